Source: an optimization exercise on an open RTL-to-GDS flow (aim: small area, a short achievable clock period and few clock cycles). Production flows keep margins and buffers that such runs may drop. RTL that was checked went through simulation tests only; none was proved equivalent to the original. The runs stand in the order in which they began. Some may have run side by side, so a run need not build on the results above it, and the first need not be the original design. Not every run is shown, and edits may drop behaviour that the tests do not exercise. Only the layout flow was run in runs 3, 4, 7 and 8; the RTL was not checked for function there. No activity file was given, so power comes from the tool's default toggle rates.

$ cat design.v
`timescale 1ns/1ns
module risc_v(clk, rst, imem_addr, imem_rdata, dmem_addr, dmem_wdata, dmem_we, dmem_rdata);
    input clk, rst;
    output [31:0] imem_addr;
    input  [31:0] imem_rdata;
    output [31:0] dmem_addr;
    output [31:0] dmem_wdata;
    output dmem_we;
    input  [31:0] dmem_rdata;
    wire RegWriteD, MemWriteD, ALUSrc2D, branchD,luiD;
    wire [1:0] ResultSrcD, PCSrcD, branch_selD;
    wire [2:0] ALUControlD, ImmSrcD;
    wire [6:0] opcode;
    wire[2:0] func3;
    wire[6:0] func7;
    datapath dp(clk, rst, RegWriteD, MemWriteD, ResultSrcD, PCSrcD,
                ALUSrc2D, ALUControlD, ImmSrcD, branchD,luiD,branch_selD, 
                opcode, func3, func7,
                imem_addr, imem_rdata, dmem_addr, dmem_wdata, dmem_we, dmem_rdata);
    controller cntr(opcode, func3, func7, 
                    PCSrcD, ResultSrcD, MemWriteD, ALUControlD, ALUSrc2D, ImmSrcD, RegWriteD, branchD, luiD, branch_selD);
endmodule
`timescale 1ns/1ns
module datapath(clk, rst, RegWriteD, MemWriteD, ResultSrcD, PCSrcD,
                ALUSrc2D, ALUControlD, ImmSrcD, branchD,luiD,branch_selD, 
                opcode, func3, func7,
                imem_addr, imem_rdata, dmem_addr, dmem_wdata, dmem_we, dmem_rdata);
    input clk, rst, RegWriteD, MemWriteD, ALUSrc2D, branchD,luiD;
    input[1:0] ResultSrcD, PCSrcD, branch_selD;
    input[2:0] ALUControlD, ImmSrcD;
    output [6:0] opcode;
    output[2:0] func3;
    output[6:0] func7;
    output [31:0] imem_addr;
    input  [31:0] imem_rdata;
    output [31:0] dmem_addr;
    output [31:0] dmem_wdata;
    output dmem_we;
    input  [31:0] dmem_rdata;
    wire [4:0] A1, A2, A3, Rs1D, Rs2D, RdD, Rs1E, Rs2E, RdE, RdM, RdW;
    wire stallF,stallD,flushD;
    wire[1:0] PCSrcE,PCSrc_undone;
    wire[31:0] PCPlus4F,PCTargetE,ALUResultE,PCF,PC_outF,instrF;
    wire[31:0] PCPlus4D,instrD, PCD, ImmExtD;
    wire [31:0] ResultW, WD, RD1, RD2;
    wire flushE;
    wire RegWriteE, MemWriteE, ALUSrc2E, branchE,luiE,out;
    wire[1:0] ResultSrcE,branch_selE;
    wire[2:0] ALUControlE;
    wire [31:0]PCPlus4E, RD1E, RD2E, PCE, SrcAE, SrcBE,writeDataE,ImmExtE;
    wire[1:0] ForwardAE,ForwardBE;
    wire lt, bge, zero;
    wire [31:0] mux_outM, writeDataM, ALUResultM, PCPlus4M, ReadDataM;
    wire RegWriteM, MemWriteM,luiM;
    wire[1:0] ResultSrcM;
    wire[31:0] ImmExtM;   
    wire [31:0] ALUResultW, PCPlus4W, ReadDataW;
    wire RegWriteW;
    wire[1:0] ResultSrcW;
    wire[31:0] ImmExtW;    
    mux3 pc_selector(PCSrcE, PCPlus4F, PCTargetE, ALUResultE, PCF);
    Register PC_reg(PCF, ~stallF, rst, clk, PC_outF);
    assign imem_addr = PC_outF;
    assign instrF = imem_rdata;
    adder_4 pc_updator(PC_outF, PCPlus4F);
    RegIF_ID F_to_D(clk, rst, ~stallD, flushD, instrF, PC_outF, PCPlus4F, PCPlus4D,instrD, PCD);
    assign A1 = instrD[19:15];
    assign A2 = instrD[24:20];
    assign A3 = instrD[11:7];
    assign WD = ResultW;
    assign opcode = instrD[6:0];
    assign func3 = instrD[14:12];
    assign func7 = instrD[31:25];
    assign Rs1D=A1;
    assign Rs2D=A2;
    assign RdD=A3;
    regfile register_file(clk,rst, RegWriteW, A1, A2, RdW, WD, RD1, RD2); 
    extension_unit extnd(instrD, ImmSrcD, ImmExtD);
    RegID_EX D_to_E(clk, rst, flushE, RegWriteD, ResultSrcD, MemWriteD, branchD, ALUControlD, ALUSrc2D, 
                RD1, RD2, PCD, Rs1D, Rs2D, RdD, ImmExtD, PCPlus4D, luiD,
                RegWriteE, ALUSrc2E, MemWriteE, luiE,
                branchE, ALUControlE, ResultSrcE, RD1E, RD2E, PCE,Rs1E,
                Rs2E,RdE, ImmExtE,PCPlus4E,PCSrcD , PCSrc_undone,branch_selD,branch_selE);
    ALU alu_comp(SrcAE, SrcBE, ALUControlE, ALUResultE, zero, bge, lt);
    mux3 A_input(ForwardAE, RD1E, ResultW, mux_outM, SrcAE);
    mux3 B_input(ForwardBE, RD2E, ResultW, mux_outM, writeDataE);
    mux2 src1_alu_selector(ALUSrc2E, writeDataE ,ImmExtE, SrcBE);
    adder_imm pc_target_counter(PCE, ImmExtE, PCTargetE);
    pc_select pc_en(branch_selE, zero, zero, lt, bge, PCSrc_undone,branchE, PCSrcE);
    RegEX_MEM E_to_M(clk, rst, RegWriteE, ResultSrcE, MemWriteE,
                 ALUResultE, writeDataE, RdE, PCPlus4E, luiE, ImmExtE,
                 RegWriteM, ResultSrcM, MemWriteM, ALUResultM,
                 writeDataM, RdM, PCPlus4M, luiM, ImmExtM);
    assign dmem_addr = ALUResultM;
    assign dmem_wdata = writeDataM;
    assign dmem_we = MemWriteM;
    assign ReadDataM = dmem_rdata;
    mux2 lui_select(luiM,ALUResultM,ImmExtM, mux_outM);
    RegMEM_WB M_to_W(clk, rst, RegWriteM, ResultSrcM, ALUResultM, ReadDataM, RdM, PCPlus4M,ImmExtM, 
                ImmExtW, RegWriteW, ResultSrcW, ALUResultW, ReadDataW, RdW, PCPlus4W);
    mux4 result_selector(ResultSrcW, ALUResultW, ReadDataW, PCPlus4W, ImmExtW, ResultW);
    HazardUnit hazard(
        .Rs1D(Rs1D), .Rs2D(Rs2D), .RdE(RdE), .RdM(RdM), 
        .RdW(RdW), .Rs2E(Rs2E), .Rs1E(Rs1E), .stallF(stallF),
        .PCSrcE(PCSrcE), .resultSrc0(ResultSrcE[0]), 
        .regWriteW(RegWriteW),.regWriteM(RegWriteM), 
        .stallD(stallD), .flushD(flushD), .flushE(flushE), 
        .forwardAE(ForwardAE), .forwardBE(ForwardBE)
    );
endmodule
`timescale 1ns/1ns
module controller (opcode, func3, func7, 
                    PCSrc, ResultSrc, MemWrite, ALUControl, ALUSrc2, ImmSrc, RegWrite, branch, lui, branch_sel);
    input [6:0] opcode;
    input [2:0] func3;
    input [6:0] func7;
    output  MemWrite, RegWrite, branch,ALUSrc2,lui;
    output [1:0] PCSrc, ResultSrc,branch_sel;
    output [2:0] ALUControl, ImmSrc;
    reg MemWrite, branch, ALUSrc2,lui,RegWrite;
    reg [1:0] PCSrc, ResultSrc,branch_sel;
    reg [2:0] ALUControl, ImmSrc;
    wire [9:0] function_choose={func7,func3};
    always @(*) begin
        {MemWrite, RegWrite} =2'd0;
        {PCSrc, ResultSrc, ALUSrc2} =5'd0;
        {ALUControl, ImmSrc} =6'd0;
        {branch,lui}=2'b00;
        branch_sel=2'b00;
        case (opcode)
            7'd51: case (function_choose)
                10'd0: {RegWrite}=2'b1;               
                10'd256:begin
                    RegWrite=1'b1;
                    ALUControl=3'b001;
                end            
                10'd6:begin
                    RegWrite=1'b1;
                    ALUControl=3'b011;
                end               
                10'd7:begin
                    ALUControl=3'b010;
                    RegWrite=1'b1;
                end               
                10'd2:begin
                    RegWrite=1'b1;
                    ALUControl=3'b101;
                end               
                10'd3:begin
                    ALUControl=3'b110;
                    RegWrite=1'b1;
                end                
            endcase 
            7'd19:case (func3)
                3'b000:begin
                    RegWrite=1'b1;
                    ALUSrc2=1'b1;
                end      
                3'b100:begin
                    ALUControl=3'b100;
                    RegWrite=1'b1;
                    ALUSrc2=1'b1;
                end      
                3'b110:begin
                    ALUControl=3'b011;
                    RegWrite=1'b1;
                    ALUSrc2=1'b1;
                end      
                3'b010:begin
                    ALUControl=3'b101;
                    RegWrite=1'b1;
                    ALUSrc2=1'b1;
                end      
                3'b011:begin
                    ALUControl=3'b110;
                    ALUSrc2=1'b1;
                    RegWrite=1'b1;
                end      
            endcase
            7'd3:begin
                ResultSrc=2'b01;
                ALUSrc2=1'b1;
                RegWrite=1'b1;
            end            
            7'd35:begin
                MemWrite=1'b1;
                ImmSrc=3'b001;
                ALUSrc2=1'b1;
            end           
            7'd99:case (func3)
                3'b000:begin
                    branch=1'b1;
                    ImmSrc=3'd2;
                    branch_sel=2'b00;
                end              
                3'b001:begin
                    branch=1'b1;
                    ImmSrc=3'd2;
                    branch_sel=2'b01;
                end              
                3'b100:begin
                    branch=1'b1;
                    ImmSrc=3'd2;
                    branch_sel=2'b10;
                end              
                3'b101:begin
                    branch=1'b1;
                    branch_sel=2'b11;
                    ImmSrc=3'd2;
                end    
            endcase
            7'd55:begin
                ImmSrc= 3'b011;
                RegWrite= 1'b1;
                ResultSrc=2'b11;
                lui=1'b1;
            end            
            7'd111:begin
                PCSrc=2'b01;
                ResultSrc=2'b10;
                ImmSrc=3'b100;
                RegWrite=1'b1;
            end             
            7'd103:begin
                PCSrc=2'b10;
                ResultSrc=2'b10;
                RegWrite=1'b1;
                ALUSrc2=1'b1;
            end  
        endcase
    end
endmodule
module HazardUnit(Rs1D, Rs2D, RdE, RdM, RdW, Rs2E, Rs1E,
                 PCSrcE, resultSrc0, regWriteW,
                 regWriteM, stallF, stallD, flushD,
                 flushE, forwardAE, forwardBE);
    input [4:0] Rs1D, Rs2D, RdE, RdM, RdW, Rs1E, Rs2E;
    input [1:0] PCSrcE;
    input regWriteM, regWriteW, resultSrc0;
    output reg [1:0] forwardAE, forwardBE;
    output stallF, stallD, flushD, flushE;
    always @(Rs1E or RdM or RdW or regWriteM or regWriteW) begin
        if(Rs1E == 5'b0)
            forwardAE <= 2'b00;
        else if((Rs1E == RdM) && regWriteM)
            forwardAE <= 2'b10;
        else if((Rs1E == RdW) && regWriteW)
            forwardAE <= 2'b01;
        else 
            forwardAE <= 2'b00;
    end    
    always @(Rs2E or RdM or RdW or regWriteM or regWriteW) begin
        if(Rs2E == 5'b0)
            forwardBE <= 2'b00;
        else if((Rs2E == RdM) && regWriteM)
            forwardBE <= 2'b10;
        else if((Rs2E == RdW) && regWriteW)
            forwardBE <= 2'b01;
        else 
            forwardBE <= 2'b00;
    end 
    wire lwStall;
    assign lwStall = ((((Rs1D == RdE) || (Rs2D == RdE)) && resultSrc0)) ? 1'b1 : 1'b0;
    assign stallF = lwStall;
    assign stallD = lwStall;
    assign flushD = (PCSrcE != 2'b00) ? 1'b1 : 1'b0 ;
    assign flushE = lwStall || (PCSrcE != 2'b00);
endmodule
`timescale 1ns/1ns
module ALU (SrcA, SrcB, ALUControl, ALUResult, zero, bge, lt);
    input [31:0] SrcA, SrcB;
    input [2:0] ALUControl;
    output [31:0] ALUResult;
    output  zero, bge, lt;
    reg [31:0] ALUResult;
    wire [1:0] mode_choose;
    assign mode_choose={SrcA[31],SrcB[31]};
    always @(*) begin
        case (ALUControl)
            3'd0: ALUResult=SrcA+SrcB;
            3'd1: ALUResult=SrcA-SrcB;
            3'd2: ALUResult=SrcA & SrcB;
            3'd3: ALUResult=SrcA | SrcB;
            3'd4: ALUResult= SrcA ^ SrcB;
            3'd5:case (mode_choose)
                2'b00: ALUResult = (SrcA < SrcB) ? 32'd1 : 32'd0;
                2'b01: ALUResult = 32'd0;
                2'b10: ALUResult = 32'd1;
                2'b11: ALUResult= (SrcA < SrcB) ? 32'd1 : 32'd0;  
            endcase  
            3'd6: ALUResult= (SrcA < SrcB) ? 32'd1 : 32'd0;  
            default: ALUResult=32'd0;
        endcase
    end
    assign zero = (SrcA == SrcB)? 1'b1 :1'b0;
    assign bge =($signed(SrcA) >= $signed(SrcB))? 1'b1 :1'b0;
    assign lt =($signed(SrcA) < $signed(SrcB))? 1'b1 :1'b0;
endmodule
module RegEX_MEM(clk, rst, regWriteE, resultSrcE, memWriteE,
                 ALUResultE, writeDataE, RdE, PCPlus4E, luiE, extImmE,
                 regWriteM, resultSrcM, memWriteM, ALUResultM,
                 writeDataM, RdM, PCPlus4M, luiM,extImmM);
    input clk, rst, memWriteE, regWriteE, luiE;
    input [1:0] resultSrcE;
    input [4:0] RdE;
    input [31:0] ALUResultE, writeDataE, PCPlus4E, extImmE;
    output reg  memWriteM, regWriteM , luiM;
    output reg [1:0] resultSrcM;
    output reg [4:0] RdM;
    output reg [31:0] ALUResultM, writeDataM, PCPlus4M, extImmM;
    always @(posedge clk or posedge rst) begin
        if (rst) begin
            ALUResultM <= 32'b0;
            writeDataM <= 32'b0;
            PCPlus4M   <= 32'b0;
            extImmM    <= 32'b0;
            RdM        <= 5'b0;
            memWriteM  <= 1'b0;
            regWriteM  <= 1'b0;
            resultSrcM <= 2'b0;
            luiM       <= 1'b0;
        end 
        else begin
            ALUResultM <= ALUResultE;
            writeDataM <= writeDataE;
            PCPlus4M   <= PCPlus4E;
            RdM        <= RdE;
            memWriteM  <= memWriteE;
            regWriteM  <= regWriteE;
            resultSrcM <= resultSrcE;
            luiM       <= luiE;
            extImmM    <= extImmE;
        end
    end
endmodule
module RegID_EX(clk, rst, clr, regWriteD, resultSrcD, memWriteD,
                branchD, ALUControlD, ALUSrcD, RD1D, RD2D, PCD,Rs1D,
                Rs2D,RdD, extImmD,PCPlus4D, luiD,
                regWriteE, ALUSrcE, memWriteE, luiE,
                branchE, ALUControlE, resultSrcE, RD1E, RD2E, PCE,Rs1E,
                Rs2E,RdE, extImmE,PCPlus4E,PCSrcD, PCSrc_undone,branch_selD,branch_selE);
    input clk, rst, clr, ALUSrcD, luiD, regWriteD, memWriteD;
    input [31:0] RD1D, RD2D, PCD;
    input [31:0] PCPlus4D, extImmD;
    input [4:0] Rs1D, Rs2D,RdD;
    input [2:0] branchD, ALUControlD;
    input [1:0] resultSrcD,PCSrcD,branch_selD;
    output reg ALUSrcE ,luiE, regWriteE, memWriteE;
    output reg [31:0] RD1E, RD2E, PCE;
    output reg [31:0] PCPlus4E, extImmE;
    output reg [4:0] Rs1E, Rs2E,RdE;
    output reg [2:0] branchE, ALUControlE;
    output reg [1:0] resultSrcE, PCSrc_undone,branch_selE;
    always @(posedge clk or posedge rst) begin
        if (rst) begin
            regWriteE <= 1'b0;
            memWriteE <= 1'b0;
            ALUControlE <= 3'b000;
            RD1E <= 32'b0;
            RD2E <= 32'b0;
            PCE <= 32'b0;
            PCPlus4E <= 32'b0;
            extImmE <= 32'b0;
            Rs1E <= 5'b0;
            Rs2E <= 5'b0;
            RdE <= 5'b0;
            branchE <= 3'b0;
            ALUSrcE <= 1'b0;
            resultSrcE <= 2'b00;
            luiE <= 1'b0;
            PCSrc_undone <= 2'b00;
            branch_selE <=2'b00;
        end
        else if (clr) begin
            regWriteE <= 1'b0;
            memWriteE <= 1'b0;
            ALUControlE <= 3'b000;
            RD1E <= 32'b0;
            RD2E <= 32'b0;
            PCE <= 32'b0;
            PCPlus4E <= 32'b0;
            extImmE <= 32'b0;
            Rs1E <= 5'b0;
            Rs2E <= 5'b0;
            RdE <= 5'b0;
            branchE <= 3'b0;
            ALUSrcE <= 1'b0;
            resultSrcE <= 2'b00;
            luiE <= 1'b0;
            PCSrc_undone <= 2'b00;
            branch_selE <=2'b00;
        end
        else begin
            regWriteE <= regWriteD;
            memWriteE <= memWriteD;
            ALUControlE <= ALUControlD;
            RD1E <= RD1D;
            RD2E <= RD2D;
            PCE <= PCD;
            PCPlus4E <= PCPlus4D;
            extImmE <= extImmD;
            Rs1E <= Rs1D;
            Rs2E <= Rs2D;
            RdE <= RdD;
            branchE <= branchD;
            ALUSrcE <= ALUSrcD;
            resultSrcE <= resultSrcD;
            luiE <= luiD;
            PCSrc_undone <= PCSrcD;
            branch_selE <= branch_selD;
        end
    end
endmodule
module RegIF_ID(clk, rst, en, clr, instrF, PCF, PCPlus4F, 
                PCPlus4D,instrD, PCD);
    input clk, rst, clr, en;
    input [31:0] instrF, PCF, PCPlus4F;
    output reg [31:0] instrD, PCD, PCPlus4D;
    always @(posedge clk or posedge rst) begin 
        if(rst) begin
            instrD   <= 32'b0;
            PCD      <= 32'b0;
            PCPlus4D <= 3'b0;
        end 
        else if(clr) begin
            instrD   <= 32'b0;
            PCD      <= 32'b0;
            PCPlus4D <= 3'b0;
        end 
        else if(en) begin
            instrD   <= instrF;
            PCD      <= PCF;
            PCPlus4D <= PCPlus4F;
        end
    end
endmodule
module RegMEM_WB(clk, rst, regWriteM, resultSrcM,
                 ALUResultM, ReadDataM, RdM, PCPlus4M,
                extImmM, extImmW, regWriteW, resultSrcW,
                ALUResultW, ReadDataW, RdW, PCPlus4W);
    input clk, rst, regWriteM;
    input [1:0] resultSrcM;
    input [4:0] RdM;
    input [31:0] ALUResultM, ReadDataM, PCPlus4M, extImmM;
    output reg regWriteW;
    output reg [1:0] resultSrcW;
    output reg [4:0] RdW;
    output reg [31:0] ALUResultW, ReadDataW, PCPlus4W, extImmW;
    always @(posedge clk or posedge rst) begin
        if (rst) begin
            regWriteW  <= 32'b0;
            ALUResultW <= 32'b0;
            PCPlus4W   <= 32'b0;
            ReadDataW  <= 32'b0;
            RdW        <= 5'b0;
            resultSrcW <= 2'b0;
            extImmW    <= 32'b0;
        end 
        else begin
            regWriteW  <= regWriteM; 
            ALUResultW <= ALUResultM;
            PCPlus4W   <= PCPlus4M;
            ReadDataW        <= ReadDataM;
            RdW        <= RdM;
            resultSrcW <= resultSrcM;
            extImmW    <= extImmM;
        end
    end
endmodule
module Register(in, en, rst, clk, out);
    input [31:0] in;
    input en, clk, rst;
    output reg [31:0] out;
    always @(posedge clk or posedge rst) begin
        if(rst)
            out <= {32{1'b0}};
        else if(en)
            out <= in;
    end
endmodule
`timescale 1ns/1ns
module adder_4(PC, PCPlus4);
    input [31:0] PC;
    output [31:0] PCPlus4;
    wire co;
    assign {co,PCPlus4} = PC + 32'd4;
endmodule
`timescale 1ns/1ns
module adder_imm(PC, immediate_data, PCTarget);
    input [31:0] PC;
    input [31:0] immediate_data;
    output [31:0] PCTarget;
    wire co;
    assign {co,PCTarget} = PC+immediate_data;
endmodule
`timescale 1ns/1ns
module extension_unit (instruction, ImmSrc, ImmExt);
    input [31:0] instruction;
    input [2:0] ImmSrc;
    output [31:0] ImmExt;
    reg [31:0] ImmExt;
    always @(*) begin
        case (ImmSrc)
            3'd0: ImmExt={{20{instruction[31]}},instruction[31:20]};  
            3'd1: ImmExt={{20{instruction[31]}},instruction[31:25],instruction[11:7]};  
            3'd2: ImmExt={{20{instruction[31]}},instruction[7],instruction[30:25],instruction[11:8],1'b0};  
            3'd3: ImmExt={instruction[31:12],12'd0};  
            3'd4: ImmExt={{12{instruction[31]}},instruction[19:12],instruction[20],instruction[30:21],1'b0};  
            3'd5:  ImmExt =32'd0;
            default: ImmExt =32'd0; 
        endcase
    end
endmodule
`timescale 1ns/1ns
module mux2(select, Src1, Src2, out);
    input select;
    input [31:0] Src1, Src2;
    output [31:0] out;
    reg [31:0] out;
    always @(*) begin
        case (select)
            1'd0: out= Src1;
            1'd1: out= Src2;
            default: out=32'd0;
        endcase
    end
endmodule
`timescale 1ns/1ns
module mux3(select, Src1, Src2, Src3, out);
    input [1:0]select;
    input [31:0] Src1, Src2, Src3;
    output [31:0] out;
    reg [31:0] out;
    always @(*) begin
        case (select)
            2'd0: out= Src1;
            2'd1: out= Src2;
            2'd2: out= Src3;
            default: out=32'd0;
        endcase
    end
endmodule
`timescale 1ns/1ns
module mux4 (select, Src1, Src2, Src3, Src4, out);
    input [1:0]select;
    input [31:0] Src1, Src2, Src3, Src4;
    output [31:0] out;
    reg [31:0] out;
    always @(*) begin
        case (select)
            2'd0: out= Src1;
            2'd1: out= Src2;
            2'd2: out= Src3;
            2'd3: out= Src4;
            default: out=32'd0;
        endcase
    end
endmodule
`timescale 1ns/1ns
module pc_select (select, Src1, Src2, Src3, Src4, PCSrc_undone,branch, out);
    input [1:0]select,PCSrc_undone;
    input  Src1, Src2, Src3, Src4,branch;
    output[1:0] out;
    reg[1:0] out;
    always @(*) begin
        case (select)
            2'd0: out= (Src1 & branch)?2'b01:PCSrc_undone;
            2'd1: out= (~Src2  &branch )?2'b01:PCSrc_undone;
            2'd2: out= (Src3 & branch)?2'b01:PCSrc_undone;
            2'd3: out= (Src4 & branch)?2'b01:PCSrc_undone;
            default: out=1'd0;
        endcase
    end
endmodule
`timescale 1ns/1ns
module regfile(clk,rst, RegWrite, A1, A2, A3, WD3, RD1, RD2);
    input clk, rst;
    input RegWrite;
    input [4:0] A1;
    input [4:0] A2;
    input [4:0] A3;
    input [31:0] WD3;
    output [31:0] RD1;
    output [31:0] RD2;
    reg [31:0] registers [31:0];
    assign RD1 = (A1 == 5'd0) ? 32'd0 : registers[A1];
    assign RD2 = (A2 == 5'd0) ? 32'd0 : registers[A2];
    always @(negedge clk) begin
      if (RegWrite & A3 !=5'd0)
	    begin
	        registers[A3] <= WD3;
      end
    end
endmodule
$ cat run.sh
#!/bin/bash
# synth_recipe.tcl (not shown) runs the flow's synth.tcl, then flattens the netlist and writes it again
# the make line also repeats each setting of config.mk as NAME=value (left out here)
make -C /OpenROAD-flow-scripts/flow DESIGN_CONFIG=/design/flow/config.mk WORK_HOME=/design/flow/orfs CLKGATE_MAP_FILE= SYNTH_SCRIPT=/design/flow/synth_recipe.tcl finish
$ cat config.mk
export PLATFORM = sky130hd
export DESIGN_NAME = risc_v
export DESIGN_NICKNAME = risc_v
export VERILOG_FILES = /design/flow/design.v
export SDC_FILE = /design/flow/constraint.sdc
export NUM_CORES = 4
export LEC_CHECK = 0
export CAP_MARGIN = 20
export CORE_MARGIN = 2
export CORE_UTILIZATION = 40
export SLEW_MARGIN = 20
$ cat constraint.sdc
create_clock -name core_clock -period 10.0 [get_ports {clk}]
set_input_delay 2.0000 -clock core_clock [delete_from_list [all_inputs] [get_ports {clk}]]
set_output_delay 2.0000 -clock core_clock [all_outputs]
set_load 0.01 [all_outputs]
==> results_dict.tcl, run 1 <==
set metrics [dict create \
    insertion_delay_ns 0.85 \
    status "no timing/DRC/antenna violations" \
    dr_total_vias 50200 \
    whs_path_depth 0 \
    setup_viol 0 \
    ys_warn_count 16 \
    synth_top_family_by_area "multiplexers" \
    finClkSkew_ns 0.0620 \
    fin_area_um2 90100 \
    final_core_util_pct 48.1 \
    cts.hold.buffers_added 0 \
    synth-edff-count 1024 \
    placed_cells 7206 \
    critPathLaunchType "flop" \
    reg2regPathDepth 27 \
    grt_first_pass_wirelength_um 356000 \
    ant_nets 0 \
    cp-end-kind "flop" \
    yosysSeqAreaShare_pct 60.3 \
    io_buffer_count 162 \
    finalNonFillerCells 8559 \
    cts_tree "yes" \
    syn_avg_cell_area_um2 15.9 \
    slowest_stage "nor2b_4" \
    synth-main-ff-cell "edfxtp_1" \
    cp-startpoint "dp.D_to_E.Rs2E[1]$_DFF_PP0_" \
    place_area_um2 80200 \
    nets 6108 \
    drt_iter0_drc 5045 \
    fp.dieH_um 438 \
    synth_fa_ha_area_share_pct 2.23 \
    antenna_found_initial 12 \
    htree_levels 4 \
    crit_family "simple AND/OR/NAND/NOR gates" \
    ir_worst_vdd_v 0.000192 \
    synth_cell_types 95 \
    cp.required_ns 10.74 \
    crit_type "reg2reg" \
    clock_path_buffers 3 \
    layout-drive-gt1-share_pct 19.2 \
    min_period_over_period_pct 89.0 \
    max_freq_ghz 0.112 \
    rsz0062_at_grt "false" \
    layout_commonest_cell "inv_1" \
    root_buffer "clkbuf_16" \
    post_cts_buffers 0 \
    viasPerCell 5.87 \
    cp_max_fo 33 \
    wirelength_um 248000 \
    grt_max_degree 160 \
    synth_compound_area_share_pct 6.15 \
    met2_wirelength_um 120000 \
    cellPowerDensity_nw_per_um2 241 \
    critical_path_depth 27 \
    synth-xor-area-share_pct 1.13 \
    pin_count 163 \
    grt_overflow 0 \
    coreArea_um2 187000 \
    layout_common_cells "inv_1 (1152), edfxtp_1 (1024), mux4_2 (673)" \
    syn_inst 4747 \
    dieArea_um2 192000 \
    die_w_um 438 \
    start_util_pct 40.2 \
    maxSlewHeadroom_pct 25.1 \
    p_leak_uw 0.0361 \
    max-cap-violations 0 \
    path_buf_inv 2 \
    finalSetupTns_ns 0 \
    finalWeightedCongestion 0.962 \
    top_layer "met5" \
    cts.clk_slew.worst_paths_ns 0.06 \
    finalHoldViolCount 0 \
    dpl.hpwl_um 156000 \
    cp.arrival_ns 9.64 \
    r2r-start "dp.D_to_E.Rs2E[1]$_DFF_PP0_" \
    synth_mux_area_share_pct 21.9 \
    worst_hold_slack_ns 0.332 \
    synth.ff_latch_count 1611 \
    gr-usage-all-layers_pct 25.8 \
    synthArstFlopShare_pct 36.4 \
    routedWlPerCell_um 29.0 \
    min-delay-start "dp.E_to_M.PCPlus4M[13]$_DFF_PP0_" \
    synth_simple_gate_area_share_pct 5.92 \
    max_stage_delay_ns 0.75 \
    clock_sinks 1611 \
    postCtsResizedCells 0 \
    ff2ff_setup_slack_ns 1.10 \
    wl_met1_um 96400 \
    tightest_slew_ns 1.12 \
    finalCriticalPeriod_ns 8.90 \
    area_growth_pct 19.7 \
    drtPass1Iterations 6 \
    row_count 159 \
    hold_class "reg2reg" \
    dr_wl_met3_um 19800 \
    grt_pass1_vias 52600 \
    drc_errors 0 \
    slew_violations 0 \
    numCtsBuffers 174 \
    syn_area_um2 75300 \
]
-- worst reg2reg max path: stages, from the launching register on --
cell      delay (ns)
dfrtp_1         0.41
or4_1           0.61
o21ai_4         0.15
buf_4           0.41
nor2b_4         0.79
a221o_1         0.31
mux2_2          0.19
ha_1            0.16
inv_1           0.06
fa_1            0.47
a21o_1          0.21
a221oi_2        0.50
nor4_1          0.11
a31oi_1         0.29
a21oi_1         0.25
a31oi_2         0.36
o21bai_1        0.12
a21oi_1         0.21
fa_1            0.44
nor2b_1         0.17
xnor2_1         0.13
nand2_1         0.07
mux2_4          0.30
nand2_2         0.41
nand2_4         0.25
nor2_4          0.68
o21ai_4         0.48
nor2_1          0.28
-- cell type report --
type | instances | area (um2)
diodes | 8 | 20.0
clock buffers | 207 | 4650
clock inverters | 1139 | 5280
fillers | 16200 | 97300
inverters | 109 | 413
multi-input cells | 2725 | 28600
flip-flops and latches | 1611 | 45500
well taps | 2495 | 3120
repair buffers | 265 | 2590
-- per-stage QoR --
| step | setup WS [ns] | power [uW] |
|---|---|---|
| 2_1_floorplan | -0.00139 | 12000 |
| 3_3_place_gp | 1.28 | 13900 |
| 3_5_place_dp | 1.16 | 13900 |
| 4_1_cts | 1.13 | 21800 |
| 5_1_grt | 0.645 | 22800 |
| 6_report | 1.10 | 21700 |
-- per-layer routing --
layer  vias up  GRT usage [%]
li1      21000              -
met1     26200           32.5
met2      2486           40.7
met3       531           6.66
met4        12           14.1
met5         -              0
-- Yosys cell counts, drive strengths merged, types with 20 or more instances --
cell type / n / area share [%]
nand2: 272 / 1.4
xnor2: 54 / 0.63
edfxtp: 1024 / 41
and2: 86 / 0.72
buf: 90 / 0.53
nor2b: 25 / 0.21
a221o: 76 / 1.0
inv: 109 / 0.54
dfrtp: 587 / 20
clkbuf: 242 / 1.2
mux4: 673 / 20
o21ai: 107 / 0.71
nand2b: 20 / 0.17
a21o: 32 / 0.32
nand3: 48 / 0.32
and3: 21 / 0.17
nor2: 374 / 1.9
o211ai: 27 / 0.27
mux2i: 114 / 1.5
a211oi: 50 / 0.51
a21oi: 224 / 1.5
xor2: 43 / 0.50
nor3: 55 / 0.38
ha: 128 / 2.1
-- flip-flops by register name, indices dropped and copies added, names as in the netlist, 3 cells and up --
name                        count
dp.register_file.registers   1024
dp.D_to_E.PCE                  32
dp.D_to_E.RD1E                 32
dp.D_to_E.RD2E                 32
dp.D_to_E.extImmE              32
dp.E_to_M.ALUResultM           32
dp.E_to_M.PCPlus4M             32
dp.E_to_M.extImmM              32
dp.E_to_M.writeDataM           32
dp.F_to_D.PCPlus4D             32
dp.F_to_D.instrD               32
dp.M_to_W.ALUResultW           32
dp.M_to_W.PCPlus4W             32
dp.M_to_W.ReadDataW            32
dp.M_to_W.extImmW              32
dp.PC_reg.out                  32
dp.D_to_E.PCPlus4E             30
dp.F_to_D.PCD                  30
dp.D_to_E.RdE                   5
dp.D_to_E.Rs1E                  5
dp.D_to_E.Rs2E                  5
dp.E_to_M.RdM                   5
dp.M_to_W.RdW                   5
dp.D_to_E.ALUControlE           3
-- power breakdown --
| part | total (uW) | switching (uW) | internal (uW) |
|---|---|---|---|
| clock | 8420 | 3920 | 4500 |
| sequential | 9090 | 664 | 8420 |
| combinational | 4180 | 2620 | 1560 |
-- kinds of logic (layout without fill, tap and decap cells) --
logic type | Yosys count | in the layout
muxes | 805 | 805
buffers and inverters | 442 | 1720
AOI/OAI and AO/OA | 683 | 683
adders and majority gates | 132 | 132
DFF | 1611 | 1611
other | 1 | 40
and+or+nand+nor | 976 | 976
xor gates and xnor gates | 97 | 97
-- path summary, 6_finish.rpt --
kind / endpoint
max: dp.D_to_E.RD1E[15]$_DFF_PP0_
min: dp.M_to_W.PCPlus4W[13]$_DFF_PP0_
min in group asynchronous: dp.M_to_W.ReadDataW[16]$_DFF_PP0_
max in group asynchronous: dp.F_to_D.instrD[16]$_DFFE_PP0P_
max reg2reg: dp.D_to_E.RD1E[15]$_DFF_PP0_
min reg2reg: dp.M_to_W.PCPlus4W[13]$_DFF_PP0_
Testbench counts, summed over its fixed seeds: cycles 37,703.
==> inputs of run 2 (changes only) <==
==> design.v (replaced) <==
`timescale 1ns/1ns
module risc_v(clk, rst, imem_addr, imem_rdata, dmem_addr, dmem_wdata, dmem_we, dmem_rdata);
    input clk, rst;
    output [31:0] imem_addr;
    input  [31:0] imem_rdata;
    output [31:0] dmem_addr;
    output [31:0] dmem_wdata;
    output dmem_we;
    input  [31:0] dmem_rdata;
    reg  [31:0] pc_f;
    reg  [31:0] ir;       
    reg  [31:0] pc_x;     
    reg         v_x;      
    wire [31:0] fi = imem_rdata;
    wire f_jal  = (fi[6:2] == 5'b11011);
    wire f_bbak = (fi[6:2] == 5'b11000) & fi[31];
    wire [31:0] f_imm = f_jal ? {{12{fi[31]}}, fi[19:12], fi[20], fi[30:21], 1'b0}
                              : {{20{fi[31]}}, fi[7], fi[30:25], fi[11:8], 1'b0};
    wire [31:0] f_target = pc_f + f_imm;
    wire [31:0] f_seq    = pc_f + 32'd4;
    wire [31:0] f_next   = (f_jal | f_bbak) ? f_target : f_seq;
    assign imem_addr = pc_f;
    wire [4:0] rs1 = ir[19:15];
    wire [4:0] rs2 = ir[24:20];
    wire [4:0] rd  = ir[11:7];
    wire [2:0] f3  = ir[14:12];
    wire is_r    = (ir[6:2] == 5'b01100);
    wire is_i    = (ir[6:2] == 5'b00100);
    wire is_ld   = (ir[6:2] == 5'b00000);
    wire is_st   = (ir[6:2] == 5'b01000);
    wire is_br   = (ir[6:2] == 5'b11000);
    wire is_lui  = (ir[6:2] == 5'b01101);
    wire is_jal  = (ir[6:2] == 5'b11011);
    wire is_jalr = (ir[6:2] == 5'b11001);
    wire [31:0] imm_i = {{20{ir[31]}}, ir[31:20]};
    wire [31:0] imm_s = {{20{ir[31]}}, ir[31:25], ir[11:7]};
    wire [31:0] imm_b = {{20{ir[31]}}, ir[7], ir[30:25], ir[11:8], 1'b0};
    wire [31:0] imm_u = {ir[31:12], 12'd0};
    reg  [31:0] rf [1:31];
    wire [31:0] a = (rs1 == 5'd0) ? 32'd0 : rf[rs1];
    wire [31:0] b = (rs2 == 5'd0) ? 32'd0 : rf[rs2];
    wire [31:0] opb = is_r ? b : (is_st ? imm_s : imm_i);
    wire        sub = is_r & ir[30];
    wire [31:0] sum = sub ? (a - opb) : (a + opb);
    wire        lt  = $signed(a) < $signed(opb);
    wire        ltu = a < opb;
    reg [31:0] alu;
    always @(*) begin
        case (f3)
            3'b010:  alu = {31'd0, lt};
            3'b011:  alu = {31'd0, ltu};
            3'b100:  alu = a ^ opb;
            3'b110:  alu = a | opb;
            3'b111:  alu = a & opb;
            default: alu = sum;
        endcase
    end
    wire [31:0] link = pc_x + 32'd4;
    wire [31:0] wd = is_ld ? dmem_rdata :
                     is_lui ? imm_u :
                     (is_jal | is_jalr) ? link : alu;
    wire rf_we = v_x & (is_r | is_i | is_ld | is_lui | is_jal | is_jalr) & (rd != 5'd0);
    always @(posedge clk) begin
        if (rf_we) rf[rd] <= wd;
    end
    wire b_eq = (a == b);
    wire b_lt = $signed(a) < $signed(b);
    reg  cond;
    always @(*) begin
        case ({f3[2], f3[0]})
            2'b00: cond = b_eq;
            2'b01: cond = ~b_eq;
            2'b10: cond = b_lt;
            default: cond = ~b_lt;
        endcase
    end
    wire redirect = v_x & (is_jalr | (is_br & (cond != ir[31])));
    wire [31:0] x_target = is_jalr ? sum : (ir[31] ? link : (pc_x + imm_b));
    assign dmem_addr  = sum;
    assign dmem_wdata = b;
    assign dmem_we    = v_x & is_st;
    always @(posedge clk or posedge rst) begin
        if (rst) begin
            pc_f <= 32'd0;
            v_x  <= 1'b0;
        end else begin
            pc_f <= redirect ? x_target : f_next;
            v_x  <= ~redirect;
        end
    end
    always @(posedge clk) begin
        ir   <= fi;
        pc_x <= pc_f;
    end
endmodule
==> run 2 against run 1 <==
Against the previous run:
- non-clock buffer count increased by 63
- cell count fell by 21%
- total power shrank 38%
- critical path depth decreased by 8
- largest cell class unchanged
- count of clock-buffer cells in the layout down 69
- still clean on timing, DRC and antenna
- final area decreased by 23%
==> results_dict.tcl, run 2 <==
set metrics [dict create \
    status "no timing/DRC/antenna violations" \
    synth_most_common_cell "edfxtp_1" \
    layout-drive-gt1-share_pct 18.0 \
    slowest_stage "dfxtp_4" \
    dieArea_um2 154000 \
    pin_count 163 \
    synth_top_area_cell "edfxtp_1" \
    wirelength_um 206000 \
    finalWeightedCongestion 0.966 \
    synthArstFlopShare_pct 3.04 \
    syn_inst 4512 \
    ys_warn_count 1 \
    grt_first_pass_wirelength_um 293000 \
    grt_pass1_vias 41200 \
    max_stage_delay_ns 0.70 \
    max-cap-violations 0 \
    drtPass1Iterations 8 \
    numCtsBuffers 112 \
    top_regs "rf: 992 flops, pc_f: 32 flops, pc_x: 32 flops" \
    yosysSeqAreaShare_pct 52.7 \
    layout_common_cells "edfxtp_1 (992), mux4_2 (402), a21oi_1 (308)" \
    cp_max_fo 86 \
    antenna_found_initial 4 \
    synth_area_leaders "edfxtp_1 (49%), mux4_2 (15%), mux2i_1 (4.7%)" \
    layout_commonest_cell "edfxtp_1" \
    finClkSkew_ns 0.0718 \
    cp.arrival_ns 7.61 \
    place_ws_ns 1.09 \
    htree_levels 3 \
    rsz0062_at_grt "false" \
    coreArea_um2 150000 \
    largest_reg_flops 992 \
    nets 4904 \
    cts_tree "yes" \
    cp_cell_sequence "buf_12 > buf_12 > mux4_2 > o22ai_1 > a211oi_1 > o21ai_0 > o21a_1 > ha_1 > nand3b_1 > or3_1 > nor2_1 > a41oi_1 > nand4b_1 > nand3_1 > a221oi_1 > nor4bb_1 > a21oi_1 > xor2_1 > clkdlybuf4s50_1" \
    insertion_delay_ns 0.78 \
    root_buffer "clkbuf_16" \
    final_core_util_pct 46.1 \
    top_register "rf" \
    crit_top_cell "buf_12" \
    fp.dieH_um 393 \
    synth.ff_latch_count 1087 \
    finalCriticalPeriod_ns 9.61 \
    tightest_slew_ns 1.13 \
    fin_area_um2 69100 \
    grt_max_degree 112 \
    critPathLaunchType "flop" \
    drt_iter0_drc 5378 \
    max_freq_ghz 0.104 \
    clock_path_buffers 3 \
    synth_cell_types 89 \
    syn_area_um2 60400 \
    area_growth_pct 14.4 \
    min_period_over_period_pct 96.1 \
    cp.required_ns 8.00 \
    io_buffer_count 160 \
    dr_total_vias 42700 \
    place_area_um2 65300 \
    synth-edff-count 992 \
    cp-end-kind "primary output" \
    worst_hold_slack_ns 0.410 \
    ant_nets 0 \
    clock_sinks 1087 \
    p_leak_uw 0.0240 \
    dpl.hpwl_um 128000 \
    cts.clk_slew.worst_paths_ns 0.06 \
    row_count 142 \
    ir_worst_vdd_v 0.000168 \
    viasPerCell 6.32 \
    fillCellCount 13300 \
    maxSlewHeadroom_pct 23.6 \
    cellPowerDensity_nw_per_um2 195 \
    finalHoldViolCount 0 \
    crit_type "reg2out" \
    slew_violations 0 \
    start_util_pct 40.3 \
    die_w_um 393 \
    drc_errors 0 \
    synth-main-ff-cell "edfxtp_1" \
    setup_viol 0 \
    synth_common_cells "edfxtp_1 (992), mux4_2 (402), a21oi_1 (317)" \
    routedWlPerCell_um 30.5 \
    synth_top_area_share_pct 49.3 \
    finalSetupTns_ns 0 \
    grt_overflow 0 \
    finalWorstSetupSlack_ns 0.393 \
    gr-usage-all-layers_pct 26.4 \
    syn_avg_cell_area_um2 13.4 \
    hold_class "reg2reg" \
]
[run 2: cell types whose count changed in the layout (fill, tap and decap cells not counted), sizes merged, moves of 103 or more]
cell / before / now
o221ai: 4 / 107
mux2i: 114 / 283
dfrtp: 587 / 33
o21ai: 107 / 244
inv: 1164 / 160
mux4: 673 / 403
nor2: 374 / 253
[run 2: area by class of cell]
cell class	count	area [um2]	share of cell area (%)
antenna	2	5.00	0.00724
clock buffer	138	2960	4.29
clock inverter	73	847	1.23
inverter	156	586	0.847
multi-input combinational	2961	27200	39.3
sequential	1087	31900	46.1
tap	2016	2520	3.65
timing repair buffer	328	3150	4.56
[run 2: where the power goes]
part / internal [uW] / total [uW] / switching, uW
Sequential: 5330 / 5600 / 267
Clock: 2480 / 4340 / 1860
Combinational: 1470 / 3570 / 2100
[run 2: path summary, 6_finish.rpt]
kind                                       endpoint  slack (ns)  cells after the start                 from
min in group asynchronous         pc_f[3]$_DFF_PP0_        1.66                      3                  rst
max in group asynchronous        pc_f[30]$_DFF_PP0_        7.97                      3                  rst
worst min-delay path                pc_x[0]$_DFF_P_        0.41                      0  pc_f[0]$_DFFE_PP0P_
worst min register to register      pc_x[0]$_DFF_P_        0.41                      0  pc_f[0]$_DFFE_PP0P_
worst max-delay path                  dmem_addr[31]        0.39                     19       ir[21]$_DFF_P_
worst max register to register  rf[6][25]$_DFFE_PP_        2.51                     22       ir[20]$_DFF_P_
[run 2: stage by stage]
step           power, uW  cells
2_1_floorplan       7890   4512
3_3_place_gp        9160   6547
3_5_place_dp        9180   6547
4_1_cts            13500   6758
5_1_grt            14100   6759
6_report           13500   6761
[run 2: kinds of logic (layout without fill, tap and decap cells)]
group,Yosys count,count (layout),synth area share (%)
adders and majority gates,194,194,4.05
DFF,1087,1087,52.7
xor gates and xnor gates,149,149,2.17
buffers and inverters,464,695,2.97
other,0,2,0
AOI/OAI and AO/OA,1117,1117,11.9
and+or+nand+nor,801,801,6.19
muxes,700,700,20.0
[run 2: repair_timing]
item | CTS | global route
setup endpoints to repair | 0 | 3
hold endpoints to repair | 0 | 0
hold buffers | 0 | 0
setup buffers | 0 | 1
resized for setup | 0 | 0
[run 2: metal layers]
layer / track usage [%] / wire (um)
met5: 0 / 8
met4: 11.3 / 9780
met3: 5.16 / 20800
met2: 40.5 / 92500
met1: 36.5 / 83300
[run 2: worst max-delay path, delay by kind of cell, from the launching register on]
| family | cells | cell delay [ns] |
|---|---|---|
| AOI/OAI and AO/OA | 7 | 2.05 |
| and+or+nand+nor | 6 | 1.48 |
| buffers and inverters | 3 | 1.32 |
| DFF | 1 | 0.70 |
| muxes | 1 | 0.40 |
| xor gates and xnor gates | 1 | 0.39 |
| adders and majority gates | 1 | 0.31 |
Testbench counts for the RTL of run 2, summed over its fixed seeds: cycles 30,804.
==> inputs of run 3 (changes only) <==
==> design.v (replaced) <==
`timescale 1ns/1ns
module risc_v(clk, rst, imem_addr, imem_rdata, dmem_addr, dmem_wdata, dmem_we, dmem_rdata);
    input clk, rst;
    output [31:0] imem_addr;
    input  [31:0] imem_rdata;
    output [31:0] dmem_addr;
    output [31:0] dmem_wdata;
    output dmem_we;
    input  [31:0] dmem_rdata;
    reg  [31:0] pc_f;
    wire [31:0] fi = imem_rdata;
    wire f_jal  = (fi[6:2] == 5'b11011);
    wire f_br   = (fi[6:2] == 5'b11000);
    wire f_pred = f_jal | (f_br & fi[31]);
    wire [11:0] f_off = f_jal ? {fi[20], fi[30:21], 1'b0} : {fi[7], fi[30:25], fi[11:8], 1'b0};
    wire [12:0] f_lo  = {1'b0, pc_f[11:0]} + {1'b0, f_off};
    wire f_ok = f_jal ? (f_lo[12] ? ({fi[31], fi[19:12]} == 9'h1ff) : ({fi[31], fi[19:12]} == 9'h000))
                      : (f_lo[12] == fi[31]);
    wire [31:0] f_seq  = pc_f + 32'd4;
    wire [31:0] f_next = f_pred ? {pc_f[31:12], f_lo[11:0]} : f_seq;
    assign imem_addr = pc_f;
    reg  [31:0] ir;
    reg  [31:0] pc_x;
    reg         v_x;
    reg         bad_x;    
    wire [4:0] rs1 = ir[19:15];
    wire [4:0] rs2 = ir[24:20];
    wire [4:0] rd  = ir[11:7];
    wire [2:0] f3  = ir[14:12];
    wire is_r    = (ir[6:2] == 5'b01100);
    wire is_i    = (ir[6:2] == 5'b00100);
    wire is_ld   = (ir[6:2] == 5'b00000);
    wire is_st   = (ir[6:2] == 5'b01000);
    wire is_br   = (ir[6:2] == 5'b11000);
    wire is_lui  = (ir[6:2] == 5'b01101);
    wire is_jal  = (ir[6:2] == 5'b11011);
    wire is_jalr = (ir[6:2] == 5'b11001);
    wire [31:0] imm_i = {{20{ir[31]}}, ir[31:20]};
    wire [31:0] imm_s = {{20{ir[31]}}, ir[31:25], ir[11:7]};
    wire [31:0] imm_b = {{20{ir[31]}}, ir[7], ir[30:25], ir[11:8], 1'b0};
    wire [31:0] imm_j = {{12{ir[31]}}, ir[19:12], ir[20], ir[30:21], 1'b0};
    wire [31:0] imm_u = {ir[31:12], 12'd0};
    reg  [31:0] res_m, wdata_m;
    reg  [4:0]  rd_m;
    reg         we_m, ld_m, st_m;
    wire [31:0] wd_m = ld_m ? dmem_rdata : res_m;
    reg  [31:0] rf [1:31];
    reg  [31:0] a, b;
    wire fwd_a = we_m & (rd_m == rs1);
    wire fwd_b = we_m & (rd_m == rs2);
    integer k;
    always @(*) begin
        a = {32{fwd_a}} & wd_m;
        b = {32{fwd_b}} & wd_m;
        for (k = 1; k < 32; k = k + 1) begin
            a = a | ({32{(rs1 == k) & ~fwd_a}} & rf[k]);
            b = b | ({32{(rs2 == k) & ~fwd_b}} & rf[k]);
        end
    end
    wire        addsub = is_ld | is_st | is_jalr | (f3 == 3'b000);
    wire [31:0] opb = (is_r | is_br) ? b : (is_st ? imm_s : imm_i);
    wire        neg = is_br | (~addsub & f3[1]) | (is_r & ir[30] & (f3 == 3'b000));
    wire [32:0] d   = {1'b0, a} + {1'b0, opb ^ {32{neg}}} + {32'd0, neg};
    wire [31:0] x   = a ^ opb;
    wire        ltu = ~d[32];
    wire        lt  = (a[31] ^ opb[31]) ? a[31] : d[31];
    wire        eq  = (x == 32'd0);
    reg [31:0] alu;
    always @(*) begin
        if (addsub) alu = d[31:0];
        else case (f3)
            3'b010:  alu = {31'd0, lt};
            3'b011:  alu = {31'd0, ltu};
            3'b100:  alu = x;
            3'b110:  alu = a | opb;
            3'b111:  alu = a & opb;
            default: alu = d[31:0];
        endcase
    end
    wire [31:0] pc4 = pc_x + 32'd4;
    wire [31:0] tgt = pc_x + (is_jal ? imm_j : imm_b);
    wire [31:0] res = (is_jal | is_jalr) ? pc4 : (is_lui ? imm_u : alu);
    wire        x_we = v_x & (is_r | is_i | is_ld | is_lui | is_jal | is_jalr) & (rd != 5'd0);
    reg  cond;
    always @(*) begin
        case ({f3[2], f3[0]})
            2'b00: cond = eq;
            2'b01: cond = ~eq;
            2'b10: cond = lt;
            default: cond = ~lt;
        endcase
    end
    wire redirect = v_x & (is_jalr | (is_jal & bad_x) |
                           (is_br & (ir[31] ? (~cond | bad_x) : cond)));
    wire [31:0] x_target = is_jalr ? d[31:0] : ((is_br & ~cond) ? pc4 : tgt);
    assign dmem_addr  = res_m;
    assign dmem_wdata = wdata_m;
    assign dmem_we    = st_m;
    always @(posedge clk) begin
        if (we_m) rf[rd_m] <= wd_m;
    end
    always @(posedge clk or posedge rst) begin
        if (rst) begin
            pc_f <= 32'd0;
            v_x  <= 1'b0;
            we_m <= 1'b0;
            ld_m <= 1'b0;
            st_m <= 1'b0;
        end else begin
            pc_f <= redirect ? x_target : f_next;
            v_x  <= ~redirect;
            we_m <= x_we;
            ld_m <= v_x & is_ld;
            st_m <= v_x & is_st;
        end
    end
    always @(posedge clk) begin
        ir      <= fi;
        pc_x    <= pc_f;
        bad_x   <= f_pred & ~f_ok;
        res_m   <= res;
        wdata_m <= b;
        rd_m    <= rd;
    end
endmodule
--- a/config.mk
+++ b/config.mk
@@ -10,2 +10,3 @@
 export CORE_UTILIZATION = 40
+export SETUP_SLACK_MARGIN = 4
 export SLEW_MARGIN = 20
==> run 3 against run 2 <==
Against the previous run:
- still clean on timing, DRC and antenna
- die area is 8.8% lower
- flip-flop and latch count rose by 73
- non-clock buffer count increased by 401
- first-iteration DRC count grew 120%
- via count increased by 19%
- hold slack better by 0.00090 ns
- area after synthesis fell by 8.9%
==> results_dict.tcl, run 3 <==
set metrics [dict create \
    finalSetupTns_ns 0 \
    dr_total_vias 50900 \
    hold_class "reg2reg" \
    antenna_found_initial 27 \
    grt_pass1_vias 46500 \
    max_freq_ghz 0.146 \
    rsz0062_at_grt "true" \
    place_area_um2 60000 \
    critPathLaunchType "flop" \
    dpl.hpwl_um 161000 \
    row_count 136 \
    cts.hold.buffers_added 0 \
    syn_inst 4376 \
    cp.required_ns 10.65 \
    htree_levels 3 \
    setup_viol 0 \
    fin_area_um2 70200 \
    start_util_pct 40.2 \
    path_buf_inv 7 \
    area_growth_pct 27.6 \
    syn_avg_cell_area_um2 12.6 \
    nets 5145 \
    crit_top_cell "buf_4" \
    slew_violations 0 \
    wirelength_um 293000 \
    viasPerCell 7.41 \
    final_core_util_pct 51.3 \
    drt_iter0_drc 11800 \
    grt_first_pass_wirelength_um 385000 \
    cts.clk_slew.worst_paths_ns 0.07 \
    ant_nets 0 \
    numCtsBuffers 116 \
    regArea_um2 33400 \
    ir_worst_vdd_v 0.000156 \
    clock_sinks 1160 \
    coreArea_um2 137000 \
    synth_most_common_cell "edfxtp_1" \
    pin_count 163 \
    grt_max_degree 42 \
    ys_warn_count 1 \
    drc_errors 0 \
    multi_input_area_um2 22700 \
    syn_area_um2 55000 \
    cts_tree "yes" \
    synth-main-ff-cell "edfxtp_1" \
    fp.dieH_um 375 \
    finalWorstSetupSlack_ns 3.13 \
    synth_area_leaders "edfxtp_1 (54%), a22oi_1 (7.9%), dfxtp_1 (4.8%)" \
    layout-drive-gt1-share_pct 24.4 \
    status "no timing/DRC/antenna violations" \
    synth-edff-count 992 \
    insertion_delay_ns 0.80 \
    cellPowerDensity_nw_per_um2 214 \
    grt_overflow 0 \
    io_buffer_count 160 \
    layout_common_cells "edfxtp_1 (992), a22oi_1 (575), buf_4 (379)" \
    synth_top_area_share_pct 54.1 \
    finalWeightedCongestion 0.972 \
    crit_family "simple AND/OR/NAND/NOR gates" \
    max_stage_delay_ns 0.88 \
    gr-usage-all-layers_pct 39.9 \
    drtPass1Iterations 12 \
    layout_commonest_cell "edfxtp_1" \
    fillCellCount 11600 \
    synthArstFlopShare_pct 3.10 \
    cp.arrival_ns 7.52 \
    die_w_um 375 \
    root_buffer "clkbuf_16" \
    crit_type "reg2reg" \
    largest_reg_flops 992 \
    clock_path_buffers 3 \
    cp-end-kind "flop" \
    synth_cell_types 83 \
    synth_common_cells "edfxtp_1 (992), a22oi_1 (582), clkbuf_1 (244)" \
    top_register "rf" \
    p_leak_uw 0.0248 \
    finalHoldViolCount 0 \
    routedWlPerCell_um 42.6 \
    max-cap-violations 0 \
    min_period_over_period_pct 68.7 \
    placed_cells 6206 \
    synth.ff_latch_count 1160 \
    tightest_slew_ns 1.19 \
    maxSlewHeadroom_pct 20.4 \
    finClkSkew_ns 0.0596 \
    cp_max_fo 16 \
    finalCriticalPeriod_ns 6.87 \
    finalNonFillerCells 6868 \
    yosysSeqAreaShare_pct 60.6 \
    dieArea_um2 141000 \
    slowest_stage "nor2_4" \
    place_ws_ns 1.48 \
    synth_top_area_cell "edfxtp_1" \
]
## run 3: cell count changes after synthesis, sizes merged, moves of 70 or more
cell and delta:
dfxtp +70, a22oi +570, a21oi -208, mux2i -165, a221oi +159, a22o +146
o21ai -125, nand3 +134, mux4 -401, nand4 +96, o221ai -103
## run 3: worst reg2reg max path, cell delays in order, from the launching register on
cell      delay (ns)
dfxtp_1         0.32
buf_6           0.22
xnor2_2         0.13
and4_4          0.24
nand2_1         0.07
buf_4           0.36
nand3_4         0.24
buf_4           0.21
nor2_4          0.88
buf_4           0.46
a22oi_1         0.15
nand3_1         0.15
or4_1           0.34
inv_1           0.09
ha_1            0.30
nor4_1          0.41
nand4_1         0.21
nor3_2          0.24
a21oi_1         0.09
xnor2_1         0.20
nor4b_4         0.25
buf_4           0.17
and3b_4         0.26
buf_12          0.17
nor3_1          0.23
a211oi_1        0.10
mux2_2          0.28
## run 3: repair_timing
item | in CTS | in global routing
hold endpoints to repair | 0 | 0
cloned | 24 | 7
setup endpoints to repair | 64 | 91
pin swaps | 120 | 102
resized for setup | 380 | 260
setup buffers | 277 | 100
## run 3: cell type report
class / instances / area share, %
inverters: 146 / 0.830
diodes: 32 / 0.114
well taps: 1794 / 3.20
flip-flops and latches: 1160 / 47.5
clock inverters: 86 / 1.20
clock buffers: 136 / 4.41
repair buffers: 729 / 10.4
repair inverters: 5 / 0.0356
multi-input cells: 2780 / 32.3
## run 3: cell families after synthesis
family	count (synthesis)	share of synthesized area, %
adder cells (fa/ha/maj)	141	3.25
flip-flops	1160	60.6
AND/OR/NAND/NOR	921	8.42
buffers and inverters	446	3.16
XOR/XNOR	163	2.59
multiplexers	155	2.94
AO/OA/AOI/OAI	1390	19.1
## run 3: power by group
group,switching [uW],internal [uW],leakage (uW)
registers,345,5850,0.0106
logic,2510,1780,0.0123
clock network,2020,2560,0.00193
total,4870,10200,0.0248
## run 3: path summary, 6_finish.rpt
path	cells past startpoint	to	startpoint	slack (ns)
max	26	pc_f[14]$_DFFE_PP0P_	ir[16]$_DFF_P_	3.13
min	0	rd_m[0]$_DFF_P_	ir[7]$_DFF_P_	0.41
max reg2reg	26	pc_f[14]$_DFFE_PP0P_	ir[16]$_DFF_P_	3.13
min reg2reg	0	rd_m[0]$_DFF_P_	ir[7]$_DFF_P_	0.41
max in group asynchronous	3	ld_m$_DFF_PP0_	rst	7.89
min in group asynchronous	3	pc_f[27]$_DFFE_PP0P_	rst	1.68
## run 3: layer usage
metal	global-route usage [%]	routed length, um	vias up
met5	1.13	528	-
met4	29.3	29900	26
met3	20.1	52600	1866
met2	55.7	115000	5857
met1	46.9	94500	24300
li1	-	-	18900
## run 3: through the flow
| stage | total power (uW) | hold WS (ns) |
|---|---|---|
| floorplan | 8000 | 0.358 |
| finish | 15100 | 0.411 |
| detailed placement | 9440 | 0.403 |
| global placement | 9420 | 0.413 |
| global route | 15400 | 0.416 |
| CTS | 14500 | 0.407 |
==> inputs of run 4 (changes only) <==
--- a/config.mk
+++ b/config.mk
@@ -10,3 +10,2 @@
 export CORE_UTILIZATION = 40
-export SETUP_SLACK_MARGIN = 4
 export SLEW_MARGIN = 20
==> run 4 against run 3 <==
Against the previous run:
- register-to-register slack lost 2.0 ns
- flip-flop and latch count unchanged
- area after synthesis unchanged
- synthesized cell count did not move
- still clean
- utilization down 4.6 points
- hold slack gained 0.016 ns
- sequential share of layout area increased by 4.6 points
==> results_dict.tcl, run 4 <==
set metrics [dict create \
    synth-main-ff-cell "edfxtp_1" \
    top_register "rf" \
    syn_avg_cell_area_um2 12.6 \
    cp_max_fo 17 \
    cp-end-kind "flop" \
    cts.hold.buffers_added 0 \
    pin_count 163 \
    worst_hold_slack_ns 0.427 \
    multi_input_area_um2 20700 \
    cp.required_ns 10.66 \
    area_growth_pct 16.2 \
    htree_levels 3 \
    layout_common_cells "edfxtp_1 (992), a22oi_1 (582), nand2_1 (196)" \
    synth_common_cells "edfxtp_1 (992), a22oi_1 (582), clkbuf_1 (244)" \
    ant_nets 0 \
    grt_first_pass_wirelength_um 362000 \
    slowest_stage "nor2_4" \
    viasPerCell 7.35 \
    p_leak_uw 0.0220 \
    status "no timing/DRC/antenna violations" \
    cts.clk_slew.worst_paths_ns 0.06 \
    wirelength_um 269000 \
    finalWorstSetupSlack_ns 1.18 \
    yosysSeqAreaShare_pct 60.6 \
    max-cap-violations 0 \
    ir_worst_vdd_v 0.000154 \
    synth_top_area_cell "edfxtp_1" \
    antenna_found_initial 12 \
    crit_top_cell "buf_4" \
    synthArstFlopShare_pct 3.10 \
    synth_top_area_share_pct 54.1 \
    syn_area_um2 55000 \
    post_cts_buffers 0 \
    grt_pass1_vias 44200 \
    fin_area_um2 64000 \
    drtPass1Iterations 14 \
    die_w_um 375 \
    grt_max_degree 37 \
    synth_most_common_cell "edfxtp_1" \
    row_count 136 \
    io_buffer_count 160 \
    placed_cells 6219 \
    grt_overflow 0 \
    drc_errors 0 \
    dpl.hpwl_um 160000 \
    min_period_over_period_pct 88.2 \
    slew_violations 0 \
    numCtsBuffers 117 \
    dieArea_um2 141000 \
    place_area_um2 59900 \
    synth-edff-count 992 \
    ys_warn_count 1 \
    root_buffer "clkbuf_16" \
    hold_class "reg2reg" \
    gr-usage-all-layers_pct 37.1 \
    routedWlPerCell_um 41.5 \
    place_ws_ns 1.27 \
    insertion_delay_ns 0.79 \
    syn_inst 4376 \
    max_stage_delay_ns 0.90 \
    nets 4752 \
    maxSlewHeadroom_pct 18.3 \
    max_freq_ghz 0.113 \
    start_util_pct 40.2 \
    largest_reg_flops 992 \
    fp.dieH_um 375 \
    setup_viol 0 \
    postCtsResizedCells 0 \
    finalHoldViolCount 0 \
    drt_iter0_drc 11600 \
    tightest_slew_ns 1.23 \
    dr_total_vias 47500 \
    cp.arrival_ns 9.48 \
    clock_path_buffers 3 \
    synth_area_leaders "edfxtp_1 (54%), a22oi_1 (7.9%), dfxtp_1 (4.8%)" \
    finalWeightedCongestion 1.03 \
    layout-drive-gt1-share_pct 11.3 \
    regArea_um2 33300 \
    finClkSkew_ns 0.0689 \
    layout_commonest_cell "edfxtp_1" \
    clock_sinks 1160 \
    synth_cell_types 83 \
    finalCriticalPeriod_ns 8.82 \
    synth.ff_latch_count 1160 \
    cellPowerDensity_nw_per_um2 220 \
    finalSetupTns_ns 0 \
    critPathLaunchType "flop" \
    coreArea_um2 137000 \
    fillCellCount 12100 \
    rsz0062_at_grt "false" \
    finalNonFillerCells 6466 \
    crit_type "reg2reg" \
    cts_tree "yes" \
]
==> run 4: layer usage <==
| layer | up-vias | track usage [%] | part of all wire [%] |
|---|---|---|---|
| li1 | 18000 | - | - |
| met1 | 22800 | 45.7 | 34 |
| met2 | 5207 | 52.4 | 40 |
| met3 | 1448 | 15.6 | 17 |
| met4 | 12 | 25.8 | 9.0 |
| met5 | - | 0.515 | 0.054 |
==> run 4: final timing paths <==
| kind | cells after the start | to | start | slack [ns] |
|---|---|---|---|---|
| setup / recovery | 25 | pc_f[30]$_DFFE_PP0P_ | ir[15]$_DFF_P_ | 1.18 |
| hold / removal | 0 | pc_x[31]$_DFF_P_ | pc_f[31]$_DFFE_PP0P_ | 0.43 |
| setup reg to reg | 25 | pc_f[30]$_DFFE_PP0P_ | ir[15]$_DFF_P_ | 1.18 |
| hold reg to reg | 0 | pc_x[31]$_DFF_P_ | pc_f[31]$_DFFE_PP0P_ | 0.43 |
| max in group asynchronous | 3 | ld_m$_DFF_PP0_ | rst | 7.89 |
| min in group asynchronous | 3 | pc_f[27]$_DFFE_PP0P_ | rst | 1.69 |
==> run 4: cell type report <==
class,instances,area share [%]
Sequential cell,1160,52.1
Multi-Input combinational cell,2770,32.4
Clock buffer,140,4.83
Timing Repair Buffer,350,4.76
Tap cell,1794,3.51
Clock inverter,76,1.43
Inverter,146,0.857
Antenna cell,30,0.117
==> run 4: kinds of logic after synthesis <==
family | count (synthesis) | synth area share [%]
AOI/OAI and AO/OA | 1390 | 19.1
xor gates and xnor gates | 163 | 2.59
adders and majority gates | 141 | 3.25
buffers and inverters | 446 | 3.16
DFF | 1160 | 60.6
muxes | 155 | 2.94
and+or+nand+nor | 921 | 8.42
==> run 4: stage by stage <==
| step | total power [uW] | util, % |
|---|---|---|
| floorplan | 7950 | - |
| global placement | 9340 | 43.7 |
| finish | 14100 | 46.7 |
| CTS | 13900 | 46.6 |
| detailed placement | 9370 | 43.7 |
| global route | 14400 | 46.7 |
==> run 4: critical path: cells and delay by family, from the launching register on <==
family / cells / cell delay [ns]
compound gates: 11 / 2.98
simple gates: 7 / 2.56
buf+inv: 3 / 1.11
flops: 1 / 0.78
xor+xnor: 2 / 0.48
fa+ha+maj: 1 / 0.43
mux: 1 / 0.29
==> run 4: power by group <==
group          internal (uW)  total [uW]  leakage [uW]  switching, uW
logic                   1140        3250       0.00945           2110
clock network           2650        4650       0.00195           2010
registers               5860        6140        0.0106            287
==> inputs of run 5 (changes only) <==
==> design.v (replaced) <==
`timescale 1ns/1ns
module risc_v(clk, rst, imem_addr, imem_rdata, dmem_addr, dmem_wdata, dmem_we, dmem_rdata);
    input clk, rst;
    output [31:0] imem_addr;
    input  [31:0] imem_rdata;
    output [31:0] dmem_addr;
    output [31:0] dmem_wdata;
    output dmem_we;
    input  [31:0] dmem_rdata;
    reg  [31:0] pc_f;
    wire [31:0] fi = imem_rdata;
    wire [2:0]  ff3 = fi[14:12];
    wire f_r    = (fi[6:2] == 5'b01100);
    wire f_i    = (fi[6:2] == 5'b00100);
    wire f_ld   = (fi[6:2] == 5'b00000);
    wire f_st   = (fi[6:2] == 5'b01000);
    wire f_br   = (fi[6:2] == 5'b11000);
    wire f_lui  = (fi[6:2] == 5'b01101);
    wire f_jal  = (fi[6:2] == 5'b11011);
    wire f_jalr = (fi[6:2] == 5'b11001);
    wire f_pred = f_jal | (f_br & fi[31]);
    wire [11:0] f_off = f_jal ? {fi[20], fi[30:21], 1'b0} : {fi[7], fi[30:25], fi[11:8], 1'b0};
    wire [11:0] f_lo  = pc_f[11:0] + f_off;
    wire [31:0] f_seq  = pc_f + 32'd4;
    wire [31:0] f_next = f_pred ? {pc_f[31:12], f_lo} : f_seq;
    assign imem_addr = pc_f;
    wire x_we, x_ld;
    wire [4:0] rd;
    wire f_use1 = ~(f_lui | f_jal);
    wire f_use2 = f_r | f_st | f_br;
    wire f_hit_a = x_we & (rd == fi[19:15]);
    wire f_hit_b = x_we & (rd == fi[24:20]);
    wire f_hold  = x_ld & ((f_hit_a & f_use1) | (f_hit_b & f_use2));
    wire f_fwd_a = f_hit_a & ~x_ld;
    wire f_fwd_b = f_hit_b & ~x_ld;
    reg  [31:1] f_sel_a, f_sel_b;
    integer n;
    always @(*) begin
        for (n = 1; n < 32; n = n + 1) begin
            f_sel_a[n] = (fi[19:15] == n) & ~f_fwd_a;
            f_sel_b[n] = (fi[24:20] == n) & ~f_fwd_b;
        end
    end
    wire f_add  = f_ld | f_st | ((f_r | f_i) & (ff3 == 3'b000));
    wire f_slt  = (f_r | f_i) & (ff3[2:1] == 2'b01);
    wire f_xor  = (f_r | f_i) & (ff3 == 3'b100);
    wire f_or   = (f_r | f_i) & (ff3 == 3'b110);
    wire f_and  = (f_r | f_i) & (ff3 == 3'b111);
    wire f_sub  = f_r & fi[30] & (ff3 == 3'b000);
    wire f_sgn  = ~(~f_br & (ff3 == 3'b011));
    wire f_immb = ~(f_r | f_br);
    wire [11:0] f_imm12 = f_st ? {fi[31:25], fi[11:7]} : fi[31:20];
    wire f_we   = (f_r | f_i | f_ld | f_lui | f_jal | f_jalr) & (fi[11:7] != 5'd0);
    reg  [31:0] ir;
    reg  [31:0] pc_x;
    reg         v_x;
    reg  [31:1] sel_a, sel_b;
    reg         fwd_a, fwd_b;
    reg  [11:0] imm12;
    reg         k_add, k_slt, k_xor, k_or, k_and, k_sub, k_sgn, k_immb;
    reg         k_we, k_ld, k_st, k_br, k_jal, k_jalr, k_lui;
    assign rd = ir[11:7];
    wire [2:0]  f3 = ir[14:12];
    wire [31:0] imm_b = {{20{ir[31]}}, ir[7], ir[30:25], ir[11:8], 1'b0};
    wire [31:0] imm_j = {{12{ir[31]}}, ir[19:12], ir[20], ir[30:21], 1'b0};
    wire [31:0] imm_u = {ir[31:12], 12'd0};
    reg  [31:0] res_m, wdata_m;
    reg  [4:0]  rd_m;
    reg         we_m, ld_m, st_m;
    reg  [31:0] rf [1:31];
    reg  [31:0] a, b;
    integer k;
    always @(*) begin
        a = {32{fwd_a}} & res_m;
        b = {32{fwd_b}} & res_m;
        for (k = 1; k < 32; k = k + 1) begin
            a = a | ({32{sel_a[k]}} & rf[k]);
            b = b | ({32{sel_b[k]}} & rf[k]);
        end
    end
    wire [31:0] opb = k_immb ? {{20{imm12[11]}}, imm12} : b;
    wire [31:0] d   = k_sub ? (a - opb) : (a + opb);
    wire [31:0] x   = a ^ opb;
    wire [31:0] ca = {a[31] ^ k_sgn, a[30:0]};
    wire [31:0] cb = {opb[31] ^ k_sgn, opb[30:0]};
    wire [31:0] l0 = ~ca & cb;
    wire [31:0] e0 = ~(ca ^ cb);
    wire [15:0] l1, e1;
    wire [7:0]  l2, e2;
    wire [3:0]  l3, e3;
    wire [1:0]  l4, e4;
    genvar gi;
    generate
        for (gi = 0; gi < 16; gi = gi + 1) begin : c1
            assign l1[gi] = l0[2*gi+1] | (e0[2*gi+1] & l0[2*gi]);
            assign e1[gi] = e0[2*gi+1] & e0[2*gi];
        end
        for (gi = 0; gi < 8; gi = gi + 1) begin : c2
            assign l2[gi] = l1[2*gi+1] | (e1[2*gi+1] & l1[2*gi]);
            assign e2[gi] = e1[2*gi+1] & e1[2*gi];
        end
        for (gi = 0; gi < 4; gi = gi + 1) begin : c3
            assign l3[gi] = l2[2*gi+1] | (e2[2*gi+1] & l2[2*gi]);
            assign e3[gi] = e2[2*gi+1] & e2[2*gi];
        end
        for (gi = 0; gi < 2; gi = gi + 1) begin : c4
            assign l4[gi] = l3[2*gi+1] | (e3[2*gi+1] & l3[2*gi]);
            assign e4[gi] = e3[2*gi+1] & e3[2*gi];
        end
    endgenerate
    wire lt = l4[1] | (e4[1] & l4[0]);
    wire eq = e4[1] & e4[0];
    wire [31:0] pc4 = pc_x + 32'd4;
    wire [31:0] tgt = pc_x + (k_jal ? imm_j : imm_b);
    wire [31:0] res = ({32{k_add}} & d) |
                      {31'd0, k_slt & lt} |
                      ({32{k_xor}} & x) |
                      ({32{k_or}} & (a | opb)) |
                      ({32{k_and}} & (a & opb)) |
                      ({32{k_jal | k_jalr}} & pc4) |
                      ({32{k_lui}} & imm_u);
    assign x_we = v_x & k_we;
    assign x_ld = k_ld;
    reg  cond;
    always @(*) begin
        case ({f3[2], f3[0]})
            2'b00: cond = eq;
            2'b01: cond = ~eq;
            2'b10: cond = lt;
            default: cond = ~lt;
        endcase
    end
    wire bad = (tgt[31:12] != pc_x[31:12]);
    wire redirect = v_x & (k_jalr | (k_jal & bad) |
                           (k_br & (ir[31] ? (~cond | bad) : cond)));
    wire [31:0] x_target = k_jalr ? d : ((k_br & ~cond) ? pc4 : tgt);
    assign dmem_addr  = res_m;
    assign dmem_wdata = wdata_m;
    assign dmem_we    = st_m;
    wire [31:0] wd_m = ld_m ? dmem_rdata : res_m;
    always @(posedge clk) begin
        if (we_m) rf[rd_m] <= wd_m;
    end
    always @(posedge clk or posedge rst) begin
        if (rst) begin
            pc_f <= 32'd0;
            v_x  <= 1'b0;
            we_m <= 1'b0;
            ld_m <= 1'b0;
            st_m <= 1'b0;
        end else begin
            pc_f <= redirect ? x_target : (f_hold ? pc_f : f_next);
            v_x  <= ~redirect & ~f_hold;
            we_m <= x_we;
            ld_m <= v_x & k_ld;
            st_m <= v_x & k_st;
        end
    end
    always @(posedge clk) begin
        ir      <= fi;
        pc_x    <= pc_f;
        sel_a   <= f_sel_a;
        sel_b   <= f_sel_b;
        fwd_a   <= f_fwd_a;
        fwd_b   <= f_fwd_b;
        imm12   <= f_imm12;
        k_add   <= f_add;
        k_slt   <= f_slt;
        k_xor   <= f_xor;
        k_or    <= f_or;
        k_and   <= f_and;
        k_sub   <= f_sub;
        k_sgn   <= f_sgn;
        k_immb  <= f_immb;
        k_we    <= f_we;
        k_ld    <= f_ld;
        k_st    <= f_st;
        k_br    <= f_br;
        k_jal   <= f_jal;
        k_jalr  <= f_jalr;
        k_lui   <= f_lui;
        res_m   <= res;
        wdata_m <= b;
        rd_m    <= rd;
    end
endmodule
--- a/config.mk
+++ b/config.mk
@@ -10,2 +10,3 @@
 export CORE_UTILIZATION = 40
+export PLACE_DENSITY = 0.5
 export SLEW_MARGIN = 20
==> run 5 against run 4 <==
Against the previous run:
- critical endpoint is now pc_f[31]$_DFFE_PP0P_
- sequential power increased by 2%
- fmax increased by 8.4%
- utilization decreased by 0.13 points
- hold slack improved by 0.0055 ns
- final area increased by 4.1%
- combinational power decreased by 6%
- area after synthesis increased by 4.3%
- clock power increased by 12%
- largest power group unchanged
- non-clock buffer count decreased by 26
- still clean on timing, DRC and antenna
==> results_dict.tcl, run 5 <==
set metrics [dict create \
    synth_cell_types 85 \
    cellPowerDensity_nw_per_um2 218 \
    reg2regPathDepth 22 \
    max_freq_ghz 0.123 \
    fp.dieH_um 383 \
    synth_top_area_share_pct 51.9 \
    htree_levels 4 \
    r2r-start "sel_b[11]$_DFF_P_" \
    r2r-end "pc_f[31]$_DFFE_PP0P_" \
    cp_max_fo 23 \
    hold_class "reg2reg" \
    drc_errors 0 \
    layout-drive-gt1-share_pct 11.2 \
    syn_inst 4661 \
    finalSetupTns_ns 0 \
    insertion_delay_ns 0.80 \
    finClkSkew_ns 0.0348 \
    grt_overflow 0 \
    rsz0062_at_grt "false" \
    crit_type "reg2reg" \
    layout_common_cells "a22oi_1 (1001), edfxtp_1 (992), nand2_1 (273)" \
    nets 5082 \
    dieArea_um2 147000 \
    min-delay-start "pc_f[31]$_DFFE_PP0P_" \
    cts.hold.buffers_added 0 \
    yosysSeqAreaShare_pct 60.8 \
    cts_tree "yes" \
    finalWorstSetupSlack_ns 1.86 \
    layout_commonest_cell "a22oi_1" \
    io_buffer_count 160 \
    grt_max_degree 51 \
    finalHoldViolCount 0 \
    placed_cells 6603 \
    whs_path_depth 0 \
    start_util_pct 40.2 \
    finalNonFillerCells 6863 \
    synth_area_leaders "edfxtp_1 (52%), a22oi_1 (13%), dfxtp_1 (7.3%)" \
    dr_total_vias 49300 \
    p_leak_uw 0.0227 \
    grt_first_pass_wirelength_um 396000 \
    dpl.hpwl_um 180000 \
    drt_iter0_drc 9649 \
    grt_pass1_vias 45800 \
    die_w_um 383 \
    root_buffer "clkbuf_16" \
    synth-main-ff-cell "edfxtp_1" \
    antenna_found_initial 19 \
    syn_avg_cell_area_um2 12.3 \
    max-cap-violations 0 \
    ff2ff_setup_slack_ns 1.86 \
    top_register "rf" \
    synthArstFlopShare_pct 2.91 \
    cts.clk_slew.worst_paths_ns 0.06 \
    coreArea_um2 143000 \
    finalWeightedCongestion 0.943 \
    tightest_slew_ns 1.21 \
    setup_viol 0 \
    multi_input_area_um2 21200 \
    ir_worst_vdd_v 0.000172 \
    cp-end-kind "flop" \
    slew_violations 0 \
    numCtsBuffers 137 \
    fillCellCount 13000 \
    synth_most_common_cell "a22oi_1" \
    area_growth_pct 16.0 \
    critPathLaunchType "flop" \
    postCtsResizedCells 0 \
    min_period_over_period_pct 81.4 \
    largest_reg_flops 992 \
    wirelength_um 300000 \
    gr-usage-all-layers_pct 39.7 \
    pin_count 163 \
    cp.required_ns 10.62 \
    row_count 139 \
    synth-edff-count 992 \
    status "no timing/DRC/antenna violations" \
    ant_nets 0 \
    finalCriticalPeriod_ns 8.14 \
    place_ws_ns 2.18 \
    synth_top_area_cell "edfxtp_1" \
    clock_sinks 1238 \
    drtPass1Iterations 9 \
    syn_area_um2 57400 \
    maxSlewHeadroom_pct 18.6 \
    synth.ff_latch_count 1238 \
    synth_common_cells "a22oi_1 (1001), edfxtp_1 (992), nand2_1 (273)" \
    clock_path_buffers 3 \
    viasPerCell 7.19 \
    routedWlPerCell_um 43.6 \
    cp.arrival_ns 8.76 \
    final_core_util_pct 46.6 \
    ys_warn_count 1 \
    holdPathEnd "pc_x[31]$_DFF_P_" \
    post_cts_buffers 0 \
    regArea_um2 35000 \
    total_power_uw 14500 \
]
==> run 5: cell count changes after synthesis, moves of 46 or more <==
cell | previous run | this run
nand3_1 | 187 | 63
a222oi_1 | 48 | 0
a22oi_1 | 582 | 1001
a22o_1 | 157 | 14
nand4_1 | 112 | 227
nand2_1 | 196 | 273
nor2_1 | 194 | 253
dfxtp_1 | 132 | 210
a221oi_1 | 177 | 36
mux2i_1 | 118 | 50
a21oi_1 | 109 | 155
==> run 5: cell families (layout without fill, tap and decap cells) <==
family	count (synthesis)	after routing	synth area share [%]
xor gates and xnor gates	180	180	2.80
and+or+nand+nor	1054	1054	9.06
adders and majority gates	173	173	3.81
AOI/OAI and AO/OA	1494	1494	18.8
DFF	1238	1238	60.8
buffers and inverters	415	705	2.78
muxes	107	107	2.01
other	0	9	0
==> run 5: final cells by class <==
type | instances | share of cell area, %
flip-flops and latches | 1238 | 52.6
clock buffers | 175 | 5.55
inverters | 134 | 0.756
repair buffers | 324 | 4.47
well taps | 1903 | 3.58
clock inverters | 72 | 1.15
multi-input cells | 3008 | 31.9
diodes | 9 | 0.0338
==> run 5: worst max path at each step <==
stage / startpoint / to / slack (ns) / cells after the start
finish: sel_b[11]$_DFF_P_ / pc_f[31]$_DFFE_PP0P_ / 1.86 / 22
CTS: sel_b[11]$_DFF_P_ / pc_f[31]$_DFFE_PP0P_ / 2.15 / 22
floorplan: imem_rdata[4] / pc_f[11]$_DFFE_PP0P_ / 4.59 / 19
detailed placement: sel_b[11]$_DFF_P_ / pc_f[31]$_DFFE_PP0P_ / 2.18 / 22
global route: sel_b[11]$_DFF_P_ / pc_f[31]$_DFFE_PP0P_ / 1.69 / 22
global placement: sel_b[11]$_DFF_P_ / pc_f[31]$_DFFE_PP0P_ / 2.24 / 22
==> run 5: per-stage QoR <==
stage	hold slack [ns]	cell area [um2]
2_1_floorplan	0.383	57400
3_3_place_gp	0.409	62000
3_5_place_dp	0.416	62000
4_1_cts	0.429	66500
5_1_grt	0.442	66500
6_report	0.433	66600
==> run 5: layer usage <==
metal	vias to the layer above	wire, um	track usage [%]
li1	18900	-	-
met1	24400	109000	51.1
met2	4716	126000	58.0
met3	1208	41600	12.8
met4	28	23100	24.6
met5	-	205	0
==> run 5: where the power goes <==
group          switching, uW  leakage, uW  internal (uW)
Combinational           1880      0.00913           1180
Clock                   2230      0.00218           2960
Sequential               395       0.0114           5840
==> run 5: worst max-delay path, cell delays in order (launching register included) <==
cell	delay [ns]
dfxtp_2	0.48
buf_4	0.45
a22oi_1	0.29
nand4_1	0.14
nor4_2	0.95
a21oi_1	0.35
inv_1	0.19
ha_1	0.18
nor3b_1	0.72
and4_1	0.45
a31oi_1	0.14
xnor2_1	0.17
ha_1	0.39
a21oi_1	0.17
o21ai_0	0.15
nor4_1	0.56
o21ai_1	0.28
a2111oi_1	0.77
nor2_1	0.20
a311oi_1	0.41
xnor2_1	0.20
a22oi_1	0.21
mux2i_1	0.09
Testbench counts for the RTL of run 5, summed over its fixed seeds: cycles 31,096.
==> inputs of run 6 (changes only) <==
--- a/config.mk
+++ b/config.mk
@@ -11,2 +11,3 @@
 export PLACE_DENSITY = 0.5
+export SETUP_SLACK_MARGIN = 4
 export SLEW_MARGIN = 20
==> run 6 against run 5 <==
Against the previous run:
- register-to-register slack better by 2.1 ns
- clock power hardly changed
- clock skew is 0.0029 ns higher
- critical endpoint is now pc_f[1]$_DFFE_PP0P_
- area after synthesis stayed put
- wire length is 0.29% higher
- hold slack better by 0.0033 ns
- fmax is 34% higher
- largest cell class unchanged
- die area stayed put
- critical path depth is 4 lower
- setup slack better by 2.1 ns
- synthesized cell count stayed put
- via count hardly changed
==> results_dict.tcl, run 6 <==
set metrics [dict create \
    insertion_delay_ns 0.80 \
    finClkSkew_ns 0.0377 \
    synth-main-ff-cell "edfxtp_1" \
    max_freq_ghz 0.165 \
    ant_nets 0 \
    finalNonFillerCells 6886 \
    cp.required_ns 10.65 \
    cellPowerDensity_nw_per_um2 216 \
    synth_simple_gate_area_share_pct 9.06 \
    io_buffer_count 160 \
    r2r-start "sel_a[22]$_DFF_P_" \
    reg2regPathDepth 18 \
    slew_violations 0 \
    synth-xor-area-share_pct 2.80 \
    max-cap-violations 0 \
    syn_area_um2 57400 \
    p_leak_uw 0.0229 \
    switching_share_pct 31.1 \
    synth_most_common_cell "a22oi_1" \
    finalWorstSetupSlack_ns 3.93 \
    yosysSeqAreaShare_pct 60.8 \
    htree_levels 4 \
    synth_top_area_cell "edfxtp_1" \
    critPathLaunchType "flop" \
    synth.ff_latch_count 1238 \
    syn_inst 4661 \
    largest_reg_flops 992 \
    p_sw_uw 4530 \
    coreArea_um2 143000 \
    drt_iter0_drc 9907 \
    synth_compound_area_share_pct 18.8 \
    start_util_pct 40.2 \
    maxSlewHeadroom_pct 21.0 \
    viasPerCell 7.16 \
    pin_count 163 \
    grt_max_degree 51 \
    status "no timing/DRC/antenna violations" \
    grt_overflow 0 \
    cp.arrival_ns 6.72 \
    cts.hold.buffers_added 0 \
    drc_errors 0 \
    crit_type "reg2reg" \
    cp-end-kind "flop" \
    synth_top_area_share_pct 51.9 \
    clock_sinks 1238 \
    hold_class "reg2reg" \
    synth-edff-count 992 \
    rsz0062_at_grt "true" \
    clkPwrFrac_pct 35.6 \
    ys_warn_count 1 \
    row_count 139 \
    layout-drive-gt1-share_pct 12.7 \
    p_int_uw 10000 \
    dr_total_vias 49300 \
    cts_tree "yes" \
    setup_viol 0 \
    layout_common_cells "a22oi_1 (1001), edfxtp_1 (992), nand2_1 (273)" \
    r2r-end "pc_f[1]$_DFFE_PP0P_" \
    synthArstFlopShare_pct 2.91 \
    die_w_um 383 \
    routedWlPerCell_um 43.6 \
    synth_common_cells "a22oi_1 (1001), edfxtp_1 (992), nand2_1 (273)" \
    finalCriticalPeriod_ns 6.07 \
    seq_power_share_pct 42.8 \
    finalHoldViolCount 0 \
    dieArea_um2 147000 \
    wirelength_um 300000 \
    finalWeightedCongestion 0.943 \
    cts.clk_slew.worst_paths_ns 0.06 \
    cp_max_fo 17 \
    tightest_slew_ns 1.18 \
    holdPathEnd "pc_x[31]$_DFF_P_" \
    grt_first_pass_wirelength_um 397000 \
    synth_area_leaders "edfxtp_1 (52%), a22oi_1 (13%), dfxtp_1 (7.3%)" \
    antenna_found_initial 15 \
    finalSetupTns_ns 0 \
    ff2ff_setup_slack_ns 3.93 \
    dpl.hpwl_um 180000 \
    syn_avg_cell_area_um2 12.3 \
    place_area_um2 62000 \
    area_growth_pct 17.4 \
    whs_path_depth 0 \
    final_core_util_pct 47.1 \
    place_ws_ns 2.18 \
    nets 5108 \
    combPwrFrac_pct 21.5 \
    fin_area_um2 67400 \
    layout_commonest_cell "a22oi_1" \
    grt_pass1_vias 46000 \
    drtPass1Iterations 7 \
    synth_cell_types 85 \
    ir_worst_vdd_v 0.000168 \
    root_buffer "clkbuf_16" \
    clock_path_buffers 3 \
    numCtsBuffers 137 \
    synth_mux_area_share_pct 2.01 \
    synth_top_family_by_area "compound AO/OA/AOI/OAI gates" \
    min_period_over_period_pct 60.7 \
    min-delay-start "pc_f[31]$_DFFE_PP0P_" \
    fp.dieH_um 383 \
    top_register "rf" \
    synth_fa_ha_area_share_pct 3.81 \
    gr-usage-all-layers_pct 39.8 \
    placed_cells 6603 \
]
## run 6: timing repair
item	4_1_cts	5_1_grt
pin swaps	7	19
setup buffers	12	13
gates resized for setup	76	52
endpoints found under the setup margin	55	45
gates cloned	1	2
## run 6: kinds of logic (layout without fill, tap and decap cells)
family	Yosys count	count (layout)
XOR/XNOR	180	180
AND/OR/NAND/NOR	1054	1054
other	0	6
multiplexers	107	108
flip-flops	1238	1238
AO/OA/AOI/OAI	1494	1494
adder cells (fa/ha/maj)	173	173
buffers and inverters	415	730
## run 6: area by class of cell
class                   count  area, um2
clock inverters            72        763
flip-flops and latches   1238      35000
diodes                      6       15.0
multi-input cells        3009      21600
fillers                 12900      75600
well taps                1903       2380
inverters                 134        510
repair buffers            348       3330
clock buffers             175       3700
repair inverters            1       5.00
## run 6: how the worst max path moves through the flow
stage	from	end	slack (ns)	cells past startpoint
finish	sel_a[22]$_DFF_P_	pc_f[1]$_DFFE_PP0P_	3.93	18
CTS	sel_b[25]$_DFF_P_	pc_f[31]$_DFFE_PP0P_	3.96	21
global route	sel_b[31]$_DFF_P_	pc_f[31]$_DFFE_PP0P_	3.95	21
floorplan	imem_rdata[4]	pc_f[11]$_DFFE_PP0P_	4.59	19
global placement	sel_b[11]$_DFF_P_	pc_f[31]$_DFFE_PP0P_	2.24	22
detailed placement	sel_b[11]$_DFF_P_	pc_f[31]$_DFFE_PP0P_	2.18	22
## run 6: power groups by stage
stage	combinational, uW	sequential (uW)	clock (uW)
finish	3140	6230	5190
global route	3360	6250	5380
CTS	3040	6220	5190
detailed placement	2970	6330	0
global placement	2970	6340	0
floorplan	1890	6170	0
## run 6: critical path: stages, from the launching register on
cell and delay (ns):
dfxtp_2 1.01, buf_4 0.50, a22oi_1 0.14, nand4_1 0.13, nor3_1 0.05, nand2_1 0.64
inv_1 0.16, ha_1 0.38, nor4b_4 0.30, nand3_1 0.19, or3_1 0.49, a311oi_2 0.31
a21oi_4 0.09, xnor2_1 0.22, a221oi_2 0.10, and3_1 0.26, a41oi_4 0.25, buf_6 0.29
mux2_2 0.36
## run 6: per-layer routing
layer  share of wire, %  global-route usage [%]  up-vias
li1                   -                       -    19000
met1                 36                    51.1    24300
met2                 42                    58.0     4672
met3                 14                    12.9     1295
met4                7.8                    24.4        8
met5              0.022                       0        -
## run 6: metrics by stage
step           total power (uW)  hold WS [ns]
2_1_floorplan              8060         0.383
3_3_place_gp               9300         0.409
3_5_place_dp               9300         0.416
4_1_cts                   14500         0.429
5_1_grt                   15000         0.442
6_report                  14600         0.436
==> inputs of run 7 (changes only) <==
--- a/design.v
+++ b/design.v
@@ -21,4 +21,5 @@
     wire f_pred = f_jal | (f_br & fi[31]);
-    wire [11:0] f_off = f_jal ? {fi[20], fi[30:21], 1'b0} : {fi[7], fi[30:25], fi[11:8], 1'b0};
-    wire [11:0] f_lo  = pc_f[11:0] + f_off;
+    wire [11:0] f_lo_j = pc_f[11:0] + {fi[20], fi[30:21], 1'b0};
+    wire [11:0] f_lo_b = pc_f[11:0] + {fi[7], fi[30:25], fi[11:8], 1'b0};
+    wire [11:0] f_lo   = f_jal ? f_lo_j : f_lo_b;
     wire [31:0] f_seq  = pc_f + 32'd4;
@@ -113,3 +114,4 @@
     wire [31:0] pc4 = pc_x + 32'd4;
-    wire [31:0] tgt = pc_x + (k_jal ? imm_j : imm_b);
+    wire [31:0] tgt = (k_jalr ? a : pc_x) +
+                      (k_jalr ? {{20{imm12[11]}}, imm12} : (k_jal ? imm_j : imm_b));
     wire [31:0] res = ({32{k_add}} & d) |
@@ -135,3 +137,3 @@
                            (k_br & (ir[31] ? (~cond | bad) : cond)));
-    wire [31:0] x_target = k_jalr ? d : ((k_br & ~cond) ? pc4 : tgt);
+    wire [31:0] x_target = (k_br & ~cond) ? pc4 : tgt;
     assign dmem_addr  = res_m;
--- a/config.mk
+++ b/config.mk
@@ -11,3 +11,3 @@
 export PLACE_DENSITY = 0.5
-export SETUP_SLACK_MARGIN = 4
+export SETUP_SLACK_MARGIN = 5
 export SLEW_MARGIN = 20
==> run 7 against run 6 <==
Against the previous run:
- still clean
- total power is 2.7% higher
- sequential share of layout area is 3.4 points lower
- utilization is 3.3 points higher
- critical path type unchanged
- largest power group unchanged
==> results_dict.tcl, run 7 <==
set metrics [dict create \
    status "no timing/DRC/antenna violations" \
    layout-drive-gt1-share_pct 21.6 \
    layout_commonest_cell "edfxtp_1" \
    critPathLaunchType "flop" \
    clock_path_buffers 3 \
    crit_type "reg2reg" \
    htree_levels 4 \
    layout_common_cells "edfxtp_1 (992), a22oi_1 (866), buf_4 (309)" \
    insertion_delay_ns 0.82 \
    top_register "rf" \
    grt_pass1_vias 48000 \
    synth-xor-area-share_pct 2.64 \
    drtPass1Iterations 9 \
    numCtsBuffers 136 \
    ant_nets 0 \
    p_leak_uw 0.0250 \
    synth_cell_types 89 \
    p_int_uw 10300 \
    clock_sinks 1238 \
    synth_mux_area_share_pct 1.88 \
    synth-edff-count 992 \
    finalNonFillerCells 7104 \
    cts.hold.buffers_added 0 \
    synth_top_family_by_area "compound AO/OA/AOI/OAI gates" \
    synth_common_cells "edfxtp_1 (992), a22oi_1 (883), nor2_1 (258)" \
    io_buffer_count 160 \
    row_count 139 \
    synth_simple_gate_area_share_pct 9.08 \
    dr_wl_met3_um 45800 \
    synth_area_leaders "edfxtp_1 (52%), a22oi_1 (12%), dfxtp_1 (7.3%)" \
    finalWeightedCongestion 0.976 \
    yosysSeqAreaShare_pct 60.6 \
    largest_reg_flops 992 \
    synth-main-ff-cell "edfxtp_1" \
    max_freq_ghz 0.183 \
    finalHoldViolCount 0 \
    hold_class "reg2reg" \
    dpl.hpwl_um 174000 \
    drc_errors 0 \
    die_w_um 383 \
    total_power_uw 15000 \
    ir_worst_vdd_v 0.000205 \
    top_layer "met5" \
    synth_fa_ha_area_share_pct 3.82 \
    synth_most_common_cell "edfxtp_1" \
    start_util_pct 40.2 \
    finClkSkew_ns 0.0274 \
    min_period_over_period_pct 54.6 \
    fp.dieH_um 383 \
    nets 5321 \
    tightest_slew_ns 1.20 \
    antenna_found_initial 11 \
    drt_iter0_drc 10200 \
    max-cap-violations 0 \
    finalSetupTns_ns 0 \
    synth_top_area_cell "edfxtp_1" \
    cp_max_fo 27 \
    synthArstFlopShare_pct 2.91 \
    viasPerCell 7.16 \
    ys_warn_count 1 \
    syn_area_um2 57600 \
    cellPowerDensity_nw_per_um2 207 \
    synth_top_area_share_pct 51.8 \
    syn_inst 4611 \
    placed_cells 6551 \
    pin_count 163 \
    dieArea_um2 147000 \
    combPwrFrac_pct 24.9 \
    area_growth_pct 25.5 \
    wl_met1_um 103000 \
    cp.arrival_ns 6.13 \
    cp.required_ns 10.68 \
    met2_wirelength_um 127000 \
    cts_tree "yes" \
    slew_violations 0 \
    synth.ff_latch_count 1238 \
    coreArea_um2 143000 \
    switching_share_pct 31.0 \
    clkPwrFrac_pct 33.8 \
    routedWlPerCell_um 43.2 \
    seq_power_share_pct 41.3 \
    cp-end-kind "flop" \
    rsz0062_at_grt "true" \
    grt_first_pass_wirelength_um 405000 \
    wirelength_um 307000 \
    grt_overflow 0 \
    root_buffer "clkbuf_16" \
    syn_avg_cell_area_um2 12.5 \
    cts.clk_slew.worst_paths_ns 0.06 \
    setup_viol 0 \
    synth_compound_area_share_pct 19.1 \
    p_sw_uw 4640 \
    maxSlewHeadroom_pct 20.0 \
    dr_total_vias 50800 \
    worst_hold_slack_ns 0.406 \
    gr-usage-all-layers_pct 40.5 \
    finalCriticalPeriod_ns 5.46 \
    grt_max_degree 88 \
]
[run 7: layout make-up]
type / count / area, um2
inverters: 130 / 508
clock inverters: 59 / 468
clock buffers: 190 / 3930
multi-input cells: 2958 / 23000
fillers: 12400 / 70900
diodes: 9 / 22.5
repair buffers: 617 / 6810
flip-flops and latches: 1238 / 35100
well taps: 1903 / 2380
[run 7: cells by family after synthesis]
logic type | after synthesis
xor+xnor | 167
compound gates | 1517
buf+inv | 415
simple gates | 998
fa+ha+maj | 174
mux | 102
flops | 1238
[run 7: final timing paths]
kind	startpoint	endpoint	slack, ns	depth (start not counted)
setup reg to reg	sel_a[12]$_DFF_P_	pc_f[10]$_DFFE_PP0P_	4.54	18
hold reg to reg	pc_f[0]$_DFFE_PP0P_	pc_x[0]$_DFF_P_	0.41	0
setup / recovery	sel_a[12]$_DFF_P_	pc_f[10]$_DFFE_PP0P_	4.54	18
min in group asynchronous	rst	st_m$_DFF_PP0_	1.70	2
max in group asynchronous	rst	ld_m$_DFF_PP0_	7.69	2
hold / removal	pc_f[0]$_DFFE_PP0P_	pc_x[0]$_DFF_P_	0.41	0
[run 7: power groups by stage]
stage               combinational, uW  clock [uW]  sequential [uW]
global route                     3930        5260             6190
CTS                              3450        5060             6160
finish                           3720        5050             6170
global placement                 2960           0             6290
floorplan                        1870           0             6170
detailed placement               2950           0             6280
[run 7: layer usage]
layer  global-route usage [%]  vias to the layer above
met2                     58.6                     4941
met4                     31.8                        6
li1                         -                    19500
met3                     16.2                     1498
met5                     1.04                        -
met1                     47.8                    24900
[run 7: through the flow]
stage	instance area, um2	worst slack (ns)	utilization (%)
after floorplan	57600	4.97	-
after global placement	62000	2.68	43.3
after detailed placement	62000	2.61	43.3
after CTS	71200	4.71	49.7
after global routing	72200	4.54	50.4
final	72200	4.54	50.5
[run 7: critical path, stage by stage, from the launching register on]
cell and delay (ns):
dfxtp_2 0.44, buf_8 0.32, a22oi_1 0.24, nand4_1 0.16
or4_4 0.63, inv_4 0.10, a21oi_1 0.07, ha_2 0.43
o21ai_0 0.12, or4b_4 0.55, and3_4 0.24, o21bai_4 0.20
a21oi_2 0.10, xor3_1 0.27, nand4_1 0.22, nor4_4 0.56
a31oi_4 0.18, buf_8 0.19, mux2_4 0.30
[run 7: repair_timing]
item                                    in CTS  in global routing
gates cloned                                16                  1
endpoints found under the setup margin      59                 47
pin swaps                                  117                 80
buffers inserted                           224                 54
gates resized for setup                    533                123
==> inputs of run 8 (changes only) <==
--- a/config.mk
+++ b/config.mk
@@ -10,2 +10,4 @@
 export CORE_UTILIZATION = 40
+export CTS_BUF_LIST = sky130_fd_sc_hd__clkbuf_8
+export CTS_CLUSTER_SIZE = 30
 export PLACE_DENSITY = 0.5
==> run 8 against run 7 <==
Against the previous run:
- fmax down 2.6%
- wire length increased by 0.56%
- cell count is 1.6% higher
- sequential share of layout area is 0.38 points higher
- area after synthesis stayed put
- via count rose by 0.24%
- combinational power decreased by 2%
- total power fell by 4.2%
- count of clock-buffer cells in the layout increased by 36
- hold slack improved by 0.0070 ns
- critical endpoint is now pc_f[11]$_DFFE_PP0P_
- largest cell class unchanged
- highest routed layer unchanged
==> results_dict.tcl, run 8 <==
set metrics [dict create \
    min_period_over_period_pct 56.1 \
    crit_type "reg2reg" \
    finalHoldViolCount 0 \
    worst_hold_slack_ns 0.413 \
    synth.ff_latch_count 1238 \
    reg2regPathDepth 21 \
    coreArea_um2 143000 \
    dpl.hpwl_um 174000 \
    synth_common_cells "edfxtp_1 (992), a22oi_1 (883), nor2_1 (258)" \
    cts.hold.buffers_added 0 \
    syn_avg_cell_area_um2 12.5 \
    fillCellCount 12600 \
    final_core_util_pct 50.1 \
    finalCriticalPeriod_ns 5.61 \
    p_sw_uw 4660 \
    top_layer "met5" \
    dr_total_vias 51000 \
    synth_area_leaders "edfxtp_1 (52%), a22oi_1 (12%), dfxtp_1 (7.3%)" \
    nets 5375 \
    hold_class "reg2reg" \
    antenna_found_initial 10 \
    synth-main-ff-cell "edfxtp_1" \
    whs_path_depth 0 \
    switching_share_pct 32.5 \
    synth_cell_types 89 \
    fp.dieH_um 383 \
    slew_violations 0 \
    finalWeightedCongestion 0.976 \
    top_register "rf" \
    area_growth_pct 24.5 \
    synth_top_area_cell "edfxtp_1" \
    max_stage_delay_ns 0.70 \
    drtPass1Iterations 10 \
    met2_wirelength_um 128000 \
    max_freq_ghz 0.178 \
    routedWlPerCell_um 42.7 \
    layout_commonest_cell "edfxtp_1" \
    slowest_stage "or4_4" \
    tightest_slew_ns 1.22 \
    regArea_um2 35100 \
    viasPerCell 7.06 \
    syn_inst 4611 \
    syn_area_um2 57600 \
    maxSlewHeadroom_pct 18.4 \
    place_area_um2 62000 \
    clock_path_buffers 3 \
    grt_overflow 0 \
    critPathLaunchType "flop" \
    cellPowerDensity_nw_per_um2 200 \
    die_w_um 383 \
    row_count 139 \
    ff2ff_setup_slack_ns 4.39 \
    cp_max_fo 13 \
    layout_common_cells "edfxtp_1 (992), a22oi_1 (856), buf_4 (295)" \
    clkPwrFrac_pct 31.4 \
    io_buffer_count 160 \
    cts_tree "yes" \
    largest_reg_flops 992 \
    start_util_pct 40.2 \
    synth_most_common_cell "edfxtp_1" \
    combPwrFrac_pct 25.6 \
    htree_levels 4 \
    synth-edff-count 992 \
    setup_viol 0 \
    seq_power_share_pct 43.1 \
    cp.arrival_ns 6.46 \
    drc_errors 0 \
    layout-drive-gt1-share_pct 22.5 \
    p_leak_uw 0.0250 \
    finClkSkew_ns 0.0596 \
    finalSetupTns_ns 0 \
    p_int_uw 9670 \
    cp_cell_sequence "buf_16 > a22oi_1 > nand4_1 > or4_4 > inv_4 > a21oi_2 > ha_2 > fa_2 > nand3_4 > a211oi_4 > buf_6 > o21ai_2 > mux2i_2 > o21ai_1 > o311a_1 > nand4_1 > nor4_4 > a31oi_4 > buf_6 > clkbuf_16 > mux2_4" \
    grt_first_pass_wirelength_um 406000 \
    fin_area_um2 71700 \
    ant_nets 0 \
    cp-end-kind "flop" \
    synthArstFlopShare_pct 2.91 \
    max-cap-violations 0 \
    ys_warn_count 1 \
    cts.clk_slew.worst_paths_ns 0.06 \
    ir_worst_vdd_v 0.000144 \
    multi_input_area_um2 22900 \
    dr_wl_met3_um 45800 \
    drt_iter0_drc 10600 \
    root_buffer "clkbuf_8" \
    synth_top_area_share_pct 51.8 \
    dieArea_um2 147000 \
    numCtsBuffers 205 \
    grt_pass1_vias 48200 \
    insertion_delay_ns 1.01 \
    yosysSeqAreaShare_pct 60.6 \
    wl_met1_um 104000 \
    status "no timing/DRC/antenna violations" \
    grt_max_degree 88 \
    cp.required_ns 10.85 \
    pin_count 163 \
    wirelength_um 308000 \
    clock_sinks 1238 \
    gr-usage-all-layers_pct 40.6 \
    rsz0062_at_grt "true" \
]
## run 8: worst paths after layout
check | start | endpoint
setup / recovery | sel_a[28]$_DFF_P_ | pc_f[11]$_DFFE_PP0P_
hold / removal | pc_f[0]$_DFFE_PP0P_ | pc_x[0]$_DFF_P_
setup reg to reg | sel_a[28]$_DFF_P_ | pc_f[11]$_DFFE_PP0P_
hold reg to reg | pc_f[0]$_DFFE_PP0P_ | pc_x[0]$_DFF_P_
max in group asynchronous | rst | ld_m$_DFF_PP0_
min in group asynchronous | rst | st_m$_DFF_PP0_
## run 8: kinds of logic (layout without fill, tap and decap cells)
family,count (synthesis),count (layout),synth area share [%]
xor gates and xnor gates,167,167,2.64
muxes,102,102,1.88
and+or+nand+nor,998,998,9.08
adders and majority gates,174,174,3.82
DFF,1238,1238,60.6
buffers and inverters,415,1111,2.80
AOI/OAI and AO/OA,1517,1517,19.1
other,0,8,0
## run 8: repair_timing
action / in CTS / in global routing
gates cloned: 18 / 4
setup buffers: 199 / 59
resized for setup: 475 / 170
setup endpoints to repair: 60 / 47
pin swaps: 71 / 90
## run 8: layer usage
layer	vias to the layer above	global-route usage [%]
met1	25000	47.4
li1	19700	-
met3	1467	16.5
met4	12	30.2
met2	4792	59.7
met5	-	1.46
## run 8: power by group through the flow
stage | Clock [uW] | Sequential (uW) | Combinational, uW
6_report | 4490 | 6170 | 3660
5_1_grt | 4710 | 6190 | 3880
4_1_cts | 4500 | 6160 | 3380
3_5_place_dp | 0 | 6280 | 2950
3_3_place_gp | 0 | 6290 | 2960
2_1_floorplan | 0 | 6170 | 1870
## run 8: area by class of cell
cell class                 instances  share of cell area, %
antenna                            8                 0.0279
clock buffer                     226                   4.34
clock inverter                   153                   1.27
inverter                         130                  0.702
multi-input combinational       2958                   32.0
sequential                      1238                   49.0
tap                             1903                   3.32
timing repair buffer             602                   9.38
## run 8: metrics by stage
stage                     cells  worst slack [ns]  power [uW]
after floorplan            4611              4.97        8050
after global placement     6551              2.68        9250
after detailed placement   6551              2.61        9240
after CTS                  7147              4.65       14000
after global routing       7212              4.40       14800
final                      7218              4.39       14300
## run 8: critical path: cells and delay by family, from the launching register on
kind	cells	cell delay [ns]
compound gates	7	1.33
fa+ha+maj	2	0.66
buf+inv	5	0.83
flops	1	0.49
mux	2	0.41
simple gates	5	1.74
==> inputs of run 9 (changes only) <==
==> design.v (replaced) <==
`timescale 1ns/1ns
module risc_v(clk, rst, imem_addr, imem_rdata, dmem_addr, dmem_wdata, dmem_we, dmem_rdata);
    input clk, rst;
    output [31:0] imem_addr;
    input  [31:0] imem_rdata;
    output [31:0] dmem_addr;
    output [31:0] dmem_wdata;
    output dmem_we;
    input  [31:0] dmem_rdata;
    reg  [31:0] pc_f;
    wire [31:0] fi = imem_rdata;
    wire [2:0]  ff3 = fi[14:12];
    wire f_r    = (fi[6:2] == 5'b01100);
    wire f_i    = (fi[6:2] == 5'b00100);
    wire f_ld   = (fi[6:2] == 5'b00000);
    wire f_st   = (fi[6:2] == 5'b01000);
    wire f_br   = (fi[6:2] == 5'b11000);
    wire f_lui  = (fi[6:2] == 5'b01101);
    wire f_jal  = (fi[6:2] == 5'b11011);
    wire f_jalr = (fi[6:2] == 5'b11001);
    wire f_pred = f_jal | (f_br & fi[31]);
    wire [12:0] f_lo_j = {1'b0, pc_f[11:0]} + {1'b0, fi[20], fi[30:21], 1'b0};
    wire [12:0] f_lo_b = {1'b0, pc_f[11:0]} + {1'b0, fi[7], fi[30:25], fi[11:8], 1'b0};
    wire [11:0] f_lo   = f_jal ? f_lo_j[11:0] : f_lo_b[11:0];
    wire        f_c12  = f_jal ? f_lo_j[12] : f_lo_b[12];
    wire [31:0] f_seq  = pc_f + 32'd4;
    wire [31:0] f_next = f_pred ? {pc_f[31:12], f_lo} : f_seq;
    assign imem_addr = pc_f;
    wire r_we, r_ld, x_we;
    wire [4:0] rd_r, rd_x;
    wire f_use1 = ~(f_lui | f_jal);
    wire f_use2 = f_r | f_st | f_br;
    wire f_rhit_a = r_we & (rd_r == fi[19:15]) & f_use1;
    wire f_rhit_b = r_we & (rd_r == fi[24:20]) & f_use2;
    wire f_xhit_a = x_we & (rd_x == fi[19:15]) & f_use1;
    wire f_xhit_b = x_we & (rd_x == fi[24:20]) & f_use2;
    wire f_hold   = r_ld & (f_rhit_a | f_rhit_b);
    wire f_fx_a = f_rhit_a;
    wire f_fx_b = f_rhit_b;
    wire f_fm_a = f_xhit_a & ~f_rhit_a;
    wire f_fm_b = f_xhit_b & ~f_rhit_b;
    reg  [31:1] f_sel_a, f_sel_b;
    integer n;
    always @(*) begin
        for (n = 1; n < 32; n = n + 1) begin
            f_sel_a[n] = (fi[19:15] == n) & f_use1 & ~f_rhit_a & ~f_xhit_a;
            f_sel_b[n] = (fi[24:20] == n) & f_use2 & ~f_rhit_b & ~f_xhit_b;
        end
    end
    wire f_add  = f_ld | f_st | f_lui | f_jal | ((f_r | f_i) & (ff3 == 3'b000));
    wire f_slt  = (f_r | f_i) & (ff3[2:1] == 2'b01);
    wire f_xor  = (f_r | f_i) & (ff3 == 3'b100);
    wire f_or   = (f_r | f_i) & (ff3 == 3'b110);
    wire f_and  = (f_r | f_i) & (ff3 == 3'b111);
    wire f_sub  = f_r & fi[30] & (ff3 == 3'b000);
    wire f_sgn  = ~(~f_br & (ff3 == 3'b011));
    wire f_we   = (f_r | f_i | f_ld | f_lui | f_jal | f_jalr) & (fi[11:7] != 5'd0);
    reg  [31:0] ir, pc_r;
    reg         v_r;
    reg  [31:1] sel_a, sel_b;
    reg         fx_a, fx_b, fm_a, fm_b;
    reg         q_add, q_slt, q_xor, q_or, q_and, q_sub, q_sgn, q_we, q_ld, q_st;
    reg         q_br, q_jal, q_jalr, q_lui, q_r, q_pred, q_c12;
    assign rd_r = ir[11:7];
    assign r_we = v_r & q_we;
    assign r_ld = q_ld;
    wire [31:0] res, wd_m;
    reg  [31:0] rf [1:31];
    reg  [31:0] a_rf, b_rf;
    integer k;
    always @(*) begin
        a_rf = ({32{fx_a}} & res) | ({32{fm_a}} & wd_m);
        b_rf = ({32{fx_b}} & res) | ({32{fm_b}} & wd_m);
        for (k = 1; k < 32; k = k + 1) begin
            a_rf = a_rf | ({32{sel_a[k]}} & rf[k]);
            b_rf = b_rf | ({32{sel_b[k]}} & rf[k]);
        end
    end
    wire [31:0] pc4_r = pc_r + 32'd4;
    wire [31:0] tgt_r = pc_r + (q_jal ? {{12{ir[31]}}, ir[19:12], ir[20], ir[30:21], 1'b0}
                                      : {{20{ir[31]}}, ir[7], ir[30:25], ir[11:8], 1'b0});
    wire r_bad = q_pred & (q_jal ? ~((~q_c12 & ({ir[31], ir[19:12]} == 9'h000)) |
                                     ( q_c12 & ({ir[31], ir[19:12]} == 9'h1ff)))
                                 : (q_c12 != ir[31]));
    wire [31:0] a_r   = q_jal ? pc4_r : a_rf;
    wire [31:0] imm_r = q_lui ? {ir[31:12], 12'd0} :
                        q_st  ? {{20{ir[31]}}, ir[31:25], ir[11:7]} :
                                {{20{ir[31]}}, ir[31:20]};
    wire [31:0] opb_r = (q_r | q_br) ? b_rf : (q_jal ? 32'd0 : imm_r);
    wire [31:0] alt_r = (q_br & ~ir[31]) ? tgt_r : pc4_r;
    reg  [31:0] a, opb, b, alt;
    reg  [4:0]  rd;
    reg  [1:0]  ct;       
    reg         v_x, pt;
    reg         k_add, k_slt, k_xor, k_or, k_and, k_sub, k_sgn, k_we, k_ld, k_st;
    reg         k_br, k_jalr;
    assign rd_x = rd;
    assign x_we = v_x & k_we;
    wire [31:0] d = k_sub ? (a - opb) : (a + opb);
    wire [31:0] x = a ^ opb;
    wire [31:0] ca = {a[31] ^ k_sgn, a[30:0]};
    wire [31:0] cb = {opb[31] ^ k_sgn, opb[30:0]};
    wire [31:0] l0 = ~ca & cb;
    wire [31:0] e0 = ~(ca ^ cb);
    wire [15:0] l1, e1;
    wire [7:0]  l2, e2;
    wire [3:0]  l3, e3;
    wire [1:0]  l4, e4;
    genvar gi;
    generate
        for (gi = 0; gi < 16; gi = gi + 1) begin : c1
            assign l1[gi] = l0[2*gi+1] | (e0[2*gi+1] & l0[2*gi]);
            assign e1[gi] = e0[2*gi+1] & e0[2*gi];
        end
        for (gi = 0; gi < 8; gi = gi + 1) begin : c2
            assign l2[gi] = l1[2*gi+1] | (e1[2*gi+1] & l1[2*gi]);
            assign e2[gi] = e1[2*gi+1] & e1[2*gi];
        end
        for (gi = 0; gi < 4; gi = gi + 1) begin : c3
            assign l3[gi] = l2[2*gi+1] | (e2[2*gi+1] & l2[2*gi]);
            assign e3[gi] = e2[2*gi+1] & e2[2*gi];
        end
        for (gi = 0; gi < 2; gi = gi + 1) begin : c4
            assign l4[gi] = l3[2*gi+1] | (e3[2*gi+1] & l3[2*gi]);
            assign e4[gi] = e3[2*gi+1] & e3[2*gi];
        end
    endgenerate
    wire lt = l4[1] | (e4[1] & l4[0]);
    wire eq = e4[1] & e4[0];
    assign res = ({32{k_add}} & d) |
                 {31'd0, k_slt & lt} |
                 ({32{k_xor}} & x) |
                 ({32{k_or}} & (a | opb)) |
                 ({32{k_and}} & (a & opb)) |
                 ({32{k_jalr}} & alt);
    reg  cond;
    always @(*) begin
        case (ct)
            2'b00: cond = eq;
            2'b01: cond = ~eq;
            2'b10: cond = lt;
            default: cond = ~lt;
        endcase
    end
    wire x_redirect = v_x & (k_jalr | (k_br & (cond != pt)));
    wire [31:0] x_target = k_jalr ? d : alt;
    wire r_redirect = v_r & r_bad;
    reg  [31:0] res_m, wdata_m;
    reg  [4:0]  rd_m;
    reg         we_m, ld_m, st_m;
    assign dmem_addr  = res_m;
    assign dmem_wdata = wdata_m;
    assign dmem_we    = st_m;
    assign wd_m = ld_m ? dmem_rdata : res_m;
    always @(posedge clk) begin
        if (we_m) rf[rd_m] <= wd_m;
    end
    always @(posedge clk or posedge rst) begin
        if (rst) begin
            pc_f <= 32'd0;
            v_r  <= 1'b0;
            v_x  <= 1'b0;
            we_m <= 1'b0;
            ld_m <= 1'b0;
            st_m <= 1'b0;
        end else begin
            pc_f <= x_redirect ? x_target : (r_redirect ? tgt_r : (f_hold ? pc_f : f_next));
            v_r  <= ~x_redirect & ~r_redirect & ~f_hold;
            v_x  <= v_r & ~x_redirect;
            we_m <= x_we;
            ld_m <= v_x & k_ld;
            st_m <= v_x & k_st;
        end
    end
    always @(posedge clk) begin
        ir     <= fi;
        pc_r   <= pc_f;
        sel_a  <= f_sel_a;
        sel_b  <= f_sel_b;
        fx_a   <= f_fx_a;
        fx_b   <= f_fx_b;
        fm_a   <= f_fm_a;
        fm_b   <= f_fm_b;
        q_add  <= f_add;
        q_slt  <= f_slt;
        q_xor  <= f_xor;
        q_or   <= f_or;
        q_and  <= f_and;
        q_sub  <= f_sub;
        q_sgn  <= f_sgn;
        q_we   <= f_we;
        q_ld   <= f_ld;
        q_st   <= f_st;
        q_br   <= f_br;
        q_jal  <= f_jal;
        q_jalr <= f_jalr;
        q_lui  <= f_lui;
        q_r    <= f_r;
        q_pred <= f_pred;
        q_c12  <= f_c12;
        a      <= a_r;
        opb    <= opb_r;
        b      <= b_rf;
        alt    <= alt_r;
        rd     <= rd_r;
        ct     <= {ir[14], ir[12]};
        pt     <= ir[31];
        k_add  <= q_add;
        k_slt  <= q_slt;
        k_xor  <= q_xor;
        k_or   <= q_or;
        k_and  <= q_and;
        k_sub  <= q_sub;
        k_sgn  <= q_sgn;
        k_we   <= q_we;
        k_ld   <= q_ld;
        k_st   <= q_st;
        k_br   <= q_br;
        k_jalr <= q_jalr;
        res_m   <= res;
        wdata_m <= b;
        rd_m    <= rd;
    end
endmodule
==> flow/run.sh (new file) <==
#!/bin/bash
set -euo pipefail
bash standard.sh SETUP_SLACK_MARGIN=6 finish > standard_flow.log 2>&1
==> standard.sh (new file) <==
#!/bin/bash
# synth_recipe.tcl (not shown) runs the flow's synth.tcl, then flattens the netlist and writes it again
# the make line also repeats each setting of config.mk as NAME=value (left out here)
make -C /OpenROAD-flow-scripts/flow DESIGN_CONFIG=/design/flow/config.mk WORK_HOME=/design/flow/orfs CLKGATE_MAP_FILE= SYNTH_SCRIPT=/design/flow/synth_recipe.tcl "${@:-finish}"
--- a/config.mk
+++ b/config.mk
@@ -10,6 +10,3 @@
 export CORE_UTILIZATION = 40
-export CTS_BUF_LIST = sky130_fd_sc_hd__clkbuf_8
-export CTS_CLUSTER_SIZE = 30
 export PLACE_DENSITY = 0.5
-export SETUP_SLACK_MARGIN = 5
 export SLEW_MARGIN = 20
removed: run.sh
==> run 9 against run 8 <==
Against the previous run:
- now fails the layout checks on max-capacitance violations, max-slew violations
- sequential share of layout area grew 3.0 points
- cell count up 1.4%
- first-iteration DRC count shrank 9.4%
- largest cell class unchanged
- final area increased by 1.9%
- clock skew shrank 0.033 ns
- hold slack worse by 0.087 ns
- flip-flop and latch count is 148 higher
- fmax rose by 31%
- global-route usage decreased by 1.9 points
- register-to-register slack gained 1.3 ns
==> results_dict.tcl, run 9 <==
set metrics [dict create \
    synth.ff_latch_count 1386 \
    cts.hold.buffers_added 0 \
    placed_cells 6911 \
    syn_area_um2 61400 \
    die_w_um 396 \
    place_ws_ns 4.35 \
    total_power_uw 15700 \
    cellPowerDensity_nw_per_um2 215 \
    cts.clk_slew.worst_paths_ns 0.06 \
    setup_viol 0 \
    cp.arrival_ns 4.94 \
    synth_top_area_share_pct 48.5 \
    min-delay-start "b[28]$_DFF_P_" \
    grt_overflow 0 \
    synthArstFlopShare_pct 2.67 \
    fp.dieH_um 396 \
    finalWeightedCongestion 0.967 \
    tightest_slew_ns 1.48 \
    max-cap-violations 1 \
    nets 5398 \
    dieArea_um2 157000 \
    root_buffer "clkbuf_16" \
    drc_errors 0 \
    status "complete, but fails checks" \
    fin_area_um2 73100 \
    dpl.hpwl_um 177000 \
    insertion_delay_ns 0.81 \
    grt_first_pass_wirelength_um 418000 \
    hold_class "reg2reg" \
    io_buffer_count 160 \
    check.faults "max-capacitance violations, max-slew violations" \
    viasPerCell 7.11 \
    finalNonFillerCells 7317 \
    ir_worst_vdd_v 0.000199 \
    fillCellCount 13600 \
    antenna_found_initial 11 \
    top_register "rf" \
    largest_reg_flops 992 \
    slew_violations 1 \
    max_freq_ghz 0.233 \
    cp_max_fo 6 \
    crit_type "reg2reg" \
    maxSlewHeadroom_pct -1.52 \
    regArea_um2 38000 \
    coreArea_um2 152000 \
    finalSetupTns_ns 0 \
    wirelength_um 312000 \
    grt_max_degree 54 \
    synth_area_leaders "edfxtp_1 (49%), dfxtp_1 (12%), a22oi_1 (7.6%)" \
    layout_commonest_cell "edfxtp_1" \
    r2r-end "opb[29]$_DFF_P_" \
    drtPass1Iterations 9 \
    routedWlPerCell_um 42.6 \
    synth_top_area_cell "edfxtp_1" \
    use_met1_pct 47.5 \
    rsz0062_at_grt "true" \
    place_area_um2 65900 \
    holdPathEnd "wdata_m[28]$_DFF_P_" \
    cp.required_ns 10.66 \
    r2r-start "opb[2]$_DFF_P_" \
    finalHoldViolCount 0 \
    synth-main-ff-cell "edfxtp_1" \
    dr_total_vias 52000 \
    row_count 143 \
    synth_cell_types 85 \
    finalCriticalPeriod_ns 4.28 \
    finalWorstSetupSlack_ns 5.72 \
    clock_sinks 1386 \
    htree_levels 4 \
    synth-edff-count 992 \
    gr-usage-all-layers_pct 38.7 \
    ant_nets 0 \
    min_period_over_period_pct 42.8 \
    numCtsBuffers 150 \
    layout-drive-gt1-share_pct 15.6 \
    synth_common_cells "edfxtp_1 (992), a22oi_1 (623), dfxtp_1 (357)" \
    syn_inst 4878 \
    multi_input_area_um2 23400 \
    ys_warn_count 1 \
    cp-end-kind "flop" \
    clock_path_buffers 3 \
    syn_avg_cell_area_um2 12.6 \
    drt_iter0_drc 9583 \
    p_leak_uw 0.0254 \
    grt_pass1_vias 49500 \
    critPathLaunchType "flop" \
    busiest_layer "met2" \
    cts_tree "yes" \
    area_growth_pct 19.0 \
    grt_use_met2_pct 58.0 \
    ff2ff_setup_slack_ns 5.72 \
    finClkSkew_ns 0.0270 \
    reg2regPathDepth 15 \
    start_util_pct 40.4 \
    synth_most_common_cell "edfxtp_1" \
    whs_path_depth 0 \
    pin_count 163 \
    grtUsageMet3_pct 13.9 \
    yosysSeqAreaShare_pct 61.7 \
    layout_common_cells "edfxtp_1 (992), a22oi_1 (620), dfxtp_1 (281)" \
]
==> run 9: per-layer routing <==
layer,share of wire [%],vias up
li1,-,20200
met1,35,25900
met2,43,4650
met3,14,1231
met4,7.4,12
met5,0.067,-
==> run 9: cell families (layout without fill, tap and decap cells) <==
kind of cell	Yosys count	in the layout	share of synthesized area, %
DFF	1386	1386	61.7
muxes	70	70	1.22
adders and majority gates	179	179	3.70
buffers and inverters	424	821	2.61
AOI/OAI and AO/OA	1660	1660	20.2
xor gates and xnor gates	158	158	2.25
and+or+nand+nor	1001	1001	8.37
other	0	12	0
==> run 9: worst max-delay path by stage <==
stage	cells after the start	endpoint	slack, ns	startpoint
3_5_place_dp	10	pc_f[27]$_DFFE_PP0P_	4.35	imem_rdata[4]
6_report	15	opb[29]$_DFF_P_	5.72	opb[2]$_DFF_P_
5_1_grt	15	opb[29]$_DFF_P_	5.70	opb[2]$_DFF_P_
3_3_place_gp	10	pc_f[27]$_DFFE_PP0P_	4.40	imem_rdata[4]
4_1_cts	16	opb[29]$_DFF_P_	5.77	opb[2]$_DFF_P_
2_1_floorplan	11	pc_f[31]$_DFFE_PP0P_	6.00	imem_rdata[3]
==> run 9: per-stage QoR <==
step	hold slack (ns)	utilization, %
6_report	0.326	48.0
5_1_grt	0.330	48.0
4_1_cts	0.327	47.3
3_5_place_dp	0.312	43.3
3_3_place_gp	0.312	43.3
2_1_floorplan	0.310	-
==> run 9: where the power goes <==
| part | switching [uW] | leakage, uW | internal (uW) | total, uW |
|---|---|---|---|---|
| Clock | 2430 | 0.00242 | 3290 | 5720 |
| Sequential | 396 | 0.0126 | 6560 | 6950 |
| Combinational | 1860 | 0.0105 | 1210 | 3070 |
==> run 9: timing repair <==
item / in CTS / in global routing
pin swaps: 61 / 71
resized for setup: 141 / 143
endpoints found under the setup margin: 136 / 100
cloned: 1 / 0
setup buffers: 62 / 57
==> run 9: worst max-delay path, stage by stage (launching register included) <==
cell and delay [ns]:
dfxtp_4 0.34, or4_4 0.58, nor2_4 0.15, and3_4 0.28, a31oi_1 0.13, xnor2_1 0.19, ha_4 0.32, and3_4 0.24
nand4_1 0.13, buf_4 0.18, a211oi_4 0.29, o211ai_1 0.23, a21o_1 0.24, a311o_1 0.37, a221o_1 0.34, o2bb2ai_1 0.12
==> run 9: layout make-up <==
type                       count  share of cell area [%]
antenna                       12                  0.0411
sequential                  1386                    52.0
clock inverter                95                    1.28
inverter                     125                   0.653
clock buffer                 179                    5.50
timing repair buffer         422                    5.09
multi-input combinational   3068                    32.0
tap                         2030                    3.48
Testbench counts for the RTL of run 9, summed over its fixed seeds: cycles 32,738.
==> inputs of run 10 (changes only) <==
==> run.sh (new file) <==
#!/bin/bash
# synth_recipe.tcl (not shown) runs the flow's synth.tcl, then flattens the netlist and writes it again
# the make line also repeats each setting of config.mk as NAME=value (left out here)
make -C /OpenROAD-flow-scripts/flow DESIGN_CONFIG=/design/flow/config.mk WORK_HOME=/design/flow/orfs CLKGATE_MAP_FILE= SYNTH_SCRIPT=/design/flow/synth_recipe.tcl finish
--- a/config.mk
+++ b/config.mk
@@ -11,2 +11,3 @@
 export PLACE_DENSITY = 0.5
+export SETUP_SLACK_MARGIN = 5
 export SLEW_MARGIN = 20
removed: flow/run.sh
removed: standard.sh
==> run 10 against run 9 <==
Against the previous run:
- the run now finishes clean
- critical path depth did not move
- critical path type unchanged
- critical endpoint unchanged
- final area fell by 3.0%
- non-clock buffer count shrank 107
- hold slack worse by 0.016 ns
==> results_dict.tcl, run 10 <==
set metrics [dict create \
    fp.dieH_um 396 \
    synth_cell_types 85 \
    place_area_um2 65900 \
    wirelength_um 310000 \
    cp_max_fo 6 \
    top_register "rf" \
    layout_common_cells "edfxtp_1 (992), a22oi_1 (623), dfxtp_1 (289)" \
    syn_avg_cell_area_um2 12.6 \
    post_cts_buffers 0 \
    synth-edff-count 992 \
    clkPwrFrac_pct 36.6 \
    pin_count 163 \
    min_period_over_period_pct 48.7 \
    synth_top_area_share_pct 48.5 \
    grt_overflow 0 \
    reg2regPathDepth 15 \
    drc_errors 0 \
    nets 5292 \
    setup_viol 0 \
    max_stage_delay_ns 0.58 \
    dpl.hpwl_um 181000 \
    root_buffer "clkbuf_16" \
    cp.required_ns 10.65 \
    layout_commonest_cell "edfxtp_1" \
    max_freq_ghz 0.205 \
    htree_levels 4 \
    switching_share_pct 29.6 \
    crit_type "reg2reg" \
    seq_power_share_pct 45.4 \
    ys_warn_count 1 \
    grt_max_degree 56 \
    synth_most_common_cell "edfxtp_1" \
    drt_iter0_drc 9847 \
    synth_top_area_cell "edfxtp_1" \
    fin_area_um2 70900 \
    rsz0062_at_grt "true" \
    grt_pass1_vias 48500 \
    syn_inst 4878 \
    ir_worst_vdd_v 0.000184 \
    drtPass1Iterations 9 \
    cts.clk_slew.worst_paths_ns 0.06 \
    cp.arrival_ns 5.53 \
    combPwrFrac_pct 17.9 \
    finClkSkew_ns 0.0366 \
    finalNonFillerCells 7201 \
    slew_violations 0 \
    finalSetupTns_ns 0 \
    p_leak_uw 0.0246 \
    start_util_pct 40.4 \
    coreArea_um2 152000 \
    io_buffer_count 160 \
    max-cap-violations 0 \
    routedWlPerCell_um 43.1 \
    yosysSeqAreaShare_pct 61.7 \
    syn_area_um2 61400 \
    numCtsBuffers 151 \
    synth_area_leaders "edfxtp_1 (49%), dfxtp_1 (12%), a22oi_1 (7.6%)" \
    antenna_found_initial 9 \
    synth-main-ff-cell "edfxtp_1" \
    cellPowerDensity_nw_per_um2 216 \
    p_int_uw 10800 \
    slowest_stage "or4_4" \
    row_count 143 \
    cts_tree "yes" \
    dieArea_um2 157000 \
    dr_total_vias 51200 \
    gr-usage-all-layers_pct 38.5 \
    status "no timing/DRC/antenna violations" \
    clock_path_buffers 3 \
    synth.ff_latch_count 1386 \
    cp_cell_sequence "or4_4 > nor2_2 > and3_2 > a21oi_1 > xnor2_1 > ha_1 > a211oi_1 > nand2_1 > nor3_4 > a211oi_2 > o211ai_1 > nand3_1 > a311o_1 > a221o_1 > o2bb2ai_1" \
    tightest_slew_ns 1.23 \
    die_w_um 396 \
    synth_common_cells "edfxtp_1 (992), a22oi_1 (623), dfxtp_1 (357)" \
    critPathLaunchType "flop" \
    insertion_delay_ns 0.81 \
    viasPerCell 7.11 \
    hold_class "reg2reg" \
    placed_cells 6924 \
    synthArstFlopShare_pct 2.67 \
    grt_first_pass_wirelength_um 415000 \
    finalWeightedCongestion 0.947 \
    finalCriticalPeriod_ns 4.87 \
    clock_sinks 1386 \
    layout-drive-gt1-share_pct 10.7 \
    ant_nets 0 \
    p_sw_uw 4530 \
    area_growth_pct 15.5 \
    finalHoldViolCount 0 \
    whs_path_depth 0 \
    cp-end-kind "flop" \
    largest_reg_flops 992 \
    maxSlewHeadroom_pct 18.1 \
]
-- run 10: cell count changes in the layout (fill, tap and decap cells not counted), moves of 9 or more --
cell,before,now
clkbuf_1,20,35
buf_6,10,0
clkinv_1,33,21
clkdlybuf4s50_1,150,160
a211oi_1,10,19
ha_1,162,175
o21ai_1,14,4
o21ai_0,104,120
a21oi_1,191,209
buf_4,244,154
a21oi_2,14,0
-- run 10: worst paths after layout --
kind / start / to / slack [ns]
worst max-delay path: opb[4]$_DFF_P_ / opb[29]$_DFF_P_ / 5.13
worst min-delay path: b[8]$_DFF_P_ / wdata_m[8]$_DFF_P_ / 0.31
worst max register to register: opb[4]$_DFF_P_ / opb[29]$_DFF_P_ / 5.13
worst min register to register: b[8]$_DFF_P_ / wdata_m[8]$_DFF_P_ / 0.31
max in group asynchronous: rst / pc_f[22]$_DFFE_PP0P_ / 7.84
min in group asynchronous: rst / st_m$_DFF_PP0_ / 1.66
-- run 10: metrics by stage --
| step | power [uW] | hold WS, ns | util [%] | setup WS, ns |
|---|---|---|---|---|
| after detailed placement | 9700 | 0.312 | 43.3 | 4.43 |
| after global placement | 9700 | 0.311 | 43.3 | 4.43 |
| after global routing | 15800 | 0.320 | 46.6 | 5.00 |
| after floorplan | 8540 | 0.310 | - | 5.86 |
| final | 15300 | 0.310 | 46.6 | 5.13 |
| after CTS | 15200 | 0.305 | 46.5 | 4.94 |
-- run 10: kinds of logic after synthesis --
kind of cell	after synthesis	share of synthesized area (%)
compound gates	1660	20.2
xor+xnor	158	2.25
fa+ha+maj	179	3.70
buf+inv	424	2.61
flops	1386	61.7
mux	70	1.22
simple gates	1001	8.37
-- run 10: timing repair --
action / in CTS / in global routing
endpoints found under the setup margin: 17 / 28
endpoints found under the hold margin: 0 / 0
resized for setup: 7 / 13
hold buffers: 0 / 0
pin swaps: 0 / 1
-- run 10: layout make-up --
class | instances | area [um2]
Tap cell | 2030 | 2540
Antenna cell | 6 | 15.0
Multi-Input combinational cell | 3068 | 22300
Timing Repair Buffer | 315 | 2780
Clock inverter | 69 | 624
Inverter | 125 | 469
Sequential cell | 1386 | 38000
Fill cell | 13700 | 81200
Clock buffer | 202 | 4210
-- run 10: critical path, delay by kind of cell, from the launching register on --
kind / cells / cell delay [ns]
xor gates and xnor gates: 1 / 0.21
AOI/OAI and AO/OA: 7 / 1.95
DFF: 1 / 0.37
adders and majority gates: 1 / 0.34
and+or+nand+nor: 6 / 1.88
-- run 10: power groups by stage --
stage	logic, uW	registers [uW]	clock network, uW
after floorplan	1610	6930	0
after global placement	2650	7050	0
after detailed placement	2650	7050	0
after CTS	2670	6930	5620
after global routing	2950	6970	5840
final	2740	6940	5600
-- run 10: layer usage --
metal / global-route usage (%) / vias to the layer above / share of wire, %
li1: - / 20000 / -
met1: 48.1 / 25400 / 36
met2: 57.9 / 4606 / 43
met3: 12.8 / 1222 / 14
met4: 23.4 / 6 / 7.6
met5: 0.308 / - / 0.029
==> inputs of run 11 (changes only) <==
==> flow/run.sh (new file) <==
#!/bin/bash
set -euo pipefail
bash standard.sh SETUP_SLACK_MARGIN=6 finish > standard_flow.log 2>&1
==> standard.sh (new file) <==
#!/bin/bash
# synth_recipe.tcl (not shown) runs the flow's synth.tcl, then flattens the netlist and writes it again
# the make line also repeats each setting of config.mk as NAME=value (left out here)
make -C /OpenROAD-flow-scripts/flow DESIGN_CONFIG=/design/flow/config.mk WORK_HOME=/design/flow/orfs CLKGATE_MAP_FILE= SYNTH_SCRIPT=/design/flow/synth_recipe.tcl "${@:-finish}"
--- a/config.mk
+++ b/config.mk
@@ -7,3 +7,3 @@
 export LEC_CHECK = 0
-export CAP_MARGIN = 20
+export CAP_MARGIN = 40
 export CORE_MARGIN = 2
@@ -11,3 +11,2 @@
 export PLACE_DENSITY = 0.5
-export SETUP_SLACK_MARGIN = 5
-export SLEW_MARGIN = 20
+export SLEW_MARGIN = 40
removed: run.sh
==> run 11 against run 10 <==
Against the previous run:
- first-iteration DRC count is 2.0% lower
- total power is 3.6% higher
- critical endpoint is now opb[31]$_DFF_P_
- count of clock-buffer cells in the layout is 9 lower
- clock power is 4.5% higher
- setup slack better by 0.56 ns
- die area stayed put
- largest power group unchanged
==> results_dict.tcl, run 11 <==
set metrics [dict create \
    syn_avg_cell_area_um2 12.6 \
    cts_tree "yes" \
    rsz0062_at_grt "true" \
    nets 5400 \
    syn_inst 4878 \
    status "no timing/DRC/antenna violations" \
    dpl.hpwl_um 179000 \
    drtPass1Iterations 10 \
    die_w_um 396 \
    dieArea_um2 157000 \
    slowest_stage "or4_4" \
    synth_most_common_cell "edfxtp_1" \
    synth_area_leaders "edfxtp_1 (49%), dfxtp_1 (12%), a22oi_1 (7.6%)" \
    wirelength_um 312000 \
    p_leak_uw 0.0255 \
    ys_warn_count 1 \
    area_growth_pct 19.5 \
    clock_path_buffers 3 \
    min_period_over_period_pct 43.1 \
    yosysSeqAreaShare_pct 61.7 \
    grt_overflow 0 \
    row_count 143 \
    dr_total_vias 52300 \
    layout_commonest_cell "edfxtp_1" \
    cp.required_ns 10.69 \
    synth_top_area_share_pct 48.5 \
    viasPerCell 7.14 \
    synth-edff-count 992 \
    top_register "rf" \
    fp.dieH_um 396 \
    worst_hold_slack_ns 0.325 \
    htree_levels 4 \
    antenna_found_initial 13 \
    numCtsBuffers 152 \
    syn_area_um2 61400 \
    grt_max_degree 54 \
    cts.clk_slew.worst_paths_ns 0.06 \
    cp_cell_sequence "or4_4 > and4b_4 > a31oi_1 > xnor2_1 > ha_1 > and3_4 > nand4_1 > or2_0 > a211o_4 > a21oi_2 > o21a_1 > nor2_2 > a2111o_1 > o21a_1" \
    finalWeightedCongestion 0.967 \
    fillCellCount 13600 \
    cellPowerDensity_nw_per_um2 216 \
    tightest_slew_ns 1.05 \
    root_buffer "clkbuf_16" \
    coreArea_um2 152000 \
    routedWlPerCell_um 42.7 \
    drt_iter0_drc 9650 \
    finClkSkew_ns 0.0285 \
    start_util_pct 40.4 \
    gr-usage-all-layers_pct 38.7 \
    setup_viol 0 \
    max_freq_ghz 0.232 \
    ir_worst_vdd_v 0.000197 \
    grt_first_pass_wirelength_um 417000 \
    crit_top_cell "o21a_1" \
    synth_cell_types 85 \
    hold_class "reg2reg" \
    maxSlewHeadroom_pct 29.6 \
    finalSetupTns_ns 0 \
    insertion_delay_ns 0.81 \
    multi_input_area_um2 23400 \
    regArea_um2 38000 \
    pin_count 163 \
    max-cap-violations 0 \
    layout_common_cells "edfxtp_1 (992), a22oi_1 (622), dfxtp_1 (281)" \
    cp_max_fo 6 \
    finalCriticalPeriod_ns 4.31 \
    ant_nets 0 \
    drc_errors 0 \
    synth-main-ff-cell "edfxtp_1" \
    grt_pass1_vias 49300 \
    synth_top_area_cell "edfxtp_1" \
    layout-drive-gt1-share_pct 15.6 \
    cp-end-kind "flop" \
    largest_reg_flops 992 \
    synth.ff_latch_count 1386 \
    crit_type "reg2reg" \
    synth_common_cells "edfxtp_1 (992), a22oi_1 (623), dfxtp_1 (357)" \
    io_buffer_count 160 \
    slew_violations 0 \
    clock_sinks 1386 \
    finalHoldViolCount 0 \
    critPathLaunchType "flop" \
    synthArstFlopShare_pct 2.67 \
    cp.arrival_ns 5.01 \
    max_stage_delay_ns 0.57 \
]
-- run 11: cell counts after synthesis --
No cell type changed its count.
-- run 11: stage by stage --
stage               setup slack [ns]  util [%]  power, uW  cell area (um2)  cells
detailed placement              4.62      43.5       9700            66200   6919
floorplan                       6.00         -       8540            61400   4878
global placement                4.40      43.3       9700            65800   6911
CTS                             5.80      47.6      15600            72400   7256
finish                          5.69      48.2      15800            73300   7323
global route                    5.61      48.2      16300            73300   7316
-- run 11: area by class of cell --
| class | count | area share [%] |
|---|---|---|
| Antenna cell | 16 | 0.0546 |
| Inverter | 125 | 0.653 |
| Clock inverter | 83 | 1.36 |
| Multi-Input combinational cell | 3069 | 31.8 |
| Timing Repair Buffer | 421 | 5.27 |
| Clock buffer | 193 | 5.57 |
| Sequential cell | 1386 | 51.8 |
| Tap cell | 2030 | 3.46 |
-- run 11: logic make-up (layout without fill, tap and decap cells) --
family,count (synthesis),count (layout),share of synthesized area (%)
AOI/OAI and AO/OA,1660,1661,20.2
adders and majority gates,179,179,3.70
and+or+nand+nor,1001,1001,8.37
other,0,16,0
muxes,70,70,1.22
xor gates and xnor gates,158,158,2.25
buffers and inverters,424,822,2.61
DFF,1386,1386,61.7
-- run 11: power by group --
group,total (uW),switching (uW),internal [uW]
clock network,5850,2430,3410
logic,3030,1850,1190
registers,6950,396,6560
total,15800,4670,11200
-- run 11: repair_timing --
item                       4_1_cts  5_1_grt
pin swaps                       58       47
gates resized for setup        137      131
hold buffers                     0        0
setup endpoints to repair      136      101
cloned                           1        1
setup buffers                   60       49
-- run 11: layer usage --
| metal | up-vias | wire length, um | global-route usage, % |
|---|---|---|---|
| met5 | - | 242 | 0.924 |
| met4 | 12 | 22900 | 23.5 |
| met3 | 1268 | 44000 | 13.5 |
| met2 | 4653 | 134000 | 57.9 |
| met1 | 26100 | 111000 | 48.0 |
| li1 | 20300 | - | - |
-- run 11: worst max-delay path, delay by kind of cell (launching register included) --
kind | cells | cell delay, ns
compound gates | 6 | 1.52
flops | 1 | 0.34
simple gates | 6 | 1.85
xor+xnor | 1 | 0.15
fa+ha+maj | 1 | 0.35
-- run 11: path summary, 6_finish.rpt --
kind | start | end | slack (ns) | depth (start not counted)
max reg2reg | opb[3]$_DFF_P_ | opb[31]$_DFF_P_ | 5.69 | 14
min reg2reg | b[0]$_DFF_P_ | wdata_m[0]$_DFF_P_ | 0.33 | 0
max | opb[3]$_DFF_P_ | opb[31]$_DFF_P_ | 5.69 | 14
min in group asynchronous | rst | st_m$_DFF_PP0_ | 1.67 | 3
max in group asynchronous | rst | pc_f[22]$_DFFE_PP0P_ | 7.84 | 3
min | b[0]$_DFF_P_ | wdata_m[0]$_DFF_P_ | 0.33 | 0
==> inputs of run 12 (changes only) <==
--- a/config.mk
+++ b/config.mk
@@ -12 +12,2 @@
 export SLEW_MARGIN = 40
+export TNS_END_PERCENT = 30
==> run 12 against run 11 <==
Against the previous run:
- still clean
- die area stayed put
- fmax down 1.5%
- total power is 1.5% lower
- utilization fell by 0.39 points
- first-iteration DRC count is 1.8% higher
- combinational power fell by 2%
- clock power shrank 3%
- area after synthesis is the same
- largest cell class unchanged
- highest routed layer unchanged
==> results_dict.tcl, run 12 <==
set metrics [dict create \
    status "no timing/DRC/antenna violations" \
    htree_levels 4 \
    crit_type "reg2reg" \
    root_buffer "clkbuf_16" \
    die_w_um 396 \
    largest_reg_flops 992 \
    finalCriticalPeriod_ns 4.38 \
    io_buffer_count 160 \
    max-cap-violations 0 \
    hold_class "reg2reg" \
    clock_sinks 1386 \
    synth_most_common_cell "edfxtp_1" \
    layout-drive-gt1-share_pct 14.7 \
    cts.hold.buffers_added 0 \
    synthArstFlopShare_pct 2.67 \
    ant_nets 0 \
    busiest_layer "met2" \
    grt_first_pass_wirelength_um 415000 \
    synth_cell_types 85 \
    cp.required_ns 10.67 \
    drc_errors 0 \
    tightest_slew_ns 1.05 \
    area_growth_pct 18.6 \
    synth.ff_latch_count 1386 \
    crit_family "compound AO/OA/AOI/OAI gates" \
    yosysSeqAreaShare_pct 61.7 \
    slowest_stage "or4_4" \
    cp-end-kind "flop" \
    grtUsageMet3_pct 12.3 \
    grt_overflow 0 \
    insertion_delay_ns 0.81 \
    coreArea_um2 152000 \
    drtPass1Iterations 10 \
    setup_viol 0 \
    cts.clk_slew.worst_paths_ns 0.06 \
    p_leak_uw 0.0253 \
    dpl.hpwl_um 180000 \
    drt_iter0_drc 9821 \
    synth_common_cells "edfxtp_1 (992), a22oi_1 (623), dfxtp_1 (357)" \
    final_core_util_pct 47.8 \
    pin_count 163 \
    critPathLaunchType "flop" \
    rsz0062_at_grt "true" \
    layout_common_cells "edfxtp_1 (992), a22oi_1 (622), dfxtp_1 (284)" \
    start_util_pct 40.4 \
    clock_path_buffers 3 \
    cellPowerDensity_nw_per_um2 214 \
    synth-edff-count 992 \
    cts_tree "yes" \
    grt_use_met2_pct 58.0 \
    path_buf_inv 0 \
    max_freq_ghz 0.228 \
    grt_pass1_vias 49300 \
    viasPerCell 7.09 \
    ys_warn_count 1 \
    synth_area_leaders "edfxtp_1 (49%), dfxtp_1 (12%), a22oi_1 (7.6%)" \
    ir_worst_vdd_v 0.000187 \
    numCtsBuffers 149 \
    dr_total_vias 51800 \
    maxSlewHeadroom_pct 30.3 \
    cp_max_fo 7 \
    nets 5383 \
    gr-usage-all-layers_pct 38.5 \
    routedWlPerCell_um 42.5 \
    dieArea_um2 157000 \
    slew_violations 0 \
    synth_top_area_share_pct 48.5 \
    layout_commonest_cell "edfxtp_1" \
    syn_area_um2 61400 \
    syn_avg_cell_area_um2 12.6 \
    finClkSkew_ns 0.0252 \
    max_stage_delay_ns 0.59 \
    top_register "rf" \
    syn_inst 4878 \
    antenna_found_initial 12 \
    min_period_over_period_pct 43.8 \
    grt_max_degree 55 \
    fp.dieH_um 396 \
    finalWeightedCongestion 0.981 \
    synth_top_area_cell "edfxtp_1" \
    row_count 143 \
    finalHoldViolCount 0 \
    wirelength_um 311000 \
    cp_cell_sequence "or4_4 > nor2_4 > and3_4 > a41oi_1 > xnor2_1 > ha_4 > a21o_4 > a21oi_1 > a211oi_1 > nand2b_4 > o211ai_1 > nand3_2 > a311o_1 > a221o_1 > o2bb2ai_1" \
    use_met1_pct 48.1 \
    cp.arrival_ns 5.05 \
    finalSetupTns_ns 0 \
    synth-main-ff-cell "edfxtp_1" \
]
-- run 12: routing by layer --
layer	up-vias	part of all wire [%]
met1	25800	36
met5	-	0.065
met3	1229	14
li1	20200	-
met2	4607	43
met4	16	7.5
-- run 12: what timing repair did --
item	in CTS	in global routing
pin swaps	55	53
resized for setup	136	92
cloned	0	0
setup buffers	62	29
endpoints found under the setup margin	135	105
-- run 12: cells by family (layout without fill, tap and decap cells) --
logic type                 count (synthesis)  in the layout  share of synthesized area, %
xor gates and xnor gates                 158            158                          2.25
DFF                                     1386           1386                          61.7
and+or+nand+nor                         1001           1001                          8.37
AOI/OAI and AO/OA                       1660           1660                          20.2
buffers and inverters                    424            809                          2.61
adders and majority gates                179            179                          3.70
other                                      0             15                             0
muxes                                     70             70                          1.22
-- run 12: area by class of cell --
type                            count  area, um2
Fill cell                       13500      79300
Sequential cell                  1386      38000
Multi-Input combinational cell   3068      23100
Clock buffer                      201       4190
Timing Repair Buffer              408       3700
Tap cell                         2030       2540
Clock inverter                     75        726
Inverter                          125        478
Antenna cell                       15       37.5
-- run 12: power breakdown --
group          leakage [uW]  internal, uW  switching [uW]
registers            0.0126          6550             398
clock network       0.00242          3260            2410
logic                0.0104          1160            1820
-- run 12: per-stage QoR --
stage          setup WS, ns  instance area, um2  instances  hold slack (ns)  total power [uW]
3_3_place_gp           4.56               65900       6919            0.311              9700
2_1_floorplan          5.99               61400       4878            0.310              8540
6_report               5.62               72800       7308            0.323             15600
4_1_cts                5.76               72100       7262            0.312             15400
5_1_grt                5.55               72700       7303            0.315             16100
3_5_place_dp           4.55               66100       6924            0.312              9700
-- run 12: path summary, 6_finish.rpt --
kind                                     start              endpoint  slack [ns]  cells after the start
worst max-delay path            opb[5]$_DFF_P_       opb[29]$_DFF_P_        5.62                     15
worst min-delay path             b[16]$_DFF_P_   wdata_m[16]$_DFF_P_        0.32                      0
worst max register to register  opb[5]$_DFF_P_       opb[29]$_DFF_P_        5.62                     15
worst min register to register   b[16]$_DFF_P_   wdata_m[16]$_DFF_P_        0.32                      0
max in group asynchronous                  rst  pc_f[21]$_DFFE_PP0P_        7.86                      3
min in group asynchronous                  rst        st_m$_DFF_PP0_        1.67                      3
==> inputs of run 13 (changes only) <==
--- a/config.mk
+++ b/config.mk
@@ -9,5 +9,4 @@
 export CORE_MARGIN = 2
-export CORE_UTILIZATION = 40
-export PLACE_DENSITY = 0.5
+export CORE_UTILIZATION = 50
+export PLACE_DENSITY = 0.6
 export SLEW_MARGIN = 40
-export TNS_END_PERCENT = 30
==> run 13 against run 12 <==
Against the previous run:
- setup slack improved by 0.080 ns
- clock skew increased by 0.019 ns
- combinational power about the same
- hold slack got worse by 0.0034 ns
- non-clock buffer count decreased by 10
- highest routed layer unchanged
- area after synthesis unchanged
- via count increased by 0.86%
- still clean
- final area decreased by 0.31%
- count of clock-buffer cells in the layout unchanged
- register-to-register slack improved by 0.08 ns
==> results_dict.tcl, run 13 <==
set metrics [dict create \
    status "no timing/DRC/antenna violations" \
    slew_violations 0 \
    maxSlewHeadroom_pct 29.2 \
    ff2ff_setup_slack_ns 5.70 \
    max_freq_ghz 0.232 \
    top_register "rf" \
    p_leak_uw 0.0254 \
    max-cap-violations 0 \
    cts.hold.buffers_added 0 \
    fillCellCount 9675 \
    cts_tree "yes" \
    rsz0062_at_grt "true" \
    grt_max_degree 55 \
    row_count 128 \
    clock_path_buffers 3 \
    synth_most_common_cell "edfxtp_1" \
    ir_worst_vdd_v 0.000196 \
    cp_max_fo 4 \
    synth_cell_types 85 \
    root_buffer "clkbuf_16" \
    finalCriticalPeriod_ns 4.30 \
    numCtsBuffers 148 \
    total_power_uw 15500 \
    layout_commonest_cell "edfxtp_1" \
    area_growth_pct 18.2 \
    cts.clk_slew.worst_paths_ns 0.06 \
    min_period_over_period_pct 43.0 \
    drt_iter0_drc 10900 \
    layout_common_cells "edfxtp_1 (992), a22oi_1 (623), dfxtp_1 (285)" \
    syn_avg_cell_area_um2 12.6 \
    cellPowerDensity_nw_per_um2 213 \
    finalWorstSetupSlack_ns 5.70 \
    viasPerCell 7.59 \
    fp.dieH_um 354 \
    antenna_found_initial 12 \
    synth-main-ff-cell "edfxtp_1" \
    dr_total_vias 52300 \
    wirelength_um 290000 \
    finalHoldViolCount 0 \
    cp.required_ns 10.65 \
    finClkSkew_ns 0.0437 \
    pin_count 163 \
    coreArea_um2 122000 \
    routedWlPerCell_um 42.2 \
    synth-edff-count 992 \
    clock_sinks 1386 \
    largest_reg_flops 992 \
    io_buffer_count 160 \
    layout-drive-gt1-share_pct 15.1 \
    die_w_um 354 \
    drc_errors 0 \
    place_ws_ns 4.60 \
    worst_hold_slack_ns 0.320 \
    synth_top_area_share_pct 48.5 \
    ys_warn_count 1 \
    grt_pass1_vias 49400 \
    cp-end-kind "flop" \
    synth_common_cells "edfxtp_1 (992), a22oi_1 (623), dfxtp_1 (357)" \
    start_util_pct 50.4 \
    dpl.hpwl_um 164000 \
    finalWeightedCongestion 0.971 \
    dieArea_um2 126000 \
    synth.ff_latch_count 1386 \
    grt_first_pass_wirelength_um 391000 \
    syn_inst 4878 \
    critPathLaunchType "flop" \
    htree_levels 4 \
    grt_overflow 0 \
    insertion_delay_ns 0.81 \
    cp.arrival_ns 4.95 \
    gr-usage-all-layers_pct 44.9 \
    setup_viol 0 \
    tightest_slew_ns 1.06 \
    finalSetupTns_ns 0 \
    crit_type "reg2reg" \
    final_core_util_pct 59.6 \
    synthArstFlopShare_pct 2.67 \
    nets 5374 \
    drtPass1Iterations 12 \
    synth_top_area_cell "edfxtp_1" \
    ant_nets 0 \
    syn_area_um2 61400 \
    synth_area_leaders "edfxtp_1 (49%), dfxtp_1 (12%), a22oi_1 (7.6%)" \
    yosysSeqAreaShare_pct 61.7 \
    hold_class "reg2reg" \
]
[run 13: cell types whose count changed in the layout (fill, tap and decap cells not counted), sizes merged]
cell	change
buf	-10
clkdlybuf4s18	+1
clkinv	+2
diode	-4
and4	+2
dlygate4sd2	-1
inv	-3
clkdlybuf4s50	-1
clkdlybuf4s15	+1
bufinv	-5
clkinvlp	+1
[run 13: cell families (layout without fill, tap and decap cells)]
kind of cell	Yosys count	after routing	share of synthesized area, %
AO/OA/AOI/OAI	1660	1660	20.2
XOR/XNOR	158	158	2.25
adder cells (fa/ha/maj)	179	179	3.70
buffers and inverters	424	794	2.61
flip-flops	1386	1386	61.7
multiplexers	70	70	1.22
other	0	11	0
AND/OR/NAND/NOR	1001	1003	8.37
[run 13: layout make-up]
type | count | area, um2 | area share, %
timing repair buffer | 398 | 3760 | 5.19
clock inverter | 70 | 609 | 0.840
inverter | 125 | 487 | 0.671
multi-input combinational | 3070 | 23400 | 32.3
clock buffer | 201 | 4200 | 5.79
tap | 1625 | 2030 | 2.80
antenna | 11 | 27.5 | 0.0380
sequential | 1386 | 38000 | 52.4
[run 13: stage by stage]
step                instance area [um2]  std cells
floorplan                         61400       4878
global placement                  65200       6495
detailed placement                65600       6507
CTS                               71300       6828
global route                      72500       6881
finish                            72500       6886
[run 13: final timing paths]
check,start,to,cells past startpoint
worst max-delay path,opb[5]$_DFF_P_,opb[29]$_DFF_P_,17
worst min-delay path,b[31]$_DFF_P_,wdata_m[31]$_DFF_P_,0
worst max register to register,opb[5]$_DFF_P_,opb[29]$_DFF_P_,17
worst min register to register,b[31]$_DFF_P_,wdata_m[31]$_DFF_P_,0
max in group asynchronous,rst,pc_f[11]$_DFFE_PP0P_,2
min in group asynchronous,rst,pc_f[8]$_DFFE_PP0P_,2
[run 13: what timing repair did]
item / in CTS / in global routing
buffers inserted: 49 / 42
cloned: 1 / 1
setup endpoints to repair: 131 / 102
pin swaps: 52 / 70
gates resized for setup: 122 / 167
[run 13: critical path: stages, from the launching register on]
cell and delay (ns):
dfxtp_4 0.35, or4_4 0.57, nor2_4 0.19, and3_4 0.27, buf_6 0.12, a31oi_4 0.09
xnor2_2 0.17, ha_4 0.31, buf_4 0.11, a21o_1 0.17, a21oi_2 0.08, a211oi_1 0.30
nand2b_4 0.22, o211ai_1 0.15, a21o_1 0.21, a311o_1 0.38, a221o_1 0.35, o2bb2ai_1 0.13
[run 13: power by group]
part	total, uW	internal [uW]	switching (uW)
Sequential	6940	6550	389
Clock	5510	3140	2370
Combinational	3000	1180	1820
[run 13: layer usage]
layer | global-route usage, % | wire (um) | part of all wire, % | vias up
met5 | 0.906 | 277 | 0.095 | -
met1 | 54.8 | 98400 | 34 | 25300
li1 | - | - | - | 20200
met2 | 65.6 | 122000 | 42 | 5247
met4 | 28.3 | 23300 | 8.0 | 18
met3 | 18.9 | 46900 | 16 | 1457

==> static timing again, ports no longer ideal <==
In the flow no input, the clock included, has a driving cell. The finished layouts below were timed again as built, in two steps. Step 1 assumes that a clkbuf_16 drives the clock port and a buf_2 every other input. Step 2 also shifts input and output timing later by t, the mid clock arrival at the registers, as if the neighbouring blocks saw the same clock. a / b / c = ideal / step 1 / step 2; a / b = the first two.
run	t, ns	setup WS [ns]	pins driven straight from the clock port
run 2	0.818	0.393 / 0.317 / 1.135	1
run 3	0.844	3.129 / 3.129 / 2.455	1
run 4	0.834	1.177 / 1.177 / 0.950	1
run 5	0.862	1.861 / 1.861 / 1.861	1
run 6	0.857	3.934 / 3.934 / 3.532	1
run 7	0.880	4.540 / 4.540 / 4.095	1
run 8	1.060	4.392 / 4.392 / 3.832	1
run 9	0.885	5.717 / 5.717 / 5.290	1
run 10	0.866	5.126 / 5.126 / 4.508	1
run 11	0.877	5.685 / 5.685 / 5.272	1
run 12	0.885	5.619 / 5.619 / 5.228	1
run 13	0.864	5.698 / 5.698 / 5.271	1
The setup slack of run 3, which loses most, moves by 0.000 ns with the drivers and by -0.674 ns with both steps.
